This is an optimization exercise on Yosys and OpenROAD, whose aim is small area and few clock cycles per item, not a production implementation.
Function was checked by simulation only, so behaviour that the tests miss may differ from the original.
Order is by start time. A run may have started before the one above it ended, and the first run may already hold edits.
Not every run is shown, and edits may drop behaviour that the tests do not exercise.
No driver is modelled on the clock port, so clocking that relies on it looks cheaper here than on a real chip.

==> design/flow/design.v <==
module lab1 #
(
	parameter WIDTHIN = 16,		 
	parameter WIDTHOUT = 32,	 
	parameter [WIDTHIN-1:0] A0 = 16'b01_00000000000000,  
	parameter [WIDTHIN-1:0] A1 = 16'b01_00000000000000,  
	parameter [WIDTHIN-1:0] A2 = 16'b00_10000000000000,  
	parameter [WIDTHIN-1:0] A3 = 16'b00_00101010101010,  
	parameter [WIDTHIN-1:0] A4 = 16'b00_00001010101010,  
	parameter [WIDTHIN-1:0] A5 = 16'b00_00000010001000   
)
(
	input clk,
	input reset,	
	input i_valid,
	input i_ready,
	output o_valid,
	output o_ready,
	input [WIDTHIN-1:0] i_x,
	output [WIDTHOUT-1:0] o_y
);
logic [WIDTHIN-1:0] x;	 
logic [WIDTHOUT-1:0] y_Q;	 
logic valid_Q1;		 
logic valid_Q2;		 
logic valid_Q3;
logic valid_Q4;
logic valid_Q5;
logic valid_Q6;
logic valid_Q7;
logic [WIDTHOUT-1:0] ans;	
logic enable;
logic [WIDTHOUT-1:0] m0_out;  
logic [31:0] m0_res; 
logic [WIDTHOUT-1:0] a0_out;  
logic [WIDTHOUT-1:0] m1_out;  
logic [47:0] m1_res;
logic [WIDTHOUT-1:0] a1_out;  
logic [WIDTHOUT-1:0] m2_out;  
logic [47:0] m2_res; 
logic [WIDTHOUT-1:0] a2_out;  
logic [WIDTHOUT-1:0] m3_out;  
logic [47:0] m3_res;
logic [WIDTHOUT-1:0] a3_out;  
logic [WIDTHOUT-1:0] m4_out;  
logic [47:0] m4_res;
logic [WIDTHOUT-1:0] a4_out;  
logic [WIDTHOUT-1:0] y_D;
logic [15:0] A5_reg;
logic [31:0] A4_reg;
logic [31:0] A3_reg;
logic [31:0] A2_reg;
logic [31:0] A1_reg;
logic [31:0] A0_reg;
logic [WIDTHIN-1:0] x1;
logic [WIDTHIN-1:0] x2;
logic [WIDTHIN-1:0] x3;
logic [WIDTHIN-1:0] x4;
logic [WIDTHOUT-1:0] F1;
logic [WIDTHOUT-1:0] F2;
logic [WIDTHOUT-1:0] F3;
logic [WIDTHOUT-1:0] F4;
always_comb begin
		m0_res = A5_reg * x;
		m0_out = {3'b000, m0_res [31:3]};
		a0_out = m0_out + A4_reg;
		m1_res = F4 * x4;
		m1_out = m1_res[45:14];
		a1_out = m1_out + A3_reg;
		m2_res = F3 * x3;
		m2_out = m2_res[45:14];
		a2_out = m2_out + A2_reg;
		m3_res = F2 * x2;
		m3_out = m3_res[45:14];
		a3_out = m3_out + A1_reg;
		m4_res = F1 * x1;
		m4_out = m4_res[45:14];
		a4_out = m4_out + A0_reg ;
		enable = i_ready;
end
always @(posedge clk) begin
if (enable) begin
		A5_reg <= A5;
		A4_reg <= {5'b00000, A4, 11'b00000000000};
   	F4 <= a0_out;
		x4 <= x;
		A3_reg <= {5'b00000, A3, 11'b00000000000};
		F3 <= a1_out;
		x3 <= x4;
		A2_reg <= {5'b00000, A2, 11'b00000000000};
		F2 <= a2_out;
		x2 <= x3;
		A1_reg <= {5'b00000, A1, 11'b00000000000};
   	F1 <= a3_out;
		x1 <= x2;
		A0_reg <= {5'b00000, A0, 11'b00000000000};
end		
end
always_ff @(posedge clk or posedge reset) begin
	if (reset) begin
		valid_Q1 <= 1'b0;
		valid_Q2 <= 1'b0;
		valid_Q3 <= 1'b0;
		valid_Q4 <= 1'b0;
		valid_Q5 <= 1'b0;
		valid_Q6 <= 1'b0;
		x <= 0;
		y_Q <= 0;
	end 
	else if (enable) begin
		valid_Q1 <= i_valid;
		valid_Q2 <= valid_Q1;
		valid_Q3 <= valid_Q2;
		valid_Q4 <= valid_Q3;
		valid_Q5 <= valid_Q4;
		valid_Q6 <= valid_Q5;
		x <= i_x;
		y_Q <= y_D;
	end
end
assign y_D = a4_out;
assign o_y = y_Q;
assign o_ready = i_ready;   		
assign o_valid = valid_Q6 & i_ready;	
endmodule
==> design/flow/run.sh <==
#!/bin/bash
# synth_recipe.tcl (not shown) runs the flow's synth.tcl, then flattens the netlist and writes it again
# the make line also repeats each setting of config.mk as NAME=value (left out here)
make -C /OpenROAD-flow-scripts/flow DESIGN_CONFIG=/design/flow/config.mk WORK_HOME=/design/flow/orfs CLKGATE_MAP_FILE= SYNTH_SCRIPT=/design/flow/synth_recipe.tcl finish
==> design/flow/config.mk <==
export PLATFORM = sky130hd
export DESIGN_NAME = lab1
export DESIGN_NICKNAME = lab1
export VERILOG_FILES = /design/flow/design.v
export SDC_FILE = /design/flow/constraint.sdc
export NUM_CORES = 4
export LEC_CHECK = 0
export CAP_MARGIN = 20
export CORE_MARGIN = 2
export CORE_UTILIZATION = 40
export SLEW_MARGIN = 20
==> design/flow/constraint.sdc <==
create_clock -name core_clock -period 8.0 [get_ports {clk}]
set_input_delay 1.6000 -clock core_clock [delete_from_list [all_inputs] [get_ports {clk}]]
set_output_delay 1.6000 -clock core_clock [all_outputs]
set_load 0.01 [all_outputs]
==> results.toml, run 1 <==
[outcome]
status = "complete, no violations"

[worst_setup_path]
rrSetupSlack_ps = 270
worstSetupEndpointType = "flop"
critPathKind = "reg -> reg"
worst-path-max-fanout = 14
crit_required_ps = 8450
cp-start-kind = "flop"
r2r_end = "y_Q[31]$_DFFE_PP0P_"
ff2ff_path_depth = 23
r2r-start = "F1[7]$_DFFE_PP_"
critPathArrivalTime_ps = 8170

[global_routing]
grt_max_degree = 134
grt_antenna_before_repair = 1
overflow = 0
grt_pass1_vias = 50100
track_usage = 0.209
grt_pass1_wl_mm = 271

[hold_path]
whs_endpoint = "x4[1]$_DFFE_PP_"
hold_path_depth = 0
hold_start = "x[1]$_DFFE_PP0P_"
min_path_type = "reg -> reg"

[layout]
drive_above_1_share = 0.0555
nFillCells = 15600
final_common_cell = "inv_1"
layout_common_cells = "inv_1, fa_1, nand2_1"
area_growth_pct = 8.40
nNetsFinal = 8909
final_core_util = 0.435

[logic_synthesis]
synth_area_leader_cell = "fa_1"
synth-async-reset-ratio = 0.237
ys_seq_area_frac = 0.102
synth-main-ff-cell = "edfxtp_1"
synth_edf_count = 174
yosysUniqueCellTypes = 81
syn_avg_cell_area_um2 = 9.32
synth_top_area_frac = 0.459
synth_area_leaders = "fa_1, ha_1, inv_1"
synth_area_mm2 = 0.0642
synthCells = 6887
ys_ff_latch = 228
ys_warn_count = 1

[cts]
clkSlewWorstSetupHoldPaths_ps = 60
cts_made_buffers = 31
cts_tree = "done"
cts.htree.levels = 1
clock_sinks = 228
root_buffer = "clkbuf_16"
clockBufferDepth = 3
clk_latency_ps = 620

[timing]
timing.final.crit_share = 0.966
period_needed_ps = 7730
final-hold-violation-count = 0
clock_skew_ps = 25.3
fin_setup_tns_ps = 0
slew-limit-headroom = 0.298
fmax_ghz = 0.129
slew_violations = 0
rsz0062_at_grt = "false"
setup_viol = 0
worstMarginPinSlew_ps = 1050

[drt]
vias_per_cell = 5.04
dr.pass1.iters = 6
drc = 0
drt_iter0_drc = 2660
totalWireLength_mm = 166
num_vias = 45600
wl_per_cell_um = 18.3
antenna_left = 0

[floorplan]
start_util = 0.401
pin_count = 54
coreArea_mm2 = 0.160
die_h_um = 405
rows = 147
fp.dieW_um = 405
dieArea_mm2 = 0.164

[placed_design]
place_congestion = 0.888
dpl.hpwl_mm = 134
placement.io_buffers = 53

[run]
drv_cap = 0
-- what timing repair did --
| item | CTS | global route |
|---|---|---|
| buffers inserted | 0 | 71 |
| setup endpoints to repair | 0 | 10 |
| hold buffers | 0 | 0 |
| gates resized for setup | 0 | 8 |
-- per-layer routing --
layer | part of all wire | global-route usage | vias to the layer above
met5 | 0 | 0 | -
met4 | 0.034 | 0.0641 | 0
met3 | 0.049 | 0.0203 | 276
met2 | 0.50 | 0.363 | 1203
met1 | 0.42 | 0.275 | 23700
li1 | - | - | 20300
-- registers in the layout, summed over array words and instances, names as in the netlist --
name	count
F2	32
F4	18
valid_Q3	1
x	16
x1	16
x4	16
F1	32
x2	16
x3	16
F3	28
valid_Q2	1
valid_Q1	1
y_Q	32
valid_Q5	1
valid_Q4	1
valid_Q6	1
-- final cells by class --
type / count / area, um2 / share of cell area
Antenna cell: 2 / 5.00 / 0.0000719
Sequential cell: 228 / 6580 / 0.0945
Clock inverter: 24 / 194 / 0.00279
Clock buffer: 34 / 797 / 0.0115
Multi-Input combinational cell: 4728 / 50400 / 0.724
Timing Repair Buffer: 315 / 2920 / 0.0420
Tap cell: 2086 / 2610 / 0.0375
Inverter: 1623 / 6090 / 0.0876
-- cell families (layout without fill, tap and decap cells) --
group,after synthesis,count (layout),share of synthesized area
and+or+nand+nor,2153,2153,0.158
AOI/OAI and AO/OA,409,409,0.0416
muxes,43,43,0.00751
xor gates and xnor gates,159,159,0.0225
buffers and inverters,1931,1996,0.113
other,1,3,0.0000584
DFF,228,228,0.102
adders and majority gates,1963,1963,0.555
-- Yosys cell counts, drive strengths merged (4+ instances only) --
library cell     n
a2111oi          6
a211oi          14
a21o            64
a21oi          142
a221oi           9
a31oi           11
and2           659
and3            11
buf             18
clkbuf         290
dfrtp           54
edfxtp         174
fa            1472
ha             490
inv           1623
mux2            41
nand2         1235
nand2b           9
nand3           29
nand4           33
nor2            96
nor2b           26
nor3            28
nor3b            4
o2111ai          5
o211ai          14
o21a            23
o21ai           58
o21bai          21
o221ai           5
o31ai            7
or2              6
or3              4
xnor2          113
xor2            43
-- worst max-delay path by stage --
stage	startpoint	to	slack [ps]	cells after the start
2_1_floorplan	x4[1]$_DFFE_PP_	F3[24]$_DFFE_PP_	900	28
3_3_place_gp	x3[2]$_DFFE_PP_	F2[31]$_DFFE_PP_	310	23
3_5_place_dp	F2[13]$_DFFE_PP_	F1[31]$_DFFE_PP_	130	23
4_1_cts	F2[13]$_DFFE_PP_	F1[31]$_DFFE_PP_	110	23
5_1_grt	x2[1]$_DFFE_PP_	F1[31]$_DFFE_PP_	5	24
6_report	F1[7]$_DFFE_PP_	y_Q[31]$_DFFE_PP0P_	270	23
-- critical path: stages, from the launching register on --
cell	delay [ps]
edfxtp_1	820
nand2_1	200
fa_1	570
inv_1	50
fa_1	400
fa_1	520
fa_1	550
inv_1	50
fa_1	470
inv_1	50
fa_1	430
ha_1	380
a21o_1	170
nor2_1	60
a221oi_1	420
nand3b_1	340
a211oi_1	560
or2_1	250
a21oi_1	150
a311oi_1	490
o31a_1	260
nand4_1	120
xnor2_1	170
a21oi_1	80
-- per-stage QoR --
stage	setup WS, ps	hold slack (ps)	std cells	area [um2]
CTS	114	487	8967	68700
global route	5.41	499	9039	69600
detailed placement	134	465	8909	67800
finish	273	484	9040	69600
global placement	305	464	8909	67800
floorplan	902	421	6887	64200
Testbench counts, summed over its fixed seeds: cycles 24,048, items 24,000.
Power of run 1 is not shown: default switching activity piles up to over one toggle a cycle in this logic, so the estimate is an artifact.
## Run 2: large edit since run 1, in outline
design/flow/design.v: 125 -> 4690 lines; modules unchanged: 0
  lab1: edited, 125 -> 4679 lines, shown in part
  csa_fa: new, 4 lines
  csa_ha: new, 4 lines
  r4_pp: new, 3 lines
==> module lab1, changes in run 2, first 70 of 4789 lines <==
@@ -1,15 +1,7 @@
-module lab1 #
-(
-	parameter WIDTHIN = 16,		 
-	parameter WIDTHOUT = 32,	 
-	parameter [WIDTHIN-1:0] A0 = 16'b01_00000000000000,  
-	parameter [WIDTHIN-1:0] A1 = 16'b01_00000000000000,  
-	parameter [WIDTHIN-1:0] A2 = 16'b00_10000000000000,  
-	parameter [WIDTHIN-1:0] A3 = 16'b00_00101010101010,  
-	parameter [WIDTHIN-1:0] A4 = 16'b00_00001010101010,  
-	parameter [WIDTHIN-1:0] A5 = 16'b00_00000010001000   
-)
-(
+module lab1 #(
+	parameter WIDTHIN = 16,
+	parameter WIDTHOUT = 32
+) (
 	input clk,
-	input reset,	
+	input reset,
 	input i_valid,
@@ -21,105 +13,4667 @@
 );
-logic [WIDTHIN-1:0] x;	 
-logic [WIDTHOUT-1:0] y_Q;	 
-logic valid_Q1;		 
-logic valid_Q2;		 
-logic valid_Q3;
-logic valid_Q4;
-logic valid_Q5;
-logic valid_Q6;
-logic valid_Q7;
-logic [WIDTHOUT-1:0] ans;	
-logic enable;
-logic [WIDTHOUT-1:0] m0_out;  
-logic [31:0] m0_res; 
-logic [WIDTHOUT-1:0] a0_out;  
-logic [WIDTHOUT-1:0] m1_out;  
-logic [47:0] m1_res;
-logic [WIDTHOUT-1:0] a1_out;  
-logic [WIDTHOUT-1:0] m2_out;  
-logic [47:0] m2_res; 
-logic [WIDTHOUT-1:0] a2_out;  
-logic [WIDTHOUT-1:0] m3_out;  
-logic [47:0] m3_res;
-logic [WIDTHOUT-1:0] a3_out;  
-logic [WIDTHOUT-1:0] m4_out;  
-logic [47:0] m4_res;
-logic [WIDTHOUT-1:0] a4_out;  
-logic [WIDTHOUT-1:0] y_D;
-logic [15:0] A5_reg;
-logic [31:0] A4_reg;
-logic [31:0] A3_reg;
-logic [31:0] A2_reg;
-logic [31:0] A1_reg;
-logic [31:0] A0_reg;
-logic [WIDTHIN-1:0] x1;
-logic [WIDTHIN-1:0] x2;
-logic [WIDTHIN-1:0] x3;
-logic [WIDTHIN-1:0] x4;
-logic [WIDTHOUT-1:0] F1;
-logic [WIDTHOUT-1:0] F2;
-logic [WIDTHOUT-1:0] F3;
-logic [WIDTHOUT-1:0] F4;
-always_comb begin
-		m0_res = A5_reg * x;
-		m0_out = {3'b000, m0_res [31:3]};
-		a0_out = m0_out + A4_reg;
-		m1_res = F4 * x4;
-		m1_out = m1_res[45:14];
==> module csa_fa as of run 2 <==
module csa_fa (input a, input b, input c, output s, output co);
assign s = a ^ b ^ c;
assign co = (a & b) | (a & c) | (b & c);
endmodule
==> module csa_ha as of run 2 <==
module csa_ha (input a, input b, output s, output co);
assign s = a ^ b;
assign co = a & b;
endmodule
==> module r4_pp as of run 2 <==
module r4_pp (input x1, input x2, input x3, input s1, input s2, input s3, output pn);
assign pn = ~((x1 & s1) | (x2 & s2) | (x3 & s3));
endmodule
--- a/design/flow/config.mk
+++ b/design/flow/config.mk
@@ -11 +11,2 @@
 export SLEW_MARGIN = 20
+export SYNTH_HIERARCHICAL = 1
==> results.toml, run 2 <==
[floorplan]
rows = 115
fp.dieW_um = 318
coreArea_mm2 = 0.0981
dieArea_mm2 = 0.101
start_util = 0.402
pin_count = 54
die_h_um = 318

[cts]
clk_latency_ps = 610
clockBufferDepth = 3
cts_made_buffers = 29
clock_sinks = 231
root_buffer = "clkbuf_16"
clkSlewWorstSetupHoldPaths_ps = 80
postCtsSetupRepairBufs = 0
holdBufCountCts = 0
cts_tree = "done"
cts.htree.levels = 1

[placed_design]
dp.cells = 4811
place_congestion = 0.942
dpl.hpwl_mm = 104
placement.io_buffers = 52
dpl_worst_slack_ps = -29.9

[worst_setup_path]
ff2ff_path_depth = 27
crit_buf_inv = 2
critPathKind = "reg -> reg"
r2r-start = "x_in[4]$_DFFE_PP_"
worstSetupEndpointType = "flop"
critPathArrivalTime_ps = 8020
worst-path-max-fanout = 8
rrSetupSlack_ps = 330
crit_required_ps = 8340
r2r_end = "f2_q[19]$_DFFE_PP_"
cp-start-kind = "flop"
crit_family = "adder cells"
cp_slowest_cell = "fa_1"
cp_slowest_stage_delay_ps = 540

[logic_synthesis]
synth_most_common_cell = "a222oi_1"
ys_warn_count = 7
synth_area_leader_cell = "fa_1"
synth_area_leaders = "fa_1, a222oi_1, edfxtp_1"
synthCells = 3291
ys_ff_latch = 231
synth-main-ff-cell = "edfxtp_1"
synth_edf_count = 226
synth_top_area_frac = 0.330
ys_seq_area_frac = 0.175
synth_area_mm2 = 0.0395
syn_avg_cell_area_um2 = 12.0
synth-async-reset-ratio = 0.0216
synth_common_cells = "a222oi_1, fa_1, ha_1, edfxtp_1, nand2_1"
yosysUniqueCellTypes = 71

[global_routing]
grt_max_degree = 63
grt_pass1_wl_mm = 222
track_usage = 0.279
busiest_layer = "met2"
met1_usage = 0.363
grt_antenna_before_repair = 1
use_met3 = 0.0626
overflow = 0
grt_pass1_vias = 36200
grt_util_met2 = 0.444

[timing]
setup_viol = 0
fmax_ghz = 0.130
fin_hold_ws_ps = 506
period_needed_ps = 7670
clock_skew_ps = 24.4
slew-limit-headroom = 0.219
slew_violations = 0
worstMarginPinSlew_ps = 1170
fin_ws_ps = 326
timing.final.crit_share = 0.959
final-hold-violation-count = 0

[layout]
largest_register_ffs = 31
final_common_cell = "a222oi_1"
drive_above_1_share = 0.0953
final_cells = 4864
final_core_util = 0.450
nNetsFinal = 4563
area_growth_pct = 11.8
diodes = 0
top_register = "y_q"
top_regs = "y_q x31, f4_q x29, f3_q x27"
layout_common_cells = "a222oi_1, fa_1, ha_1"

[drt]
dr.pass1.iters = 22
antenna_left = 0
vias_per_cell = 7.31
totalWireLength_mm = 144
wl_per_cell_um = 29.6
drt_iter0_drc = 9487
num_vias = 35600
drc = 0

[hold_path]
hold_path_depth = 1
hold_start = "v[0]$_DFFE_PP0P_"
whs_endpoint = "v[1]$_DFFE_PP0P_"
min_path_type = "reg -> reg"

[outcome]
status = "complete, no violations"

[run]
drv_cap = 0
## run 2: cell types whose count changed in the layout (fill, tap and decap cells not counted), sizes merged, moves of 53 or more
cell    delta
a222oi   +746
and2     -592
buf       -53
fa       -821
ha       -153
inv     -1456
nand2   -1041
nor2b     +73
## run 2: worst max-delay path by stage
stage | depth (start not counted) | endpoint | slack [ps] | startpoint
finish | 27 | f2_q[19]$_DFFE_PP_ | 330 | x_in[4]$_DFFE_PP_
global route | 27 | f2_q[19]$_DFFE_PP_ | -40 | x_in[4]$_DFFE_PP_
CTS | 27 | f2_q[19]$_DFFE_PP_ | 20 | x_in[4]$_DFFE_PP_
detailed placement | 26 | f2_q[19]$_DFFE_PP_ | -30 | x_in[4]$_DFFE_PP_
global placement | 25 | f2_q[23]$_DFFE_PP_ | 0.8 | x_in[4]$_DFFE_PP_
floorplan | 28 | f2_q[23]$_DFFE_PP_ | 50 | x_in[2]$_DFFE_PP_
## run 2: area by class of cell
class	count	area, um2
Fill cell	9197	54000
Multi-Input combinational cell	2860	31900
Sequential cell	231	6910
Timing Repair Buffer	261	2120
Tap cell	1287	1610
Clock buffer	31	733
Inverter	172	646
Clock inverter	22	218
## run 2: routing by layer
layer | up-vias | part of all wire | wire length (um)
met3 | 617 | 0.13 | 18600
met1 | 17400 | 0.36 | 52400
met4 | 0 | 0.058 | 8280
met2 | 3004 | 0.45 | 64500
met5 | - | 0 | 0
li1 | 14500 | - | -
## run 2: cells by family (layout without fill, tap and decap cells)
| kind of cell | count (synthesis) | after routing | synth area share |
|---|---|---|---|
| mux | 46 | 46 | 0.0131 |
| flops | 231 | 231 | 0.175 |
| compound gates | 1109 | 1109 | 0.251 |
| buf+inv | 200 | 486 | 0.0195 |
| fa+ha+maj | 988 | 988 | 0.437 |
| simple gates | 582 | 582 | 0.0740 |
| xor+xnor | 134 | 134 | 0.0297 |
| other cells | 1 | 1 | 0.0000951 |
## run 2: timing repair
action | in CTS | in global routing
endpoints found under the setup margin | 3 | 15
gates resized for setup | 2 | 23
pin swaps | 0 | 8
cloned | 0 | 0
## run 2: worst register-to-register path: cells and delay by family, from the launching register on
kind | cells | cell delay, ps
adder cells (fa/ha/maj) | 8 | 3230
AO/OA/AOI/OAI | 13 | 2790
AND/OR/NAND/NOR | 3 | 530
flip-flops | 1 | 460
buffers and inverters | 2 | 290
XOR/XNOR | 1 | 80
## run 2: modules after synthesis, one instance, submodules excluded
module  flip-flops and latches  copies in the design
csa_ha                       0                   102
r4_pp                        0                   746
lab1                       231                     1
csa_fa                       0                   647
## run 2: per-stage QoR
| step | cell area [um2] | setup TNS, ps |
|---|---|---|
| final | 44100 | 0 |
| after global routing | 44100 | -89.6 |
| after CTS | 44000 | 0 |
| after detailed placement | 43100 | -50.3 |
| after global placement | 43000 | 0 |
| after floorplan | 39500 | 0 |
Testbench counts for the RTL of run 2, summed over its fixed seeds: cycles 24,040, items 24,000.
Power of run 2 is left out for the same reason.
--- run 3: outline of the changes from run 2 ---
design/flow/design.v: 4690 -> 6788 lines; modules unchanged: 3
  lab1: edited, 4679 -> 6770 lines, shown in part
  csa_maj: new, 3 lines
  csa_fa1: new, 4 lines
==> module lab1, changes in run 3, first 115 of 5280 lines <==
@@ -29,3 +29,3 @@
 reg [28:0] f4_q;
-reg [4:0] v;
+reg [3:0] v;
 reg [15:0] x_in;
@@ -594,5 +594,5 @@
 wire n_560;
-wire [37:0] n_561;
-wire [37:0] n_562;
-wire [37:0] n_563;
+wire n_561;
+wire n_562;
+wire n_563;
 wire n_564;
@@ -1221,5 +1221,5 @@
 wire n_1187;
-wire [40:0] n_1188;
-wire [40:0] n_1189;
-wire [40:0] n_1190;
+wire n_1188;
+wire n_1189;
+wire n_1190;
 wire n_1191;
@@ -1943,5 +1943,5 @@
 wire n_1909;
-wire [42:0] n_1910;
-wire [42:0] n_1911;
-wire [42:0] n_1912;
+wire n_1910;
+wire n_1911;
+wire n_1912;
 wire n_1913;
@@ -2714,7 +2714,1057 @@
 wire n_2680;
-wire [44:0] n_2681;
-wire [44:0] n_2682;
-wire [44:0] n_2683;
-assign f1 = 22'(17 * x_0) + 22'({16'h02AA, 11'b0});
-assign t_0 = 18'(x_0) + 18'({x_0, 1'b0});
+wire n_2681;
+wire n_2682;
+wire n_2683;
+wire n_2684;
+wire n_2685;
+wire n_2686;
+wire n_2687;
+wire n_2688;
+wire n_2689;
+wire n_2690;
+wire n_2691;
+wire n_2692;
+wire n_2693;
+wire n_2694;
+wire n_2695;
+wire n_2696;
+wire n_2697;
+wire n_2698;
+wire n_2699;
+wire n_2700;
+wire n_2701;
+wire n_2702;
+wire n_2703;
+wire n_2704;
+wire n_2705;
+wire n_2706;
+wire n_2707;
+wire n_2708;
+wire n_2709;
+wire n_2710;
+wire n_2711;
+wire n_2712;
+wire n_2713;
+wire n_2714;
+wire n_2715;
+wire n_2716;
+wire n_2717;
+wire n_2718;
+wire n_2719;
+wire n_2720;
+wire n_2721;
+wire n_2722;
+wire n_2723;
+wire n_2724;
+wire n_2725;
+wire n_2726;
+wire n_2727;
+wire n_2728;
+wire n_2729;
+wire n_2730;
+wire n_2731;
+wire n_2732;
+wire n_2733;
+wire n_2734;
+wire n_2735;
+wire n_2736;
+wire n_2737;
+wire n_2738;
+wire n_2739;
+wire n_2740;
+wire n_2741;
+wire n_2742;
+wire n_2743;
+wire n_2744;
+wire n_2745;
+wire n_2746;
+wire n_2747;
+wire n_2748;
+wire n_2749;
+wire n_2750;
+wire n_2751;
+wire n_2752;
+wire n_2753;
+wire n_2754;
+wire n_2755;
+wire n_2756;
==> module csa_maj as of run 3 <==
module csa_maj (input a, input b, input c, output co);
assign co = (a & b) | (a & c) | (b & c);
endmodule
==> module csa_fa1 as of run 3 <==
module csa_fa1 (input b, input c, output s, output co);
assign s = ~(b ^ c);
assign co = b | c;
endmodule
removed: design/flow/run.sh
==> design/flow/flow/run.sh (new file) <==
#!/bin/bash
# Standard ORFS layout (standard.sh, unchanged synthesis), with two changes:
#  - the port buffers are the smallest buffer cell (every port still gets its own buffer);
#  - after global routing, cells on paths with spare slack are downsized (RECOVER_POWER).
set -euo pipefail
bash standard.sh "BUFFER_PORTS_ARGS=-buffer_cell sky130_fd_sc_hd__buf_1" RECOVER_POWER=100 finish > standard.log 2>&1
==> design/flow/standard.sh (new file) <==
#!/bin/bash
# synth_recipe.tcl (not shown) runs the flow's synth.tcl, then flattens the netlist and writes it again
# the make line also repeats each setting of config.mk as NAME=value (left out here)
make -C /OpenROAD-flow-scripts/flow DESIGN_CONFIG=/design/flow/config.mk WORK_HOME=/design/flow/orfs CLKGATE_MAP_FILE= SYNTH_SCRIPT=/design/flow/synth_recipe.tcl "${@:-finish}"
--- a/design/flow/config.mk
+++ b/design/flow/config.mk
@@ -10,2 +10,5 @@
 export CORE_UTILIZATION = 40
+export CTS_CLUSTER_DIAMETER = 150
+export CTS_CLUSTER_SIZE = 30
+export GPL_TIMING_DRIVEN = 0
 export SLEW_MARGIN = 20
==> results.toml, run 3 <==
[global_routing]
grt_pass1_wl_mm = 214
grt_antenna_before_repair = 3
track_usage = 0.280
grt_pass1_vias = 34500
grt_max_degree = 34
overflow = 0

[logic_synthesis]
ys_ff_latch = 268
synth-async-reset-ratio = 0.0261
synth_area_leader_cell = "fa_1"
synthCells = 3201
synth_most_common_cell = "a222oi_1"
ys_seq_area_frac = 0.150
yosysUniqueCellTypes = 61
synth_edf_count = 31
ys_warn_count = 7
synth_area_leaders = "fa_1, a222oi_1, dfxtp_1"
syn_avg_cell_area_um2 = 11.9
synth-main-ff-cell = "dfxtp_1"
synth_top_area_frac = 0.371
synth_area_mm2 = 0.0381
synth_common_cells = "a222oi_1, fa_1, ha_1, inv_1, dfxtp_1"

[cts]
root_buffer = "clkbuf_16"
clockBufferDepth = 3
clk_latency_ps = 550
clkSlewWorstSetupHoldPaths_ps = 120
postCtsSetupRepairBufs = 0
cts_made_buffers = 13
cts.htree.levels = 1
ctsResizeCount = 0
clock_sinks = 268
holdBufCountCts = 0
cts_tree = "done"

[drt]
num_vias = 33300
wl_per_cell_um = 30.7
drt-met1-wl_mm = 52.0
drc = 0
vias_per_cell = 7.33
wl_met3_mm = 20.1
top_layer = "met5"
drt_iter0_drc = 8941
totalWireLength_mm = 140
met2_length_mm = 59.9
antenna_left = 0
dr.pass1.iters = 17

[timing]
fin_setup_tns_ps = 0
slew-limit-headroom = -0.263
clock_skew_ps = 16.2
worstMarginPinSlew_ps = 1900
final-hold-violation-count = 0
period_needed_ps = 7670
timing.final.crit_share = 0.959
setup_viol = 0
rsz0062_at_grt = "false"
slew_violations = 92
fmax_ghz = 0.130

[floorplan]
pin_count = 54
die_h_um = 312
fp.dieW_um = 312
start_util = 0.402
dieArea_mm2 = 0.0976
coreArea_mm2 = 0.0946
rows = 113

[placed_design]
placed_cell_area_mm2 = 0.0401
dpl.hpwl_mm = 95.5
placement.io_buffers = 52
place_congestion = 0.919

[worst_setup_path]
critPathArrivalTime_ps = 8120
worstSetupEndpointType = "flop"
worst-path-max-fanout = 29
critPathKind = "reg -> reg"
cp-start-kind = "flop"
crit_chain = "nor2b_1 -> a222oi_1 -> fa_1 -> fa_1 -> fa_1 -> fa_1 -> ha_1 -> nand4_1 -> inv_1 -> a221o_1 -> a221oi_1 -> o31ai_2 -> a31oi_4 -> a31oi_1 -> a41oi_2 -> a21oi_1 -> a31oi_1 -> fa_1 -> xor2_1 -> xnor2_1"
cp_common_cell = "fa_1"
cp_slowest_stage_delay_ps = 1150
crit_family = "adder cells"
crit_buf_inv = 1
crit_required_ps = 8450
cp_slowest_cell = "dfxtp_1"

[layout]
final_common_cell = "a222oi_1"
top_regs = "y_q x31, f4_q x29, f3_q x27"
drive_above_1_share = 0.0619
fin_area_mm2 = 0.0406
layout_common_cells = "a222oi_1, fa_1, ha_1"
final_core_util = 0.429
area_growth_pct = 6.56
top_register = "y_q"
nNetsFinal = 4332
largest_register_ffs = 31

[run]
drv_cap = 3

[outcome]
status = "finished with violations"
so_faults = "capacitance limit, slew limit"

[hold_path]
min_path_type = "reg -> reg"
## run 3: layer usage
metal	up-vias	GRT usage
li1	13300	-
met3	618	0.0748
met2	3010	0.423
met5	-	0
met4	2	0.121
met1	16400	0.378
## run 3: final timing paths
path	start	to	slack [ps]	depth (start not counted)
worst min-delay path	v[1]$_DFF_PP0_	v[2]$_DFF_PP0_	360	0
worst max-delay path	f1_r[2]$_DFF_P_	f2_q[23]$_DFF_P_	330	20
max in group asynchronous	reset	v[0]$_DFF_PP0_	6860	2
worst max register to register	f1_r[2]$_DFF_P_	f2_q[23]$_DFF_P_	330	20
min in group asynchronous	reset	v[1]$_DFF_PP0_	930	2
worst min register to register	v[1]$_DFF_PP0_	v[2]$_DFF_PP0_	360	0
## run 3: per-stage QoR
stage / setup slack [ps] / hold WS (ps) / cells
4_1_cts: 327 / 364 / 4545
3_5_place_dp: 423 / 337 / 4524
2_1_floorplan: 1960 / 331 / 3201
6_report: 327 / 364 / 4547
5_1_grt: 150 / 376 / 4546
3_3_place_gp: 438 / 331 / 4518
## run 3: cell families after synthesis
family / after synthesis / share of synthesized area
other cells: 1 / 0.0000985
simple gates: 500 / 0.0692
fa+ha+maj: 1037 / 0.480
compound gates: 980 / 0.237
flops: 268 / 0.150
mux: 68 / 0.0186
buf+inv: 267 / 0.0264
xor+xnor: 80 / 0.0184
## run 3: per-module statistics from Yosys (local to each module, per instance)
module   flops+latches  times used  cell area [um2]
csa_ha               0         102             12.5
csa_fa               0         647             20.0
r4_pp                0         746             10.0
lab1               268           1            15600
csa_fa1              0          27             27.5
## run 3: layout make-up
type / count / area [um2]
inverters: 246 / 923
well taps: 1265 / 1580
clock inverters: 5 / 48.8
flip-flops and latches: 268 / 5730
multi-input cells: 2666 / 31600
diodes: 1 / 2.50
plain buffers: 21 / 82.6
fillers: 9016 / 54000
clock buffers: 16 / 347
repair buffers: 59 / 259
Testbench counts for the RTL of run 3, summed over its fixed seeds: cycles 24,040, items 24,000.
Power of run 3 is left out for the same reason.
==> run 4: changes to the inputs <==
==> design/flow/flow/run.sh (replaced) <==
#!/bin/bash
# Standard ORFS layout (standard.sh, unchanged synthesis), with two changes:
#  - the port buffers are the smallest buffer cell (every port still gets its own buffer);
#  - the detailed placer keeps one free site on each side of every a222oi cell
#    (flow/pad.tcl, sourced before each step that runs detailed placement).
set -euo pipefail
PAD="$PWD/flow/pad.tcl"
bash standard.sh "BUFFER_PORTS_ARGS=-buffer_cell sky130_fd_sc_hd__buf_1" \
  "PRE_DETAIL_PLACE_TCL=$PAD" "PRE_CTS_TCL=$PAD" "PRE_GLOBAL_ROUTE_TCL=$PAD" \
  finish > standard.log 2>&1
==> design/flow/flow/pad.tcl (new file) <==
# The a222oi cells have six input pins in one row; give each one free site on
# either side so the router can reach all of them.
set_placement_padding -masters {sky130_fd_sc_hd__a222oi_1} -left 1 -right 1
==> results.toml, run 4 <==
[global_routing]
grt_max_degree = 34

[outcome]
error = "[ERROR DPL-0033] detailed placement checks failed during check placement."
status = "aborted with a tool error"
failed_stage = "5_1_grt"

[logic_synthesis]
synth_edf_count = 31
synth_common_cells = "a222oi_1, fa_1, ha_1, inv_1, dfxtp_1"
synth_area_leader_cell = "fa_1"
ys_warn_count = 7
synth_most_common_cell = "a222oi_1"
syn_avg_cell_area_um2 = 11.9
ys_seq_area_frac = 0.150
synth_area_leaders = "fa_1, a222oi_1, dfxtp_1"
ys_ff_latch = 268
synthCells = 3201
synth_area_mm2 = 0.0381
synth-main-ff-cell = "dfxtp_1"
synth_top_area_frac = 0.371
synth-async-reset-ratio = 0.0261
yosysUniqueCellTypes = 61

[cts]
cts_made_buffers = 13
holdBufCountCts = 0
ctsResizeCount = 0
postCtsSetupRepairBufs = 0
clock_sinks = 268

[placed_design]
placed_cell_area_mm2 = 0.0401
dpl.hpwl_mm = 96.2
dpl_worst_slack_ps = 438
place_congestion = 0.919
placement.io_buffers = 52

[floorplan]
fp.dieW_um = 312
start_util = 0.402
rows = 113
pin_count = 54
die_h_um = 312

[timing]
endpoint_type = "register data pin"
grt-worst-endpoint = "f2_q[23]$_DFF_P_/D"
[run 4: cells by family after synthesis]
family                   after synthesis  synth area share
AO/OA/AOI/OAI                        980             0.237
XOR/XNOR                              80            0.0184
adder cells (fa/ha/maj)             1037             0.480
buffers and inverters                267            0.0264
flip-flops                           268             0.150
multiplexers                          68            0.0186
other                                  1         0.0000985
AND/OR/NAND/NOR                      500            0.0692
[run 4: worst min path at each step]
stage                endpoint  slack [ps]  depth (start not counted)
2_1_floorplan  v[1]$_DFF_PP0_         330                          0
3_3_place_gp   v[1]$_DFF_PP0_         330                          0
3_5_place_dp   v[2]$_DFF_PP0_         340                          0
4_1_cts        v[2]$_DFF_PP0_         370                          0
[run 4: metrics by stage]
| step | std cells | hold WS [ps] |
|---|---|---|
| 2_1_floorplan | 3201 | 331 |
| 3_3_place_gp | 4518 | 331 |
| 3_5_place_dp | 4524 | 337 |
| 4_1_cts | 4545 | 366 |
[run 4: per-module statistics from Yosys (local to each module, per instance)]
| module | flip-flops and latches | area [um2] | times used |
|---|---|---|---|
| csa_fa | 0 | 20.0 | 647 |
| csa_fa1 | 0 | 27.5 | 27 |
| csa_ha | 0 | 12.5 | 102 |
| lab1 | 268 | 15600 | 1 |
| r4_pp | 0 | 10.0 | 746 |
==> run 5: changes to the inputs <==
==> design/flow/flow/run.sh (replaced) <==
#!/bin/bash
# Standard ORFS layout (standard.sh, unchanged synthesis), with two changes:
#  - the port buffers are the smallest buffer cell (every port still gets its own buffer);
#  - the detailed placer keeps one free site on each side of every a222oi cell
#    (flow/pad.tcl, sourced before detailed placement and CTS; not in global
#    routing, whose placement check would then trip over the diodes it inserts).
set -euo pipefail
PAD="$PWD/flow/pad.tcl"
bash standard.sh "BUFFER_PORTS_ARGS=-buffer_cell sky130_fd_sc_hd__buf_1" \
  "PRE_DETAIL_PLACE_TCL=$PAD" "PRE_CTS_TCL=$PAD" \
  finish > standard.log 2>&1
--- a/design/flow/config.mk
+++ b/design/flow/config.mk
@@ -10,4 +10,2 @@
 export CORE_UTILIZATION = 40
-export CTS_CLUSTER_DIAMETER = 150
-export CTS_CLUSTER_SIZE = 30
 export GPL_TIMING_DRIVEN = 0
==> results.toml, run 5 <==
[logic_synthesis]
ys_warn_count = 7
ys_seq_area_frac = 0.150
syn_avg_cell_area_um2 = 11.9
synth_edf_count = 31
synth_top_area_frac = 0.371
yosysUniqueCellTypes = 61
yosys.area_share.simple = 0.0692
synthCells = 3201
synth_xor_area_frac = 0.0184
synth_most_common_cell = "a222oi_1"
synth_compound_area_frac = 0.237
synth_area_leader_cell = "fa_1"
synth_fa_ha_area_frac = 0.480
synth_common_cells = "a222oi_1, fa_1, ha_1, inv_1, dfxtp_1"
synth_top_family_by_area = "adder cells"
synth-main-ff-cell = "dfxtp_1"
synth-async-reset-ratio = 0.0261
synthMuxAreaShare = 0.0186
synth_area_leaders = "fa_1, a222oi_1, dfxtp_1"
synth_area_mm2 = 0.0381
ys_ff_latch = 268

[global_routing]
grt_antenna_before_repair = 6
overflow = 0
grt_pass1_vias = 35000
grt_pass1_wl_mm = 216
grt_max_degree = 34
track_usage = 0.284

[floorplan]
pin_count = 54
dieArea_mm2 = 0.0976
start_util = 0.402
coreArea_mm2 = 0.0946
fp.dieW_um = 312
rows = 113
die_h_um = 312

[layout]
final_common_cell = "a222oi_1"
drive_above_1_share = 0.0870
top_register = "y_q"
top_regs = "y_q x31, f4_q x29, f3_q x27"
area_growth_pct = 8.73
largest_register_ffs = 31
nNetsFinal = 4354
layout_common_cells = "a222oi_1, fa_1, ha_1"

[drt]
dr.pass1.iters = 19
drc = 0
antenna_left = 0
wl_per_cell_um = 30.6
totalWireLength_mm = 141
num_vias = 33400
vias_per_cell = 7.29
drt_iter0_drc = 8456

[worst_setup_path]
critPathKind = "reg -> reg"
cp_common_cell = "fa_1"
cp-start-kind = "flop"
crit_chain = "nor2b_1 -> a222oi_1 -> fa_1 -> fa_1 -> fa_1 -> fa_1 -> ha_1 -> nand4_1 -> inv_1 -> a221o_1 -> a221oi_2 -> o31ai_2 -> a31oi_4 -> a31oi_1 -> a41oi_2 -> a21oi_1 -> a31oi_1 -> fa_1 -> xor2_1 -> xnor2_1"
ff2ff_path_depth = 20
worst-path-max-fanout = 27
critPathArrivalTime_ps = 7990
cp_slowest_stage_delay_ps = 1090
cp_slowest_cell = "dfxtp_1"
crit_required_ps = 8470
worstSetupEndpointType = "flop"

[timing]
final-hold-violation-count = 0
fmax_ghz = 0.133
fin_setup_tns_ps = 0
clock_skew_ps = 29.9
worstMarginPinSlew_ps = 1290
period_needed_ps = 7520
slew_violations = 0
setup_viol = 0
timing.final.crit_share = 0.940
slew-limit-headroom = 0.137
rsz0062_at_grt = "false"

[cts]
holdBufCountCts = 0
clkSlewWorstSetupHoldPaths_ps = 60
clk_latency_ps = 570
ctsResizeCount = 0
cts_tree = "done"
postCtsSetupRepairBufs = 0
cts_made_buffers = 34
clock_sinks = 268

[placed_design]
placement.io_buffers = 52
place_congestion = 0.919
dpl.hpwl_mm = 96.2

[outcome]
status = "complete, no violations"

[hold_path]
min_path_type = "reg -> reg"
hold_path_depth = 0

[run]
drv_cap = 0
## run 5: cell counts after synthesis
Identical to the previous run, type by type.
## run 5: modules after synthesis, one instance, submodules excluded
module	area, um2	flops+latches	copies in the design
csa_fa	20.0	0	647
csa_fa1	27.5	0	27
csa_ha	12.5	0	102
lab1	15600	268	1
r4_pp	10.0	0	746
## run 5: kinds of logic after synthesis
kind of cell    count (synthesis)
simple gates                  500
flops                         268
xor+xnor                       80
mux                            68
other cells                     1
compound gates                980
fa+ha+maj                    1037
buf+inv                       267
## run 5: final cells by class
type                    count  area, um2
diodes                      2       5.00
plain buffers              21       82.6
clock buffers              43        957
clock inverters            18        166
fillers                  9231      53200
inverters                 246        923
multi-input cells        2666      31600
flip-flops and latches    268       5760
well taps                1265       1580
repair buffers             60        283
## run 5: stage by stage
stage,hold WS (ps),worst slack [ps],std cells,utilization,cell area [um2]
final,349,483,4589,0.438,41400
after global routing,357,239,4588,0.438,41400
after CTS,352,352,4585,0.436,41200
after detailed placement,337,438,4524,0.424,40100
after global placement,331,438,4518,0.421,39800
after floorplan,331,1960,3201,-,38100
## run 5: final timing paths
path	from	endpoint	slack, ps
worst max-delay path	f1_r[3]$_DFF_P_	f2_q[23]$_DFF_P_	480
worst max register to register	f1_r[3]$_DFF_P_	f2_q[23]$_DFF_P_	480
max in group asynchronous	reset	v[0]$_DFF_PP0_	6870
worst min register to register	v[1]$_DFF_PP0_	v[2]$_DFF_PP0_	350
worst min-delay path	v[1]$_DFF_PP0_	v[2]$_DFF_PP0_	350
min in group asynchronous	reset	yv$_DFF_PP0_	920
## run 5: critical path: cells and delay by family, from the launching register on
family	cells	cell delay [ps]
flops	1	1090
simple gates	2	1240
buf+inv	1	70
compound gates	9	2260
fa+ha+maj	6	2420
xor+xnor	2	320
## run 5: per-layer routing
layer  up-vias  GRT usage  wire length, um
li1      13400          -                -
met4         4      0.138             7370
met5         -          0               25
met3       576     0.0797            20100
met2      2928      0.425            60800
met1     16500      0.378            52200
Power of run 5 is left out for the same reason.
==> run 6: changes to the inputs <==
--- a/design/flow/design.v
+++ b/design/flow/design.v
@@ -4170,112 +4170,76 @@
 assign n_560 = ~n_230;
-assign n_561 = n_6 & n_493;
-assign n_562 = n_6 ^ n_493;
-assign n_563 = n_25 & n_494;
-assign n_564 = n_25 ^ n_494;
-assign n_565 = n_495 & n_496;
-assign n_566 = n_495 ^ n_496;
-assign n_567 = n_497 & n_498;
-assign n_568 = n_497 ^ n_498;
-assign n_569 = n_499 & n_500;
-assign n_570 = n_499 ^ n_500;
-assign n_571 = n_501 & n_502;
-assign n_572 = n_501 ^ n_502;
-assign n_573 = n_503 & n_504;
-assign n_574 = n_503 ^ n_504;
-assign n_575 = n_505 & n_506;
-assign n_576 = n_505 ^ n_506;
-assign n_577 = n_507 & n_508;
-assign n_578 = n_507 ^ n_508;
-assign n_579 = n_509 & n_510;
-assign n_580 = n_509 ^ n_510;
-assign n_581 = n_511 & n_512;
-assign n_582 = n_511 ^ n_512;
-assign n_583 = n_513 & n_514;
-assign n_584 = n_513 ^ n_514;
-assign n_585 = n_515 & n_516;
-assign n_586 = n_515 ^ n_516;
-assign n_587 = n_517 & n_518;
-assign n_588 = n_517 ^ n_518;
-assign n_589 = n_519 & n_520;
-assign n_590 = n_519 ^ n_520;
-assign n_591 = n_521 & n_522;
-assign n_592 = n_521 ^ n_522;
-assign n_593 = n_523 & n_524;
-assign n_594 = n_523 ^ n_524;
-assign n_595 = n_525 & n_526;
-assign n_596 = n_525 ^ n_526;
-assign n_597 = n_527 & n_528;
-assign n_598 = n_527 ^ n_528;
-assign n_599 = n_529 & n_530;
-assign n_600 = n_529 ^ n_530;
-assign n_601 = n_531 & n_532;
-assign n_602 = n_531 ^ n_532;
-assign n_603 = n_533 & n_534;
-assign n_604 = n_533 ^ n_534;
-assign n_605 = n_535 & n_536;
-assign n_606 = n_535 ^ n_536;
-assign n_607 = n_538 & n_537;
-assign n_608 = n_538 ^ n_537;
-assign n_609 = n_539 & n_540;
-assign n_610 = n_539 ^ n_540;
-assign n_611 = n_541 & n_542;
-assign n_612 = n_541 ^ n_542;
-assign n_613 = n_543 & n_544;
-assign n_614 = n_543 ^ n_544;
-assign n_615 = n_545 & n_546;
-assign n_616 = n_545 ^ n_546;
-assign n_617 = n_548 & n_547;
-assign n_618 = n_548 ^ n_547;
-assign n_619 = n_549 & n_550;
-assign n_620 = n_549 ^ n_550;
-assign n_621 = n_551 & n_552;
-assign n_622 = n_551 ^ n_552;
-assign n_623 = n_554 & n_553;
-assign n_624 = n_554 ^ n_553;
-assign n_625 = n_556 & n_555;
-assign n_626 = n_556 ^ n_555;
-assign n_627 = n_558 & n_557;
-assign n_628 = n_558 ^ n_557;
-assign n_629 = n_560 & n_559;
-assign n_630 = n_560 ^ n_559;
-assign n_631 = n_230 & n_231;
-assign n_632 = n_230 ^ n_231;
+csa_ha un_561 (.a(n_6), .b(n_493), .s(n_561), .co(n_562));
+csa_ha un_563 (.a(n_25), .b(n_494), .s(n_563), .co(n_564));
+csa_ha un_565 (.a(n_495), .b(n_496), .s(n_565), .co(n_566));
+csa_ha un_567 (.a(n_497), .b(n_498), .s(n_567), .co(n_568));
+csa_ha un_569 (.a(n_499), .b(n_500), .s(n_569), .co(n_570));
+csa_ha un_571 (.a(n_501), .b(n_502), .s(n_571), .co(n_572));
+csa_ha un_573 (.a(n_503), .b(n_504), .s(n_573), .co(n_574));
+csa_ha un_575 (.a(n_505), .b(n_506), .s(n_575), .co(n_576));
+csa_ha un_577 (.a(n_507), .b(n_508), .s(n_577), .co(n_578));
+csa_ha un_579 (.a(n_509), .b(n_510), .s(n_579), .co(n_580));
+csa_ha un_581 (.a(n_511), .b(n_512), .s(n_581), .co(n_582));
+csa_ha un_583 (.a(n_513), .b(n_514), .s(n_583), .co(n_584));
+csa_ha un_585 (.a(n_515), .b(n_516), .s(n_585), .co(n_586));
+csa_ha un_587 (.a(n_517), .b(n_518), .s(n_587), .co(n_588));
+csa_ha un_589 (.a(n_519), .b(n_520), .s(n_589), .co(n_590));
+csa_ha un_591 (.a(n_521), .b(n_522), .s(n_591), .co(n_592));
+csa_ha un_593 (.a(n_523), .b(n_524), .s(n_593), .co(n_594));
+csa_ha un_595 (.a(n_525), .b(n_526), .s(n_595), .co(n_596));
+csa_ha un_597 (.a(n_527), .b(n_528), .s(n_597), .co(n_598));
+csa_ha un_599 (.a(n_529), .b(n_530), .s(n_599), .co(n_600));
+csa_ha un_601 (.a(n_531), .b(n_532), .s(n_601), .co(n_602));
+csa_ha un_603 (.a(n_533), .b(n_534), .s(n_603), .co(n_604));
+csa_ha un_605 (.a(n_535), .b(n_536), .s(n_605), .co(n_606));
+csa_ha un_607 (.a(n_538), .b(n_537), .s(n_607), .co(n_608));
+csa_ha un_609 (.a(n_539), .b(n_540), .s(n_609), .co(n_610));
+csa_ha un_611 (.a(n_541), .b(n_542), .s(n_611), .co(n_612));
+csa_ha un_613 (.a(n_543), .b(n_544), .s(n_613), .co(n_614));
+csa_ha un_615 (.a(n_545), .b(n_546), .s(n_615), .co(n_616));
+csa_ha un_617 (.a(n_548), .b(n_547), .s(n_617), .co(n_618));
+csa_ha un_619 (.a(n_549), .b(n_550), .s(n_619), .co(n_620));
+csa_ha un_621 (.a(n_551), .b(n_552), .s(n_621), .co(n_622));
+csa_ha un_623 (.a(n_554), .b(n_553), .s(n_623), .co(n_624));
+csa_ha un_625 (.a(n_556), .b(n_555), .s(n_625), .co(n_626));
+csa_ha un_627 (.a(n_558), .b(n_557), .s(n_627), .co(n_628));
+csa_ha un_629 (.a(n_560), .b(n_559), .s(n_629), .co(n_630));
+csa_ha un_631 (.a(n_230), .b(n_231), .s(n_631), .co(n_632));
 assign n_633 = n_5 & 1'b0;
 assign n_634 = n_5 & n_4;
-assign n_635 = n_563 | (n_564 & n_561);
-assign n_636 = n_564 & n_562;
-assign n_637 = n_567 | (n_568 & n_565);
-assign n_638 = n_568 & n_566;
-assign n_639 = n_571 | (n_572 & n_569);
-assign n_640 = n_572 & n_570;
-assign n_641 = n_575 | (n_576 & n_573);
-assign n_642 = n_576 & n_574;
-assign n_643 = n_579 | (n_580 & n_577);
-assign n_644 = n_580 & n_578;
-assign n_645 = n_583 | (n_584 & n_581);
-assign n_646 = n_584 & n_582;
-assign n_647 = n_587 | (n_588 & n_585);
-assign n_648 = n_588 & n_586;
-assign n_649 = n_591 | (n_592 & n_589);
-assign n_650 = n_592 & n_590;
-assign n_651 = n_595 | (n_596 & n_593);
-assign n_652 = n_596 & n_594;
-assign n_653 = n_599 | (n_600 & n_597);
-assign n_654 = n_600 & n_598;
-assign n_655 = n_603 | (n_604 & n_601);
-assign n_656 = n_604 & n_602;
-assign n_657 = n_607 | (n_608 & n_605);
-assign n_658 = n_608 & n_606;
-assign n_659 = n_611 | (n_612 & n_609);
-assign n_660 = n_612 & n_610;
-assign n_661 = n_615 | (n_616 & n_613);
-assign n_662 = n_616 & n_614;
-assign n_663 = n_619 | (n_620 & n_617);
-assign n_664 = n_620 & n_618;
-assign n_665 = n_623 | (n_624 & n_621);
-assign n_666 = n_624 & n_622;
-assign n_667 = n_627 | (n_628 & n_625);
-assign n_668 = n_628 & n_626;
-assign n_669 = n_631 | (n_632 & n_629);
-assign n_670 = n_632 & n_630;
+assign n_635 = n_564 | (n_563 & n_562);
+assign n_636 = n_563 & n_561;
+assign n_637 = n_568 | (n_567 & n_566);
+assign n_638 = n_567 & n_565;
+assign n_639 = n_572 | (n_571 & n_570);
+assign n_640 = n_571 & n_569;
+assign n_641 = n_576 | (n_575 & n_574);
+assign n_642 = n_575 & n_573;
+assign n_643 = n_580 | (n_579 & n_578);
+assign n_644 = n_579 & n_577;
+assign n_645 = n_584 | (n_583 & n_582);
+assign n_646 = n_583 & n_581;
+assign n_647 = n_588 | (n_587 & n_586);
+assign n_648 = n_587 & n_585;
+assign n_649 = n_592 | (n_591 & n_590);
+assign n_650 = n_591 & n_589;
+assign n_651 = n_596 | (n_595 & n_594);
+assign n_652 = n_595 & n_593;
+assign n_653 = n_600 | (n_599 & n_598);
+assign n_654 = n_599 & n_597;
+assign n_655 = n_604 | (n_603 & n_602);
+assign n_656 = n_603 & n_601;
+assign n_657 = n_608 | (n_607 & n_606);
+assign n_658 = n_607 & n_605;
+assign n_659 = n_612 | (n_611 & n_610);
+assign n_660 = n_611 & n_609;
+assign n_661 = n_616 | (n_615 & n_614);
+assign n_662 = n_615 & n_613;
+assign n_663 = n_620 | (n_619 & n_618);
+assign n_664 = n_619 & n_617;
+assign n_665 = n_624 | (n_623 & n_622);
+assign n_666 = n_623 & n_621;
+assign n_667 = n_628 | (n_627 & n_626);
+assign n_668 = n_627 & n_625;
+assign n_669 = n_632 | (n_631 & n_630);
+assign n_670 = n_631 & n_629;
 assign n_671 = n_635 | (n_636 & n_633);
@@ -4340,74 +4304,74 @@
 assign n_730 = n_670 & n_712;
-assign n_731 = n_561 | (n_562 & n_633);
-assign n_732 = n_562 & n_634;
-assign n_733 = n_565 | (n_566 & n_671);
-assign n_734 = n_566 & n_672;
-assign n_735 = n_569 | (n_570 & n_713);
-assign n_736 = n_570 & n_714;
-assign n_737 = n_573 | (n_574 & n_689);
-assign n_738 = n_574 & n_690;
-assign n_739 = n_577 | (n_578 & n_715);
-assign n_740 = n_578 & n_716;
-assign n_741 = n_581 | (n_582 & n_705);
-assign n_742 = n_582 & n_706;
-assign n_743 = n_585 | (n_586 & n_717);
-assign n_744 = n_586 & n_718;
-assign n_745 = n_589 | (n_590 & n_697);
-assign n_746 = n_590 & n_698;
-assign n_747 = n_593 | (n_594 & n_719);
-assign n_748 = n_594 & n_720;
-assign n_749 = n_597 | (n_598 & n_707);
-assign n_750 = n_598 & n_708;
-assign n_751 = n_601 | (n_602 & n_721);
-assign n_752 = n_602 & n_722;
-assign n_753 = n_605 | (n_606 & n_703);
-assign n_754 = n_606 & n_704;
-assign n_755 = n_609 | (n_610 & n_723);
-assign n_756 = n_610 & n_724;
-assign n_757 = n_613 | (n_614 & n_709);
-assign n_758 = n_614 & n_710;
-assign n_759 = n_617 | (n_618 & n_725);
-assign n_760 = n_618 & n_726;
-assign n_761 = n_621 | (n_622 & n_701);
-assign n_762 = n_622 & n_702;
-assign n_763 = n_625 | (n_626 & n_727);
-assign n_764 = n_626 & n_728;
-assign n_765 = n_629 | (n_630 & n_711);
-assign n_766 = n_630 & n_712;
-assign n_767 = n_562 ^ n_633;
-assign n_768 = n_564 ^ n_731;
-assign n_769 = n_566 ^ n_671;
-assign n_770 = n_568 ^ n_733;
-assign n_771 = n_570 ^ n_713;
-assign n_772 = n_572 ^ n_735;
-assign n_773 = n_574 ^ n_689;
-assign n_774 = n_576 ^ n_737;
-assign n_775 = n_578 ^ n_715;
-assign n_776 = n_580 ^ n_739;
-assign n_777 = n_582 ^ n_705;
-assign n_778 = n_584 ^ n_741;
-assign n_779 = n_586 ^ n_717;
-assign n_780 = n_588 ^ n_743;
-assign n_781 = n_590 ^ n_697;
-assign n_782 = n_592 ^ n_745;
-assign n_783 = n_594 ^ n_719;
-assign n_784 = n_596 ^ n_747;
-assign n_785 = n_598 ^ n_707;
-assign n_786 = n_600 ^ n_749;
-assign n_787 = n_602 ^ n_721;
-assign n_788 = n_604 ^ n_751;
-assign n_789 = n_606 ^ n_703;
-assign n_790 = n_608 ^ n_753;
-assign n_791 = n_610 ^ n_723;
-assign n_792 = n_612 ^ n_755;
-assign n_793 = n_614 ^ n_709;
-assign n_794 = n_616 ^ n_757;
-assign n_795 = n_618 ^ n_725;
-assign n_796 = n_620 ^ n_759;
-assign n_797 = n_622 ^ n_701;
-assign n_798 = n_624 ^ n_761;
-assign n_799 = n_626 ^ n_727;
-assign n_800 = n_628 ^ n_763;
-assign n_801 = n_630 ^ n_711;
-assign n_802 = n_632 ^ n_765;
+assign n_731 = n_562 | (n_561 & n_633);
+assign n_732 = n_561 & n_634;
+assign n_733 = n_566 | (n_565 & n_671);
+assign n_734 = n_565 & n_672;
+assign n_735 = n_570 | (n_569 & n_713);
+assign n_736 = n_569 & n_714;
+assign n_737 = n_574 | (n_573 & n_689);
+assign n_738 = n_573 & n_690;
+assign n_739 = n_578 | (n_577 & n_715);
+assign n_740 = n_577 & n_716;
+assign n_741 = n_582 | (n_581 & n_705);
+assign n_742 = n_581 & n_706;
+assign n_743 = n_586 | (n_585 & n_717);
+assign n_744 = n_585 & n_718;
+assign n_745 = n_590 | (n_589 & n_697);
+assign n_746 = n_589 & n_698;
+assign n_747 = n_594 | (n_593 & n_719);
+assign n_748 = n_593 & n_720;
+assign n_749 = n_598 | (n_597 & n_707);
+assign n_750 = n_597 & n_708;
+assign n_751 = n_602 | (n_601 & n_721);
+assign n_752 = n_601 & n_722;
+assign n_753 = n_606 | (n_605 & n_703);
+assign n_754 = n_605 & n_704;
+assign n_755 = n_610 | (n_609 & n_723);
+assign n_756 = n_609 & n_724;
+assign n_757 = n_614 | (n_613 & n_709);
+assign n_758 = n_613 & n_710;
+assign n_759 = n_618 | (n_617 & n_725);
+assign n_760 = n_617 & n_726;
+assign n_761 = n_622 | (n_621 & n_701);
+assign n_762 = n_621 & n_702;
+assign n_763 = n_626 | (n_625 & n_727);
+assign n_764 = n_625 & n_728;
+assign n_765 = n_630 | (n_629 & n_711);
+assign n_766 = n_629 & n_712;
+assign n_767 = n_561 ^ n_633;
+assign n_768 = n_563 ^ n_731;
+assign n_769 = n_565 ^ n_671;
+assign n_770 = n_567 ^ n_733;
+assign n_771 = n_569 ^ n_713;
+assign n_772 = n_571 ^ n_735;
+assign n_773 = n_573 ^ n_689;
+assign n_774 = n_575 ^ n_737;
+assign n_775 = n_577 ^ n_715;
+assign n_776 = n_579 ^ n_739;
+assign n_777 = n_581 ^ n_705;
+assign n_778 = n_583 ^ n_741;
+assign n_779 = n_585 ^ n_717;
+assign n_780 = n_587 ^ n_743;
+assign n_781 = n_589 ^ n_697;
+assign n_782 = n_591 ^ n_745;
+assign n_783 = n_593 ^ n_719;
+assign n_784 = n_595 ^ n_747;
+assign n_785 = n_597 ^ n_707;
+assign n_786 = n_599 ^ n_749;
+assign n_787 = n_601 ^ n_721;
+assign n_788 = n_603 ^ n_751;
+assign n_789 = n_605 ^ n_703;
+assign n_790 = n_607 ^ n_753;
+assign n_791 = n_609 ^ n_723;
+assign n_792 = n_611 ^ n_755;
+assign n_793 = n_613 ^ n_709;
+assign n_794 = n_615 ^ n_757;
+assign n_795 = n_617 ^ n_725;
+assign n_796 = n_619 ^ n_759;
+assign n_797 = n_621 ^ n_701;
+assign n_798 = n_623 ^ n_761;
+assign n_799 = n_625 ^ n_727;
+assign n_800 = n_627 ^ n_763;
+assign n_801 = n_629 ^ n_711;
+assign n_802 = n_631 ^ n_765;
 assign f2_d = {n_802, n_801, n_800, n_799, n_798, n_797, n_796, n_795, n_794, n_793, n_792, n_791, n_790, n_789, n_788, n_787, n_786, n_785, n_784, n_783, n_782, n_781, n_780, n_779};
@@ -4856,118 +4820,80 @@
 csa_fa1 un_1425 (.b(n_1033), .c(n_1053), .s(n_1425), .co(n_1426));
-assign n_1427 = n_827 & n_1354;
-assign n_1428 = n_827 ^ n_1354;
-assign n_1429 = n_808 & n_1355;
-assign n_1430 = n_808 ^ n_1355;
-assign n_1431 = n_1356 & n_1357;
-assign n_1432 = n_1356 ^ n_1357;
-assign n_1433 = n_1358 & n_1359;
-assign n_1434 = n_1358 ^ n_1359;
-assign n_1435 = n_1360 & n_1361;
-assign n_1436 = n_1360 ^ n_1361;
-assign n_1437 = n_1362 & n_1363;
-assign n_1438 = n_1362 ^ n_1363;
-assign n_1439 = n_1364 & n_1365;
-assign n_1440 = n_1364 ^ n_1365;
-assign n_1441 = n_1366 & n_1367;
-assign n_1442 = n_1366 ^ n_1367;
-assign n_1443 = n_1368 & n_1369;
-assign n_1444 = n_1368 ^ n_1369;
-assign n_1445 = n_1370 & n_1371;
-assign n_1446 = n_1370 ^ n_1371;
-assign n_1447 = n_1372 & n_1373;
-assign n_1448 = n_1372 ^ n_1373;
-assign n_1449 = n_1374 & n_1375;
-assign n_1450 = n_1374 ^ n_1375;
-assign n_1451 = n_1376 & n_1377;
-assign n_1452 = n_1376 ^ n_1377;
-assign n_1453 = n_1378 & n_1379;
-assign n_1454 = n_1378 ^ n_1379;
-assign n_1455 = n_1380 & n_1381;
-assign n_1456 = n_1380 ^ n_1381;
-assign n_1457 = n_1382 & n_1383;
-assign n_1458 = n_1382 ^ n_1383;
-assign n_1459 = n_1384 & n_1385;
-assign n_1460 = n_1384 ^ n_1385;
-assign n_1461 = n_1386 & n_1387;
-assign n_1462 = n_1386 ^ n_1387;
-assign n_1463 = n_1388 & n_1389;
-assign n_1464 = n_1388 ^ n_1389;
-assign n_1465 = n_1390 & n_1391;
-assign n_1466 = n_1390 ^ n_1391;
-assign n_1467 = n_1392 & n_1393;
-assign n_1468 = n_1392 ^ n_1393;
-assign n_1469 = n_1394 & n_1395;
-assign n_1470 = n_1394 ^ n_1395;
-assign n_1471 = n_1396 & n_1397;
-assign n_1472 = n_1396 ^ n_1397;
-assign n_1473 = n_1398 & n_1399;
-assign n_1474 = n_1398 ^ n_1399;
-assign n_1475 = n_1400 & n_1401;
-assign n_1476 = n_1400 ^ n_1401;
-assign n_1477 = n_1403 & n_1402;
-assign n_1478 = n_1403 ^ n_1402;
-assign n_1479 = n_1404 & n_1405;
-assign n_1480 = n_1404 ^ n_1405;
-assign n_1481 = n_1406 & n_1407;
-assign n_1482 = n_1406 ^ n_1407;
-assign n_1483 = n_1408 & n_1409;
-assign n_1484 = n_1408 ^ n_1409;
-assign n_1485 = n_1410 & n_1411;
-assign n_1486 = n_1410 ^ n_1411;
-assign n_1487 = n_1413 & n_1412;
-assign n_1488 = n_1413 ^ n_1412;
-assign n_1489 = n_1415 & n_1414;
-assign n_1490 = n_1415 ^ n_1414;
-assign n_1491 = n_1416 & n_1417;
-assign n_1492 = n_1416 ^ n_1417;
-assign n_1493 = n_1418 & n_1419;
-assign n_1494 = n_1418 ^ n_1419;
-assign n_1495 = n_1421 & n_1420;
-assign n_1496 = n_1421 ^ n_1420;
-assign n_1497 = n_1423 & n_1422;
-assign n_1498 = n_1423 ^ n_1422;
-assign n_1499 = n_1425 & n_1424;
-assign n_1500 = n_1425 ^ n_1424;
-assign n_1501 = n_1054 & n_1426;
-assign n_1502 = n_1054 ^ n_1426;
+csa_ha un_1427 (.a(n_827), .b(n_1354), .s(n_1427), .co(n_1428));
+csa_ha un_1429 (.a(n_808), .b(n_1355), .s(n_1429), .co(n_1430));
+csa_ha un_1431 (.a(n_1356), .b(n_1357), .s(n_1431), .co(n_1432));
+csa_ha un_1433 (.a(n_1358), .b(n_1359), .s(n_1433), .co(n_1434));
+csa_ha un_1435 (.a(n_1360), .b(n_1361), .s(n_1435), .co(n_1436));
+csa_ha un_1437 (.a(n_1362), .b(n_1363), .s(n_1437), .co(n_1438));
+csa_ha un_1439 (.a(n_1364), .b(n_1365), .s(n_1439), .co(n_1440));
+csa_ha un_1441 (.a(n_1366), .b(n_1367), .s(n_1441), .co(n_1442));
+csa_ha un_1443 (.a(n_1368), .b(n_1369), .s(n_1443), .co(n_1444));
+csa_ha un_1445 (.a(n_1370), .b(n_1371), .s(n_1445), .co(n_1446));
+csa_ha un_1447 (.a(n_1372), .b(n_1373), .s(n_1447), .co(n_1448));
+csa_ha un_1449 (.a(n_1374), .b(n_1375), .s(n_1449), .co(n_1450));
+csa_ha un_1451 (.a(n_1376), .b(n_1377), .s(n_1451), .co(n_1452));
+csa_ha un_1453 (.a(n_1378), .b(n_1379), .s(n_1453), .co(n_1454));
+csa_ha un_1455 (.a(n_1380), .b(n_1381), .s(n_1455), .co(n_1456));
+csa_ha un_1457 (.a(n_1382), .b(n_1383), .s(n_1457), .co(n_1458));
+csa_ha un_1459 (.a(n_1384), .b(n_1385), .s(n_1459), .co(n_1460));
+csa_ha un_1461 (.a(n_1386), .b(n_1387), .s(n_1461), .co(n_1462));
+csa_ha un_1463 (.a(n_1388), .b(n_1389), .s(n_1463), .co(n_1464));
+csa_ha un_1465 (.a(n_1390), .b(n_1391), .s(n_1465), .co(n_1466));
+csa_ha un_1467 (.a(n_1392), .b(n_1393), .s(n_1467), .co(n_1468));
+csa_ha un_1469 (.a(n_1394), .b(n_1395), .s(n_1469), .co(n_1470));
+csa_ha un_1471 (.a(n_1396), .b(n_1397), .s(n_1471), .co(n_1472));
+csa_ha un_1473 (.a(n_1398), .b(n_1399), .s(n_1473), .co(n_1474));
+csa_ha un_1475 (.a(n_1400), .b(n_1401), .s(n_1475), .co(n_1476));
+csa_ha un_1477 (.a(n_1403), .b(n_1402), .s(n_1477), .co(n_1478));
+csa_ha un_1479 (.a(n_1404), .b(n_1405), .s(n_1479), .co(n_1480));
+csa_ha un_1481 (.a(n_1406), .b(n_1407), .s(n_1481), .co(n_1482));
+csa_ha un_1483 (.a(n_1408), .b(n_1409), .s(n_1483), .co(n_1484));
+csa_ha un_1485 (.a(n_1410), .b(n_1411), .s(n_1485), .co(n_1486));
+csa_ha un_1487 (.a(n_1413), .b(n_1412), .s(n_1487), .co(n_1488));
+csa_ha un_1489 (.a(n_1415), .b(n_1414), .s(n_1489), .co(n_1490));
+csa_ha un_1491 (.a(n_1416), .b(n_1417), .s(n_1491), .co(n_1492));
+csa_ha un_1493 (.a(n_1418), .b(n_1419), .s(n_1493), .co(n_1494));
+csa_ha un_1495 (.a(n_1421), .b(n_1420), .s(n_1495), .co(n_1496));
+csa_ha un_1497 (.a(n_1423), .b(n_1422), .s(n_1497), .co(n_1498));
+csa_ha un_1499 (.a(n_1425), .b(n_1424), .s(n_1499), .co(n_1500));
+csa_ha un_1501 (.a(n_1054), .b(n_1426), .s(n_1501), .co(n_1502));
 assign n_1503 = n_807 & 1'b0;
 assign n_1504 = n_807 & n_806;
-assign n_1505 = n_1429 | (n_1430 & n_1427);
-assign n_1506 = n_1430 & n_1428;
-assign n_1507 = n_1433 | (n_1434 & n_1431);
-assign n_1508 = n_1434 & n_1432;
-assign n_1509 = n_1437 | (n_1438 & n_1435);
-assign n_1510 = n_1438 & n_1436;
-assign n_1511 = n_1441 | (n_1442 & n_1439);
-assign n_1512 = n_1442 & n_1440;
-assign n_1513 = n_1445 | (n_1446 & n_1443);
-assign n_1514 = n_1446 & n_1444;
-assign n_1515 = n_1449 | (n_1450 & n_1447);
-assign n_1516 = n_1450 & n_1448;
-assign n_1517 = n_1453 | (n_1454 & n_1451);
-assign n_1518 = n_1454 & n_1452;
-assign n_1519 = n_1457 | (n_1458 & n_1455);
-assign n_1520 = n_1458 & n_1456;
-assign n_1521 = n_1461 | (n_1462 & n_1459);
-assign n_1522 = n_1462 & n_1460;
-assign n_1523 = n_1465 | (n_1466 & n_1463);
-assign n_1524 = n_1466 & n_1464;
-assign n_1525 = n_1469 | (n_1470 & n_1467);
-assign n_1526 = n_1470 & n_1468;
-assign n_1527 = n_1473 | (n_1474 & n_1471);
-assign n_1528 = n_1474 & n_1472;
-assign n_1529 = n_1477 | (n_1478 & n_1475);
-assign n_1530 = n_1478 & n_1476;
-assign n_1531 = n_1481 | (n_1482 & n_1479);
-assign n_1532 = n_1482 & n_1480;
-assign n_1533 = n_1485 | (n_1486 & n_1483);
-assign n_1534 = n_1486 & n_1484;
-assign n_1535 = n_1489 | (n_1490 & n_1487);
-assign n_1536 = n_1490 & n_1488;
-assign n_1537 = n_1493 | (n_1494 & n_1491);
-assign n_1538 = n_1494 & n_1492;
-assign n_1539 = n_1497 | (n_1498 & n_1495);
-assign n_1540 = n_1498 & n_1496;
-assign n_1541 = n_1501 | (n_1502 & n_1499);
-assign n_1542 = n_1502 & n_1500;
+assign n_1505 = n_1430 | (n_1429 & n_1428);
+assign n_1506 = n_1429 & n_1427;
+assign n_1507 = n_1434 | (n_1433 & n_1432);
+assign n_1508 = n_1433 & n_1431;
+assign n_1509 = n_1438 | (n_1437 & n_1436);
+assign n_1510 = n_1437 & n_1435;
+assign n_1511 = n_1442 | (n_1441 & n_1440);
+assign n_1512 = n_1441 & n_1439;
+assign n_1513 = n_1446 | (n_1445 & n_1444);
+assign n_1514 = n_1445 & n_1443;
+assign n_1515 = n_1450 | (n_1449 & n_1448);
+assign n_1516 = n_1449 & n_1447;
+assign n_1517 = n_1454 | (n_1453 & n_1452);
+assign n_1518 = n_1453 & n_1451;
+assign n_1519 = n_1458 | (n_1457 & n_1456);
+assign n_1520 = n_1457 & n_1455;
+assign n_1521 = n_1462 | (n_1461 & n_1460);
+assign n_1522 = n_1461 & n_1459;
+assign n_1523 = n_1466 | (n_1465 & n_1464);
+assign n_1524 = n_1465 & n_1463;
+assign n_1525 = n_1470 | (n_1469 & n_1468);
+assign n_1526 = n_1469 & n_1467;
+assign n_1527 = n_1474 | (n_1473 & n_1472);
+assign n_1528 = n_1473 & n_1471;
+assign n_1529 = n_1478 | (n_1477 & n_1476);
+assign n_1530 = n_1477 & n_1475;
+assign n_1531 = n_1482 | (n_1481 & n_1480);
+assign n_1532 = n_1481 & n_1479;
+assign n_1533 = n_1486 | (n_1485 & n_1484);
+assign n_1534 = n_1485 & n_1483;
+assign n_1535 = n_1490 | (n_1489 & n_1488);
+assign n_1536 = n_1489 & n_1487;
+assign n_1537 = n_1494 | (n_1493 & n_1492);
+assign n_1538 = n_1493 & n_1491;
+assign n_1539 = n_1498 | (n_1497 & n_1496);
+assign n_1540 = n_1497 & n_1495;
+assign n_1541 = n_1502 | (n_1501 & n_1500);
+assign n_1542 = n_1501 & n_1499;
 assign n_1543 = n_1505 | (n_1506 & n_1503);
@@ -5038,78 +4964,78 @@
 assign n_1608 = n_1540 & n_1590;
-assign n_1609 = n_1427 | (n_1428 & n_1503);
-assign n_1610 = n_1428 & n_1504;
-assign n_1611 = n_1431 | (n_1432 & n_1543);
-assign n_1612 = n_1432 & n_1544;
-assign n_1613 = n_1435 | (n_1436 & n_1591);
-assign n_1614 = n_1436 & n_1592;
-assign n_1615 = n_1439 | (n_1440 & n_1563);
-assign n_1616 = n_1440 & n_1564;
-assign n_1617 = n_1443 | (n_1444 & n_1593);
-assign n_1618 = n_1444 & n_1594;
-assign n_1619 = n_1447 | (n_1448 & n_1583);
-assign n_1620 = n_1448 & n_1584;
-assign n_1621 = n_1451 | (n_1452 & n_1595);
-assign n_1622 = n_1452 & n_1596;
-assign n_1623 = n_1455 | (n_1456 & n_1573);
-assign n_1624 = n_1456 & n_1574;
-assign n_1625 = n_1459 | (n_1460 & n_1597);
-assign n_1626 = n_1460 & n_1598;
-assign n_1627 = n_1463 | (n_1464 & n_1585);
-assign n_1628 = n_1464 & n_1586;
-assign n_1629 = n_1467 | (n_1468 & n_1599);
-assign n_1630 = n_1468 & n_1600;
-assign n_1631 = n_1471 | (n_1472 & n_1579);
-assign n_1632 = n_1472 & n_1580;
-assign n_1633 = n_1475 | (n_1476 & n_1601);
-assign n_1634 = n_1476 & n_1602;
-assign n_1635 = n_1479 | (n_1480 & n_1587);
-assign n_1636 = n_1480 & n_1588;
-assign n_1637 = n_1483 | (n_1484 & n_1603);
-assign n_1638 = n_1484 & n_1604;
-assign n_1639 = n_1487 | (n_1488 & n_1577);
-assign n_1640 = n_1488 & n_1578;
-assign n_1641 = n_1491 | (n_1492 & n_1605);
-assign n_1642 = n_1492 & n_1606;
-assign n_1643 = n_1495 | (n_1496 & n_1589);
-assign n_1644 = n_1496 & n_1590;
-assign n_1645 = n_1499 | (n_1500 & n_1607);
-assign n_1646 = n_1500 & n_1608;
-assign n_1647 = n_1428 ^ n_1503;
-assign n_1648 = n_1430 ^ n_1609;
-assign n_1649 = n_1432 ^ n_1543;
-assign n_1650 = n_1434 ^ n_1611;
-assign n_1651 = n_1436 ^ n_1591;
-assign n_1652 = n_1438 ^ n_1613;
-assign n_1653 = n_1440 ^ n_1563;
-assign n_1654 = n_1442 ^ n_1615;
-assign n_1655 = n_1444 ^ n_1593;
-assign n_1656 = n_1446 ^ n_1617;
-assign n_1657 = n_1448 ^ n_1583;
-assign n_1658 = n_1450 ^ n_1619;
-assign n_1659 = n_1452 ^ n_1595;
-assign n_1660 = n_1454 ^ n_1621;
-assign n_1661 = n_1456 ^ n_1573;
-assign n_1662 = n_1458 ^ n_1623;
-assign n_1663 = n_1460 ^ n_1597;
-assign n_1664 = n_1462 ^ n_1625;
-assign n_1665 = n_1464 ^ n_1585;
-assign n_1666 = n_1466 ^ n_1627;
-assign n_1667 = n_1468 ^ n_1599;
-assign n_1668 = n_1470 ^ n_1629;
-assign n_1669 = n_1472 ^ n_1579;
-assign n_1670 = n_1474 ^ n_1631;
-assign n_1671 = n_1476 ^ n_1601;
-assign n_1672 = n_1478 ^ n_1633;
-assign n_1673 = n_1480 ^ n_1587;
-assign n_1674 = n_1482 ^ n_1635;
-assign n_1675 = n_1484 ^ n_1603;
-assign n_1676 = n_1486 ^ n_1637;
-assign n_1677 = n_1488 ^ n_1577;
-assign n_1678 = n_1490 ^ n_1639;
-assign n_1679 = n_1492 ^ n_1605;
-assign n_1680 = n_1494 ^ n_1641;
-assign n_1681 = n_1496 ^ n_1589;
-assign n_1682 = n_1498 ^ n_1643;
-assign n_1683 = n_1500 ^ n_1607;
-assign n_1684 = n_1502 ^ n_1645;
+assign n_1609 = n_1428 | (n_1427 & n_1503);
+assign n_1610 = n_1427 & n_1504;
+assign n_1611 = n_1432 | (n_1431 & n_1543);
+assign n_1612 = n_1431 & n_1544;
+assign n_1613 = n_1436 | (n_1435 & n_1591);
+assign n_1614 = n_1435 & n_1592;
+assign n_1615 = n_1440 | (n_1439 & n_1563);
+assign n_1616 = n_1439 & n_1564;
+assign n_1617 = n_1444 | (n_1443 & n_1593);
+assign n_1618 = n_1443 & n_1594;
+assign n_1619 = n_1448 | (n_1447 & n_1583);
+assign n_1620 = n_1447 & n_1584;
+assign n_1621 = n_1452 | (n_1451 & n_1595);
+assign n_1622 = n_1451 & n_1596;
+assign n_1623 = n_1456 | (n_1455 & n_1573);
+assign n_1624 = n_1455 & n_1574;
+assign n_1625 = n_1460 | (n_1459 & n_1597);
+assign n_1626 = n_1459 & n_1598;
+assign n_1627 = n_1464 | (n_1463 & n_1585);
+assign n_1628 = n_1463 & n_1586;
+assign n_1629 = n_1468 | (n_1467 & n_1599);
+assign n_1630 = n_1467 & n_1600;
+assign n_1631 = n_1472 | (n_1471 & n_1579);
+assign n_1632 = n_1471 & n_1580;
+assign n_1633 = n_1476 | (n_1475 & n_1601);
+assign n_1634 = n_1475 & n_1602;
+assign n_1635 = n_1480 | (n_1479 & n_1587);
+assign n_1636 = n_1479 & n_1588;
+assign n_1637 = n_1484 | (n_1483 & n_1603);
+assign n_1638 = n_1483 & n_1604;
+assign n_1639 = n_1488 | (n_1487 & n_1577);
+assign n_1640 = n_1487 & n_1578;
+assign n_1641 = n_1492 | (n_1491 & n_1605);
+assign n_1642 = n_1491 & n_1606;
+assign n_1643 = n_1496 | (n_1495 & n_1589);
+assign n_1644 = n_1495 & n_1590;
+assign n_1645 = n_1500 | (n_1499 & n_1607);
+assign n_1646 = n_1499 & n_1608;
+assign n_1647 = n_1427 ^ n_1503;
+assign n_1648 = n_1429 ^ n_1609;
+assign n_1649 = n_1431 ^ n_1543;
+assign n_1650 = n_1433 ^ n_1611;
+assign n_1651 = n_1435 ^ n_1591;
+assign n_1652 = n_1437 ^ n_1613;
+assign n_1653 = n_1439 ^ n_1563;
+assign n_1654 = n_1441 ^ n_1615;
+assign n_1655 = n_1443 ^ n_1593;
+assign n_1656 = n_1445 ^ n_1617;
+assign n_1657 = n_1447 ^ n_1583;
+assign n_1658 = n_1449 ^ n_1619;
+assign n_1659 = n_1451 ^ n_1595;
+assign n_1660 = n_1453 ^ n_1621;
+assign n_1661 = n_1455 ^ n_1573;
+assign n_1662 = n_1457 ^ n_1623;
+assign n_1663 = n_1459 ^ n_1597;
+assign n_1664 = n_1461 ^ n_1625;
+assign n_1665 = n_1463 ^ n_1585;
+assign n_1666 = n_1465 ^ n_1627;
+assign n_1667 = n_1467 ^ n_1599;
+assign n_1668 = n_1469 ^ n_1629;
+assign n_1669 = n_1471 ^ n_1579;
+assign n_1670 = n_1473 ^ n_1631;
+assign n_1671 = n_1475 ^ n_1601;
+assign n_1672 = n_1477 ^ n_1633;
+assign n_1673 = n_1479 ^ n_1587;
+assign n_1674 = n_1481 ^ n_1635;
+assign n_1675 = n_1483 ^ n_1603;
+assign n_1676 = n_1485 ^ n_1637;
+assign n_1677 = n_1487 ^ n_1577;
+assign n_1678 = n_1489 ^ n_1639;
+assign n_1679 = n_1491 ^ n_1605;
+assign n_1680 = n_1493 ^ n_1641;
+assign n_1681 = n_1495 ^ n_1589;
+assign n_1682 = n_1497 ^ n_1643;
+assign n_1683 = n_1499 ^ n_1607;
+assign n_1684 = n_1501 ^ n_1645;
 assign f3_d = {n_1581, n_1684, n_1683, n_1682, n_1681, n_1680, n_1679, n_1678, n_1677, n_1676, n_1675, n_1674, n_1673, n_1672, n_1671, n_1670, n_1669, n_1668, n_1667, n_1666, n_1665, n_1664, n_1663, n_1662, n_1661, n_1660, n_1659};
@@ -5623,126 +5549,85 @@
 csa_fa1 un_2402 (.b(n_1973), .c(n_1957), .s(n_2402), .co(n_2403));
-assign n_2404 = n_1709 & n_2325;
-assign n_2405 = n_1709 ^ n_2325;
-assign n_2406 = n_1690 & n_2326;
-assign n_2407 = n_1690 ^ n_2326;
-assign n_2408 = n_2327 & n_2328;
-assign n_2409 = n_2327 ^ n_2328;
-assign n_2410 = n_2329 & n_2330;
-assign n_2411 = n_2329 ^ n_2330;
-assign n_2412 = n_2331 & n_2332;
-assign n_2413 = n_2331 ^ n_2332;
-assign n_2414 = n_2333 & n_2334;
-assign n_2415 = n_2333 ^ n_2334;
-assign n_2416 = n_2335 & n_2336;
-assign n_2417 = n_2335 ^ n_2336;
-assign n_2418 = n_2337 & n_2338;
-assign n_2419 = n_2337 ^ n_2338;
-assign n_2420 = n_2339 & n_2340;
-assign n_2421 = n_2339 ^ n_2340;
-assign n_2422 = n_2341 & n_2342;
-assign n_2423 = n_2341 ^ n_2342;
-assign n_2424 = n_2343 & n_2344;
-assign n_2425 = n_2343 ^ n_2344;
-assign n_2426 = n_2345 & n_2346;
-assign n_2427 = n_2345 ^ n_2346;
-assign n_2428 = n_2347 & n_2348;
-assign n_2429 = n_2347 ^ n_2348;
-assign n_2430 = n_2349 & n_2350;
-assign n_2431 = n_2349 ^ n_2350;
-assign n_2432 = n_2351 & n_2352;
-assign n_2433 = n_2351 ^ n_2352;
-assign n_2434 = n_2353 & n_2354;
-assign n_2435 = n_2353 ^ n_2354;
-assign n_2436 = n_2355 & n_2356;
-assign n_2437 = n_2355 ^ n_2356;
-assign n_2438 = n_2357 & n_2358;
-assign n_2439 = n_2357 ^ n_2358;
-assign n_2440 = n_2359 & n_2360;
-assign n_2441 = n_2359 ^ n_2360;
-assign n_2442 = n_2361 & n_2362;
-assign n_2443 = n_2361 ^ n_2362;
-assign n_2444 = n_2363 & n_2364;
-assign n_2445 = n_2363 ^ n_2364;
-assign n_2446 = n_2365 & n_2366;
-assign n_2447 = n_2365 ^ n_2366;
-assign n_2448 = n_2367 & n_2368;
-assign n_2449 = n_2367 ^ n_2368;
-assign n_2450 = n_2369 & n_2370;
-assign n_2451 = n_2369 ^ n_2370;
-assign n_2452 = n_2371 & n_2372;
-assign n_2453 = n_2371 ^ n_2372;
-assign n_2454 = n_2373 & n_2374;
-assign n_2455 = n_2373 ^ n_2374;
-assign n_2456 = n_2375 & n_2376;
-assign n_2457 = n_2375 ^ n_2376;
-assign n_2458 = n_2377 & n_2378;
-assign n_2459 = n_2377 ^ n_2378;
-assign n_2460 = n_2379 & n_2380;
-assign n_2461 = n_2379 ^ n_2380;
-assign n_2462 = n_2382 & n_2381;
-assign n_2463 = n_2382 ^ n_2381;
-assign n_2464 = n_2383 & n_2384;
-assign n_2465 = n_2383 ^ n_2384;
-assign n_2466 = n_2385 & n_2386;
-assign n_2467 = n_2385 ^ n_2386;
-assign n_2468 = n_2387 & n_2388;
-assign n_2469 = n_2387 ^ n_2388;
-assign n_2470 = n_2389 & n_2390;
-assign n_2471 = n_2389 ^ n_2390;
-assign n_2472 = n_2392 & n_2391;
-assign n_2473 = n_2392 ^ n_2391;
-assign n_2474 = n_2394 & n_2393;
-assign n_2475 = n_2394 ^ n_2393;
-assign n_2476 = n_2395 & n_2396;
-assign n_2477 = n_2395 ^ n_2396;
-assign n_2478 = n_2397 & n_2398;
-assign n_2479 = n_2397 ^ n_2398;
-assign n_2480 = n_2400 & n_2399;
-assign n_2481 = n_2400 ^ n_2399;
-assign n_2482 = n_2402 & n_2401;
-assign n_2483 = n_2402 ^ n_2401;
-assign n_2484 = 1'b1 & n_2403;
-assign n_2485 = 1'b1 ^ n_2403;
+csa_ha un_2404 (.a(n_1709), .b(n_2325), .s(n_2404), .co(n_2405));
+csa_ha un_2406 (.a(n_1690), .b(n_2326), .s(n_2406), .co(n_2407));
+csa_ha un_2408 (.a(n_2327), .b(n_2328), .s(n_2408), .co(n_2409));
+csa_ha un_2410 (.a(n_2329), .b(n_2330), .s(n_2410), .co(n_2411));
+csa_ha un_2412 (.a(n_2331), .b(n_2332), .s(n_2412), .co(n_2413));
+csa_ha un_2414 (.a(n_2333), .b(n_2334), .s(n_2414), .co(n_2415));
+csa_ha un_2416 (.a(n_2335), .b(n_2336), .s(n_2416), .co(n_2417));
+csa_ha un_2418 (.a(n_2337), .b(n_2338), .s(n_2418), .co(n_2419));
+csa_ha un_2420 (.a(n_2339), .b(n_2340), .s(n_2420), .co(n_2421));
+csa_ha un_2422 (.a(n_2341), .b(n_2342), .s(n_2422), .co(n_2423));
+csa_ha un_2424 (.a(n_2343), .b(n_2344), .s(n_2424), .co(n_2425));
+csa_ha un_2426 (.a(n_2345), .b(n_2346), .s(n_2426), .co(n_2427));
+csa_ha un_2428 (.a(n_2347), .b(n_2348), .s(n_2428), .co(n_2429));
+csa_ha un_2430 (.a(n_2349), .b(n_2350), .s(n_2430), .co(n_2431));
+csa_ha un_2432 (.a(n_2351), .b(n_2352), .s(n_2432), .co(n_2433));
+csa_ha un_2434 (.a(n_2353), .b(n_2354), .s(n_2434), .co(n_2435));
+csa_ha un_2436 (.a(n_2355), .b(n_2356), .s(n_2436), .co(n_2437));
+csa_ha un_2438 (.a(n_2357), .b(n_2358), .s(n_2438), .co(n_2439));
+csa_ha un_2440 (.a(n_2359), .b(n_2360), .s(n_2440), .co(n_2441));
+csa_ha un_2442 (.a(n_2361), .b(n_2362), .s(n_2442), .co(n_2443));
+csa_ha un_2444 (.a(n_2363), .b(n_2364), .s(n_2444), .co(n_2445));
+csa_ha un_2446 (.a(n_2365), .b(n_2366), .s(n_2446), .co(n_2447));
+csa_ha un_2448 (.a(n_2367), .b(n_2368), .s(n_2448), .co(n_2449));
+csa_ha un_2450 (.a(n_2369), .b(n_2370), .s(n_2450), .co(n_2451));
+csa_ha un_2452 (.a(n_2371), .b(n_2372), .s(n_2452), .co(n_2453));
+csa_ha un_2454 (.a(n_2373), .b(n_2374), .s(n_2454), .co(n_2455));
+csa_ha un_2456 (.a(n_2375), .b(n_2376), .s(n_2456), .co(n_2457));
+csa_ha un_2458 (.a(n_2377), .b(n_2378), .s(n_2458), .co(n_2459));
+csa_ha un_2460 (.a(n_2379), .b(n_2380), .s(n_2460), .co(n_2461));
+csa_ha un_2462 (.a(n_2382), .b(n_2381), .s(n_2462), .co(n_2463));
+csa_ha un_2464 (.a(n_2383), .b(n_2384), .s(n_2464), .co(n_2465));
+csa_ha un_2466 (.a(n_2385), .b(n_2386), .s(n_2466), .co(n_2467));
+csa_ha un_2468 (.a(n_2387), .b(n_2388), .s(n_2468), .co(n_2469));
+csa_ha un_2470 (.a(n_2389), .b(n_2390), .s(n_2470), .co(n_2471));
+csa_ha un_2472 (.a(n_2392), .b(n_2391), .s(n_2472), .co(n_2473));
+csa_ha un_2474 (.a(n_2394), .b(n_2393), .s(n_2474), .co(n_2475));
+csa_ha un_2476 (.a(n_2395), .b(n_2396), .s(n_2476), .co(n_2477));
+csa_ha un_2478 (.a(n_2397), .b(n_2398), .s(n_2478), .co(n_2479));
+csa_ha un_2480 (.a(n_2400), .b(n_2399), .s(n_2480), .co(n_2481));
+csa_ha un_2482 (.a(n_2402), .b(n_2401), .s(n_2482), .co(n_2483));
+csa_ha un_2484 (.a(1'b1), .b(n_2403), .s(n_2484), .co(n_2485));
 assign n_2486 = n_1689 & 1'b0;
 assign n_2487 = n_1689 & n_1688;
-assign n_2488 = n_2406 | (n_2407 & n_2404);
-assign n_2489 = n_2407 & n_2405;
-assign n_2490 = n_2410 | (n_2411 & n_2408);
-assign n_2491 = n_2411 & n_2409;
-assign n_2492 = n_2414 | (n_2415 & n_2412);
-assign n_2493 = n_2415 & n_2413;
-assign n_2494 = n_2418 | (n_2419 & n_2416);
-assign n_2495 = n_2419 & n_2417;
-assign n_2496 = n_2422 | (n_2423 & n_2420);
-assign n_2497 = n_2423 & n_2421;
-assign n_2498 = n_2426 | (n_2427 & n_2424);
-assign n_2499 = n_2427 & n_2425;
-assign n_2500 = n_2430 | (n_2431 & n_2428);
-assign n_2501 = n_2431 & n_2429;
-assign n_2502 = n_2434 | (n_2435 & n_2432);
-assign n_2503 = n_2435 & n_2433;
-assign n_2504 = n_2438 | (n_2439 & n_2436);
-assign n_2505 = n_2439 & n_2437;
-assign n_2506 = n_2442 | (n_2443 & n_2440);
-assign n_2507 = n_2443 & n_2441;
-assign n_2508 = n_2446 | (n_2447 & n_2444);
-assign n_2509 = n_2447 & n_2445;
-assign n_2510 = n_2450 | (n_2451 & n_2448);
-assign n_2511 = n_2451 & n_2449;
-assign n_2512 = n_2454 | (n_2455 & n_2452);
-assign n_2513 = n_2455 & n_2453;
-assign n_2514 = n_2458 | (n_2459 & n_2456);
-assign n_2515 = n_2459 & n_2457;
-assign n_2516 = n_2462 | (n_2463 & n_2460);
-assign n_2517 = n_2463 & n_2461;
-assign n_2518 = n_2466 | (n_2467 & n_2464);
-assign n_2519 = n_2467 & n_2465;
-assign n_2520 = n_2470 | (n_2471 & n_2468);
-assign n_2521 = n_2471 & n_2469;
-assign n_2522 = n_2474 | (n_2475 & n_2472);
-assign n_2523 = n_2475 & n_2473;
-assign n_2524 = n_2478 | (n_2479 & n_2476);
-assign n_2525 = n_2479 & n_2477;
-assign n_2526 = n_2482 | (n_2483 & n_2480);
-assign n_2527 = n_2483 & n_2481;
+assign n_2488 = n_2407 | (n_2406 & n_2405);
+assign n_2489 = n_2406 & n_2404;
+assign n_2490 = n_2411 | (n_2410 & n_2409);
+assign n_2491 = n_2410 & n_2408;
+assign n_2492 = n_2415 | (n_2414 & n_2413);
+assign n_2493 = n_2414 & n_2412;
+assign n_2494 = n_2419 | (n_2418 & n_2417);
+assign n_2495 = n_2418 & n_2416;
+assign n_2496 = n_2423 | (n_2422 & n_2421);
+assign n_2497 = n_2422 & n_2420;
+assign n_2498 = n_2427 | (n_2426 & n_2425);
+assign n_2499 = n_2426 & n_2424;
+assign n_2500 = n_2431 | (n_2430 & n_2429);
+assign n_2501 = n_2430 & n_2428;
+assign n_2502 = n_2435 | (n_2434 & n_2433);
+assign n_2503 = n_2434 & n_2432;
+assign n_2504 = n_2439 | (n_2438 & n_2437);
+assign n_2505 = n_2438 & n_2436;
+assign n_2506 = n_2443 | (n_2442 & n_2441);
+assign n_2507 = n_2442 & n_2440;
+assign n_2508 = n_2447 | (n_2446 & n_2445);
+assign n_2509 = n_2446 & n_2444;
+assign n_2510 = n_2451 | (n_2450 & n_2449);
+assign n_2511 = n_2450 & n_2448;
+assign n_2512 = n_2455 | (n_2454 & n_2453);
+assign n_2513 = n_2454 & n_2452;
+assign n_2514 = n_2459 | (n_2458 & n_2457);
+assign n_2515 = n_2458 & n_2456;
+assign n_2516 = n_2463 | (n_2462 & n_2461);
+assign n_2517 = n_2462 & n_2460;
+assign n_2518 = n_2467 | (n_2466 & n_2465);
+assign n_2519 = n_2466 & n_2464;
+assign n_2520 = n_2471 | (n_2470 & n_2469);
+assign n_2521 = n_2470 & n_2468;
+assign n_2522 = n_2475 | (n_2474 & n_2473);
+assign n_2523 = n_2474 & n_2472;
+assign n_2524 = n_2479 | (n_2478 & n_2477);
+assign n_2525 = n_2478 & n_2476;
+assign n_2526 = n_2483 | (n_2482 & n_2481);
+assign n_2527 = n_2482 & n_2480;
 assign n_2528 = n_2488 | (n_2489 & n_2486);
@@ -5815,85 +5700,85 @@
 assign n_2595 = n_2527 & n_2567;
-assign n_2596 = n_2404 | (n_2405 & n_2486);
-assign n_2597 = n_2405 & n_2487;
-assign n_2598 = n_2408 | (n_2409 & n_2528);
-assign n_2599 = n_2409 & n_2529;
-assign n_2600 = n_2412 | (n_2413 & n_2576);
-assign n_2601 = n_2413 & n_2577;
-assign n_2602 = n_2416 | (n_2417 & n_2548);
-assign n_2603 = n_2417 & n_2549;
-assign n_2604 = n_2420 | (n_2421 & n_2578);
-assign n_2605 = n_2421 & n_2579;
-assign n_2606 = n_2424 | (n_2425 & n_2568);
-assign n_2607 = n_2425 & n_2569;
-assign n_2608 = n_2428 | (n_2429 & n_2580);
-assign n_2609 = n_2429 & n_2581;
-assign n_2610 = n_2432 | (n_2433 & n_2558);
-assign n_2611 = n_2433 & n_2559;
-assign n_2612 = n_2436 | (n_2437 & n_2582);
-assign n_2613 = n_2437 & n_2583;
-assign n_2614 = n_2440 | (n_2441 & n_2570);
-assign n_2615 = n_2441 & n_2571;
-assign n_2616 = n_2444 | (n_2445 & n_2584);
-assign n_2617 = n_2445 & n_2585;
-assign n_2618 = n_2448 | (n_2449 & n_2564);
-assign n_2619 = n_2449 & n_2565;
-assign n_2620 = n_2452 | (n_2453 & n_2586);
-assign n_2621 = n_2453 & n_2587;
-assign n_2622 = n_2456 | (n_2457 & n_2572);
-assign n_2623 = n_2457 & n_2573;
-assign n_2624 = n_2460 | (n_2461 & n_2588);
-assign n_2625 = n_2461 & n_2589;
-assign n_2626 = n_2464 | (n_2465 & n_2562);
-assign n_2627 = n_2465 & n_2563;
-assign n_2628 = n_2468 | (n_2469 & n_2590);
-assign n_2629 = n_2469 & n_2591;
-assign n_2630 = n_2472 | (n_2473 & n_2574);
-assign n_2631 = n_2473 & n_2575;
-assign n_2632 = n_2476 | (n_2477 & n_2592);
-assign n_2633 = n_2477 & n_2593;
-assign n_2634 = n_2480 | (n_2481 & n_2566);
-assign n_2635 = n_2481 & n_2567;
-assign n_2636 = n_2484 | (n_2485 & n_2594);
-assign n_2637 = n_2485 & n_2595;
-assign n_2638 = n_2405 ^ n_2486;
-assign n_2639 = n_2407 ^ n_2596;
-assign n_2640 = n_2409 ^ n_2528;
-assign n_2641 = n_2411 ^ n_2598;
-assign n_2642 = n_2413 ^ n_2576;
-assign n_2643 = n_2415 ^ n_2600;
-assign n_2644 = n_2417 ^ n_2548;
-assign n_2645 = n_2419 ^ n_2602;
-assign n_2646 = n_2421 ^ n_2578;
-assign n_2647 = n_2423 ^ n_2604;
-assign n_2648 = n_2425 ^ n_2568;
-assign n_2649 = n_2427 ^ n_2606;
-assign n_2650 = n_2429 ^ n_2580;
-assign n_2651 = n_2431 ^ n_2608;
-assign n_2652 = n_2433 ^ n_2558;
-assign n_2653 = n_2435 ^ n_2610;
-assign n_2654 = n_2437 ^ n_2582;
-assign n_2655 = n_2439 ^ n_2612;
-assign n_2656 = n_2441 ^ n_2570;
-assign n_2657 = n_2443 ^ n_2614;
-assign n_2658 = n_2445 ^ n_2584;
-assign n_2659 = n_2447 ^ n_2616;
-assign n_2660 = n_2449 ^ n_2564;
-assign n_2661 = n_2451 ^ n_2618;
-assign n_2662 = n_2453 ^ n_2586;
-assign n_2663 = n_2455 ^ n_2620;
-assign n_2664 = n_2457 ^ n_2572;
-assign n_2665 = n_2459 ^ n_2622;
-assign n_2666 = n_2461 ^ n_2588;
-assign n_2667 = n_2463 ^ n_2624;
-assign n_2668 = n_2465 ^ n_2562;
-assign n_2669 = n_2467 ^ n_2626;
-assign n_2670 = n_2469 ^ n_2590;
-assign n_2671 = n_2471 ^ n_2628;
-assign n_2672 = n_2473 ^ n_2574;
-assign n_2673 = n_2475 ^ n_2630;
-assign n_2674 = n_2477 ^ n_2592;
-assign n_2675 = n_2479 ^ n_2632;
-assign n_2676 = n_2481 ^ n_2566;
-assign n_2677 = n_2483 ^ n_2634;
-assign n_2678 = n_2485 ^ n_2594;
+assign n_2596 = n_2405 | (n_2404 & n_2486);
+assign n_2597 = n_2404 & n_2487;
+assign n_2598 = n_2409 | (n_2408 & n_2528);
+assign n_2599 = n_2408 & n_2529;
+assign n_2600 = n_2413 | (n_2412 & n_2576);
+assign n_2601 = n_2412 & n_2577;
+assign n_2602 = n_2417 | (n_2416 & n_2548);
+assign n_2603 = n_2416 & n_2549;
+assign n_2604 = n_2421 | (n_2420 & n_2578);
+assign n_2605 = n_2420 & n_2579;
+assign n_2606 = n_2425 | (n_2424 & n_2568);
+assign n_2607 = n_2424 & n_2569;
+assign n_2608 = n_2429 | (n_2428 & n_2580);
+assign n_2609 = n_2428 & n_2581;
+assign n_2610 = n_2433 | (n_2432 & n_2558);
+assign n_2611 = n_2432 & n_2559;
+assign n_2612 = n_2437 | (n_2436 & n_2582);
+assign n_2613 = n_2436 & n_2583;
+assign n_2614 = n_2441 | (n_2440 & n_2570);
+assign n_2615 = n_2440 & n_2571;
+assign n_2616 = n_2445 | (n_2444 & n_2584);
+assign n_2617 = n_2444 & n_2585;
+assign n_2618 = n_2449 | (n_2448 & n_2564);
+assign n_2619 = n_2448 & n_2565;
+assign n_2620 = n_2453 | (n_2452 & n_2586);
+assign n_2621 = n_2452 & n_2587;
+assign n_2622 = n_2457 | (n_2456 & n_2572);
+assign n_2623 = n_2456 & n_2573;
+assign n_2624 = n_2461 | (n_2460 & n_2588);
+assign n_2625 = n_2460 & n_2589;
+assign n_2626 = n_2465 | (n_2464 & n_2562);
+assign n_2627 = n_2464 & n_2563;
+assign n_2628 = n_2469 | (n_2468 & n_2590);
+assign n_2629 = n_2468 & n_2591;
+assign n_2630 = n_2473 | (n_2472 & n_2574);
+assign n_2631 = n_2472 & n_2575;
+assign n_2632 = n_2477 | (n_2476 & n_2592);
+assign n_2633 = n_2476 & n_2593;
+assign n_2634 = n_2481 | (n_2480 & n_2566);
+assign n_2635 = n_2480 & n_2567;
+assign n_2636 = n_2485 | (n_2484 & n_2594);
+assign n_2637 = n_2484 & n_2595;
+assign n_2638 = n_2404 ^ n_2486;
+assign n_2639 = n_2406 ^ n_2596;
+assign n_2640 = n_2408 ^ n_2528;
+assign n_2641 = n_2410 ^ n_2598;
+assign n_2642 = n_2412 ^ n_2576;
+assign n_2643 = n_2414 ^ n_2600;
+assign n_2644 = n_2416 ^ n_2548;
+assign n_2645 = n_2418 ^ n_2602;
+assign n_2646 = n_2420 ^ n_2578;
+assign n_2647 = n_2422 ^ n_2604;
+assign n_2648 = n_2424 ^ n_2568;
+assign n_2649 = n_2426 ^ n_2606;
+assign n_2650 = n_2428 ^ n_2580;
+assign n_2651 = n_2430 ^ n_2608;
+assign n_2652 = n_2432 ^ n_2558;
+assign n_2653 = n_2434 ^ n_2610;
+assign n_2654 = n_2436 ^ n_2582;
+assign n_2655 = n_2438 ^ n_2612;
+assign n_2656 = n_2440 ^ n_2570;
+assign n_2657 = n_2442 ^ n_2614;
+assign n_2658 = n_2444 ^ n_2584;
+assign n_2659 = n_2446 ^ n_2616;
+assign n_2660 = n_2448 ^ n_2564;
+assign n_2661 = n_2450 ^ n_2618;
+assign n_2662 = n_2452 ^ n_2586;
+assign n_2663 = n_2454 ^ n_2620;
+assign n_2664 = n_2456 ^ n_2572;
+assign n_2665 = n_2458 ^ n_2622;
+assign n_2666 = n_2460 ^ n_2588;
+assign n_2667 = n_2462 ^ n_2624;
+assign n_2668 = n_2464 ^ n_2562;
+assign n_2669 = n_2466 ^ n_2626;
+assign n_2670 = n_2468 ^ n_2590;
+assign n_2671 = n_2470 ^ n_2628;
+assign n_2672 = n_2472 ^ n_2574;
+assign n_2673 = n_2474 ^ n_2630;
+assign n_2674 = n_2476 ^ n_2592;
+assign n_2675 = n_2478 ^ n_2632;
+assign n_2676 = n_2480 ^ n_2566;
+assign n_2677 = n_2482 ^ n_2634;
+assign n_2678 = n_2484 ^ n_2594;
 assign f4_d = {n_2678, n_2677, n_2676, n_2675, n_2674, n_2673, n_2672, n_2671, n_2670, n_2669, n_2668, n_2667, n_2666, n_2665, n_2664, n_2663, n_2662, n_2661, n_2660, n_2659, n_2658, n_2657, n_2656, n_2655, n_2654, n_2653, n_2652, n_2651, n_2650};
@@ -6442,132 +6327,89 @@
 csa_fa1 un_3445 (.b(n_2988), .c(n_2972), .s(n_3445), .co(n_3446));
-assign n_3447 = n_2703 & n_3364;
-assign n_3448 = n_2703 ^ n_3364;
-assign n_3449 = n_2684 & n_3365;
-assign n_3450 = n_2684 ^ n_3365;
-assign n_3451 = n_3366 & n_3367;
-assign n_3452 = n_3366 ^ n_3367;
-assign n_3453 = n_3368 & n_3369;
-assign n_3454 = n_3368 ^ n_3369;
-assign n_3455 = n_3370 & n_3371;
-assign n_3456 = n_3370 ^ n_3371;
-assign n_3457 = n_3372 & n_3373;
-assign n_3458 = n_3372 ^ n_3373;
-assign n_3459 = n_3374 & n_3375;
-assign n_3460 = n_3374 ^ n_3375;
-assign n_3461 = n_3376 & n_3377;
-assign n_3462 = n_3376 ^ n_3377;
-assign n_3463 = n_3378 & n_3379;
-assign n_3464 = n_3378 ^ n_3379;
-assign n_3465 = n_3380 & n_3381;
-assign n_3466 = n_3380 ^ n_3381;
-assign n_3467 = n_3382 & n_3383;
-assign n_3468 = n_3382 ^ n_3383;
-assign n_3469 = n_3384 & n_3385;
-assign n_3470 = n_3384 ^ n_3385;
-assign n_3471 = n_3386 & n_3387;
-assign n_3472 = n_3386 ^ n_3387;
-assign n_3473 = n_3388 & n_3389;
-assign n_3474 = n_3388 ^ n_3389;
-assign n_3475 = n_3390 & n_3391;
-assign n_3476 = n_3390 ^ n_3391;
-assign n_3477 = n_3392 & n_3393;
-assign n_3478 = n_3392 ^ n_3393;
-assign n_3479 = n_3394 & n_3395;
-assign n_3480 = n_3394 ^ n_3395;
-assign n_3481 = n_3396 & n_3397;
-assign n_3482 = n_3396 ^ n_3397;
-assign n_3483 = n_3398 & n_3399;
-assign n_3484 = n_3398 ^ n_3399;
-assign n_3485 = n_3400 & n_3401;
-assign n_3486 = n_3400 ^ n_3401;
-assign n_3487 = n_3402 & n_3403;
-assign n_3488 = n_3402 ^ n_3403;
-assign n_3489 = n_3404 & n_3405;
-assign n_3490 = n_3404 ^ n_3405;
-assign n_3491 = n_3406 & n_3407;
-assign n_3492 = n_3406 ^ n_3407;
-assign n_3493 = n_3408 & n_3409;
-assign n_3494 = n_3408 ^ n_3409;
-assign n_3495 = n_3410 & n_3411;
-assign n_3496 = n_3410 ^ n_3411;
-assign n_3497 = n_3412 & n_3413;
-assign n_3498 = n_3412 ^ n_3413;
-assign n_3499 = n_3414 & n_3415;
-assign n_3500 = n_3414 ^ n_3415;
-assign n_3501 = n_3416 & n_3417;
-assign n_3502 = n_3416 ^ n_3417;
-assign n_3503 = n_3418 & n_3419;
-assign n_3504 = n_3418 ^ n_3419;
-assign n_3505 = n_3420 & n_3421;
-assign n_3506 = n_3420 ^ n_3421;
-assign n_3507 = n_3422 & n_3423;
-assign n_3508 = n_3422 ^ n_3423;
-assign n_3509 = n_3425 & n_3424;
-assign n_3510 = n_3425 ^ n_3424;
-assign n_3511 = n_3426 & n_3427;
-assign n_3512 = n_3426 ^ n_3427;
-assign n_3513 = n_3428 & n_3429;
-assign n_3514 = n_3428 ^ n_3429;
-assign n_3515 = n_3430 & n_3431;
-assign n_3516 = n_3430 ^ n_3431;
-assign n_3517 = n_3432 & n_3433;
-assign n_3518 = n_3432 ^ n_3433;
-assign n_3519 = n_3435 & n_3434;
-assign n_3520 = n_3435 ^ n_3434;
-assign n_3521 = n_3437 & n_3436;
-assign n_3522 = n_3437 ^ n_3436;
-assign n_3523 = n_3438 & n_3439;
-assign n_3524 = n_3438 ^ n_3439;
-assign n_3525 = n_3441 & n_3440;
-assign n_3526 = n_3441 ^ n_3440;
-assign n_3527 = n_3443 & n_3442;
-assign n_3528 = n_3443 ^ n_3442;
-assign n_3529 = n_3445 & n_3444;
-assign n_3530 = n_3445 ^ n_3444;
-assign n_3531 = 1'b1 & n_3446;
-assign n_3532 = 1'b1 ^ n_3446;
+csa_ha un_3447 (.a(n_2703), .b(n_3364), .s(n_3447), .co(n_3448));
+csa_ha un_3449 (.a(n_2684), .b(n_3365), .s(n_3449), .co(n_3450));
+csa_ha un_3451 (.a(n_3366), .b(n_3367), .s(n_3451), .co(n_3452));
+csa_ha un_3453 (.a(n_3368), .b(n_3369), .s(n_3453), .co(n_3454));
+csa_ha un_3455 (.a(n_3370), .b(n_3371), .s(n_3455), .co(n_3456));
+csa_ha un_3457 (.a(n_3372), .b(n_3373), .s(n_3457), .co(n_3458));
+csa_ha un_3459 (.a(n_3374), .b(n_3375), .s(n_3459), .co(n_3460));
+csa_ha un_3461 (.a(n_3376), .b(n_3377), .s(n_3461), .co(n_3462));
+csa_ha un_3463 (.a(n_3378), .b(n_3379), .s(n_3463), .co(n_3464));
+csa_ha un_3465 (.a(n_3380), .b(n_3381), .s(n_3465), .co(n_3466));
+csa_ha un_3467 (.a(n_3382), .b(n_3383), .s(n_3467), .co(n_3468));
+csa_ha un_3469 (.a(n_3384), .b(n_3385), .s(n_3469), .co(n_3470));
+csa_ha un_3471 (.a(n_3386), .b(n_3387), .s(n_3471), .co(n_3472));
+csa_ha un_3473 (.a(n_3388), .b(n_3389), .s(n_3473), .co(n_3474));
+csa_ha un_3475 (.a(n_3390), .b(n_3391), .s(n_3475), .co(n_3476));
+csa_ha un_3477 (.a(n_3392), .b(n_3393), .s(n_3477), .co(n_3478));
+csa_ha un_3479 (.a(n_3394), .b(n_3395), .s(n_3479), .co(n_3480));
+csa_ha un_3481 (.a(n_3396), .b(n_3397), .s(n_3481), .co(n_3482));
+csa_ha un_3483 (.a(n_3398), .b(n_3399), .s(n_3483), .co(n_3484));
+csa_ha un_3485 (.a(n_3400), .b(n_3401), .s(n_3485), .co(n_3486));
+csa_ha un_3487 (.a(n_3402), .b(n_3403), .s(n_3487), .co(n_3488));
+csa_ha un_3489 (.a(n_3404), .b(n_3405), .s(n_3489), .co(n_3490));
+csa_ha un_3491 (.a(n_3406), .b(n_3407), .s(n_3491), .co(n_3492));
+csa_ha un_3493 (.a(n_3408), .b(n_3409), .s(n_3493), .co(n_3494));
+csa_ha un_3495 (.a(n_3410), .b(n_3411), .s(n_3495), .co(n_3496));
+csa_ha un_3497 (.a(n_3412), .b(n_3413), .s(n_3497), .co(n_3498));
+csa_ha un_3499 (.a(n_3414), .b(n_3415), .s(n_3499), .co(n_3500));
+csa_ha un_3501 (.a(n_3416), .b(n_3417), .s(n_3501), .co(n_3502));
+csa_ha un_3503 (.a(n_3418), .b(n_3419), .s(n_3503), .co(n_3504));
+csa_ha un_3505 (.a(n_3420), .b(n_3421), .s(n_3505), .co(n_3506));
+csa_ha un_3507 (.a(n_3422), .b(n_3423), .s(n_3507), .co(n_3508));
+csa_ha un_3509 (.a(n_3425), .b(n_3424), .s(n_3509), .co(n_3510));
+csa_ha un_3511 (.a(n_3426), .b(n_3427), .s(n_3511), .co(n_3512));
+csa_ha un_3513 (.a(n_3428), .b(n_3429), .s(n_3513), .co(n_3514));
+csa_ha un_3515 (.a(n_3430), .b(n_3431), .s(n_3515), .co(n_3516));
+csa_ha un_3517 (.a(n_3432), .b(n_3433), .s(n_3517), .co(n_3518));
+csa_ha un_3519 (.a(n_3435), .b(n_3434), .s(n_3519), .co(n_3520));
+csa_ha un_3521 (.a(n_3437), .b(n_3436), .s(n_3521), .co(n_3522));
+csa_ha un_3523 (.a(n_3438), .b(n_3439), .s(n_3523), .co(n_3524));
+csa_ha un_3525 (.a(n_3441), .b(n_3440), .s(n_3525), .co(n_3526));
+csa_ha un_3527 (.a(n_3443), .b(n_3442), .s(n_3527), .co(n_3528));
+csa_ha un_3529 (.a(n_3445), .b(n_3444), .s(n_3529), .co(n_3530));
+csa_ha un_3531 (.a(1'b1), .b(n_3446), .s(n_3531), .co(n_3532));
 assign n_3533 = n_2683 & 1'b0;
 assign n_3534 = n_2683 & n_2682;
-assign n_3535 = n_3449 | (n_3450 & n_3447);
-assign n_3536 = n_3450 & n_3448;
-assign n_3537 = n_3453 | (n_3454 & n_3451);
-assign n_3538 = n_3454 & n_3452;
-assign n_3539 = n_3457 | (n_3458 & n_3455);
-assign n_3540 = n_3458 & n_3456;
-assign n_3541 = n_3461 | (n_3462 & n_3459);
-assign n_3542 = n_3462 & n_3460;
-assign n_3543 = n_3465 | (n_3466 & n_3463);
-assign n_3544 = n_3466 & n_3464;
-assign n_3545 = n_3469 | (n_3470 & n_3467);
-assign n_3546 = n_3470 & n_3468;
-assign n_3547 = n_3473 | (n_3474 & n_3471);
-assign n_3548 = n_3474 & n_3472;
-assign n_3549 = n_3477 | (n_3478 & n_3475);
-assign n_3550 = n_3478 & n_3476;
-assign n_3551 = n_3481 | (n_3482 & n_3479);
-assign n_3552 = n_3482 & n_3480;
-assign n_3553 = n_3485 | (n_3486 & n_3483);
-assign n_3554 = n_3486 & n_3484;
-assign n_3555 = n_3489 | (n_3490 & n_3487);
-assign n_3556 = n_3490 & n_3488;
-assign n_3557 = n_3493 | (n_3494 & n_3491);
-assign n_3558 = n_3494 & n_3492;
-assign n_3559 = n_3497 | (n_3498 & n_3495);
-assign n_3560 = n_3498 & n_3496;
-assign n_3561 = n_3501 | (n_3502 & n_3499);
-assign n_3562 = n_3502 & n_3500;
-assign n_3563 = n_3505 | (n_3506 & n_3503);
-assign n_3564 = n_3506 & n_3504;
-assign n_3565 = n_3509 | (n_3510 & n_3507);
-assign n_3566 = n_3510 & n_3508;
-assign n_3567 = n_3513 | (n_3514 & n_3511);
-assign n_3568 = n_3514 & n_3512;
-assign n_3569 = n_3517 | (n_3518 & n_3515);
-assign n_3570 = n_3518 & n_3516;
-assign n_3571 = n_3521 | (n_3522 & n_3519);
-assign n_3572 = n_3522 & n_3520;
-assign n_3573 = n_3525 | (n_3526 & n_3523);
-assign n_3574 = n_3526 & n_3524;
-assign n_3575 = n_3529 | (n_3530 & n_3527);
-assign n_3576 = n_3530 & n_3528;
+assign n_3535 = n_3450 | (n_3449 & n_3448);
+assign n_3536 = n_3449 & n_3447;
+assign n_3537 = n_3454 | (n_3453 & n_3452);
+assign n_3538 = n_3453 & n_3451;
+assign n_3539 = n_3458 | (n_3457 & n_3456);
+assign n_3540 = n_3457 & n_3455;
+assign n_3541 = n_3462 | (n_3461 & n_3460);
+assign n_3542 = n_3461 & n_3459;
+assign n_3543 = n_3466 | (n_3465 & n_3464);
+assign n_3544 = n_3465 & n_3463;
+assign n_3545 = n_3470 | (n_3469 & n_3468);
+assign n_3546 = n_3469 & n_3467;
+assign n_3547 = n_3474 | (n_3473 & n_3472);
+assign n_3548 = n_3473 & n_3471;
+assign n_3549 = n_3478 | (n_3477 & n_3476);
+assign n_3550 = n_3477 & n_3475;
+assign n_3551 = n_3482 | (n_3481 & n_3480);
+assign n_3552 = n_3481 & n_3479;
+assign n_3553 = n_3486 | (n_3485 & n_3484);
+assign n_3554 = n_3485 & n_3483;
+assign n_3555 = n_3490 | (n_3489 & n_3488);
+assign n_3556 = n_3489 & n_3487;
+assign n_3557 = n_3494 | (n_3493 & n_3492);
+assign n_3558 = n_3493 & n_3491;
+assign n_3559 = n_3498 | (n_3497 & n_3496);
+assign n_3560 = n_3497 & n_3495;
+assign n_3561 = n_3502 | (n_3501 & n_3500);
+assign n_3562 = n_3501 & n_3499;
+assign n_3563 = n_3506 | (n_3505 & n_3504);
+assign n_3564 = n_3505 & n_3503;
+assign n_3565 = n_3510 | (n_3509 & n_3508);
+assign n_3566 = n_3509 & n_3507;
+assign n_3567 = n_3514 | (n_3513 & n_3512);
+assign n_3568 = n_3513 & n_3511;
+assign n_3569 = n_3518 | (n_3517 & n_3516);
+assign n_3570 = n_3517 & n_3515;
+assign n_3571 = n_3522 | (n_3521 & n_3520);
+assign n_3572 = n_3521 & n_3519;
+assign n_3573 = n_3526 | (n_3525 & n_3524);
+assign n_3574 = n_3525 & n_3523;
+assign n_3575 = n_3530 | (n_3529 & n_3528);
+assign n_3576 = n_3529 & n_3527;
 assign n_3577 = n_3535 | (n_3536 & n_3533);
@@ -6644,89 +6486,89 @@
 assign n_3648 = n_3574 & n_3618;
-assign n_3649 = n_3447 | (n_3448 & n_3533);
-assign n_3650 = n_3448 & n_3534;
-assign n_3651 = n_3451 | (n_3452 & n_3577);
-assign n_3652 = n_3452 & n_3578;
-assign n_3653 = n_3455 | (n_3456 & n_3629);
-assign n_3654 = n_3456 & n_3630;
-assign n_3655 = n_3459 | (n_3460 & n_3599);
-assign n_3656 = n_3460 & n_3600;
-assign n_3657 = n_3463 | (n_3464 & n_3631);
-assign n_3658 = n_3464 & n_3632;
-assign n_3659 = n_3467 | (n_3468 & n_3619);
-assign n_3660 = n_3468 & n_3620;
-assign n_3661 = n_3471 | (n_3472 & n_3633);
-assign n_3662 = n_3472 & n_3634;
-assign n_3663 = n_3475 | (n_3476 & n_3609);
-assign n_3664 = n_3476 & n_3610;
-assign n_3665 = n_3479 | (n_3480 & n_3635);
-assign n_3666 = n_3480 & n_3636;
-assign n_3667 = n_3483 | (n_3484 & n_3621);
-assign n_3668 = n_3484 & n_3622;
-assign n_3669 = n_3487 | (n_3488 & n_3637);
-assign n_3670 = n_3488 & n_3638;
-assign n_3671 = n_3491 | (n_3492 & n_3615);
-assign n_3672 = n_3492 & n_3616;
-assign n_3673 = n_3495 | (n_3496 & n_3639);
-assign n_3674 = n_3496 & n_3640;
-assign n_3675 = n_3499 | (n_3500 & n_3623);
-assign n_3676 = n_3500 & n_3624;
-assign n_3677 = n_3503 | (n_3504 & n_3641);
-assign n_3678 = n_3504 & n_3642;
-assign n_3679 = n_3507 | (n_3508 & n_3613);
-assign n_3680 = n_3508 & n_3614;
-assign n_3681 = n_3511 | (n_3512 & n_3643);
-assign n_3682 = n_3512 & n_3644;
-assign n_3683 = n_3515 | (n_3516 & n_3625);
-assign n_3684 = n_3516 & n_3626;
-assign n_3685 = n_3519 | (n_3520 & n_3645);
-assign n_3686 = n_3520 & n_3646;
-assign n_3687 = n_3523 | (n_3524 & n_3617);
-assign n_3688 = n_3524 & n_3618;
-assign n_3689 = n_3527 | (n_3528 & n_3647);
-assign n_3690 = n_3528 & n_3648;
-assign n_3691 = n_3531 | (n_3532 & n_3627);
-assign n_3692 = n_3532 & n_3628;
-assign n_3693 = n_3448 ^ n_3533;
-assign n_3694 = n_3450 ^ n_3649;
-assign n_3695 = n_3452 ^ n_3577;
-assign n_3696 = n_3454 ^ n_3651;
-assign n_3697 = n_3456 ^ n_3629;
-assign n_3698 = n_3458 ^ n_3653;
-assign n_3699 = n_3460 ^ n_3599;
-assign n_3700 = n_3462 ^ n_3655;
-assign n_3701 = n_3464 ^ n_3631;
-assign n_3702 = n_3466 ^ n_3657;
-assign n_3703 = n_3468 ^ n_3619;
-assign n_3704 = n_3470 ^ n_3659;
-assign n_3705 = n_3472 ^ n_3633;
-assign n_3706 = n_3474 ^ n_3661;
-assign n_3707 = n_3476 ^ n_3609;
-assign n_3708 = n_3478 ^ n_3663;
-assign n_3709 = n_3480 ^ n_3635;
-assign n_3710 = n_3482 ^ n_3665;
-assign n_3711 = n_3484 ^ n_3621;
-assign n_3712 = n_3486 ^ n_3667;
-assign n_3713 = n_3488 ^ n_3637;
-assign n_3714 = n_3490 ^ n_3669;
-assign n_3715 = n_3492 ^ n_3615;
-assign n_3716 = n_3494 ^ n_3671;
-assign n_3717 = n_3496 ^ n_3639;
-assign n_3718 = n_3498 ^ n_3673;
-assign n_3719 = n_3500 ^ n_3623;
-assign n_3720 = n_3502 ^ n_3675;
-assign n_3721 = n_3504 ^ n_3641;
-assign n_3722 = n_3506 ^ n_3677;
-assign n_3723 = n_3508 ^ n_3613;
-assign n_3724 = n_3510 ^ n_3679;
-assign n_3725 = n_3512 ^ n_3643;
-assign n_3726 = n_3514 ^ n_3681;
-assign n_3727 = n_3516 ^ n_3625;
-assign n_3728 = n_3518 ^ n_3683;
-assign n_3729 = n_3520 ^ n_3645;
-assign n_3730 = n_3522 ^ n_3685;
-assign n_3731 = n_3524 ^ n_3617;
-assign n_3732 = n_3526 ^ n_3687;
-assign n_3733 = n_3528 ^ n_3647;
-assign n_3734 = n_3530 ^ n_3689;
-assign n_3735 = n_3532 ^ n_3627;
+assign n_3649 = n_3448 | (n_3447 & n_3533);
+assign n_3650 = n_3447 & n_3534;
+assign n_3651 = n_3452 | (n_3451 & n_3577);
+assign n_3652 = n_3451 & n_3578;
+assign n_3653 = n_3456 | (n_3455 & n_3629);
+assign n_3654 = n_3455 & n_3630;
+assign n_3655 = n_3460 | (n_3459 & n_3599);
+assign n_3656 = n_3459 & n_3600;
+assign n_3657 = n_3464 | (n_3463 & n_3631);
+assign n_3658 = n_3463 & n_3632;
+assign n_3659 = n_3468 | (n_3467 & n_3619);
+assign n_3660 = n_3467 & n_3620;
+assign n_3661 = n_3472 | (n_3471 & n_3633);
+assign n_3662 = n_3471 & n_3634;
+assign n_3663 = n_3476 | (n_3475 & n_3609);
+assign n_3664 = n_3475 & n_3610;
+assign n_3665 = n_3480 | (n_3479 & n_3635);
+assign n_3666 = n_3479 & n_3636;
+assign n_3667 = n_3484 | (n_3483 & n_3621);
+assign n_3668 = n_3483 & n_3622;
+assign n_3669 = n_3488 | (n_3487 & n_3637);
+assign n_3670 = n_3487 & n_3638;
+assign n_3671 = n_3492 | (n_3491 & n_3615);
+assign n_3672 = n_3491 & n_3616;
+assign n_3673 = n_3496 | (n_3495 & n_3639);
+assign n_3674 = n_3495 & n_3640;
+assign n_3675 = n_3500 | (n_3499 & n_3623);
+assign n_3676 = n_3499 & n_3624;
+assign n_3677 = n_3504 | (n_3503 & n_3641);
+assign n_3678 = n_3503 & n_3642;
+assign n_3679 = n_3508 | (n_3507 & n_3613);
+assign n_3680 = n_3507 & n_3614;
+assign n_3681 = n_3512 | (n_3511 & n_3643);
+assign n_3682 = n_3511 & n_3644;
+assign n_3683 = n_3516 | (n_3515 & n_3625);
+assign n_3684 = n_3515 & n_3626;
+assign n_3685 = n_3520 | (n_3519 & n_3645);
+assign n_3686 = n_3519 & n_3646;
+assign n_3687 = n_3524 | (n_3523 & n_3617);
+assign n_3688 = n_3523 & n_3618;
+assign n_3689 = n_3528 | (n_3527 & n_3647);
+assign n_3690 = n_3527 & n_3648;
+assign n_3691 = n_3532 | (n_3531 & n_3627);
+assign n_3692 = n_3531 & n_3628;
+assign n_3693 = n_3447 ^ n_3533;
+assign n_3694 = n_3449 ^ n_3649;
+assign n_3695 = n_3451 ^ n_3577;
+assign n_3696 = n_3453 ^ n_3651;
+assign n_3697 = n_3455 ^ n_3629;
+assign n_3698 = n_3457 ^ n_3653;
+assign n_3699 = n_3459 ^ n_3599;
+assign n_3700 = n_3461 ^ n_3655;
+assign n_3701 = n_3463 ^ n_3631;
+assign n_3702 = n_3465 ^ n_3657;
+assign n_3703 = n_3467 ^ n_3619;
+assign n_3704 = n_3469 ^ n_3659;
+assign n_3705 = n_3471 ^ n_3633;
+assign n_3706 = n_3473 ^ n_3661;
+assign n_3707 = n_3475 ^ n_3609;
+assign n_3708 = n_3477 ^ n_3663;
+assign n_3709 = n_3479 ^ n_3635;
+assign n_3710 = n_3481 ^ n_3665;
+assign n_3711 = n_3483 ^ n_3621;
+assign n_3712 = n_3485 ^ n_3667;
+assign n_3713 = n_3487 ^ n_3637;
+assign n_3714 = n_3489 ^ n_3669;
+assign n_3715 = n_3491 ^ n_3615;
+assign n_3716 = n_3493 ^ n_3671;
+assign n_3717 = n_3495 ^ n_3639;
+assign n_3718 = n_3497 ^ n_3673;
+assign n_3719 = n_3499 ^ n_3623;
+assign n_3720 = n_3501 ^ n_3675;
+assign n_3721 = n_3503 ^ n_3641;
+assign n_3722 = n_3505 ^ n_3677;
+assign n_3723 = n_3507 ^ n_3613;
+assign n_3724 = n_3509 ^ n_3679;
+assign n_3725 = n_3511 ^ n_3643;
+assign n_3726 = n_3513 ^ n_3681;
+assign n_3727 = n_3515 ^ n_3625;
+assign n_3728 = n_3517 ^ n_3683;
+assign n_3729 = n_3519 ^ n_3645;
+assign n_3730 = n_3521 ^ n_3685;
+assign n_3731 = n_3523 ^ n_3617;
+assign n_3732 = n_3525 ^ n_3687;
+assign n_3733 = n_3527 ^ n_3647;
+assign n_3734 = n_3529 ^ n_3689;
+assign n_3735 = n_3531 ^ n_3627;
 assign y_d = ~{n_3735, n_3734, n_3733, n_3732, n_3731, n_3730, n_3729, n_3728, n_3727, n_3726, n_3725, n_3724, n_3723, n_3722, n_3721, n_3720, n_3719, n_3718, n_3717, n_3716, n_3715, n_3714, n_3713, n_3712, n_3711, n_3710, n_3709, n_3708, n_3707, n_3706, n_3705};
@@ -6737,2 +6579,421 @@
 wire [15:0] x_nx = advance ? i_x : x_3;
+wire [21:0] f1_nx;
+wire [17:1] t_nx;
+wire a_1;
+wire a_2;
+wire a_3;
+wire a_4;
+wire a_5;
+wire a_6;
+wire a_7;
+wire a_8;
+wire a_9;
+wire a_10;
+wire a_11;
+wire a_12;
+wire a_13;
+wire a_14;
+wire a_15;
+wire a_16;
+wire a_17;
+wire a_18;
+wire a_19;
+wire a_20;
+wire a_21;
+wire a_22;
+wire a_23;
+wire a_24;
+wire a_25;
+wire a_26;
+wire a_27;
+wire a_28;
+wire a_29;
+wire a_30;
+wire a_31;
+wire a_32;
+wire a_33;
+wire a_34;
+wire a_35;
+wire a_36;
+wire a_37;
+wire a_38;
+wire a_39;
+wire a_40;
+wire a_41;
+wire a_42;
+wire a_43;
+wire a_44;
+wire a_45;
+wire a_46;
+wire a_47;
+wire a_48;
+wire a_49;
+wire a_50;
+wire a_51;
+wire a_52;
+wire a_53;
+wire a_54;
+wire a_55;
+wire a_56;
+wire a_57;
+wire a_58;
+wire a_59;
+wire a_60;
+wire a_61;
+wire a_62;
+wire a_63;
+wire a_64;
+wire a_65;
+wire a_66;
+wire a_67;
+wire a_68;
+wire a_69;
+wire a_70;
+wire a_71;
+wire a_72;
+wire a_73;
+wire a_74;
+wire a_75;
+wire a_76;
+wire a_77;
+wire a_78;
+wire a_79;
+wire a_80;
+wire a_81;
+wire a_82;
+wire a_83;
+wire a_84;
+wire a_85;
+wire a_86;
+wire a_87;
+wire a_88;
+wire a_89;
+wire a_90;
+wire a_91;
+wire a_92;
+wire a_93;
+wire a_94;
+wire a_95;
+wire a_96;
+wire a_97;
+wire a_98;
+wire a_99;
+wire a_100;
+wire a_101;
+wire a_102;
+wire a_103;
+wire a_104;
+wire a_105;
+wire a_106;
+wire a_107;
+wire a_108;
+wire a_109;
+wire a_110;
+wire a_111;
+wire a_112;
+wire a_113;
+wire a_114;
+wire a_115;
+wire a_116;
+wire a_117;
+wire a_118;
+wire a_119;
+wire a_120;
+wire a_121;
+wire a_122;
+wire a_123;
+wire a_124;
+wire a_125;
+wire a_126;
+wire a_127;
+wire a_128;
+wire a_129;
+wire a_130;
+wire a_131;
+wire a_132;
+wire a_133;
+wire a_134;
+wire a_135;
+wire a_136;
+wire a_137;
+wire a_138;
+wire a_139;
+wire a_140;
+wire a_141;
+wire a_142;
+wire a_143;
+wire a_144;
+wire a_145;
+wire a_146;
+wire a_147;
+wire a_148;
+wire a_149;
+wire a_150;
+wire a_151;
+wire a_152;
+wire a_153;
+wire a_154;
+wire a_155;
+wire a_156;
+wire a_157;
+wire a_158;
+wire a_159;
+wire a_160;
+wire a_161;
+wire a_162;
+wire a_163;
+wire a_164;
+wire a_165;
+wire a_166;
+wire a_167;
+wire a_168;
+wire a_169;
+wire a_170;
+wire a_171;
+wire a_172;
+wire a_173;
+wire a_174;
+wire a_175;
+wire a_176;
+wire a_177;
+wire a_178;
+wire a_179;
+wire a_180;
+wire a_181;
+wire a_182;
+wire a_183;
+wire a_184;
+wire a_185;
+wire a_186;
+wire a_187;
+wire a_188;
+wire a_189;
+wire a_190;
+wire a_191;
+wire a_192;
+wire a_193;
+wire a_194;
+wire a_195;
+wire a_196;
+wire a_197;
+wire a_198;
+wire a_199;
+wire a_200;
+wire a_201;
+wire a_202;
+wire a_203;
+wire a_204;
+wire a_205;
+wire a_206;
+wire a_207;
+wire a_208;
+wire a_209;
+wire a_210;
+wire a_211;
+wire a_212;
+wire a_213;
+wire a_214;
+wire a_215;
+wire a_216;
+wire a_217;
+wire a_218;
+wire a_219;
+wire a_220;
+wire a_221;
+wire a_222;
+wire a_223;
+wire a_224;
+assign a_1 = ~x_nx[12];
+csa_ha ua_2 (.a(x_nx[13]), .b(x_nx[9]), .s(a_2), .co(a_3));
+csa_fa1 ua_4 (.b(x_nx[10]), .c(x_nx[14]), .s(a_4), .co(a_5));
+csa_ha ua_6 (.a(x_nx[11]), .b(x_nx[15]), .s(a_6), .co(a_7));
+assign a_8 = ~x_nx[12];
+csa_ha ua_9 (.a(x_nx[0]), .b(x_nx[4]), .s(a_9), .co(a_10));
+csa_ha ua_11 (.a(x_nx[1]), .b(x_nx[5]), .s(a_11), .co(a_12));
+csa_ha ua_13 (.a(x_nx[2]), .b(x_nx[6]), .s(a_13), .co(a_14));
+csa_ha ua_15 (.a(x_nx[3]), .b(x_nx[7]), .s(a_15), .co(a_16));
+csa_ha ua_17 (.a(x_nx[4]), .b(x_nx[8]), .s(a_17), .co(a_18));
+csa_ha ua_19 (.a(x_nx[5]), .b(x_nx[9]), .s(a_19), .co(a_20));
+csa_ha ua_21 (.a(x_nx[10]), .b(x_nx[6]), .s(a_21), .co(a_22));
+csa_ha ua_23 (.a(x_nx[11]), .b(x_nx[7]), .s(a_23), .co(a_24));
+csa_ha ua_25 (.a(x_nx[8]), .b(a_1), .s(a_25), .co(a_26));
+csa_ha ua_27 (.a(x_nx[12]), .b(a_2), .s(a_27), .co(a_28));
+csa_ha ua_29 (.a(a_3), .b(a_4), .s(a_29), .co(a_30));
+csa_ha ua_31 (.a(a_6), .b(a_5), .s(a_31), .co(a_32));
+csa_ha ua_33 (.a(a_8), .b(a_7), .s(a_33), .co(a_34));
+csa_ha ua_35 (.a(x_nx[12]), .b(x_nx[13]), .s(a_35), .co(a_36));
+csa_ha ua_37 (.a(1'b1), .b(x_nx[14]), .s(a_37), .co(a_38));
+assign a_39 = x_nx[1] & 1'b0;
+assign a_40 = x_nx[1] & x_nx[0];
+assign a_41 = x_nx[3] & 1'b0;
+assign a_42 = x_nx[3] & x_nx[2];
+assign a_43 = a_12 | (a_11 & a_10);
+assign a_44 = a_11 & a_9;
+assign a_45 = a_16 | (a_15 & a_14);
+assign a_46 = a_15 & a_13;
+assign a_47 = a_20 | (a_19 & a_18);
+assign a_48 = a_19 & a_17;
+assign a_49 = a_24 | (a_23 & a_22);
+assign a_50 = a_23 & a_21;
+assign a_51 = a_28 | (a_27 & a_26);
+assign a_52 = a_27 & a_25;
+assign a_53 = a_32 | (a_31 & a_30);
+assign a_54 = a_31 & a_29;
+assign a_55 = a_36 | (a_35 & a_34);
+assign a_56 = a_35 & a_33;
+assign a_57 = x_nx[15] & a_38;
+assign a_58 = x_nx[15] & a_37;
+assign a_59 = a_41 | (a_42 & a_39);
+assign a_60 = a_42 & a_40;
+assign a_61 = a_45 | (a_46 & a_43);
+assign a_62 = a_46 & a_44;
+assign a_63 = a_49 | (a_50 & a_47);
+assign a_64 = a_50 & a_48;
+assign a_65 = a_53 | (a_54 & a_51);
+assign a_66 = a_54 & a_52;
+assign a_67 = a_57 | (a_58 & a_55);
+assign a_68 = a_58 & a_56;
+assign a_69 = a_61 | (a_62 & a_59);
+assign a_70 = a_62 & a_60;
+assign a_71 = a_65 | (a_66 & a_63);
+assign a_72 = a_66 & a_64;
+assign a_73 = a_71 | (a_72 & a_69);
+assign a_74 = a_72 & a_70;
+assign a_75 = a_63 | (a_64 & a_69);
+assign a_76 = a_64 & a_70;
+assign a_77 = a_67 | (a_68 & a_73);
+assign a_78 = a_68 & a_74;
+assign a_79 = a_43 | (a_44 & a_59);
+assign a_80 = a_44 & a_60;
+assign a_81 = a_47 | (a_48 & a_69);
+assign a_82 = a_48 & a_70;
+assign a_83 = a_51 | (a_52 & a_75);
+assign a_84 = a_52 & a_76;
+assign a_85 = a_55 | (a_56 & a_73);
+assign a_86 = a_56 & a_74;
+assign a_87 = x_nx[2] & a_39;
+assign a_88 = x_nx[2] & a_40;
+assign a_89 = a_10 | (a_9 & a_59);
+assign a_90 = a_9 & a_60;
+assign a_91 = a_14 | (a_13 & a_79);
+assign a_92 = a_13 & a_80;
+assign a_93 = a_18 | (a_17 & a_69);
+assign a_94 = a_17 & a_70;
+assign a_95 = a_22 | (a_21 & a_81);
+assign a_96 = a_21 & a_82;
+assign a_97 = a_26 | (a_25 & a_75);
+assign a_98 = a_25 & a_76;
+assign a_99 = a_30 | (a_29 & a_83);
+assign a_100 = a_29 & a_84;
+assign a_101 = a_34 | (a_33 & a_73);
+assign a_102 = a_33 & a_74;
+assign a_103 = a_38 | (a_37 & a_85);
+assign a_104 = a_37 & a_86;
+assign a_105 = 1'b1 & a_77;
+assign a_106 = 1'b1 & a_78;
+assign a_107 = x_nx[2] ^ a_39;
+assign a_108 = x_nx[3] ^ a_87;
+assign a_109 = a_9 ^ a_59;
+assign a_110 = a_11 ^ a_89;
+assign a_111 = a_13 ^ a_79;
+assign a_112 = a_15 ^ a_91;
+assign a_113 = a_17 ^ a_69;
+assign a_114 = a_19 ^ a_93;
+assign a_115 = a_21 ^ a_81;
+assign a_116 = a_23 ^ a_95;
+assign a_117 = a_25 ^ a_75;
+assign a_118 = a_27 ^ a_97;
+assign a_119 = a_29 ^ a_83;
+assign a_120 = a_31 ^ a_99;
+assign a_121 = a_33 ^ a_73;
+assign a_122 = a_35 ^ a_101;
+assign a_123 = a_37 ^ a_85;
+assign a_124 = x_nx[15] ^ a_103;
+assign a_125 = 1'b1 ^ a_77;
+assign f1_nx = {a_105, a_125, a_124, a_123, a_122, a_121, a_120, a_119, a_118, a_117, a_116, a_115, a_114, a_113, a_112, a_111, a_110, a_109, a_108, a_107, x_nx[1], x_nx[0]};
+csa_ha ua_126 (.a(x_nx[1]), .b(x_nx[0]), .s(a_126), .co(a_127));
+csa_ha ua_128 (.a(x_nx[2]), .b(x_nx[1]), .s(a_128), .co(a_129));
+csa_ha ua_130 (.a(x_nx[3]), .b(x_nx[2]), .s(a_130), .co(a_131));
+csa_ha ua_132 (.a(x_nx[4]), .b(x_nx[3]), .s(a_132), .co(a_133));
+csa_ha ua_134 (.a(x_nx[5]), .b(x_nx[4]), .s(a_134), .co(a_135));
+csa_ha ua_136 (.a(x_nx[6]), .b(x_nx[5]), .s(a_136), .co(a_137));
+csa_ha ua_138 (.a(x_nx[7]), .b(x_nx[6]), .s(a_138), .co(a_139));
+csa_ha ua_140 (.a(x_nx[8]), .b(x_nx[7]), .s(a_140), .co(a_141));
+csa_ha ua_142 (.a(x_nx[9]), .b(x_nx[8]), .s(a_142), .co(a_143));
+csa_ha ua_144 (.a(x_nx[10]), .b(x_nx[9]), .s(a_144), .co(a_145));
+csa_ha ua_146 (.a(x_nx[11]), .b(x_nx[10]), .s(a_146), .co(a_147));
+csa_ha ua_148 (.a(x_nx[12]), .b(x_nx[11]), .s(a_148), .co(a_149));
+csa_ha ua_150 (.a(x_nx[13]), .b(x_nx[12]), .s(a_150), .co(a_151));
+csa_ha ua_152 (.a(x_nx[14]), .b(x_nx[13]), .s(a_152), .co(a_153));
+csa_ha ua_154 (.a(x_nx[15]), .b(x_nx[14]), .s(a_154), .co(a_155));
+assign a_156 = a_127 | (a_126 & 1'b0);
+assign a_157 = a_126 & x_nx[0];
+assign a_158 = a_131 | (a_130 & a_129);
+assign a_159 = a_130 & a_128;
+assign a_160 = a_135 | (a_134 & a_133);
+assign a_161 = a_134 & a_132;
+assign a_162 = a_139 | (a_138 & a_137);
+assign a_163 = a_138 & a_136;
+assign a_164 = a_143 | (a_142 & a_141);
+assign a_165 = a_142 & a_140;
+assign a_166 = a_147 | (a_146 & a_145);
+assign a_167 = a_146 & a_144;
+assign a_168 = a_151 | (a_150 & a_149);
+assign a_169 = a_150 & a_148;
+assign a_170 = a_155 | (a_154 & a_153);
+assign a_171 = a_154 & a_152;
+assign a_172 = a_158 | (a_159 & a_156);
+assign a_173 = a_159 & a_157;
+assign a_174 = a_162 | (a_163 & a_160);
+assign a_175 = a_163 & a_161;
+assign a_176 = a_166 | (a_167 & a_164);
+assign a_177 = a_167 & a_165;
+assign a_178 = a_170 | (a_171 & a_168);
+assign a_179 = a_171 & a_169;
+assign a_180 = a_174 | (a_175 & a_172);
+assign a_181 = a_175 & a_173;
+assign a_182 = a_178 | (a_179 & a_176);
+assign a_183 = a_179 & a_177;
+assign a_184 = a_182 | (a_183 & a_180);
+assign a_185 = a_183 & a_181;
+assign a_186 = a_176 | (a_177 & a_180);
+assign a_187 = a_177 & a_181;
+assign a_188 = a_160 | (a_161 & a_172);
+assign a_189 = a_161 & a_173;
+assign a_190 = a_164 | (a_165 & a_180);
+assign a_191 = a_165 & a_181;
+assign a_192 = a_168 | (a_169 & a_186);
+assign a_193 = a_169 & a_187;
+assign a_194 = a_129 | (a_128 & a_156);
+assign a_195 = a_128 & a_157;
+assign a_196 = a_133 | (a_132 & a_172);
+assign a_197 = a_132 & a_173;
+assign a_198 = a_137 | (a_136 & a_188);
+assign a_199 = a_136 & a_189;
+assign a_200 = a_141 | (a_140 & a_180);
+assign a_201 = a_140 & a_181;
+assign a_202 = a_145 | (a_144 & a_190);
+assign a_203 = a_144 & a_191;
+assign a_204 = a_149 | (a_148 & a_186);
+assign a_205 = a_148 & a_187;
+assign a_206 = a_153 | (a_152 & a_192);
+assign a_207 = a_152 & a_193;
+assign a_208 = x_nx[15] & a_184;
+assign a_209 = x_nx[15] & a_185;
+assign a_210 = a_128 ^ a_156;
+assign a_211 = a_130 ^ a_194;
+assign a_212 = a_132 ^ a_172;
+assign a_213 = a_134 ^ a_196;
+assign a_214 = a_136 ^ a_188;
+assign a_215 = a_138 ^ a_198;
+assign a_216 = a_140 ^ a_180;
+assign a_217 = a_142 ^ a_200;
+assign a_218 = a_144 ^ a_190;
+assign a_219 = a_146 ^ a_202;
+assign a_220 = a_148 ^ a_186;
+assign a_221 = a_150 ^ a_204;
+assign a_222 = a_152 ^ a_192;
+assign a_223 = a_154 ^ a_206;
+assign a_224 = x_nx[15] ^ a_184;
+assign t_nx = {a_208, a_224, a_223, a_222, a_221, a_220, a_219, a_218, a_217, a_216, a_215, a_214, a_213, a_212, a_211, a_210, a_126};
 reg [21:0] f1_r;
@@ -6743,4 +7004,4 @@
 	x_in <= x_nx;
-	f1_r <= 22'(17 * x_nx) + 22'({16'h02AA, 11'b0});
-	t_r <= 17'(({2'b0, x_nx} + {1'b0, x_nx, 1'b0}) >> 1);
+	f1_r <= f1_nx;
+	t_r <= t_nx;
 	x_1 <= x_0;
==> design/flow/run.sh (new file) <==
#!/bin/bash
# synth_recipe.tcl (not shown) runs the flow's synth.tcl, then flattens the netlist and writes it again
# the make line also repeats each setting of config.mk as NAME=value (left out here)
make -C /OpenROAD-flow-scripts/flow DESIGN_CONFIG=/design/flow/config.mk WORK_HOME=/design/flow/orfs CLKGATE_MAP_FILE= SYNTH_SCRIPT=/design/flow/synth_recipe.tcl finish
--- a/design/flow/config.mk
+++ b/design/flow/config.mk
@@ -8,2 +8,4 @@
 export CAP_MARGIN = 20
+export CELL_PAD_IN_SITES_DETAIL_PLACEMENT = 1
+export CELL_PAD_IN_SITES_GLOBAL_PLACEMENT = 1
 export CORE_MARGIN = 2
@@ -11,2 +13,3 @@
 export GPL_TIMING_DRIVEN = 0
+export PLACE_DENSITY = 0.45
 export SLEW_MARGIN = 20
removed: design/flow/flow/run.sh
removed: design/flow/flow/pad.tcl
removed: design/flow/standard.sh
==> results.toml, run 6 <==
[layout]
layout_common_cells = "a222oi_1, fa_1, ha_1"
final_common_cell = "a222oi_1"
top_regs = "y_q x31, f4_q x29, f3_q x27"
nFillCells = 9815
area_growth_pct = 10.3
largest_register_ffs = 31
top_register = "y_q"
drive_above_1_share = 0.0944
nNetsFinal = 4307

[logic_synthesis]
synth-async-reset-ratio = 0.0261
synthCells = 3140
synth_top_area_frac = 0.347
synth_area_mm2 = 0.0373
synth_area_leaders = "fa_1, a222oi_1, ha_1"
synth_area_leader_cell = "fa_1"
ys_ff_latch = 268
synth_most_common_cell = "a222oi_1"
syn_avg_cell_area_um2 = 11.9
synth_edf_count = 31
yosysUniqueCellTypes = 66
synth-main-ff-cell = "dfxtp_1"
ys_warn_count = 7
synth_common_cells = "a222oi_1, fa_1, ha_1, dfxtp_1, inv_1"
ys_seq_area_frac = 0.153

[worst_setup_path]
critPathKind = "reg -> reg"
critPathArrivalTime_ps = 8230
worstSetupEndpointType = "flop"
crit_required_ps = 8500
worst-path-max-fanout = 16
cp-start-kind = "flop"

[placed_design]
dpl.hpwl_mm = 108
placement.io_buffers = 52
place_congestion = 0.891
dpl_worst_slack_ps = -159

[run]
drv_cap = 0

[timing]
clock_skew_ps = 49.7
setup_viol = 0
final-hold-violation-count = 0
timing.final.crit_share = 0.965
period_needed_ps = 7720
fmax_ghz = 0.129
rsz0062_at_grt = "false"
slew_violations = 0
worstMarginPinSlew_ps = 1230
fin_ws_ps = 276
slew-limit-headroom = 0.178

[hold_path]
min_path_type = "reg -> reg"

[drt]
drc = 0
totalWireLength_mm = 151
met2_length_mm = 70.1
num_vias = 33000
dr.pass1.iters = 17
drt_iter0_drc = 7400
vias_per_cell = 7.27
antenna_left = 0
top_layer = "met4"
wl_per_cell_um = 33.2
wl_met3_mm = 15.7
drt-met1-wl_mm = 58.9

[cts]
postCtsSetupRepairBufs = 0
root_buffer = "clkbuf_16"
ctsResizeCount = 2
clockBufferDepth = 3
cts_tree = "done"
clk_latency_ps = 610
clkSlewWorstSetupHoldPaths_ps = 60
clock_sinks = 268
cts.htree.levels = 2
cts_made_buffers = 35
holdBufCountCts = 0

[floorplan]
pin_count = 54
dieArea_mm2 = 0.0958
start_util = 0.402
rows = 112
coreArea_mm2 = 0.0929
die_h_um = 310
fp.dieW_um = 310

[global_routing]
grt_pass1_wl_mm = 227
grt_pass1_vias = 35200
overflow = 0
track_usage = 0.312
grt_antenna_before_repair = 1
grt_max_degree = 31

[outcome]
status = "complete, no violations"
[run 6: final timing paths]
check                                startpoint          endpoint  slack [ps]  depth (start not counted)
worst max-delay path            f1_r[0]$_DFF_P_  f2_q[23]$_DFF_P_         280                         20
worst min-delay path             v[2]$_DFF_PP0_    v[3]$_DFF_PP0_         350                          0
worst max register to register  f1_r[0]$_DFF_P_  f2_q[23]$_DFF_P_         280                         20
worst min register to register   v[2]$_DFF_PP0_    v[3]$_DFF_PP0_         350                          0
max in group asynchronous                 reset  rot[1]$_DFF_PP0_        6540                          2
min in group asynchronous                 reset      yv$_DFF_PP0_        1250                          2
[run 6: metal layers]
metal,global-route usage,up-vias
met5,0,-
li1,-,13300
met4,0.119,0
met2,0.504,2325
met3,0.0549,390
met1,0.419,16900
[run 6: critical path: stages (launching register included)]
cell	delay (ps)
dfxtp_1	950
clkbuf_1	500
nor2b_1	1010
a222oi_1	310
ha_1	390
fa_1	410
fa_1	520
fa_1	430
ha_1	310
a21oi_1	200
o21bai_1	80
a21o_1	180
a41o_1	260
a211o_1	380
a311o_1	410
a21oi_1	350
o21ai_1	160
o41a_1	340
ha_1	190
nor2_1	120
xnor2_1	130
[run 6: final cells by class]
class	instances	area, um2	share of cell area
plain buffers	21	83.8	0.00204
well taps	1254	1570	0.0381
clock buffers	43	957	0.0232
inverters	188	706	0.0171
flip-flops and latches	268	5770	0.140
clock inverters	20	189	0.00459
diodes	2	5.00	0.000122
repair buffers	70	772	0.0187
multi-input cells	2665	31100	0.756
[run 6: per-module statistics from Yosys (local to each module, per instance)]
| module | flip-flops and latches | cells |
|---|---|---|
| csa_fa1 | 0 | 5 |
| csa_fa | 0 | 1 |
| lab1 | 268 | 1315 |
| r4_pp | 0 | 1 |
| csa_ha | 0 | 1 |
[run 6: cells by family (layout without fill, tap and decap cells)]
logic type      count (synthesis)  count (layout)  synth area share
fa+ha+maj                    1038            1038             0.478
compound gates                963             963             0.240
simple gates                  523             523            0.0723
flops                         268             268             0.153
buf+inv                       209             342            0.0211
mux                            69              69            0.0194
xor+xnor                       68              68            0.0159
other cells                     2               6          0.000201
[run 6: stage by stage]
step / hold WS (ps) / TNS, ps / std cells / area (um2) / util
floorplan: 331 / 0 / 3142 / 37400 / -
global placement: 335 / -153 / 4448 / 39400 / 0.425
detailed placement: 336 / -247 / 4464 / 39900 / 0.429
CTS: 350 / 0 / 4527 / 41000 / 0.442
global route: 361 / 0 / 4529 / 41200 / 0.443
finish: 349 / 0 / 4531 / 41200 / 0.443
Testbench counts for the RTL of run 6, summed over its fixed seeds: cycles 24,040, items 24,000.
Power of run 6 is left out for the same reason.
==> run 7: changes to the inputs <==
==> design/flow/flow/run.sh (new file) <==
#!/bin/bash
# Standard ORFS layout (standard.sh, unchanged synthesis), with two changes:
#  - the port buffers are the smallest buffer cell (every port still gets its own buffer);
#  - the detailed placer keeps one free site on each side of every a222oi cell
#    (flow/pad.tcl, sourced before detailed placement and CTS; not in global
#    routing, whose placement check would then trip over the diodes it inserts).
set -euo pipefail
PAD="$PWD/flow/pad.tcl"
bash standard.sh "BUFFER_PORTS_ARGS=-buffer_cell sky130_fd_sc_hd__buf_1" \
  "PRE_DETAIL_PLACE_TCL=$PAD" "PRE_CTS_TCL=$PAD" \
  finish > standard.log 2>&1
==> design/flow/flow/pad.tcl (new file) <==
# The a222oi cells have six input pins in one row; give each one free site on
# either side so the router can reach all of them.
set_placement_padding -masters {sky130_fd_sc_hd__a222oi_1} -left 1 -right 1
==> design/flow/standard.sh (new file) <==
#!/bin/bash
# synth_recipe.tcl (not shown) runs the flow's synth.tcl, then flattens the netlist and writes it again
# the make line also repeats each setting of config.mk as NAME=value (left out here)
make -C /OpenROAD-flow-scripts/flow DESIGN_CONFIG=/design/flow/config.mk WORK_HOME=/design/flow/orfs CLKGATE_MAP_FILE= SYNTH_SCRIPT=/design/flow/synth_recipe.tcl "${@:-finish}"
--- a/design/flow/config.mk
+++ b/design/flow/config.mk
@@ -8,4 +8,2 @@
 export CAP_MARGIN = 20
-export CELL_PAD_IN_SITES_DETAIL_PLACEMENT = 1
-export CELL_PAD_IN_SITES_GLOBAL_PLACEMENT = 1
 export CORE_MARGIN = 2
@@ -13,3 +11,2 @@
 export GPL_TIMING_DRIVEN = 0
-export PLACE_DENSITY = 0.45
 export SLEW_MARGIN = 20
removed: design/flow/run.sh
==> results.toml, run 7 <==
[outcome]
status = "complete, no violations"

[floorplan]
dieArea_mm2 = 0.0958
start_util = 0.402
rows = 112
pin_count = 54
die_h_um = 310
fp.dieW_um = 310
coreArea_mm2 = 0.0929

[placed_design]
dp.cells = 4455
placed_cell_area_mm2 = 0.0394
placement.io_buffers = 52
dpl.hpwl_mm = 90.1
place_congestion = 0.924

[layout]
top_register = "y_q"
top_regs = "y_q x31, f4_q x29, f3_q x27"
final_common_cell = "a222oi_1"
nFillCells = 9003
final_cells = 4521
diodes = 0
layout_common_cells = "a222oi_1, fa_1, ha_1"
drive_above_1_share = 0.0869
area_growth_pct = 9.07
nNetsFinal = 4299
largest_register_ffs = 31
fin_area_mm2 = 0.0407

[logic_synthesis]
synth_common_cells = "a222oi_1, fa_1, ha_1, dfxtp_1, inv_1"
synth_top_area_frac = 0.347
ys_ff_latch = 268
synth-async-reset-ratio = 0.0261
synthCells = 3140
synth_area_leader_cell = "fa_1"
ys_seq_area_frac = 0.153
syn_avg_cell_area_um2 = 11.9
synth-main-ff-cell = "dfxtp_1"
synth_edf_count = 31
yosysUniqueCellTypes = 66
ys_warn_count = 7
synth_area_mm2 = 0.0373
synth_most_common_cell = "a222oi_1"
synth_area_leaders = "fa_1, a222oi_1, ha_1"

[global_routing]
overflow = 0
grt_pass1_wl_mm = 203
grt_max_degree = 32
grt_antenna_before_repair = 0
grt_pass1_vias = 34000
track_usage = 0.271

[cts]
cts_tree = "done"
clock_sinks = 268
holdBufCountCts = 0
clk_latency_ps = 570
cts_made_buffers = 35
postCtsSetupRepairBufs = 0
ctsResizeCount = 0
clkSlewWorstSetupHoldPaths_ps = 60

[timing]
fmax_ghz = 0.132
fin_setup_tns_ps = 0
worstMarginPinSlew_ps = 1250
final-hold-violation-count = 0
setup_viol = 0
slew-limit-headroom = 0.167
period_needed_ps = 7600
fin_hold_ws_ps = 352
clock_skew_ps = 27.0
timing.final.crit_share = 0.950
rsz0062_at_grt = "false"
slew_violations = 0

[worst_setup_path]
crit_required_ps = 8320
worst-path-max-fanout = 21
critPathArrivalTime_ps = 7920
critPathKind = "reg -> reg"
worstSetupEndpointType = "flop"
cp-start-kind = "flop"

[drt]
drt_iter0_drc = 8000
num_vias = 32600
drc = 0
vias_per_cell = 7.22
antenna_left = 0
dr.pass1.iters = 17
wl_per_cell_um = 28.9
totalWireLength_mm = 131

[hold_path]
min_path_type = "reg -> reg"

[run]
drv_cap = 0
## run 7: cell types whose count changed in the layout (fill, tap and decap cells not counted), sizes merged
cell | previous run | this run
inv | 195 | 194
diode | 2 | 0
clkinvlp | 1 | 4
clkinv | 10 | 8
clkdlybuf4s50 | 52 | 0
clkbuf | 62 | 63
buf | 20 | 63
## run 7: final timing paths
| path | startpoint | to | slack [ps] | cells after the start |
|---|---|---|---|---|
| setup / recovery | x_3[15]$_DFF_P_ | y_q[29]$_DFFE_PP_ | 400 | 20 |
| hold / removal | v[2]$_DFF_PP0_ | v[3]$_DFF_PP0_ | 350 | 0 |
| setup reg to reg | x_3[15]$_DFF_P_ | y_q[29]$_DFFE_PP_ | 400 | 20 |
| hold reg to reg | v[2]$_DFF_PP0_ | v[3]$_DFF_PP0_ | 350 | 0 |
| max in group asynchronous | reset | yv$_DFF_PP0_ | 6840 | 2 |
| min in group asynchronous | reset | rot[0]$_DFF_PP0_ | 930 | 2 |
## run 7: per-layer routing
metal,vias up,part of all wire,wire length (um),GRT usage
met4,0,0.046,6060,0.122
met5,-,0,0,0
li1,13300,-,-,-
met3,524,0.13,17300,0.0566
met2,2770,0.44,57800,0.418
met1,16000,0.38,49700,0.367
## run 7: final cells by class
cell class / count / area (um2) / share of cell area
clock buffer: 43 / 980 / 0.0241
buffer: 21 / 83.8 / 0.00206
inverter: 188 / 706 / 0.0173
multi-input combinational: 2665 / 31100 / 0.764
tap: 1254 / 1570 / 0.0385
sequential: 268 / 5750 / 0.141
timing repair buffer: 62 / 305 / 0.00750
clock inverter: 20 / 216 / 0.00531
## run 7: kinds of logic (layout without fill, tap and decap cells)
group | after synthesis | count (layout) | share of synthesized area
xor gates and xnor gates | 68 | 68 | 0.0159
and+or+nand+nor | 523 | 523 | 0.0723
muxes | 69 | 69 | 0.0194
other | 2 | 4 | 0.000201
buffers and inverters | 209 | 334 | 0.0211
AOI/OAI and AO/OA | 963 | 963 | 0.240
adders and majority gates | 1038 | 1038 | 0.478
DFF | 268 | 268 | 0.153
## run 7: through the flow
stage / utilization / worst slack [ps]
after global placement: 0.421 / 296
after global routing: 0.438 / 24.0
final: 0.438 / 398
after floorplan: - / 2200
after detailed placement: 0.424 / 403
after CTS: 0.437 / 430
## run 7: worst max-delay path, cell delays in order, from the launching register on
cell	delay, ps
dfxtp_1	1050
clkbuf_1	540
mux2i_1	150
or2_2	360
ha_1	320
fa_1	510
fa_1	420
fa_1	520
fa_1	410
ha_1	360
nand4_1	170
or3_1	400
nor4_1	640
o41ai_2	290
a21oi_1	290
o31a_1	210
a21oi_1	110
o21ai_1	200
ha_1	170
nor2_1	50
xor2_1	140
## run 7: Yosys stat by module (local to each module, per instance)
module / area, um2 / copies in the design / flops+latches / cells inside
csa_fa: 20.0 / 647 / 0 / 1
csa_fa1: 27.5 / 28 / 0 / 5
lab1: 12500 / 1 / 268 / 1315
csa_ha: 12.5 / 292 / 0 / 1
r4_pp: 10.0 / 746 / 0 / 1
Power of run 7 is left out for the same reason.
==> run 8: changes to the inputs <==
==> design/flow/run.sh (new file) <==
#!/bin/bash
# synth_recipe.tcl (not shown) runs the flow's synth.tcl, then flattens the netlist and writes it again
# the make line also repeats each setting of config.mk as NAME=value (left out here)
make -C /OpenROAD-flow-scripts/flow DESIGN_CONFIG=/design/flow/config.mk WORK_HOME=/design/flow/orfs CLKGATE_MAP_FILE= SYNTH_SCRIPT=/design/flow/synth_recipe.tcl finish
--- a/design/flow/config.mk
+++ b/design/flow/config.mk
@@ -8,5 +8,10 @@
 export CAP_MARGIN = 20
+export CELL_PAD_IN_SITES_DETAIL_PLACEMENT = 1
+export CELL_PAD_IN_SITES_GLOBAL_PLACEMENT = 1
 export CORE_MARGIN = 2
 export CORE_UTILIZATION = 40
+export CTS_CLUSTER_DIAMETER = 120
+export CTS_CLUSTER_SIZE = 20
 export GPL_TIMING_DRIVEN = 0
+export PLACE_DENSITY = 0.45
 export SLEW_MARGIN = 20
removed: design/flow/flow/run.sh
removed: design/flow/flow/pad.tcl
removed: design/flow/standard.sh
==> results.toml, run 8 <==
[timing]
rsz0062_at_grt = "false"
period_needed_ps = 7670
timing.final.crit_share = 0.958
slew_violations = 0
slew-limit-headroom = 0.177
setup_viol = 0
fmax_ghz = 0.130
final-hold-violation-count = 0
clock_skew_ps = 25.2
worstMarginPinSlew_ps = 1230

[worst_setup_path]
r2r-start = "f1_r[0]$_DFF_P_"
worstSetupEndpointType = "flop"
worst-path-max-fanout = 16
rrSetupSlack_ps = 330
critPathKind = "reg -> reg"
startpoint = "f1_r[0]$_DFF_P_"
ff2ff_path_depth = 20
crit_required_ps = 8500
cp-start-kind = "flop"
r2r_end = "f2_q[23]$_DFF_P_"
critPathArrivalTime_ps = 8170

[cts]
clockBufferDepth = 3
clk_latency_ps = 580
cts_tree = "done"
clock_sinks = 268
clkSlewWorstSetupHoldPaths_ps = 90
cts_made_buffers = 20
cts.htree.levels = 1
holdBufCountCts = 0
root_buffer = "clkbuf_16"

[layout]
top_regs = "y_q x31, f4_q x29, f3_q x27"
layout_common_cells = "a222oi_1, fa_1, ha_1"
multiInputGateArea_mm2 = 0.0311
register_area_mm2 = 0.00577
nNetsFinal = 4291
top_register = "y_q"
final_common_cell = "a222oi_1"
area_growth_pct = 8.88
largest_register_ffs = 31
diodes = 0
drive_above_1_share = 0.0857
fin_area_mm2 = 0.0407
nFillCells = 9829

[drt]
num_vias = 32800
drc = 0
vias_per_cell = 7.30
antenna_left = 0
totalWireLength_mm = 150
drt_iter0_drc = 6991
dr.pass1.iters = 17
wl_per_cell_um = 33.4

[floorplan]
rows = 112
start_util = 0.402
die_h_um = 310
pin_count = 54
dieArea_mm2 = 0.0958
coreArea_mm2 = 0.0929
fp.dieW_um = 310

[global_routing]
track_usage = 0.309
grt_pass1_vias = 35100
grt_pass1_wl_mm = 226
overflow = 0
grt_max_degree = 31
grt_antenna_before_repair = 0

[logic_synthesis]
yosysUniqueCellTypes = 66
synth_top_area_frac = 0.347
synth_common_cells = "a222oi_1, fa_1, ha_1, dfxtp_1, inv_1"
synthCells = 3140
synth_edf_count = 31
synth-main-ff-cell = "dfxtp_1"
ys_warn_count = 7
synth-async-reset-ratio = 0.0261
synth_area_leaders = "fa_1, a222oi_1, ha_1"
synth_most_common_cell = "a222oi_1"
ys_seq_area_frac = 0.153
synth_area_mm2 = 0.0373
ys_ff_latch = 268
synth_area_leader_cell = "fa_1"
syn_avg_cell_area_um2 = 11.9

[placed_design]
placed_cell_area_mm2 = 0.0399
placement.io_buffers = 52
dpl.hpwl_mm = 108
place_congestion = 0.891

[outcome]
status = "complete, no violations"

[hold_path]
hold_start = "v[2]$_DFF_PP0_"
whs_endpoint = "v[3]$_DFF_PP0_"
min_path_type = "reg -> reg"
hold_path_depth = 0

[run]
drv_cap = 0
## run 8: cell counts after synthesis
No cell type changed its count.
## run 8: what timing repair did
item                                    in CTS  in global routing
hold endpoints to repair                     0                  0
resized for setup                            2                  0
buffers inserted                             0                  0
endpoints found under the setup margin       2                  0
## run 8: final cells by class
class | count | share of cell area
inverter | 188 | 0.0174
sequential | 268 | 0.142
tap | 1254 | 0.0386
timing repair buffer | 69 | 0.0188
buffer | 21 | 0.00206
clock inverter | 8 | 0.00249
clock buffer | 25 | 0.0130
multi-input combinational | 2665 | 0.766
## run 8: cells by family after synthesis
logic type | synth area share
compound gates | 0.240
mux | 0.0194
fa+ha+maj | 0.478
buf+inv | 0.0211
other cells | 0.000201
flops | 0.153
simple gates | 0.0723
xor+xnor | 0.0159
## run 8: metrics by stage
step / util / TNS, ps / instances / hold WS, ps / setup WS, ps
global placement: 0.425 / -153 / 4448 / 335 / -120
floorplan: - / 0 / 3142 / 331 / 2200
detailed placement: 0.429 / -247 / 4464 / 336 / -159
CTS: 0.436 / 0 / 4497 / 358 / 276
finish: 0.438 / 0 / 4498 / 356 / 334
global route: 0.438 / 0 / 4498 / 370 / 48.3
## run 8: worst max-delay path: stages, from the launching register on
cell and delay (ps):
dfxtp_1 950, clkbuf_1 500, nor2b_1 990, a222oi_1 310, ha_1 320, fa_1 460, fa_1 540, fa_1 430
ha_1 320, a21oi_1 200, o21bai_1 80, a21o_1 180, a41o_1 260, a211o_1 370, a311o_1 410, a21oi_1 320
o21ai_1 150, o41a_1 330, ha_1 180, nor2_1 130, xnor2_1 130
## run 8: worst max-delay path by stage
stage | cells after the start | endpoint | slack [ps]
after global placement | 20 | y_q[29]$_DFFE_PP_ | -120
final | 20 | f2_q[23]$_DFF_P_ | 330
after floorplan | 20 | f2_q[23]$_DFF_P_ | 2200
after detailed placement | 20 | y_q[29]$_DFFE_PP_ | -160
after global routing | 19 | f2_q[23]$_DFF_P_ | 50
after CTS | 20 | f2_q[23]$_DFF_P_ | 280
## run 8: layer usage
layer  vias to the layer above  GRT usage  part of all wire
li1                      13300          -                 -
met1                     16900      0.417              0.40
met2                      2253      0.504              0.47
met3                       363     0.0473             0.098
met4                         0      0.112             0.037
met5                         -          0                 0
## run 8: modules after synthesis, one instance, submodules excluded
module / cells inside / flip-flops and latches / copies in the design / cell area (um2)
csa_fa1: 5 / 0 / 28 / 27.5
csa_fa: 1 / 0 / 647 / 20.0
lab1: 1315 / 268 / 1 / 12500
r4_pp: 1 / 0 / 746 / 10.0
csa_ha: 1 / 0 / 292 / 12.5
Power of run 8 is left out for the same reason.
==> run 9: changes to the inputs <==
==> design/flow/flow/run.sh (new file) <==
#!/bin/bash
# Standard ORFS layout (standard.sh, unchanged synthesis), with two changes:
#  - the port buffers are the smallest buffer cell (every port still gets its own buffer);
#  - the detailed placer keeps one free site on each side of every a222oi cell
#    (flow/pad.tcl, sourced before detailed placement and CTS; not in global
#    routing, whose placement check would then trip over the diodes it inserts).
set -euo pipefail
PAD="$PWD/flow/pad.tcl"
bash standard.sh "BUFFER_PORTS_ARGS=-buffer_cell sky130_fd_sc_hd__buf_1" \
  "PRE_DETAIL_PLACE_TCL=$PAD" "PRE_CTS_TCL=$PAD" \
  finish > standard.log 2>&1
==> design/flow/flow/pad.tcl (new file) <==
# The a222oi cells have six input pins in one row; give each one free site on
# either side so the router can reach all of them.
set_placement_padding -masters {sky130_fd_sc_hd__a222oi_1} -left 1 -right 1
==> design/flow/standard.sh (new file) <==
#!/bin/bash
# synth_recipe.tcl (not shown) runs the flow's synth.tcl, then flattens the netlist and writes it again
# the make line also repeats each setting of config.mk as NAME=value (left out here)
make -C /OpenROAD-flow-scripts/flow DESIGN_CONFIG=/design/flow/config.mk WORK_HOME=/design/flow/orfs CLKGATE_MAP_FILE= SYNTH_SCRIPT=/design/flow/synth_recipe.tcl "${@:-finish}"
--- a/design/flow/config.mk
+++ b/design/flow/config.mk
@@ -8,4 +8,2 @@
 export CAP_MARGIN = 20
-export CELL_PAD_IN_SITES_DETAIL_PLACEMENT = 1
-export CELL_PAD_IN_SITES_GLOBAL_PLACEMENT = 1
 export CORE_MARGIN = 2
@@ -15,3 +13,2 @@
 export GPL_TIMING_DRIVEN = 0
-export PLACE_DENSITY = 0.45
 export SLEW_MARGIN = 20
removed: design/flow/run.sh
==> results.toml, run 9 <==
[outcome]
status = "complete, no violations"

[timing]
period_needed_ps = 7570
fin_setup_tns_ps = 0
clock_skew_ps = 48.9
final-hold-violation-count = 0
setup_viol = 0
rsz0062_at_grt = "false"
slew-limit-headroom = 0.179
slew_violations = 0
worstMarginPinSlew_ps = 1230
fmax_ghz = 0.132
timing.final.crit_share = 0.946

[logic_synthesis]
synth_most_common_cell = "a222oi_1"
yosysUniqueCellTypes = 66
ys_warn_count = 7
synth_area_leader_cell = "fa_1"
synth_edf_count = 31
synthCells = 3140
synth-async-reset-ratio = 0.0261
ys_ff_latch = 268
synth_top_area_frac = 0.347
synth-main-ff-cell = "dfxtp_1"
synth_common_cells = "a222oi_1, fa_1, ha_1, dfxtp_1, inv_1"
synth_area_mm2 = 0.0373
syn_avg_cell_area_um2 = 11.9
synth_area_leaders = "fa_1, a222oi_1, ha_1"
ys_seq_area_frac = 0.153

[floorplan]
dieArea_mm2 = 0.0958
die_h_um = 310
coreArea_mm2 = 0.0929
start_util = 0.402
fp.dieW_um = 310
pin_count = 54
rows = 112

[worst_setup_path]
r2r-start = "x_3[15]$_DFF_P_"
cp_slowest_cell = "dfxtp_1"
crit_required_ps = 8340
worst-path-max-fanout = 21
startpoint = "x_3[15]$_DFF_P_"
cp-start-kind = "flop"
critPathKind = "reg -> reg"
crit_chain = "clkbuf_1 -> mux2i_1 -> or2_2 -> ha_1 -> fa_1 -> fa_1 -> fa_1 -> fa_1 -> ha_1 -> nand4_1 -> or3_1 -> nor4_1 -> o41ai_2 -> a21oi_1 -> o31a_1 -> a21oi_1 -> o21ai_1 -> ha_1 -> nor2_1 -> xor2_1"
worstSetupEndpointType = "flop"
cp_slowest_stage_delay_ps = 1060
critPathArrivalTime_ps = 7910
cp_common_cell = "fa_1"

[drt]
antenna_left = 0
wl_per_cell_um = 29.1
dr.pass1.iters = 21
totalWireLength_mm = 131
num_vias = 32600
drt_iter0_drc = 8353
drc = 0
vias_per_cell = 7.25

[hold_path]
min_path_type = "reg -> reg"
hold_start = "v[0]$_DFF_PP0_"

[global_routing]
grt_pass1_vias = 33900
grt_antenna_before_repair = 0
grt_max_degree = 32
grt_pass1_wl_mm = 203
overflow = 0
track_usage = 0.269

[layout]
drive_above_1_share = 0.0788
fin_area_mm2 = 0.0402
nNetsFinal = 4287
top_register = "y_q"
layout_common_cells = "a222oi_1, fa_1, ha_1"
diodes = 0
area_growth_pct = 7.70
top_regs = "y_q x31, f4_q x29, f3_q x27"
final_common_cell = "a222oi_1"
largest_register_ffs = 31

[cts]
holdBufCountCts = 0
postCtsSetupRepairBufs = 0
clock_sinks = 268
clkSlewWorstSetupHoldPaths_ps = 100
cts_tree = "done"
clk_latency_ps = 580
cts_made_buffers = 20
ctsResizeCount = 0

[placed_design]
dpl.hpwl_mm = 90.1
placed_cell_area_mm2 = 0.0394
place_congestion = 0.924
placement.io_buffers = 52

[run]
drv_cap = 0
==> run 9: cell count changes in the layout (fill, tap and decap cells not counted), moves of 10 or more <==
| cell | delta |
|---|---|
| nor2b_1 | +12 |
| dfxtp_1 | +10 |
| clkdlybuf4s50_1 | -52 |
| dfxtp_2 | -10 |
| buf_1 | +52 |
| nor2b_2 | -12 |
==> run 9: worst max-delay path, delay by kind of cell, from the launching register on <==
kind	cells	cell delay [ps]
mux	1	140
compound gates	5	1110
fa+ha+maj	7	2720
xor+xnor	1	140
buf+inv	1	540
simple gates	5	1610
flops	1	1060
==> run 9: cells by family after synthesis <==
group | after synthesis | share of synthesized area
compound gates | 963 | 0.240
other cells | 2 | 0.000201
flops | 268 | 0.153
simple gates | 523 | 0.0723
fa+ha+maj | 1038 | 0.478
xor+xnor | 68 | 0.0159
buf+inv | 209 | 0.0211
mux | 69 | 0.0194
==> run 9: through the flow <==
step	hold WS (ps)	cells	worst slack [ps]	utilization
global route	364	4492	60.8	0.433
detailed placement	340	4455	403	0.424
finish	358	4492	429	0.433
floorplan	331	3142	2200	-
global placement	336	4448	296	0.421
CTS	362	4486	454	0.431
==> run 9: layout make-up <==
| class | count | area (um2) |
|---|---|---|
| repair buffers | 65 | 335 |
| well taps | 1254 | 1570 |
| inverters | 188 | 706 |
| clock inverters | 7 | 113 |
| fillers | 9020 | 52700 |
| clock buffers | 24 | 537 |
| flip-flops and latches | 268 | 5750 |
| plain buffers | 21 | 83.8 |
| multi-input cells | 2665 | 31100 |
==> run 9: path summary, 6_finish.rpt <==
kind	slack [ps]	depth (start not counted)	to
setup / recovery	430	20	y_q[29]$_DFFE_PP_
hold / removal	360	0	v[1]$_DFF_PP0_
setup reg to reg	430	20	y_q[29]$_DFFE_PP_
hold reg to reg	360	0	v[1]$_DFF_PP0_
max in group asynchronous	6850	2	rot[1]$_DFF_PP0_
min in group asynchronous	900	2	rot[0]$_DFF_PP0_
==> run 9: modules after synthesis, one instance, submodules excluded <==
module	flip-flops and latches	cells
csa_fa	0	1
csa_fa1	0	5
csa_ha	0	1
lab1	268	1315
r4_pp	0	1
==> run 9: routing by layer <==
metal | global-route usage | routed length (um) | vias to the layer above | share of wire
li1 | - | - | 13300 | -
met1 | 0.369 | 49500 | 16000 | 0.38
met2 | 0.417 | 57200 | 2836 | 0.44
met3 | 0.0528 | 17600 | 500 | 0.14
met4 | 0.114 | 6150 | 0 | 0.047
met5 | 0 | 0 | - | 0
Power of run 9 is left out for the same reason.
==> run 10: changes to the inputs <==
==> design/flow/run.sh (new file) <==
#!/bin/bash
# synth_recipe.tcl (not shown) runs the flow's synth.tcl, then flattens the netlist and writes it again
# the make line also repeats each setting of config.mk as NAME=value (left out here)
make -C /OpenROAD-flow-scripts/flow DESIGN_CONFIG=/design/flow/config.mk WORK_HOME=/design/flow/orfs CLKGATE_MAP_FILE= SYNTH_SCRIPT=/design/flow/synth_recipe.tcl finish
--- a/design/flow/config.mk
+++ b/design/flow/config.mk
@@ -8,7 +8,10 @@
 export CAP_MARGIN = 20
+export CELL_PAD_IN_SITES_DETAIL_PLACEMENT = 1
+export CELL_PAD_IN_SITES_GLOBAL_PLACEMENT = 1
 export CORE_MARGIN = 2
 export CORE_UTILIZATION = 40
-export CTS_CLUSTER_DIAMETER = 120
-export CTS_CLUSTER_SIZE = 20
+export CTS_CLUSTER_DIAMETER = 135
+export CTS_CLUSTER_SIZE = 25
 export GPL_TIMING_DRIVEN = 0
+export PLACE_DENSITY = 0.45
 export SLEW_MARGIN = 20
removed: design/flow/flow/run.sh
removed: design/flow/flow/pad.tcl
removed: design/flow/standard.sh
==> results.toml, run 10 <==
[timing]
fmax_ghz = 0.131
slew_violations = 0
clock_skew_ps = 23.7
timing.final.crit_share = 0.956
final-hold-violation-count = 0
worstMarginPinSlew_ps = 1270
period_needed_ps = 7650
slew-limit-headroom = 0.153
setup_viol = 0
rsz0062_at_grt = "false"

[global_routing]
overflow = 0
grt_pass1_vias = 35000
grt_max_degree = 31
grt_antenna_before_repair = 0
grt_pass1_wl_mm = 226
track_usage = 0.309

[cts]
cts_made_buffers = 17
clkSlewWorstSetupHoldPaths_ps = 100
cts.htree.levels = 1
holdBufCountCts = 0
cts_tree = "done"
postCtsSetupRepairBufs = 0
clk_latency_ps = 550
clockBufferDepth = 3
root_buffer = "clkbuf_16"
clock_sinks = 268

[drt]
dr.pass1.iters = 17
wl_per_cell_um = 33.3
drt_iter0_drc = 7405
num_vias = 32700
drc = 0
totalWireLength_mm = 150
antenna_left = 0
vias_per_cell = 7.27

[placed_design]
place_congestion = 0.891
placement.io_buffers = 52
dpl.hpwl_mm = 108
dp.cells = 4464

[worst_setup_path]
rrSetupSlack_ps = 350
r2r_end = "f2_q[23]$_DFF_P_"
crit_family = "compound AO/OA/AOI/OAI gates"
critPathKind = "reg -> reg"
cp_slowest_stage_delay_ps = 1000
path_depth = 20
r2r-start = "f1_r[0]$_DFF_P_"
crit_required_ps = 8490
crit_end = "f2_q[23]$_DFF_P_"
critPathArrivalTime_ps = 8140
worst-path-max-fanout = 16
cp_slowest_cell = "dfxtp_1"
crit_chain = "clkbuf_1 -> nor2b_1 -> a222oi_1 -> ha_1 -> fa_1 -> fa_1 -> fa_1 -> ha_1 -> a21oi_1 -> o21bai_1 -> a21o_1 -> a41o_1 -> a211o_1 -> a311o_1 -> a21oi_1 -> o21ai_1 -> o41a_1 -> ha_1 -> nor2_1 -> xnor2_1"
cp-start-kind = "flop"
startpoint = "f1_r[0]$_DFF_P_"
ff2ff_path_depth = 20
worstSetupEndpointType = "flop"
crit_buf_inv = 1

[logic_synthesis]
syn_avg_cell_area_um2 = 11.9
synth_edf_count = 31
synth_most_common_cell = "a222oi_1"
synth_area_leaders = "fa_1, a222oi_1, ha_1"
synth_top_area_frac = 0.347
ys_seq_area_frac = 0.153
synth-async-reset-ratio = 0.0261
synth_common_cells = "a222oi_1, fa_1, ha_1, dfxtp_1, inv_1"
synth_area_leader_cell = "fa_1"
yosysUniqueCellTypes = 66
synth-main-ff-cell = "dfxtp_1"
synth_area_mm2 = 0.0373
ys_ff_latch = 268
synthCells = 3140
ys_warn_count = 7

[layout]
final_common_cell = "a222oi_1"
largest_register_ffs = 31
final_cells = 4492
area_growth_pct = 8.62
layout_common_cells = "a222oi_1, fa_1, ha_1"
diodes = 0
nNetsFinal = 4288
final_core_util = 0.437
drive_above_1_share = 0.0846
top_regs = "y_q x31, f4_q x29, f3_q x27"
top_register = "y_q"

[floorplan]
dieArea_mm2 = 0.0958
rows = 112
fp.dieW_um = 310
start_util = 0.402
pin_count = 54
die_h_um = 310
coreArea_mm2 = 0.0929

[hold_path]
min_path_type = "reg -> reg"

[run]
drv_cap = 0

[outcome]
status = "complete, no violations"
-- run 10: cell count changes in the layout (fill, tap and decap cells not counted), sizes merged --
cell and delta:
clkbuf -7, bufinv -1, clkinv +3, buf -47
clkdlybuf4s50 +52
-- run 10: layout make-up --
| class | instances | area (um2) |
|---|---|---|
| sequential | 268 | 5770 |
| timing repair buffer | 69 | 764 |
| clock buffer | 18 | 429 |
| multi-input combinational | 2665 | 31100 |
| clock inverter | 9 | 104 |
| inverter | 188 | 706 |
| buffer | 21 | 83.8 |
| tap | 1254 | 1570 |
| fill | 9827 | 52300 |
-- run 10: worst min-delay path by stage --
stage / start / end / slack, ps / cells after the start
CTS: v[2]$_DFF_PP0_ / v[3]$_DFF_PP0_ / 360 / 0
floorplan: v[0]$_DFF_PP0_ / v[1]$_DFF_PP0_ / 330 / 0
detailed placement: v[2]$_DFF_PP0_ / v[3]$_DFF_PP0_ / 340 / 0
finish: t_r[17]$_DFF_P_ / t_1r[17]$_DFF_P_ / 360 / 0
global route: v[2]$_DFF_PP0_ / v[3]$_DFF_PP0_ / 370 / 0
global placement: v[2]$_DFF_PP0_ / v[3]$_DFF_PP0_ / 340 / 0
-- run 10: cell families after synthesis --
family          synth area share
other cells             0.000201
buf+inv                   0.0211
compound gates             0.240
xor+xnor                  0.0159
flops                      0.153
simple gates              0.0723
fa+ha+maj                  0.478
mux                       0.0194
-- run 10: Yosys stat by module (local to each module, per instance) --
module	cell area, um2	copies in the design	cells inside
lab1	12500	1	1315
csa_fa1	27.5	28	5
csa_fa	20.0	647	1
csa_ha	12.5	292	1
r4_pp	10.0	746	1
-- run 10: metrics by stage --
| stage | hold WS, ps | setup TNS, ps | area (um2) | setup slack, ps |
|---|---|---|---|---|
| 6_report | 357 | 0 | 40600 | 348 |
| 3_3_place_gp | 335 | -153 | 39400 | -120 |
| 3_5_place_dp | 336 | -247 | 39900 | -159 |
| 2_1_floorplan | 331 | 0 | 37400 | 2200 |
| 5_1_grt | 372 | 0 | 40600 | 52.9 |
| 4_1_cts | 361 | 0 | 40400 | 0.774 |
-- run 10: what timing repair did --
action / CTS / global route
endpoints found under the hold margin: 0 / 0
gates resized for setup: 1 / 1
endpoints found under the setup margin: 2 / 5
-- run 10: worst register-to-register path, delay by kind of cell (launching register included) --
family	cells	cell delay, ps
AOI/OAI and AO/OA	10	2630
adders and majority gates	6	2250
DFF	1	1000
and+or+nand+nor	2	1080
buffers and inverters	1	520
xor gates and xnor gates	1	130
-- run 10: layer usage --
layer	routed length [um]	GRT usage	vias to the layer above
li1	-	-	13300
met1	58900	0.416	16800
met2	69800	0.504	2220
met3	15200	0.0496	366
met4	5800	0.111	0
met5	0	0	-
Power of run 10 is left out for the same reason.
==> run 11: changes to the inputs <==
==> design/flow/flow/run.sh (new file) <==
#!/bin/bash
# Standard ORFS layout (standard.sh, unchanged synthesis), with two changes:
#  - the port buffers are the smallest buffer cell (every port still gets its own buffer);
#  - the detailed placer keeps one free site on each side of every a222oi cell
#    (flow/pad.tcl, sourced before detailed placement and CTS; not in global
#    routing, whose placement check would then trip over the diodes it inserts).
set -euo pipefail
PAD="$PWD/flow/pad.tcl"
bash standard.sh "BUFFER_PORTS_ARGS=-buffer_cell sky130_fd_sc_hd__buf_1" \
  "PRE_DETAIL_PLACE_TCL=$PAD" "PRE_CTS_TCL=$PAD" \
  finish > standard.log 2>&1
==> design/flow/flow/pad.tcl (new file) <==
# The a222oi cells have six input pins in one row; give each one free site on
# either side so the router can reach all of them.
set_placement_padding -masters {sky130_fd_sc_hd__a222oi_1} -left 1 -right 1
==> design/flow/standard.sh (new file) <==
#!/bin/bash
# synth_recipe.tcl (not shown) runs the flow's synth.tcl, then flattens the netlist and writes it again
# the make line also repeats each setting of config.mk as NAME=value (left out here)
make -C /OpenROAD-flow-scripts/flow DESIGN_CONFIG=/design/flow/config.mk WORK_HOME=/design/flow/orfs CLKGATE_MAP_FILE= SYNTH_SCRIPT=/design/flow/synth_recipe.tcl "${@:-finish}"
--- a/design/flow/config.mk
+++ b/design/flow/config.mk
@@ -8,4 +8,2 @@
 export CAP_MARGIN = 20
-export CELL_PAD_IN_SITES_DETAIL_PLACEMENT = 1
-export CELL_PAD_IN_SITES_GLOBAL_PLACEMENT = 1
 export CORE_MARGIN = 2
@@ -15,3 +13,2 @@
 export GPL_TIMING_DRIVEN = 0
-export PLACE_DENSITY = 0.45
 export SLEW_MARGIN = 20
removed: design/flow/run.sh
==> results.toml, run 11 <==
[drt]
totalWireLength_mm = 130
wl_per_cell_um = 29.0
drc = 0
num_vias = 32400
vias_per_cell = 7.23
drt_iter0_drc = 8424
antenna_left = 0
dr.pass1.iters = 17

[floorplan]
start_util = 0.402
die_h_um = 310
coreArea_mm2 = 0.0929
pin_count = 54
dieArea_mm2 = 0.0958
rows = 112
fp.dieW_um = 310

[placed_design]
dpl.hpwl_mm = 90.1
dpl_worst_slack_ps = 403
placement.io_buffers = 52
place_congestion = 0.924
placed_cell_area_mm2 = 0.0394

[outcome]
status = "complete, no violations"

[timing]
timing.final.crit_share = 0.952
slew-limit-headroom = 0.155
final-hold-violation-count = 0
worstMarginPinSlew_ps = 1260
fmax_ghz = 0.131
setup_viol = 0
fin_setup_tns_ps = 0
clock_skew_ps = 24.6
rsz0062_at_grt = "false"
fin_ws_ps = 383
slew_violations = 0
period_needed_ps = 7620

[global_routing]
grt_pass1_vias = 33800
track_usage = 0.269
grt_pass1_wl_mm = 202
grt_antenna_before_repair = 0
grt_max_degree = 32
overflow = 0

[logic_synthesis]
synthCells = 3140
synth-async-reset-ratio = 0.0261
synth_edf_count = 31
synth_most_common_cell = "a222oi_1"
synth_common_cells = "a222oi_1, fa_1, ha_1, dfxtp_1, inv_1"
synth_area_leaders = "fa_1, a222oi_1, ha_1"
ys_seq_area_frac = 0.153
synth_top_area_frac = 0.347
synth_area_mm2 = 0.0373
ys_ff_latch = 268
syn_avg_cell_area_um2 = 11.9
synth_area_leader_cell = "fa_1"
synth-main-ff-cell = "dfxtp_1"
ys_warn_count = 7
yosysUniqueCellTypes = 66

[worst_setup_path]
crit_required_ps = 8310
critPathKind = "reg -> reg"
worstSetupEndpointType = "flop"
cp_common_cell = "fa_1"
cp_slowest_cell = "dfxtp_1"
r2r-start = "x_3[15]$_DFF_P_"
cp_slowest_stage_delay_ps = 1050
critPathArrivalTime_ps = 7930
ff2ff_path_depth = 20
r2r_end = "y_q[29]$_DFFE_PP_"
worst-path-max-fanout = 21
crit_chain = "clkbuf_1 -> mux2i_1 -> or2_2 -> ha_1 -> fa_1 -> fa_1 -> fa_1 -> fa_1 -> ha_1 -> nand4_1 -> or3_1 -> nor4_1 -> o41ai_2 -> a21oi_1 -> o31a_1 -> a21oi_1 -> o21ai_1 -> ha_1 -> nor2_1 -> xor2_1"
rrSetupSlack_ps = 380
cp-start-kind = "flop"

[layout]
nFillCells = 9040
top_register = "y_q"
diodes = 0
final_common_cell = "a222oi_1"
register_area_mm2 = 0.00575
nNetsFinal = 4281
largest_register_ffs = 31
multiInputGateArea_mm2 = 0.0311
final_core_util = 0.431
layout_common_cells = "a222oi_1, fa_1, ha_1"
fin_area_mm2 = 0.0401
top_regs = "y_q x31, f4_q x29, f3_q x27"
drive_above_1_share = 0.0765
area_growth_pct = 7.26

[hold_path]
whs_endpoint = "v[1]$_DFF_PP0_"
min_path_type = "reg -> reg"
hold_start = "v[0]$_DFF_PP0_"
hold_path_depth = 0

[cts]
holdBufCountCts = 0
ctsResizeCount = 0
cts_tree = "done"
cts_made_buffers = 16
clkSlewWorstSetupHoldPaths_ps = 100
clk_latency_ps = 550
postCtsSetupRepairBufs = 0
clock_sinks = 268

[run]
drv_cap = 0
run 11: cell count changes in the layout (fill, tap and decap cells not counted), moves of 4 or more:
cell             previous run  this run
buf_1                       0        52
clkdlybuf4s50_1            52         0
nor2b_1                    23        35
nor2b_2                    85        73
dfxtp_1                   185       195
dfxtp_2                    45        35
buf_16                      4         0
nor2_1                    106       102
nor2_2                     27        31
run 11: final cells by class:
type                       count  share of cell area
timing repair buffer          63             0.00800
clock buffer                  20              0.0109
multi-input combinational   2665               0.777
tap                         1254              0.0392
buffer                        21             0.00209
inverter                     188              0.0176
sequential                   268               0.144
clock inverter                 5             0.00166
run 11: per-module statistics from Yosys (local to each module, per instance):
module | times used | flip-flops and latches | cells inside | area [um2]
r4_pp | 746 | 0 | 1 | 10.0
lab1 | 1 | 268 | 1315 | 12500
csa_fa1 | 28 | 0 | 5 | 27.5
csa_ha | 292 | 0 | 1 | 12.5
csa_fa | 647 | 0 | 1 | 20.0
run 11: worst max path at each step:
stage	start	end	slack, ps	cells past startpoint
2_1_floorplan	f1_r[0]$_DFF_P_	f2_q[23]$_DFF_P_	2200	20
3_3_place_gp	x_3[15]$_DFF_P_	y_q[29]$_DFFE_PP_	300	20
3_5_place_dp	x_3[15]$_DFF_P_	y_q[29]$_DFFE_PP_	400	20
4_1_cts	x_3[15]$_DFF_P_	y_q[29]$_DFFE_PP_	420	20
5_1_grt	x_3[15]$_DFF_P_	y_q[29]$_DFFE_PP_	20	20
6_report	x_3[15]$_DFF_P_	y_q[29]$_DFFE_PP_	380	20
run 11: logic make-up (layout without fill, tap and decap cells):
kind of cell,count (synthesis),in the layout,share of synthesized area
flip-flops,268,268,0.153
XOR/XNOR,68,68,0.0159
adder cells (fa/ha/maj),1038,1038,0.478
other,2,4,0.000201
buffers and inverters,209,297,0.0211
AND/OR/NAND/NOR,523,523,0.0723
multiplexers,69,69,0.0194
AO/OA/AOI/OAI,963,963,0.240
run 11: through the flow:
stage          hold slack, ps  cells
6_report                  361   4484
5_1_grt                   368   4484
4_1_cts                   365   4480
3_5_place_dp              340   4455
3_3_place_gp              336   4448
2_1_floorplan             331   3142
run 11: metal layers:
layer,track usage,routed length [um]
met1,0.369,49300
met2,0.417,57300
met3,0.0518,17500
met4,0.111,6010
met5,0,0
run 11: critical path: cells and delay by family, from the launching register on:
family / cells / cell delay [ps]
AOI/OAI and AO/OA: 5 / 1100
xor gates and xnor gates: 1 / 140
buffers and inverters: 1 / 550
DFF: 1 / 1050
adders and majority gates: 7 / 2720
and+or+nand+nor: 5 / 1630
muxes: 1 / 150
Power of run 11 is left out for the same reason.

==> separate check: timing with driven ports <==
How much do the figures lean on ideal ports? The routed layouts below were timed once more, with nothing changed but the port constraints. Step 1: set_driving_cell puts a clkbuf_16 on clk and a buf_2 on each other input, an assumption about the parent block. Step 2, shift: input delay + t, output delay - t, t = (earliest + latest rising clock arrival at the registers) / 2. This alone moves slack from input paths to output paths. a / b / c = ideal / step 1 / step 2; a / b = the first two.
| run | t (ns) | slack for setup (ns) | clock arrival spread, ns | worst register clock-pin slew, ns | cell pins on the clock port's net |
|---|---|---|---|---|---|
| run 1 | 0.686 | 0.273 / 0.273 / 0.273 | 0.027 / 0.027 | 0.07 / 0.07 | 1 |
| run 2 | 0.673 | 0.326 / 0.326 / 0.326 | 0.024 / 0.025 | 0.08 / 0.08 | 1 |
| run 3 | 0.614 | 0.327 / 0.327 / 0.327 | 0.018 / 0.018 | 0.12 / 0.12 | 1 |
| run 5 | 0.627 | 0.483 / 0.483 / 0.483 | 0.032 / 0.031 | 0.06 / 0.06 | 1 |
| run 6 | 0.646 | 0.276 / 0.276 / 0.276 | 0.049 / 0.050 | 0.07 / 0.07 | 1 |
| run 7 | 0.629 | 0.398 / 0.398 / 0.398 | 0.027 / 0.027 | 0.07 / 0.07 | 1 |
| run 8 | 0.634 | 0.334 / 0.334 / 0.334 | 0.026 / 0.026 | 0.09 / 0.09 | 1 |
| run 9 | 0.623 | 0.429 / 0.429 / 0.429 | 0.051 / 0.051 | 0.10 / 0.10 | 1 |
| run 10 | 0.607 | 0.348 / 0.348 / 0.348 | 0.025 / 0.025 | 0.10 / 0.10 | 1 |
| run 11 | 0.611 | 0.383 / 0.383 / 0.383 | 0.025 / 0.025 | 0.10 / 0.10 | 1 |
